This design comes from an exercise in tuning for small area on the open sky130 flow, not from production work.
In this exercise RTL edits were held to simulation tests only and were not proved equivalent to the original.
The runs stand in the order in which they began. Some may have run side by side, so a run need not build on the results above it, and the first need not be the original design.
Not every run is shown, and edits may drop behaviour that the tests do not exercise.
Power and IR drop assume default switching activity.

<file path="flow/design.v">
module sdram_pro_sync_fifo #(
		parameter DEPTH = 16,
		parameter AW    = 4
)(
		input				clk		,
		input				aclr	,	 
		input		[15:0]	data	,
		input				wrreq	,
		input				rdreq	,
		output	reg	[15:0]	q		,
		output				empty	,
		output				full	,
		output		[9:0]	usedw
);
	reg [15:0]  mem [0:DEPTH-1];
	reg [AW-1:0] wr_ptr;
	reg [AW-1:0] rd_ptr;
	reg [AW:0]   count;
	wire do_wr = wrreq && !full;
	wire do_rd = rdreq && !empty;
	assign empty = (count == 0);
	assign full  = (count == DEPTH);
	assign usedw = count;
	always @(posedge clk) begin
		if(do_wr)
			mem[wr_ptr] <= data;
	end
	always @(posedge clk or posedge aclr) begin
		if(aclr) begin
			wr_ptr <= 'd0;
			rd_ptr <= 'd0;
			count  <= 'd0;
			q      <= 16'd0;
		end
		else begin
			if(do_wr)
				wr_ptr <= wr_ptr + 1'b1;
			if(do_rd) begin
				rd_ptr <= rd_ptr + 1'b1;
				q      <= mem[rd_ptr];
			end
			if(do_wr && !do_rd)
				count <= count + 1'b1;
			else if(do_rd && !do_wr)
				count <= count - 1'b1;
		end
	end
endmodule
module sdram_pro_arbit(
		input					sys_clk					,
		input					sys_rst_n				,
		input   wire    [3:0]   init_cmd    			,   
		input   wire            init_end    			,   
		input   wire    [1:0]   init_bank				,    
		input   wire    [11:0]  init_addr   			,   
		input   wire            atref_req				,   
		input   wire            atref_end				,   
		input   wire    [3:0]   atref_cmd				,   
		input   wire    [1:0]   atref_bank				,    
		input   wire    [11:0]  atref_addr				,   
		input   wire            wr_req     				,   
		input   wire    [1:0]   wr_bank					,    
		input   wire            wr_end     				,   
		input   wire    [3:0]   wr_cmd     				,   
		input   wire    [11:0]  wr_addr    				,   
		input   wire            rd_req      			,   
		input   wire            rd_end      			,   
		input   wire    [3:0]   rd_cmd      			,   
		input   wire    [11:0]  rd_addr     			,   
		input   wire    [1:0]   rd_bank					,    
		output  reg             atref_en    			,   
		output  reg             wr_en       			,   
		output  reg             rd_en       			,   
		output  wire            sdram_cke   			,    
		output	reg		[2:0]	cur_state				,
		output	reg		[2:0]	next_state
);
	parameter INIT 			= 'd0;
	parameter ARBIT 		= 'd1;
	parameter AUTO_REFRESH 	= 'd2;
	parameter WRITE 		= 'd3;
	parameter READ 			= 'd4;
	assign sdram_cke = 1'b1;
	always @(posedge sys_clk or negedge sys_rst_n) begin
		if(!sys_rst_n) begin
			cur_state <= INIT;
		end
		else begin
			cur_state <= next_state;
		end
	end
	always @(*) begin
		case(cur_state)
			INIT :begin
				if(init_end) begin
					next_state = ARBIT;
				end
				else begin
					next_state = INIT;
				end
			end
			ARBIT : begin  
				if((atref_req && wr_end) || (atref_req && rd_end) || (atref_req && !wr_req && !rd_req)) begin  
					next_state = AUTO_REFRESH;
				end
				else if(wr_req && !atref_req) begin
					next_state = WRITE;
				end
				else if(rd_req && !atref_req) begin
					next_state = READ;
				end
				else begin
					next_state = ARBIT;
				end
			end
			AUTO_REFRESH : begin
				if(atref_end) begin
					next_state = ARBIT;
				end
				else begin
					next_state = AUTO_REFRESH;
				end
			end
			WRITE : begin
				if(wr_end) begin
					next_state = ARBIT;
				end
				else begin
					next_state = WRITE;
				end
			end
			READ : begin
				if(rd_end) begin
					next_state = ARBIT;
				end
				else begin
					next_state = READ;
				end
			end
			default : begin
				next_state = ARBIT;
			end
		endcase
	end
	always @(posedge sys_clk or negedge sys_rst_n) begin
		if(!sys_rst_n) begin
			atref_en   <= 1'b0;
			wr_en      <= 1'b0;
			rd_en      <= 1'b0;
		end
		else begin
			case(cur_state)
				INIT : begin
					atref_en <= 1'b0;
					wr_en    <= 1'b0;
					rd_en    <= 1'b0;
				end
				ARBIT : begin
					atref_en <= 1'b0;
					wr_en    <= 1'b0;
					rd_en    <= 1'b0;
				end
				AUTO_REFRESH : begin
					atref_en <= 1'b1;
					wr_en    <= 1'b0;
					rd_en    <= 1'b0;
				end
				WRITE : begin
					atref_en <= 1'b0;
					wr_en    <= 1'b1;
					rd_en    <= 1'b0;
				end
				READ : begin
					atref_en <= 1'b0;
					wr_en    <= 1'b0;
					rd_en    <= 1'b1;
				end
				default : begin
					atref_en <= 1'b0;
					wr_en    <= 1'b0;
					rd_en    <= 1'b0;
				end
			endcase
		end
	end
endmodule
module sdram_pro_autorefresh(
		input					sys_clk					,
		input					sys_rst_n				,
		input					init_end				,   
		output	reg	[ 3:0]		atref_cmd				,
		output	reg	[ 1:0]		atref_bank				,
		output	reg [11:0]		atref_addr				,
		output	reg				atref_end				,
		input					atref_en				,
		output	reg				atref_req
);
	parameter ATREF_IDLE		= 3'd0;
	parameter ATREF_PRECHARGE	= 3'd1;
	parameter ATREF_ATREF 		= 3'd2;
	parameter ATREF_END 		= 3'd3;
	parameter CNT_15US			= 750;
	parameter CNT_TRP			= 2;  
	parameter CNT_TRC			= 4;  
	reg [2:0] cur_state, next_state;
	reg [9:0] cnt_15us;
	wire flag_cnt_15us;
	reg [1:0] cnt_trp;
	wire flag_trp;
	reg [1:0] cnt_trc;
	wire flag_trc;
	assign flag_cnt_15us = (cnt_15us == CNT_15US - 1'b1) ? 1'b1 : 1'b0;
	assign flag_trp = (cnt_trp == CNT_TRP - 1'b1) ? 1'b1 : 1'b0;
	assign flag_trc = (cnt_trc == CNT_TRC - 1'b1) ? 1'b1 : 1'b0;
	always @(posedge sys_clk or negedge sys_rst_n) begin
		if(!sys_rst_n) begin
			cnt_15us <= 'd0;
		end
		else if(init_end) begin
			if(cnt_15us == CNT_15US - 1'b1) begin
				cnt_15us <= 'd0;
			end
			else begin
				cnt_15us <= cnt_15us + 1'b1;
			end
		end
	end
	always @(posedge sys_clk or negedge sys_rst_n) begin
		if(!sys_rst_n) begin
			cnt_trp <= 'd0;
		end
		else if(cur_state == ATREF_PRECHARGE) begin
			cnt_trp <= cnt_trp + 1'b1;
		end
		else begin
			cnt_trp <= 'd0;
		end
	end
	always @(posedge sys_clk or negedge sys_rst_n) begin
		if(!sys_rst_n) begin
			cnt_trc <= 'd0;
		end
		else if(cur_state == ATREF_END) begin
			cnt_trc <= cnt_trc + 1'b1;
		end
		else begin
			cnt_trc <= 'd0;
		end
	end
	always @(posedge sys_clk or negedge sys_rst_n) begin
		if(!sys_rst_n) begin
			atref_req <= 1'b0;
		end
		else if(flag_cnt_15us) begin  
			atref_req <= 1'b1;
		end
		else if(atref_end) begin  
			atref_req <= 1'b0;
		end
		else begin
			atref_req <= atref_req;
		end
	end
	always @(posedge sys_clk or negedge sys_rst_n) begin
		if(!sys_rst_n) begin
			cur_state <= ATREF_IDLE;
		end
		else begin
			cur_state <= next_state;
		end
	end
	always @(*) begin
		case(cur_state)
			ATREF_IDLE : begin
				if(atref_en) begin   
					next_state = ATREF_PRECHARGE;
				end
				else begin
					next_state = ATREF_IDLE;
				end
			end
			ATREF_PRECHARGE : begin
				if(flag_trp) begin
					next_state = ATREF_ATREF;
				end
				else begin
					next_state = ATREF_PRECHARGE;
				end
			end
			ATREF_ATREF : begin
				next_state = ATREF_END;
			end
			ATREF_END : begin
				if(flag_trc) begin
					next_state = ATREF_IDLE;
				end
				else begin
					next_state = ATREF_END;
				end
			end
			default : begin
				next_state = ATREF_IDLE;
			end
		endcase
	end
	always @(posedge sys_clk or negedge sys_rst_n) begin
		if(!sys_rst_n) begin
			atref_cmd	<= 4'b0111;
			atref_bank	<= 2'b11;
			atref_addr	<= 12'hfff;
			atref_end	<= 1'b0;
		end
		else begin
			case(cur_state)
				ATREF_IDLE : begin
					atref_cmd	<= 4'b0111;
					atref_bank	<= 2'b11;
					atref_addr	<= 12'hfff;
					atref_end	<= 1'b0;
				end
				ATREF_PRECHARGE : begin
					atref_cmd	<= 4'b0010;
					atref_bank	<= 2'b11;
					atref_addr	<= 12'hfff;
					atref_end	<= 1'b0;
				end
				ATREF_ATREF : begin
					atref_cmd	<= 4'b0001;
					atref_bank	<= 2'b11;
					atref_addr	<= 12'hfff;
					atref_end	<= 1'b0;
				end
				ATREF_END : begin
					atref_cmd	<= 4'b0111;
					atref_bank	<= 2'b11;
					atref_addr	<= 12'hfff;
					atref_end	<= 1'b1;
				end
				default : begin
					atref_cmd	<= 4'b0111;
					atref_bank	<= 2'b11;
					atref_addr	<= 12'hfff;
					atref_end	<= 1'b0;
				end
			endcase
		end
	end
endmodule
module sdram_pro_init(
		input					sys_clk					,
		input					sys_rst_n				,
		output	reg	[ 3:0]		init_cmd				,
		output	reg	[11:0]		init_addr				,
		output	reg	[ 1:0]		init_bank				,
		output	reg				init_end
);
	parameter	INIT_IDLE			= 3'd0;
	parameter	INIT_PRECHARGE		= 3'd1;
	parameter	INIT_AT_REFRESH_1	= 3'd2; 
	parameter	INIT_Trc_1			= 3'd3; 
	parameter	INIT_AT_REFRESH_2	= 3'd4; 
	parameter	INIT_Trc_2			= 3'd5;  
	parameter	INIT_MODE_RESGISTER	= 3'd6;
	parameter	INIT_END			= 3'd7;
	parameter	CNT_200US			= 10000;
	parameter	CNT_TRP				= 2;  
	parameter	CNT_TRC				= 4;  
	parameter	CNT_TMRD			= 3;  
	reg [ 2:0] cur_state, next_state;
	reg	[13:0] cnt_wait_200us;
	wire flag_200us;
	reg [1:0] cnt_trp;
	wire flag_trp;
	reg [1:0] cnt_trc;
	wire flag_trc;
	reg [1:0] cnt_mrd;
	wire flag_mrd;
	assign flag_200us = (cnt_wait_200us == CNT_200US - 1'b1) ? 1'b1 : 1'b0;
	assign flag_trp = (cnt_trp == CNT_TRP - 1'b1) ? 1'b1 : 1'b0;
	assign flag_trc = (cnt_trc == CNT_TRC - 1'b1) ? 1'b1 : 1'b0;
	assign flag_mrd = (cnt_mrd == CNT_TMRD - 1'b1) ? 1'b1 : 1'b0;
	always @(posedge sys_clk or negedge sys_rst_n) begin
		if(!sys_rst_n) begin
			cnt_wait_200us <= 'd0;
		end
		else if(cur_state == INIT_IDLE) begin
			if(cnt_wait_200us == CNT_200US - 1'b1) begin
				cnt_wait_200us <= CNT_200US;
			end
			else begin
				cnt_wait_200us <= cnt_wait_200us + 1'b1;
			end
		end
		else begin
			cnt_wait_200us <= 'd0;
		end
	end
	always @(posedge sys_clk or negedge sys_rst_n) begin
		if(!sys_rst_n) begin
			cnt_trp <= 'd0;
		end
		else if(cur_state == INIT_PRECHARGE) begin
			cnt_trp <= cnt_trp + 1'b1;
		end
		else begin
			cnt_trp <= 'd0;
		end
	end
	always @(posedge sys_clk or negedge sys_rst_n) begin
		if(!sys_rst_n) begin
			cnt_trc <= 'd0;
		end
		else if(cur_state == INIT_Trc_1 || cur_state == INIT_Trc_2) begin
			cnt_trc <= cnt_trc + 1'b1;
		end
		else begin
			cnt_trc <= 'd0;
		end
	end
	always @(posedge sys_clk or negedge sys_rst_n) begin
		if(!sys_rst_n) begin
			cnt_mrd <= 'd0;
		end
		else if(cur_state == INIT_MODE_RESGISTER) begin
			cnt_mrd <= cnt_mrd + 1'b1;
		end
		else begin
			cnt_mrd <= 'd0;
		end
	end
	always @(posedge sys_clk or negedge sys_rst_n) begin
		if(!sys_rst_n) begin
			cur_state <= INIT_IDLE;
		end
		else begin
			cur_state <= next_state;
		end
	end
	always @(*) begin
		case(cur_state)
			INIT_IDLE : begin
				if(flag_200us) begin
					next_state = INIT_PRECHARGE;
				end
				else begin
					next_state = INIT_IDLE;
				end
			end
			INIT_PRECHARGE : begin
				if(flag_trp) begin  
					next_state = INIT_AT_REFRESH_1;
				end
				else begin
					next_state = INIT_PRECHARGE;
				end
			end
			INIT_AT_REFRESH_1 : begin
				next_state = INIT_Trc_1;
			end
			INIT_Trc_1 : begin
				if(flag_trc) begin  
					next_state = INIT_AT_REFRESH_2;
				end
				else begin
					next_state = INIT_Trc_1;
				end
			end
			INIT_AT_REFRESH_2 : begin
				next_state = INIT_Trc_2;
			end
			INIT_Trc_2 : begin
				if(flag_trc) begin  
					next_state = INIT_MODE_RESGISTER;
				end
				else begin
					next_state = INIT_Trc_2;
				end
			end
			INIT_MODE_RESGISTER : begin
					next_state = INIT_END;
			end
			INIT_END : begin
				next_state = INIT_END;
			end
			default : begin
				next_state = INIT_IDLE;
			end
		endcase
	end
	always @(posedge sys_clk or negedge sys_rst_n) begin
		if(!sys_rst_n) begin
			init_cmd  <= 4'b0111;
			init_addr <= 12'hfff;
			init_bank <= 2'b11;
			init_end  <= 1'b0;
		end
		else begin
			case(cur_state)
				INIT_IDLE : begin
					init_cmd  <= 4'b0111;
					init_addr <= 12'hfff;
					init_bank <= 2'b11;
					init_end  <= 1'b0;
				end
				INIT_PRECHARGE : begin
					init_cmd  <= 4'b0010;
					init_addr <= 12'hfff;  
					init_bank <= 2'b11;
				end
				INIT_AT_REFRESH_1 : begin
					init_cmd  <= 4'b0001;
					init_addr <= 12'hfff;
					init_bank <= 2'b11;
				end
				INIT_Trc_1 : begin
					init_cmd  <= 4'b0111;
					init_addr <= 12'hfff;
					init_bank <= 2'b11;
				end
				INIT_AT_REFRESH_2 : begin
					init_cmd  <= 4'b0001;
					init_addr <= 12'hfff;
					init_bank <= 2'b11;
				end
				INIT_Trc_2 : begin
					init_cmd  <= 4'b0111;
					init_addr <= 12'hfff;
					init_bank <= 2'b11;
				end
				INIT_MODE_RESGISTER : begin
					init_cmd  <= 4'b0000;
					init_addr <= 12'b00_0_00_011_0_111;  
					init_bank <= 2'b00;
				end
				INIT_END : begin
					init_cmd  <= 4'b0111;
					init_addr <= 12'hfff;
					init_bank <= 2'b11;
					init_end  <= 1'b1;
				end
				default : begin
					init_cmd  <= 4'b0111;
					init_addr <= 12'hfff;
					init_bank <= 2'b11;
					init_end  <= 1'b0;
				end
			endcase
		end
	end
endmodule
module sdram_pro_write(
		input					sys_clk						,
		input					sys_rst_n					,
		input		[9:0]		wr_burst_len				, 
		input		[15:0]		wr_data						,  
		input		[22:0]		wr_addr						,  
		input					init_end					, 
		output	reg	[3:0]		wr_sdram_cmd				,
		output	reg	[11:0]		wr_sdram_addr				,
		output	reg	[1:0]		wr_sdram_bank				,
		output	reg				wr_end						,
		output					wr_ack						,  
		output		[15:0]		wr_sdram_data				,  
		output	reg				wr_sdram_en					,  
		input					wr_en						  
);
	parameter WR_IDLE 			= 'd0;
	parameter WR_ACTIVE 		= 'd1;
	parameter WR_TRCD 			= 'd2;
	parameter WR_WRITE_BEGIN 	= 'd3; 
	parameter WR_WRITE_DATA 	= 'd4; 
	parameter WR_TERMINATE 		= 'd5; 
	parameter WR_PRECHARGE 		= 'd6; 
	parameter WR_TRP 			= 'd7; 
	parameter WR_END 			= 'd8; 
	parameter	CNT_TRP			= 2;  
	parameter	CNT_TRC			= 4;  
	reg [3:0] cur_state, next_state;
	reg [1:0] cnt_trp;
	wire flag_trp;
	reg [1:0] cnt_trc;
	wire flag_trc;
	reg [9:0] cnt_burst;
	wire flag_burst_end;
	wire flag_ack;
	assign wr_ack = (cnt_burst <= wr_burst_len - 'd2) &&
						(cur_state == WR_WRITE_DATA || cur_state == WR_WRITE_BEGIN)
						? 1'b1 : 1'b0;
	assign wr_sdram_data = flag_ack ? wr_data : 'd999;
	always @(posedge sys_clk or negedge sys_rst_n) begin
		if(!sys_rst_n) begin
			wr_sdram_en <= 1'b0;
		end
		else begin
			wr_sdram_en <= wr_ack;
		end
	end
	assign flag_trc = (cnt_trc == CNT_TRC - 1'b1) ? 1'b1 : 1'b0;
	assign flag_trp = (cnt_trp == CNT_TRP - 1'b1) ? 1'b1 : 1'b0;
	assign flag_burst_end = (cnt_burst == wr_burst_len - 'd1) ? 1'b1 : 1'b0;
	assign flag_ack = (cnt_burst <= wr_burst_len - 'd1) &&
						(cur_state == WR_WRITE_DATA || cur_state == WR_WRITE_BEGIN)
						? 1'b1 : 1'b0;
	always @(posedge sys_clk or negedge sys_rst_n) begin
		if(!sys_rst_n) begin
			cnt_trc <= 'd0;
		end
		else if(cur_state == WR_TRCD) begin
			cnt_trc <= cnt_trc + 1'b1;
		end
		else begin
			cnt_trc <= 'd0;
		end
	end
	always @(posedge sys_clk or negedge sys_rst_n) begin
		if(!sys_rst_n) begin
			cnt_trp <= 'd0;
		end
		else if(cur_state == WR_TRP) begin
			cnt_trp <= cnt_trp + 1'b1;
		end
		else begin
			cnt_trp <= 'd0;
		end
	end
	always @(posedge sys_clk or negedge sys_rst_n) begin
		if(!sys_rst_n) begin
			cnt_burst <= 'd0;
		end
		else if(cur_state == WR_WRITE_DATA) begin
			cnt_burst <= cnt_burst + 1'b1;
		end
		else begin
			cnt_burst <= 'd0;
		end
	end
	always @(posedge sys_clk or negedge sys_rst_n) begin
		if(!sys_rst_n) begin
			cur_state <= WR_IDLE;
		end
		else begin
			cur_state <= next_state;
		end
	end
	always @(*) begin
		case(cur_state)
			WR_IDLE : begin
				if(init_end && wr_en) begin	
					next_state = WR_ACTIVE;
				end
				else begin
					next_state = WR_IDLE;
				end
			end
			WR_ACTIVE : begin
				next_state = WR_TRCD;
			end
			WR_TRCD : begin  
				if(flag_trc) begin
					next_state = WR_WRITE_BEGIN;
				end
				else begin
					next_state = WR_TRCD;
				end
			end
			WR_WRITE_BEGIN : begin 
				next_state = WR_WRITE_DATA;
			end
			WR_WRITE_DATA : begin 
				if(flag_burst_end) begin
					next_state = WR_TERMINATE;
				end
				else begin
					next_state = WR_WRITE_DATA;
				end
			end
			WR_TERMINATE : begin
				next_state = WR_PRECHARGE;
			end
			WR_PRECHARGE : begin 
				next_state = WR_TRP;
			end
			WR_TRP : begin
				if(flag_trp) begin
					next_state = WR_END;
				end
				else begin
					next_state = WR_TRP;
				end
			end
			WR_END : begin
				if(wr_en) begin
					next_state = WR_IDLE;
				end
				else begin
					next_state = WR_END;
				end
			end
			default : begin
				next_state = WR_IDLE;
			end
		endcase
	end
	always @(posedge sys_clk or negedge sys_rst_n) begin
		if(!sys_rst_n) begin
			wr_sdram_cmd	<= 4'b0111;
			wr_sdram_addr	<= 12'hfff;
			wr_sdram_bank	<= 2'b11;
			wr_end			<= 1'b0;
		end
		else begin
			case(cur_state)
				WR_IDLE : begin
					wr_sdram_cmd	<= 4'b0010;
					wr_sdram_addr	<= 12'hfff;
					wr_sdram_bank	<= 2'b11;
					wr_end			<= 1'b0;
				end
				WR_ACTIVE : begin
					wr_sdram_cmd	<= 4'b0011;
					wr_sdram_addr	<= wr_addr[20:9];
					wr_sdram_bank	<= wr_addr[22:21];
					wr_end			<= 1'b0;
				end
				WR_TRCD : begin
					wr_sdram_cmd	<= 4'b0111;
					wr_sdram_addr	<= 12'hfff;
					wr_sdram_bank	<= 2'b11;
					wr_end			<= 1'b0;
				end
				WR_WRITE_BEGIN : begin
					wr_sdram_cmd	<= 4'b0100;
					wr_sdram_addr	<= {3'd0, wr_addr[8:0]};
					wr_sdram_bank	<= wr_addr[22:21];
					wr_end			<= 1'b0;
				end
				WR_WRITE_DATA : begin
					if(cnt_burst == wr_burst_len - 'd1) begin
						wr_sdram_cmd	<= 4'b0110;
						wr_sdram_addr	<= 12'hfff;
						wr_sdram_bank	<= 2'b11;
						wr_end			<= 1'b0;
					end
					else begin
						wr_sdram_cmd	<= 4'b0111;
						wr_sdram_addr	<= 12'hfff;
						wr_sdram_bank	<= 2'b11;
						wr_end			<= 1'b0;
					end
				end
				WR_TERMINATE : begin
					wr_sdram_cmd	<= 4'b0110;
					wr_sdram_addr	<= 12'hfff;
					wr_sdram_bank	<= 2'b11;
					wr_end			<= 1'b0;
				end
				WR_PRECHARGE : begin
					wr_sdram_cmd	<= 4'b0010;
					wr_sdram_addr	<= 12'hfff;
					wr_sdram_bank	<= wr_addr[22:21];
					wr_end			<= 1'b0;
				end
				WR_TRP : begin
					wr_sdram_cmd	<= 4'b0111;
					wr_sdram_addr	<= 12'hfff;
					wr_sdram_bank	<= 2'b11;
					wr_end			<= 1'b1;   
				end
				WR_END : begin
					wr_sdram_cmd	<= 4'b0111;
					wr_sdram_addr	<= 12'hfff;
					wr_sdram_bank	<= 2'b11;
					wr_end			<= 1'b1;
				end
				default : begin
					wr_sdram_cmd	<= 4'b0111;
					wr_sdram_addr	<= 12'hfff;
					wr_sdram_bank	<= 2'b11;
					wr_end			<= 1'b0;
				end
			endcase
		end
	end
endmodule
module sdram_pro_read(
		input					sys_clk					,
		input					sys_rst_n				,
		input					init_end				,  
		input		[22:0]		rd_addr					,  
		input		[9:0]		rd_burst_len			,
		input		[15:0]		rd_sdram_data			,  
		output	reg				rd_data_valid			, 
		output					rd_ack					, 
		output	reg				rd_end					,
		output	reg	[15:0]		rd_data_out				,
		output	reg	[3:0]		rd_sdram_cmd			,
		output	reg	[11:0]		rd_sdram_addr			,
		output	reg	[1:0]		rd_sdram_bank			,
		input					rd_en
);
	parameter RD_IDLE 			= 'd0;
	parameter RD_ACTIVE 		= 'd1;
	parameter RD_TRCD 			= 'd2;
	parameter RD_READ_CMD 		= 'd3;
	parameter RD_CAS_LATENCY 	= 'd4;
	parameter RD_READ_DATA 		= 'd5;
	parameter RD_TERMINATE 		= 'd6;
	parameter RD_PRECHARGE 		= 'd7;
	parameter RD_TRP 			= 'd8;
	parameter RD_END 			= 'd9;
	parameter RD_PLUS			= 'd10;  
	reg [3:0] cur_state, next_state;
	parameter	CNT_TRP			= 2;  
	parameter	CNT_TRC			= 4;  
	parameter	CNT_CAS_LATENCY	= 3;  
	reg [1:0] cnt_trp;
	wire flag_trp;
	reg [1:0] cnt_trc;
	wire flag_trc;
	reg [1:0] cnt_cas_latency;
	wire flag_cas_latency;
	reg [9:0] cnt_burst;
	wire flag_burst_end;
	reg [9:0] cnt_plus;
	wire flag_plus_end;
	assign flag_trc = (cnt_trc == CNT_TRC - 1'b1) ? 1'b1 : 1'b0;
	assign flag_trp = (cnt_trp == CNT_TRP - 1'b1) ? 1'b1 : 1'b0;
	assign flag_cas_latency = (cnt_cas_latency == CNT_CAS_LATENCY - 1'b1) ? 1'b1 : 1'b0;
	assign flag_burst_end = (cnt_burst == rd_burst_len - 'd4) ? 1'b1 : 1'b0;
	assign flag_plus_end = (cnt_plus == rd_burst_len - 1'b1) ? 1'b1 : 1'b0;
	assign rd_ack = rd_data_valid;
	always @(posedge sys_clk or negedge sys_rst_n) begin
		if(!sys_rst_n) begin
			cnt_trc <= 'd0;
		end
		else if(cur_state == RD_TRCD) begin
			cnt_trc <= cnt_trc + 1'b1;
		end
		else begin
			cnt_trc <= 'd0;
		end
	end
	always @(posedge sys_clk or negedge sys_rst_n) begin
		if(!sys_rst_n) begin
			cnt_trp <= 'd0;
		end
		else if(cur_state == RD_TRP) begin
			cnt_trp <= cnt_trp + 1'b1;
		end
		else begin
			cnt_trp <= 'd0;
		end
	end
	always @(posedge sys_clk or negedge sys_rst_n) begin
		if(!sys_rst_n) begin
			cnt_cas_latency <= 'd0;
		end
		else if(cur_state == RD_CAS_LATENCY) begin
			cnt_cas_latency <= cnt_cas_latency + 1'b1;
		end
		else begin
			cnt_cas_latency <= 'd0;
		end
	end
	always @(posedge sys_clk or negedge sys_rst_n) begin
		if(!sys_rst_n) begin
			cnt_burst <= 'd0;
		end
		else if(cur_state == RD_READ_DATA) begin
			cnt_burst <= cnt_burst + 1'b1;
		end
		else begin
			cnt_burst <= 'd0;
		end
	end
	always @(posedge sys_clk or negedge sys_rst_n) begin
		if(!sys_rst_n) begin
			cnt_plus <= 'd0;
		end
		else if(cur_state == RD_READ_DATA || cur_state == RD_PLUS) begin
			cnt_plus <= cnt_plus + 1'b1;
		end
		else begin
			cnt_plus <= 'd0;
		end
	end
	always @(posedge sys_clk or negedge sys_rst_n) begin
		if(!sys_rst_n) begin
			cur_state <= RD_IDLE;
		end
		else begin
			cur_state <= next_state;
		end
	end
	always @(*) begin
		case(cur_state)
			RD_IDLE : begin
				if(rd_en) begin
					next_state = RD_ACTIVE;
				end
				else begin
					next_state = RD_IDLE;
				end
			end
			RD_ACTIVE : begin
				next_state = RD_TRCD;
			end
			RD_TRCD : begin
				if(flag_trc) begin
					next_state = RD_READ_CMD;
				end
				else begin
					next_state = RD_TRCD;
				end
			end
			RD_READ_CMD : begin  
				next_state = RD_CAS_LATENCY;
			end
			RD_CAS_LATENCY : begin  
				if(flag_cas_latency) begin
					next_state = RD_READ_DATA;
				end
				else begin
					next_state = RD_CAS_LATENCY;
				end
			end
			RD_READ_DATA : begin
				if(flag_burst_end) begin
					next_state = RD_PLUS;
				end
				else begin
					next_state = RD_READ_DATA;
				end
			end
			RD_PLUS : begin
				if(flag_plus_end) begin
					next_state = RD_TERMINATE;
				end
				else begin
					next_state = RD_PLUS;
				end
			end
			RD_TERMINATE : begin
				next_state = RD_PRECHARGE;
			end
			RD_PRECHARGE : begin
				next_state = RD_TRP;
			end
			RD_TRP : begin
				if(flag_trp) begin
					next_state = RD_END;
				end
				else begin
					next_state = RD_TRP;
				end
			end
			RD_END : begin  
				if(rd_en) begin
					next_state = RD_IDLE;
				end
				else begin
					next_state = RD_END;
				end
			end
			default : begin
				next_state = RD_IDLE;
			end
		endcase
	end
	always @(posedge sys_clk or negedge sys_rst_n) begin
		if(!sys_rst_n) begin
			rd_sdram_cmd  <= 4'b0111;
			rd_sdram_addr <= 12'hfff;
			rd_sdram_bank <= 2'b11;
			rd_end        <= 1'b0;
			rd_data_out   <= 16'd0;
			rd_data_valid <= 1'b0;
		end
		else begin
			case(cur_state)
				RD_IDLE : begin
					rd_sdram_cmd  <= 4'b0111;
					rd_sdram_addr <= 12'hfff;
					rd_sdram_bank <= 2'b11;
					rd_end        <= 1'b0;
				end
				RD_ACTIVE : begin
					rd_sdram_cmd  <= 4'b0011;
					rd_sdram_addr <= rd_addr[20:9];
					rd_sdram_bank <= rd_addr[22:21];
					rd_end        <= 1'b0;
				end
				RD_TRCD : begin
					rd_sdram_cmd  <= 4'b0111;
					rd_sdram_addr <= 12'hfff;
					rd_sdram_bank <= 2'b11;
					rd_end        <= 1'b0;
				end
				RD_READ_CMD : begin
					rd_sdram_cmd  <= 4'b0101;
					rd_sdram_addr <= {3'd0, rd_addr[8:0]};
					rd_sdram_bank <= rd_addr[22:21];
					rd_end        <= 1'b0;
				end
				RD_CAS_LATENCY : begin
					rd_sdram_cmd  <= 4'b0111;
					rd_sdram_addr <= 12'hfff;
					rd_sdram_bank <= 2'b11;
					rd_end        <= 1'b0;
				end
				RD_READ_DATA : begin
					if(cnt_burst == rd_burst_len - 'd4) begin
						rd_sdram_cmd	<= 4'b0110;
						rd_sdram_addr	<= 12'hfff;
						rd_sdram_bank	<= 2'b11;
						rd_end			<= 1'b0;
						rd_data_out     <= rd_sdram_data;
						rd_data_valid   <= 1'b1; 
					end
					else begin
						rd_sdram_cmd	<= 4'b0111;
						rd_sdram_addr   <= 12'hfff;
						rd_sdram_bank   <= 2'b11;
						rd_end          <= 1'b0;
						rd_data_out     <= rd_sdram_data;
						rd_data_valid   <= 1'b1; 
					end
				end
				RD_PLUS : begin
					rd_sdram_cmd  <= 4'b0111;
					rd_sdram_addr <= 12'hfff;
					rd_sdram_bank <= 2'b11;
					rd_end        <= 1'b0;
					rd_data_out   <= rd_sdram_data;
					rd_data_valid <= 1'b1; 
				end
				RD_TERMINATE : begin
					rd_sdram_cmd  <= 4'b0110;
					rd_sdram_addr <= 12'hfff;
					rd_sdram_bank <= 2'b11;
					rd_end        <= 1'b0;
					rd_data_out   <= 16'd0;
					rd_data_valid <= 1'b0; 
				end
				RD_PRECHARGE : begin
					rd_sdram_cmd  <= 4'b0010;
					rd_sdram_addr <= 12'hfff;
					rd_sdram_bank <= rd_addr[22:21];
					rd_end        <= 1'b0;
				end
				RD_TRP : begin
					rd_sdram_cmd  <= 4'b0111;
					rd_sdram_addr <= 12'hfff;
					rd_sdram_bank <= 2'b11;
					rd_end        <= 1'b1;
				end
				RD_END : begin
					rd_sdram_cmd  <= 4'b0111;
					rd_sdram_addr <= 12'hfff;
					rd_sdram_bank <= 2'b11;
					rd_end        <= 1'b1;
				end
				default : begin
					rd_sdram_cmd  <= 4'b0111;
					rd_sdram_addr <= 12'hfff;
					rd_sdram_bank <= 2'b11;
					rd_end        <= 1'b0;
				end
			endcase
		end
	end
endmodule
module sdram_pro_sdram_ctrl(
		input					sys_clk					,
		input					sys_rst_n				,
		output					init_end				,
		input		[15:0]		sdram_data_in			,
		input		[9:0]		WR_BURST_LEN			,
		input					sdram_wr_req			,
		input		[22:0]		sdram_wr_addr			,  
		output  	            sdram_wr_ack    		,  
		input					sdram_rd_req			,
		input		[9:0]		RD_BURST_LEN			,
		input		[22:0]		sdram_rd_addr			,  
		output		[15:0]		sdram_data_out			,
		output  	            sdram_rd_ack    		,  
		output					sdram_cke				,
		output	reg	[3:0]		sdram_cmd				,
		output	reg	[1:0]		sdram_bank				,
		output	reg	[11:0]		sdram_addr				,
		input		[15:0]		sdram_dq_in				,
		output		[15:0]		sdram_dq_out			,
		output					sdram_dq_oe
);
	wire [3:0]  init_cmd;
	wire [11:0] init_addr;
	wire [1:0]  init_bank;
	wire [3:0]  atref_cmd;
	wire [11:0] atref_addr;
	wire [1:0]  atref_bank;
	wire atref_req;
	wire atref_en;
	wire atref_end;
	wire [3:0]  wr_sdram_cmd;
	wire [11:0] wr_sdram_addr;
	wire [1:0]  wr_sdram_bank;
	wire [15:0]  wr_sdram_data;
	wire wr_end;
	wire wr_en;
	wire wr_data_valid;
	wire [3:0]  rd_sdram_cmd;
	wire [11:0] rd_sdram_addr;
	wire [1:0]  rd_sdram_bank;
	wire rd_end;
	wire rd_en;
	wire rd_data_valid;
	wire [2:0] cur_state;
	wire [2:0] next_state;
	assign sdram_dq_out = wr_sdram_data;
	assign sdram_dq_oe  = wr_data_valid;
	always @(*) begin
		if(cur_state == 'd3) begin
			sdram_addr = wr_sdram_addr;
			sdram_bank = wr_sdram_bank;
			sdram_cmd  = wr_sdram_cmd;
		end
		else if(cur_state == 'd4) begin
			sdram_addr = rd_sdram_addr;
			sdram_bank = rd_sdram_bank;
			sdram_cmd  = rd_sdram_cmd;
		end
		else if(cur_state == 'd0) begin
			sdram_addr = init_addr;
			sdram_bank = init_bank;
			sdram_cmd  = init_cmd;
		end
		else if(cur_state == 'd2) begin
			sdram_addr = atref_addr;
			sdram_bank = atref_bank;
			sdram_cmd  = atref_cmd;
		end
		else begin
			sdram_addr = 12'hfff;
			sdram_bank = 2'b11;
			sdram_cmd  = 4'b0111;
		end
	end
	sdram_pro_arbit U_sdram_pro_arbit(
		.sys_clk		(sys_clk		),
		.sys_rst_n		(sys_rst_n		),
		.init_cmd       (init_cmd		),
		.init_end       (init_end		),
		.init_bank      (init_bank		),
		.init_addr 		(init_addr 		),
		.atref_req      (atref_req    	),
		.atref_end      (atref_end    	),
	    .atref_cmd      (atref_cmd    	),
	    .atref_bank     (atref_bank   	),
	    .atref_addr     (atref_addr   	),
	    .wr_req         (sdram_wr_req   ),
	    .wr_bank		(wr_sdram_bank	),
	    .wr_end         (wr_end			),
	    .wr_cmd         (wr_sdram_cmd   ),
	    .wr_addr        (wr_sdram_addr  ),
	    .rd_req         (sdram_rd_req   ),
	    .rd_end         (rd_end       	),
	    .rd_cmd         (rd_sdram_cmd   ),
	    .rd_addr        (rd_sdram_addr  ),
	    .rd_bank		(rd_sdram_bank	),
	    .atref_en       (atref_en     	),
	    .wr_en          (wr_en        	),
	    .rd_en          (rd_en        	),
		.sdram_cke      (sdram_cke    	),
		.cur_state		(cur_state		),
		.next_state		(next_state		)
	);
	sdram_pro_init  U_sdram_pro_init(
		.sys_clk   		(sys_clk    	),
		.sys_rst_n 		(sys_rst_n  	),
		.init_cmd   	(init_cmd   	),
		.init_bank		(init_bank		),
		.init_addr  	(init_addr  	),
		.init_end   	(init_end   	)
	);
	sdram_pro_autorefresh U_sdram_pro_autorefresh(
		.sys_clk		(sys_clk		),
		.sys_rst_n		(sys_rst_n		),
		.init_end		(init_end		),
		.atref_en		(atref_en   	),
		.atref_req		(atref_req		),
		.atref_addr		(atref_addr		),
		.atref_cmd		(atref_cmd		),
		.atref_bank		(atref_bank 	),
		.atref_end		(atref_end  	)
	);
	sdram_pro_write U_sdram_pro_write(
		.sys_clk        (sys_clk		),
		.sys_rst_n      (sys_rst_n      ),
		.init_end       (init_end       ),
		.wr_en          (wr_en          ),
		.wr_addr        (sdram_wr_addr  ),
		.wr_data        (sdram_data_in  ),
		.wr_burst_len   (WR_BURST_LEN   ),
		.wr_ack         (sdram_wr_ack   ),
		.wr_end         (wr_end         ),
		.wr_sdram_cmd	(wr_sdram_cmd	),
		.wr_sdram_bank	(wr_sdram_bank	),
		.wr_sdram_addr	(wr_sdram_addr	),
		.wr_sdram_en    (wr_data_valid  ),
		.wr_sdram_data  (wr_sdram_data  )
	);
	sdram_pro_read  U_sdram_pro_read(
		.sys_clk       	(sys_clk        ),
		.sys_rst_n     	(sys_rst_n      ),
		.init_end       (init_end       ),
		.rd_en          (rd_en          ),
		.rd_addr        (sdram_rd_addr	),
		.rd_sdram_data  (sdram_dq_in    ),
		.rd_burst_len   (WR_BURST_LEN   ),
		.rd_ack         (sdram_rd_ack   ),
		.rd_end         (rd_end         ),
		.rd_sdram_cmd	(rd_sdram_cmd	),
		.rd_sdram_bank	(rd_sdram_bank	),
		.rd_sdram_addr	(rd_sdram_addr	),
		.rd_data_valid	(rd_data_valid	),
		.rd_data_out	(sdram_data_out	)
	);
endmodule
module sdram_pro_fifo_ctrl(
		input					sys_clk					,
		input					sys_rst_n				,
		input	[15:0]			wr_fifo_wr_data			,  
		input					wr_fifo_wr_req			,  
		input	[22:0]			sdram_wr_b_addr			,  
		input	[22:0]			sdram_wr_e_addr			,  
		input	[9:0]			wr_burst_len			, 
		output	[9:0]			wr_fifo_num				,  
		output	[15:0]			rd_fifo_rd_data			,  
		input					rd_fifo_rd_req			,  
		input	[22:0]			sdram_rd_b_addr			,  
		input	[22:0]			sdram_rd_e_addr			,  
		input	[9:0]			rd_burst_len			, 
		output	[9:0]			rd_fifo_num				,  
		input   	            read_valid      		,    
		input   	            init_end        		,    
		output	[15:0]			sdram_in_data			,  
		output	reg				sdram_wr_req			,  
		input					sdram_wr_ack			,  
		output	    [22:0]			sdram_wr_addr			,  
		input	[15:0]			sdram_out_data			,  
		output	reg				sdram_rd_req			,  
		input					sdram_rd_ack			,  
		output	    [22:0]			sdram_rd_addr			   
);
	reg [15:0] reg_rd_fifo_rd_data;
	reg [15:0] reg_sdram_in_data;
	reg [15:0] reg_sdram_out_data;
	reg [22:0] reg_sdram_wr_addr;
	wire	sdram_wr_ack_fall ;   
	wire	sdram_rd_ack_fall ;   
	reg		sdram_wr_ack_d1	;      
	reg		sdram_wr_ack_d2	;      
	reg		sdram_rd_ack_d1	;      
	reg		sdram_rd_ack_d2	;      
	always@(posedge sys_clk or negedge sys_rst_n)begin
		if(!sys_rst_n)begin
			sdram_wr_ack_d1 <=  1'b0;
			sdram_wr_ack_d2 <=  1'b0;
		end
		else begin
			sdram_wr_ack_d1 <=  sdram_wr_ack;
			sdram_wr_ack_d2 <=  sdram_wr_ack_d1;
		end
	end
	always@(posedge sys_clk or negedge sys_rst_n)begin
		if(!sys_rst_n)begin
			sdram_rd_ack_d1 <=  1'b0;
			sdram_rd_ack_d2 <=  1'b0;
		end
		else begin
			sdram_rd_ack_d1 <=  sdram_rd_ack;
			sdram_rd_ack_d2 <=  sdram_rd_ack_d1;
		end
	end
	assign  sdram_wr_ack_fall = (sdram_wr_ack_d2 & ~sdram_wr_ack_d1);
	assign  sdram_rd_ack_fall = (sdram_rd_ack_d2 & ~sdram_rd_ack_d1);
	reg  [22:0] wr_addr_q;
	reg         wr_addr_vld;
	reg  [22:0] rd_addr_q;
	reg         rd_addr_vld;
	assign sdram_wr_addr = wr_addr_vld ? wr_addr_q : sdram_wr_b_addr;
	assign sdram_rd_addr = rd_addr_vld ? rd_addr_q : sdram_rd_b_addr;
	always@(posedge sys_clk or negedge sys_rst_n)begin
		if(!sys_rst_n) begin
			wr_addr_q   <= 23'd0;
			wr_addr_vld <= 1'b0;
		end
		else if(sdram_wr_ack_fall) begin
			wr_addr_vld <= 1'b1;
			if(sdram_wr_addr < (sdram_wr_e_addr - wr_burst_len))
				wr_addr_q <= sdram_wr_addr + wr_burst_len;
			else
				wr_addr_q <= sdram_wr_b_addr;
		end
	end
	always@(posedge sys_clk or negedge sys_rst_n)begin
		if(!sys_rst_n) begin
			rd_addr_q   <= 23'd0;
			rd_addr_vld <= 1'b0;
		end
		else if(sdram_rd_ack_fall) begin
			rd_addr_vld <= 1'b1;
			if(sdram_rd_addr < (sdram_rd_e_addr - rd_burst_len))
				rd_addr_q <= sdram_rd_addr + rd_burst_len;
			else
				rd_addr_q <= sdram_rd_b_addr;
		end
	end
	always@(posedge sys_clk or negedge sys_rst_n)begin
		if(!sys_rst_n)
			begin
				sdram_wr_req <= 1'b0;
				sdram_rd_req <= 1'b0;
			end
		else if(init_end)   							
			begin   									 
				if(wr_fifo_num >= 'd1) begin
					sdram_wr_req <=  1'b1;   			
					sdram_rd_req <=  1'b0;
				end
				else if((rd_fifo_num < rd_burst_len) && (read_valid))begin  
					sdram_wr_req <=  1'b0;
					sdram_rd_req <=  1'b1;   			
				end
				else begin
					sdram_wr_req <=  1'b0;
					sdram_rd_req <= 1'b0;
				end
			end
		else begin
			sdram_wr_req <= 1'b0;
			sdram_rd_req <= 1'b0;
		end
	end
	sdram_pro_sync_fifo #(.DEPTH(16), .AW(4)) write_fifo_inst (
	.clk 				( sys_clk 				),
	.aclr 				( !sys_rst_n 			),
	.data 				( wr_fifo_wr_data 		),
	.wrreq 				( wr_fifo_wr_req 		),
	.rdreq 				( sdram_wr_ack 			),
	.q 					( sdram_in_data 		),
	.empty 				(  						),
	.full 				(  						),
	.usedw 				( wr_fifo_num 			)
	);
	sdram_pro_sync_fifo #(.DEPTH(16), .AW(4)) read_fifo_inst (
	.clk 				( sys_clk 				),
	.aclr 				( !sys_rst_n 			),
	.data 				( sdram_out_data 		),
	.wrreq 				( sdram_rd_ack 			),
	.rdreq 				( rd_fifo_rd_req 		),
	.q 					( rd_fifo_rd_data 		),
	.empty 				(  						),
	.full 				(  						),
	.usedw 				( rd_fifo_num			)
	);
endmodule
`timescale  1ns/1ns
module  sdram_pro_top
(
    input   wire            sys_clk		,    
    input   wire            sys_rst_n		,    
    input   wire            wr_fifo_wr_req  ,    
    input   wire    [15:0]  wr_fifo_wr_data ,    
    input   wire    [22:0]  sdram_wr_b_addr ,    
    input   wire    [22:0]  sdram_wr_e_addr ,    
    input   wire    [9:0]   wr_burst_len    ,    
    output  wire    [9:0]   wr_fifo_num     ,    
    input   wire            rd_fifo_rd_req  ,    
    input   wire    [22:0]  sdram_rd_b_addr ,    
    input   wire    [22:0]  sdram_rd_e_addr ,    
    input   wire    [9:0]   rd_burst_len    ,    
    output  wire    [15:0]  rd_fifo_rd_data ,    
    output  wire    [9:0]   rd_fifo_num     ,    
    input   wire            read_valid      ,    
    output  wire            init_end        ,    
    output  wire            sdram_cke       ,    
    output  wire            sdram_cs_n      ,    
    output  wire            sdram_ras_n     ,    
    output  wire            sdram_cas_n     ,    
    output  wire            sdram_we_n      ,    
    output  wire    [1:0]   sdram_bank		,    
    output  wire    [11:0]  sdram_addr      ,    
    output  wire    [1:0]   sdram_dqm       ,    
    input   wire    [15:0]  sdram_dq_in     ,    
    output  wire    [15:0]  sdram_dq_out    ,    
    output  wire            sdram_dq_oe          
);
wire            sdram_wr_req    ;    
wire            sdram_wr_ack    ;    
wire    [22:0]  sdram_wr_addr   ;    
wire    [15:0]  sdram_data_in   ;    
wire            sdram_rd_req    ;    
wire            sdram_rd_ack    ;    
wire    [22:0]  sdram_rd_addr   ;    
wire    [15:0]  sdram_data_out  ;    
wire 	[3:0]	sdram_cmd		;
assign  sdram_dqm = 2'b00;
assign  {sdram_cs_n, sdram_ras_n, sdram_cas_n, sdram_we_n} = sdram_cmd;
sdram_pro_fifo_ctrl   fifo_ctrl_inst(
    .sys_clk		(sys_clk		),   
    .sys_rst_n	(sys_rst_n	),  
    .wr_fifo_wr_req (wr_fifo_wr_req ),   
    .wr_fifo_wr_data(wr_fifo_wr_data),   
    .sdram_wr_b_addr(sdram_wr_b_addr),   
    .sdram_wr_e_addr(sdram_wr_e_addr),   
    .wr_burst_len   (wr_burst_len   ),   
	.wr_fifo_num	(wr_fifo_num	),	 
    .rd_fifo_rd_req (rd_fifo_rd_req ),   
    .rd_fifo_rd_data(rd_fifo_rd_data),   
    .rd_fifo_num    (rd_fifo_num    ),   
    .sdram_rd_b_addr(sdram_rd_b_addr),   
    .sdram_rd_e_addr(sdram_rd_e_addr),   
    .rd_burst_len   (rd_burst_len   ),   
    .read_valid     (read_valid     ),   
    .init_end       (init_end       ),   
    .sdram_wr_ack   (sdram_wr_ack   ),   
    .sdram_wr_req   (sdram_wr_req   ),   
    .sdram_wr_addr  (sdram_wr_addr  ),   
    .sdram_in_data  (sdram_data_in  ),   
    .sdram_rd_ack   (sdram_rd_ack   ),   
    .sdram_out_data (sdram_data_out ),   
    .sdram_rd_req   (sdram_rd_req   ),   
    .sdram_rd_addr  (sdram_rd_addr  )   
);
sdram_pro_sdram_ctrl  sdram_ctrl_inst(
    .sys_clk		(sys_clk        ),   
    .sys_rst_n	(sys_rst_n	),   
    .sdram_wr_req   (sdram_wr_req   ),    
    .sdram_wr_addr  (sdram_wr_addr  ),    
    .WR_BURST_LEN   (wr_burst_len   ),    
    .sdram_data_in  (sdram_data_in  ),    
    .sdram_wr_ack   (sdram_wr_ack   ),    
    .sdram_rd_req   (sdram_rd_req   ),   
    .sdram_rd_addr  (sdram_rd_addr  ),   
    .RD_BURST_LEN   (rd_burst_len   ),   
    .sdram_data_out (sdram_data_out ),   
    .init_end       (init_end       ),   
    .sdram_rd_ack   (sdram_rd_ack   ),   
    .sdram_cke      (sdram_cke      ),   
	.sdram_cmd		(sdram_cmd		),
    .sdram_bank		(sdram_bank		),   
    .sdram_addr     (sdram_addr     ),   
    .sdram_dq_in    (sdram_dq_in    ),
    .sdram_dq_out   (sdram_dq_out   ),
    .sdram_dq_oe    (sdram_dq_oe    )
);
endmodule
</file>
<file path="flow/run.sh">
#!/bin/bash
# synth_recipe.tcl (not shown) runs the flow's synth.tcl, then flattens the netlist and writes it again
# the make line also repeats each setting of config.mk as NAME=value (left out here)
make -C /OpenROAD-flow-scripts/flow DESIGN_CONFIG=/design/flow/config.mk WORK_HOME=/design/flow/orfs CLKGATE_MAP_FILE= SYNTH_SCRIPT=/design/flow/synth_recipe.tcl finish
</file>
<file path="flow/config.mk">
export PLATFORM = sky130hd
export DESIGN_NAME = sdram_pro_top
export DESIGN_NICKNAME = sdram_pro_top
export VERILOG_FILES = /design/flow/design.v
export SDC_FILE = /design/flow/constraint.sdc
export NUM_CORES = 4
export LEC_CHECK = 0
export CAP_MARGIN = 20
export CORE_MARGIN = 2
export CORE_UTILIZATION = 40
export SLEW_MARGIN = 20
</file>
<file path="flow/constraint.sdc">
create_clock -name core_clock -period 10.0 [get_ports {sys_clk}]
set_input_delay 2.0000 -clock core_clock [delete_from_list [all_inputs] [get_ports {sys_clk}]]
set_output_delay 2.0000 -clock core_clock [all_outputs]
set_load 0.01 [all_outputs]
</file>
==> results of run 1 <==
[placed cells by master (no fill, tap or decap), drive strengths merged, types with 17 or more instances in the layout]
| cell | n |
|---|---|
| a211oi | 41 |
| a21o | 18 |
| a21oi | 109 |
| and2 | 24 |
| and3 | 22 |
| buf | 55 |
| clkbuf | 115 |
| clkdlybuf4s50 | 208 |
| clkinv | 26 |
| dfrtp | 225 |
| dfstp | 41 |
| edfxtp | 512 |
| ha | 151 |
| inv | 101 |
| mux2 | 63 |
| mux2i | 41 |
| mux4 | 160 |
| nand2 | 221 |
| nand2b | 22 |
| nand3 | 59 |
| nand4 | 34 |
| nor2 | 185 |
| nor2b | 28 |
| nor3 | 57 |
| nor4 | 19 |
| o211ai | 24 |
| o21a | 28 |
| o21ai | 125 |
| o22a | 21 |
| or3 | 17 |
| xnor2 | 96 |
| xor2 | 55 |
[cell families (layout without fill, tap and decap cells)]
| group | count (synthesis) | after routing | synth area share |
|---|---|---|---|
| AOI/OAI and AO/OA | 465 | 465 | 0.0818 |
| other | 2 | 17 | 0.000198 |
| DFF | 778 | 778 | 0.583 |
| xor gates and xnor gates | 151 | 151 | 0.0351 |
| and+or+nand+nor | 748 | 748 | 0.0957 |
| adders and majority gates | 156 | 156 | 0.0525 |
| muxes | 264 | 264 | 0.125 |
| buffers and inverters | 246 | 519 | 0.0270 |
[worst max path at each step]
| stage | to | start | depth (start not counted) |
|---|---|---|---|
| global route | sdram_dq_out[11] | wr_burst_len[1] | 12 |
| global placement | sdram_dq_out[15] | wr_burst_len[1] | 13 |
| CTS | sdram_dq_out[4] | wr_burst_len[1] | 13 |
| detailed placement | sdram_dq_out[4] | wr_burst_len[1] | 13 |
| floorplan | sdram_dq_out[10] | wr_burst_len[1] | 10 |
| finish | sdram_dq_out[13] | wr_burst_len[1] | 13 |
[cell type report]
type                            count  area (sq um)
Antenna cell                        3          7.51
Clock buffer                      115          2380
Clock inverter                     43           512
Fill cell                        8227         49300
Inverter                           98           368
Multi-Input combinational cell   1798         14900
Sequential cell                   778         22100
Tap cell                         1254          1570
Timing Repair Buffer              263          2510
[metal layers]
metal	GRT usage	vias to the layer above	routed length, um
met2	0.326	624	46400
met3	0.0371	170	5210
met1	0.267	12300	42300
li1	-	11000	-
met4	0.0640	10	2870
met5	0	-	69
[power groups by stage]
stage	Combinational, mW	Sequential, mW	Clock (mW)
finish	2.61	4.00	3.19
global route	2.85	4.04	3.39
CTS	2.63	4.01	3.27
detailed placement	2.61	4.07	0
global placement	2.55	4.06	0
floorplan	1.91	3.89	0
[metrics by stage]
stage / setup slack [ns] / cells / total power, mW / utilization
global placement: 1.57 / 4190 / 6.61 / 0.442
detailed placement: 1.52 / 4190 / 6.68 / 0.442
global route: 1.02 / 4351 / 10.3 / 0.473
floorplan: 3.29 / 2822 / 5.80 / -
CTS: 1.40 / 4348 / 9.91 / 0.473
finish: 1.31 / 4352 / 9.80 / 0.473
[state kept, by name, indices dropped and copies added (netlist names), 4 cells and up]
register                                          count
sdram_ctrl_inst.U_sdram_pro_write.cnt_burst          10
fifo_ctrl_inst.read_fifo_inst.q                      16
fifo_ctrl_inst.write_fifo_inst.count                  5
sdram_ctrl_inst.U_sdram_pro_write.cur_state           4
sdram_ctrl_inst.U_sdram_pro_autorefresh.cnt_15us     10
fifo_ctrl_inst.write_fifo_inst.q                     16
fifo_ctrl_inst.rd_addr_q                             23
sdram_ctrl_inst.U_sdram_pro_read.cnt_burst           10
fifo_ctrl_inst.wr_addr_q                             23
sdram_ctrl_inst.U_sdram_pro_read.rd_data_out         16
fifo_ctrl_inst.write_fifo_inst.wr_ptr                 4
sdram_ctrl_inst.U_sdram_pro_read.cur_state            4
sdram_ctrl_inst.U_sdram_pro_read.cnt_plus            10
fifo_ctrl_inst.read_fifo_inst.mem                   256
sdram_ctrl_inst.U_sdram_pro_write.wr_sdram_addr      12
fifo_ctrl_inst.write_fifo_inst.rd_ptr                 4
sdram_ctrl_inst.U_sdram_pro_read.rd_sdram_addr       12
fifo_ctrl_inst.read_fifo_inst.rd_ptr                  4
fifo_ctrl_inst.read_fifo_inst.count                   5
sdram_ctrl_inst.U_sdram_pro_init.cnt_wait_200us      14
fifo_ctrl_inst.read_fifo_inst.wr_ptr                  4
fifo_ctrl_inst.write_fifo_inst.mem                  256
==> impl_metrics.sql, run 1 <==
INSERT INTO impl_metrics (metric_group, metric, value, unit) VALUES
('global_route', 'pin_count_of_the_biggest_net_entering_global_routing', '91', ''),
('power_and_ir_drop', 'seq_power_share', '0.408', ''),
('timing', 'worstMarginPinSlew', '1.14', 'ns'),
('clocking', 'cts_made_buffers', '84', ''),
('finish', 'drive_above_1_share', '0.164', ''),
('timing', 'final.period_utilization', '0.869', ''),
('floorplan', 'core.rowCount', '112', ''),
('timing', 'finalSetupTns', '0', 'ns'),
('yosys', 'yosys_warnings', '8', ''),
('global_route', 'grt_antenna_before_repair', '7', ''),
('floorplan', 'floorplan.core_area', '93600', 'sq um'),
('power_and_ir_drop', 'switching_power', '3.03', 'mW'),
('route', 'routed_wirelength', '96.9', 'mm'),
('floorplan', 'floorplan.die_area', '97200', 'sq um'),
('floorplan', 'dieHeight', '312', 'um'),
('route', 'dr_total_vias', '24100', ''),
('power_and_ir_drop', 'ir_worst_vdd', '0.166', 'mV'),
('route', 'drtPass1Iterations', '5', ''),
('yosys', 'yosys_most_used_dff', 'sky130_fd_sc_hd__edfxtp_1', ''),
('yosys', 'postSynthRegisterBits', '778', ''),
('critical_path', 'worstPathRequired', '8.00', 'ns'),
('yosys', 'post-synth-top-area-fraction', '0.406', ''),
('global_route', 'grt_overflow', '0', ''),
('yosys', 'ys_top_cells_by_area', 'sky130_fd_sc_hd__edfxtp_1 41%, sky130_fd_sc_hd__dfrtp_1 15%, sky130_fd_sc_hd__mux4_2 9.5%', ''),
('yosys', 'yosys.area.top_type', 'sky130_fd_sc_hd__edfxtp_1', ''),
('clocking', 'cts.clk_slew.worst_paths', '0.06', 'ns'),
('timing', 'finalSetupViolations', '0', ''),
('critical_path', 'cp_slowest_stage_delay', '0.65', 'ns'),
('placement', 'portBuffers', '209', ''),
('clocking', 'clock_insertion_delay_worst_skew', '0.66', 'ns'),
('timing', 'relSlewSlack', '0.243', ''),
('global_route', 'first_global_vias', '24900', ''),
('critical_path', 'setup.worst_path.start_class', 'input port', ''),
('timing', 'finalHoldWorstSlack', '0.432', 'ns'),
('clocking', 'cts_hold_buf', '0', ''),
('critical_path', 'worst-endpoint-arrival', '6.69', 'ns'),
('timing', 'rsz0062_at_grt', 'no', ''),
('critical_path', 'endpoint_kind', 'primary output', ''),
('clocking', 'postCtsSetupRepairBufs', '0', ''),
('critical_path', 'worst-path-max-fanout', '8', ''),
('placement', 'detailedPlacementHpwl', '64.2', 'mm'),
('route', 'first_iter_violations', '1950', ''),
('power_and_ir_drop', 'power_switching_share', '0.309', ''),
('clocking', 'root_buffer', 'sky130_fd_sc_hd__clkbuf_16', ''),
('yosys', 'yosysSeqAreaShare', '0.583', ''),
('timing', 'hold_viol_final', '0', ''),
('min_path', 'hold_path_end', 'sdram_ctrl_inst.U_sdram_pro_write.cnt_trc[0]$_DFF_PN0_', ''),
('status', 'run_status', 'complete, no violations', ''),
('critical_path', 'critPathKind', 'input port to primary output', ''),
('critical_path', 'crit-reg2reg-launch', 'sdram_ctrl_inst.U_sdram_pro_write.cur_state[1]$_DFF_PN0_', ''),
('power_and_ir_drop', 'clkPwrFrac', '0.326', ''),
('clocking', 'cts.sink_count', '778', ''),
('finish', 'layout.cell_area.non_filler', '44300', 'sq um'),
('clocking', 'h_tree_depth', '3', ''),
('yosys', 'synth.most_common_cell', 'sky130_fd_sc_hd__edfxtp_1', ''),
('route', 'detail_route.drc_violations', '0', ''),
('power_and_ir_drop', 'leakage', '16.9', 'nW'),
('power_and_ir_drop', 'power_per_cell_area', '221', 'nW/um^2'),
('yosys', 'async_reset_ff_frac', '0.342', ''),
('clocking', 'tritoncts', 'built', ''),
('min_path', 'worstHoldPathCells', '1', ''),
('critical_path', 'worst_path_max_delay_cell', 'sky130_fd_sc_hd__nor3b_1', ''),
('critical_path', 'timing.critical_path.max_delay_family', 'buffers and inverters', ''),
('min_path', 'holdCritPathClass', 'flop to flop', ''),
('critical_path', 'timing.reg2reg.setup_slack', '5.55', 'ns'),
('floorplan', 'dieWidth', '312', 'um'),
('power_and_ir_drop', 'pwr-share-comb', '0.267', ''),
('yosys', 'syn-cell-area', '37900', 'sq um'),
('critical_path', 'ff2ff_path_depth', '11', ''),
('critical_path', 'critical_path.reg2reg.endpoint', 'fifo_ctrl_inst.write_fifo_inst.count[4]$_DFFE_PN0P_', ''),
('floorplan', 'boundaryPins', '224', '');
==> run 2: changes to the inputs <==
==> flow/design.v (replaced) <==
`timescale  1ns/1ns
module  sdram_pro_top
(
    input   wire            sys_clk         ,
    input   wire            sys_rst_n       ,
    input   wire            wr_fifo_wr_req  ,
    input   wire    [15:0]  wr_fifo_wr_data ,
    input   wire    [22:0]  sdram_wr_b_addr ,
    input   wire    [22:0]  sdram_wr_e_addr ,
    input   wire    [9:0]   wr_burst_len    ,
    output  wire    [9:0]   wr_fifo_num     ,
    input   wire            rd_fifo_rd_req  ,
    input   wire    [22:0]  sdram_rd_b_addr ,
    input   wire    [22:0]  sdram_rd_e_addr ,
    input   wire    [9:0]   rd_burst_len    ,
    output  wire    [15:0]  rd_fifo_rd_data ,
    output  wire    [9:0]   rd_fifo_num     ,
    input   wire            read_valid      ,
    output  wire            init_end        ,
    output  wire            sdram_cke       ,
    output  wire            sdram_cs_n      ,
    output  wire            sdram_ras_n     ,
    output  wire            sdram_cas_n     ,
    output  wire            sdram_we_n      ,
    output  wire    [1:0]   sdram_bank      ,
    output  wire    [11:0]  sdram_addr      ,
    output  wire    [1:0]   sdram_dqm       ,
    input   wire    [15:0]  sdram_dq_in     ,
    output  wire    [15:0]  sdram_dq_out    ,
    output  wire            sdram_dq_oe
);
    localparam A_INIT = 3'd0, A_ARB = 3'd1, A_REF = 3'd2, A_WR = 3'd3, A_RD = 3'd4;
    localparam W_IDLE = 4'd0, W_ACT = 4'd1, W_TRCD = 4'd2, W_BEGIN = 4'd3,
               W_DATA = 4'd4, W_TERM = 4'd5, W_PRE = 4'd6, W_TRP0 = 4'd7,
               W_TRP1 = 4'd8, W_END = 4'd9;
    localparam R_IDLE = 4'd0, R_ACT = 4'd1, R_TRCD = 4'd2, R_RCMD = 4'd3,
               R_CAS0 = 4'd4, R_CAS1 = 4'd5, R_CAS2 = 4'd6, R_DATA = 4'd7,
               R_PLUS = 4'd8, R_TERM = 4'd9, R_PRE = 4'd10, R_TRP0 = 4'd11,
               R_TRP1 = 4'd12, R_END = 4'd13;
    function [23:0] add_23_10;
        input [22:0] a;
        input [9:0]  b;
        integer i;
        reg c;
        begin
            c = 1'b0;
            for(i = 0; i < 23; i = i + 1) begin
                if(i < 10) begin
                    add_23_10[i] = a[i] ^ b[i] ^ c;
                    c = (a[i] & b[i]) | (c & (a[i] ^ b[i]));
                end
                else begin
                    add_23_10[i] = a[i] ^ c;
                    c = a[i] & c;
                end
            end
            add_23_10[23] = c;
        end
    endfunction
    function [13:0] inc_14;
        input [13:0] a;
        integer i;
        reg c;
        begin
            c = 1'b1;
            for(i = 0; i < 14; i = i + 1) begin
                inc_14[i] = a[i] ^ c;
                c = a[i] & c;
            end
        end
    endfunction
    function [4:0] dec_5;
        input [4:0] a;
        integer i;
        reg c;
        begin
            c = 1'b1;
            for(i = 0; i < 5; i = i + 1) begin
                dec_5[i] = a[i] ^ c;
                c = ~a[i] & c;
            end
        end
    endfunction
    function lt_23;
        input [22:0] a;
        input [22:0] b;
        integer i;
        reg l;
        begin
            l = 1'b0;
            for(i = 0; i < 23; i = i + 1)
                l = (~a[i] & b[i]) | (~(a[i] ^ b[i]) & l);
            lt_23 = l;
        end
    endfunction
    function lt_10;
        input [9:0] a;
        input [9:0] b;
        integer i;
        reg l;
        begin
            l = 1'b0;
            for(i = 0; i < 10; i = i + 1)
                l = (~a[i] & b[i]) | (~(a[i] ^ b[i]) & l);
            lt_10 = l;
        end
    endfunction
    function [22:0] next_addr;
        input [22:0] addr;
        input [22:0] b;
        input [22:0] e;
        input [9:0]  len;
        reg [23:0] s;
        reg bw;
        reg c;
        begin
            s  = add_23_10(addr, len);
            bw = (e[22:10] == 13'd0) & lt_10(e[9:0], len);
            c  = (s[23] == bw) ? lt_23(s[22:0], e) : bw;
            next_addr = c ? s[22:0] : b;
        end
    endfunction
    reg  [13:0] cnt;
    reg         init_done;
    wire        c_hi   = cnt[13] & cnt[10] & cnt[9] & cnt[8] & cnt[4];     
    wire        c_last = c_hi & cnt[3] & cnt[2] & ~cnt[1] & cnt[0];         
    wire        c_749  = cnt[9] & cnt[7] & cnt[6] & cnt[5] & cnt[3] & cnt[2] & cnt[0];
    wire        ref_tick = init_done & c_749;
    always @(posedge sys_clk or negedge sys_rst_n) begin
        if(!sys_rst_n) begin
            cnt       <= 14'd0;
            init_done <= 1'b0;
        end
        else begin
            if(init_done ? c_749 : c_last)
                cnt <= 14'd0;
            else
                cnt <= inc_14(cnt);
            if(c_last)
                init_done <= 1'b1;
        end
    end
    assign init_end = init_done;
    reg  [2:0]  rs_ref;
    reg         atref_end;
    reg         atref_req;
    reg         atref_en, wr_en, rd_en;
    always @(posedge sys_clk or negedge sys_rst_n) begin
        if(!sys_rst_n) begin
            rs_ref    <= 3'd0;
            atref_end <= 1'b0;
            atref_req <= 1'b0;
        end
        else begin
            if(rs_ref == 3'd0)
                rs_ref <= {2'b00, atref_en};
            else
                rs_ref <= inc_14({11'd0, rs_ref});
            atref_end <= rs_ref[2];
            if(ref_tick)
                atref_req <= 1'b1;
            else if(atref_end)
                atref_req <= 1'b0;
        end
    end
    reg  [4:0]  wf_cnt;
    reg  [4:0]  rf_cnt;
    wire        wf_empty = (wf_cnt == 5'd0);
    wire        wf_full  = wf_cnt[4];
    wire        rf_empty = (rf_cnt == 5'd0);
    wire        rf_full  = rf_cnt[4];
    reg         wr_req, rd_req;
    always @(posedge sys_clk or negedge sys_rst_n) begin
        if(!sys_rst_n) begin
            wr_req <= 1'b0;
            rd_req <= 1'b0;
        end
        else begin
            wr_req <= init_done & ~wf_empty;
            rd_req <= init_done & wf_empty & lt_10({5'd0, rf_cnt}, rd_burst_len) & read_valid;
        end
    end
    reg  [3:0]  ws;
    reg  [9:0]  wk;
    reg         wr_end;
    reg         wr_oe;
    reg         wr_oe_d;
    wire [13:0] wk1x    = inc_14({4'd0, wk});
    wire [10:0] wk1     = wk1x[10:0];
    wire        w_lt    = ~wk1[10] & lt_10(wk1[9:0], wr_burst_len);
    wire        w_eq    = wk1 == {1'b0, wr_burst_len};
    wire        wlen_le1 = (wr_burst_len[9:1] == 9'd0);
    wire        wlen_0  = wlen_le1 & ~wr_burst_len[0];
    wire        w_begin = (ws == W_BEGIN);
    wire        w_data  = (ws == W_DATA);
    wire        wr_ack  = w_begin | (w_data & (w_lt | wlen_le1));
    wire        w_flag_ack = w_begin | (w_data & (w_lt | w_eq | wlen_0));
    wire        wr_ack_fall = wr_oe_d & ~wr_oe;
    always @(posedge sys_clk or negedge sys_rst_n) begin
        if(!sys_rst_n) begin
            ws      <= W_IDLE;
            wr_end  <= 1'b0;
            wr_oe   <= 1'b0;
            wr_oe_d <= 1'b0;
        end
        else begin
            case(ws)
                W_IDLE : if(wr_en) ws <= W_ACT;
                W_ACT  : ws <= W_TRCD;
                W_TRCD : if(wk[1:0] == 2'd3) ws <= W_BEGIN;
                W_BEGIN: ws <= W_DATA;
                W_DATA : if(w_eq) ws <= W_TERM;
                W_TERM : ws <= W_PRE;
                W_PRE  : ws <= W_TRP0;
                W_TRP0 : ws <= W_TRP1;
                W_TRP1 : ws <= W_END;
                W_END  : if(wr_en) ws <= W_IDLE;
                default: ws <= W_IDLE;
            endcase
            wr_end  <= (ws == W_TRP0) | (ws == W_TRP1) | (ws == W_END);
            wr_oe   <= wr_ack;
            wr_oe_d <= wr_oe;
        end
    end
    always @(posedge sys_clk) begin
        if((ws == W_TRCD) | w_data)
            wk <= wk1[9:0];
        else
            wk <= 10'd0;
    end
    reg  [3:0]  rs;
    reg  [9:0]  rp;
    reg         rd_end;
    reg         rd_valid;
    wire [13:0] rp1x   = inc_14({4'd0, rp});
    wire [9:0]  rp1    = rp1x[9:0];
    wire [13:0] rp4x   = inc_14({6'd0, rp[9:2]});
    wire        r_bend = ({rp4x[8:0], rp[1:0]} == {1'b0, wr_burst_len});
    wire        r_pend = (rp1 == wr_burst_len);
    wire        r_dp   = (rs == R_DATA) | (rs == R_PLUS);
    wire        rd_ack_fall = (rs == R_TRP0);
    always @(posedge sys_clk or negedge sys_rst_n) begin
        if(!sys_rst_n) begin
            rs       <= R_IDLE;
            rd_end   <= 1'b0;
            rd_valid <= 1'b0;
        end
        else begin
            case(rs)
                R_IDLE : if(rd_en) rs <= R_ACT;
                R_ACT  : rs <= R_TRCD;
                R_TRCD : if(rp[1:0] == 2'd3) rs <= R_RCMD;
                R_RCMD : rs <= R_CAS0;
                R_CAS0 : rs <= R_CAS1;
                R_CAS1 : rs <= R_CAS2;
                R_CAS2 : rs <= R_DATA;
                R_DATA : if(r_bend) rs <= R_PLUS;
                R_PLUS : if(r_pend) rs <= R_TERM;
                R_TERM : rs <= R_PRE;
                R_PRE  : rs <= R_TRP0;
                R_TRP0 : rs <= R_TRP1;
                R_TRP1 : rs <= R_END;
                R_END  : if(rd_en) rs <= R_IDLE;
                default: rs <= R_IDLE;
            endcase
            rd_end   <= (rs == R_TRP0) | (rs == R_TRP1) | (rs == R_END);
            rd_valid <= r_dp;
        end
    end
    always @(posedge sys_clk) begin
        if((rs == R_TRCD) | r_dp)
            rp <= rp1;
        else
            rp <= 10'd0;
    end
    reg  [22:0] wa_q;
    reg         wa_v;
    reg  [22:0] ra_q;
    reg         ra_v;
    wire [22:0] wa = wa_v ? wa_q : sdram_wr_b_addr;
    wire [22:0] ra = ra_v ? ra_q : sdram_rd_b_addr;
    always @(posedge sys_clk or negedge sys_rst_n) begin
        if(!sys_rst_n) begin
            wa_v <= 1'b0;
            ra_v <= 1'b0;
        end
        else begin
            if(wr_ack_fall) wa_v <= 1'b1;
            if(rd_ack_fall) ra_v <= 1'b1;
        end
    end
    always @(posedge sys_clk) begin
        if(wr_ack_fall)
            wa_q <= next_addr(wa, sdram_wr_b_addr, sdram_wr_e_addr, wr_burst_len);
        if(rd_ack_fall)
            ra_q <= next_addr(ra, sdram_rd_b_addr, sdram_rd_e_addr, rd_burst_len);
    end
    reg  [2:0]  arb;
    reg  [2:0]  arb_nxt;
    always @(*) begin
        case(arb)
            A_INIT : arb_nxt = init_done ? A_ARB : A_INIT;
            A_ARB  : begin
                if(atref_req) begin
                    if(wr_end | rd_end | ~(wr_req | rd_req))
                        arb_nxt = A_REF;
                    else
                        arb_nxt = A_ARB;
                end
                else if(wr_req)
                    arb_nxt = A_WR;
                else if(rd_req)
                    arb_nxt = A_RD;
                else
                    arb_nxt = A_ARB;
            end
            A_REF  : arb_nxt = atref_end ? A_ARB : A_REF;
            A_WR   : arb_nxt = wr_end ? A_ARB : A_WR;
            A_RD   : arb_nxt = rd_end ? A_ARB : A_RD;
            default: arb_nxt = A_ARB;
        endcase
    end
    always @(posedge sys_clk or negedge sys_rst_n) begin
        if(!sys_rst_n) begin
            arb      <= A_INIT;
            atref_en <= 1'b0;
            wr_en    <= 1'b0;
            rd_en    <= 1'b0;
        end
        else begin
            arb      <= arb_nxt;
            atref_en <= (arb == A_REF);
            wr_en    <= (arb == A_WR);
            rd_en    <= (arb == A_RD);
        end
    end
    reg  [3:0]  o_cmd;
    reg  [1:0]  o_bank;
    reg  [11:0] o_addr;
    reg  [3:0]  n_cmd;
    reg  [1:0]  n_bank;
    reg  [11:0] n_addr;
    always @(*) begin
        n_cmd  = 4'b0111;
        n_bank = 2'b11;
        n_addr = 12'hfff;
        case(arb_nxt)
            A_INIT : begin
                if(c_hi) begin
                    case(cnt[3:0])
                        4'd0, 4'd1 : n_cmd = 4'b0010;
                        4'd2, 4'd7 : n_cmd = 4'b0001;
                        4'd12      : begin
                            n_cmd  = 4'b0000;
                            n_bank = 2'b00;
                            n_addr = 12'b00_0_00_011_0_111;
                        end
                        default    : ;
                    endcase
                end
            end
            A_REF : begin
                if(rs_ref == 3'd1 || rs_ref == 3'd2)
                    n_cmd = 4'b0010;
                else if(rs_ref == 3'd3)
                    n_cmd = 4'b0001;
            end
            A_WR : begin
                case(ws)
                    W_IDLE : n_cmd = 4'b0010;
                    W_ACT  : begin
                        n_cmd  = 4'b0011;
                        n_addr = wa[20:9];
                        n_bank = wa[22:21];
                    end
                    W_BEGIN: begin
                        n_cmd  = 4'b0100;
                        n_addr = {3'd0, wa[8:0]};
                        n_bank = wa[22:21];
                    end
                    W_DATA : if(w_eq) n_cmd = 4'b0110;
                    W_TERM : n_cmd = 4'b0110;
                    W_PRE  : begin
                        n_cmd  = 4'b0010;
                        n_bank = wa[22:21];
                    end
                    default: ;
                endcase
            end
            A_RD : begin
                case(rs)
                    R_ACT  : begin
                        n_cmd  = 4'b0011;
                        n_addr = ra[20:9];
                        n_bank = ra[22:21];
                    end
                    R_RCMD : begin
                        n_cmd  = 4'b0101;
                        n_addr = {3'd0, ra[8:0]};
                        n_bank = ra[22:21];
                    end
                    R_DATA : if(r_bend) n_cmd = 4'b0110;
                    R_TERM : n_cmd = 4'b0110;
                    R_PRE  : begin
                        n_cmd  = 4'b0010;
                        n_bank = ra[22:21];
                    end
                    default: ;
                endcase
            end
            default: ;
        endcase
    end
    always @(posedge sys_clk or negedge sys_rst_n) begin
        if(!sys_rst_n) begin
            o_cmd  <= 4'b0111;
            o_bank <= 2'b11;
            o_addr <= 12'hfff;
        end
        else begin
            o_cmd  <= n_cmd;
            o_bank <= n_bank;
            o_addr <= n_addr;
        end
    end
    assign {sdram_cs_n, sdram_ras_n, sdram_cas_n, sdram_we_n} = o_cmd;
    assign sdram_bank = o_bank;
    assign sdram_addr = o_addr;
    assign sdram_cke  = 1'b1;
    assign sdram_dqm  = 2'b00;
    reg  [15:0] wf_mem [0:15];
    reg  [3:0]  wf_wp;
    reg  [3:0]  wf_last;
    wire        wf_push = wr_fifo_wr_req & ~wf_full;
    wire        wf_pop  = wr_ack & ~wf_empty;
    always @(posedge sys_clk or negedge sys_rst_n) begin
        if(!sys_rst_n) begin
            wf_cnt  <= 5'd0;
            wf_wp   <= 4'd0;
            wf_last <= 4'hf;
        end
        else begin
            if(wf_push)
                wf_wp <= inc_14({10'd0, wf_wp});
            if(wf_pop)
                wf_last <= inc_14({10'd0, wf_last});
            if(wf_push & ~wf_pop)
                wf_cnt <= inc_14({9'd0, wf_cnt});
            else if(wf_pop & ~wf_push)
                wf_cnt <= dec_5(wf_cnt);
        end
    end
    always @(posedge sys_clk) begin
        if(wf_push)
            wf_mem[wf_wp] <= wr_fifo_wr_data;
    end
    assign wr_fifo_num  = {5'd0, wf_cnt};
    assign sdram_dq_oe  = wr_oe;
    assign sdram_dq_out = w_flag_ack ? wf_mem[wf_last] : 16'd999;
    reg  [15:0] rf_mem [0:15];
    reg  [3:0]  rf_wp;
    reg  [3:0]  rf_rp;
    reg  [15:0] rf_q;
    wire        rf_push = rd_valid & ~rf_full;
    wire        rf_pop  = rd_fifo_rd_req & ~rf_empty;
    wire [13:0] rf_cnt_inc = inc_14({9'd0, rf_cnt});
    wire [13:0] rf_wp_inc  = inc_14({10'd0, rf_wp});
    wire [4:0]  rf_cnt_nxt = (rf_push & ~rf_pop) ? rf_cnt_inc[4:0] :
                             (rf_pop & ~rf_push) ? dec_5(rf_cnt) : rf_cnt;
    wire [3:0]  rf_wp_nxt  = rf_push ? rf_wp_inc[3:0] : rf_wp;
    always @(posedge sys_clk or negedge sys_rst_n) begin
        if(!sys_rst_n) begin
            rf_cnt <= 5'd0;
            rf_wp  <= 4'd0;
            rf_rp  <= 4'd0;
            rf_q   <= 16'd0;
        end
        else begin
            rf_cnt <= rf_cnt_nxt;
            rf_wp  <= rf_wp_nxt;
            if(rf_pop) begin
                rf_rp <= inc_14({10'd0, rf_rp});
                rf_q  <= rf_mem[rf_rp];
            end
        end
    end
    always @(posedge sys_clk) begin
        if(r_dp & ~rf_cnt_nxt[4])
            rf_mem[rf_wp_nxt] <= sdram_dq_in;
    end
    assign rd_fifo_num     = {5'd0, rf_cnt};
    assign rd_fifo_rd_data = rf_q;
endmodule
==> impl_metrics.sql, run 2 <==
INSERT INTO impl_metrics (metric_group, metric, value, unit) VALUES
('status', 'run_status', 'complete, no violations', ''),
('timing', 'finalSetupViolations', '0', ''),
('route', 'detail_route.drc_violations', '0', ''),
('finish', 'reg_top3', 'rf_mem x256, wf_mem x256', ''),
('route', 'first_iter_violations', '1269', ''),
('clocking', 'clock_insertion_delay_worst_skew', '0.64', 'ns'),
('critical_path', 'timing.reg2reg.setup_slack', '1.87', 'ns'),
('placement', 'portBuffers', '209', ''),
('timing', 'period_minus_slack', '9.55', 'ns'),
('finish', 'mostFrequentLayoutCell', 'sky130_fd_sc_hd__edfxtp_1', ''),
('power_and_ir_drop', 'power_per_cell_area', '249', 'nW/um^2'),
('power_and_ir_drop', 'leakage', '13.5', 'nW'),
('timing', 'worstMarginPinSlew', '1.10', 'ns'),
('critical_path', 'cp_slowest_stage_delay', '0.52', 'ns'),
('finish', 'filler_cell_count', '6515', ''),
('min_path', 'holdCritPathClass', 'flop to flop', ''),
('clocking', 'h_tree_depth', '3', ''),
('floorplan', 'dieHeight', '283', 'um'),
('floorplan', 'boundaryPins', '224', ''),
('clocking', 'cts_hold_buf', '0', ''),
('finish', 'area.sequential', '19700', 'sq um'),
('finish', 'layout_common_cells', '558 x sky130_fd_sc_hd__edfxtp_1, 208 x sky130_fd_sc_hd__clkdlybuf4s50_1, 168 x sky130_fd_sc_hd__ha_1', ''),
('critical_path', 'ff2ff_path_depth', '32', ''),
('yosys', 'ys_types', '67', ''),
('critical_path', 'critical_path.reg2reg.endpoint', 'wa_q[11]$_DFFE_PP_', ''),
('route', 'antenna_nets_post_route', '0', ''),
('yosys', 'post-synth-top-area-fraction', '0.538', ''),
('min_path', 'min-delay-start', 'rs_ref[2]$_DFF_PN0_', ''),
('critical_path', 'worst-path-max-fanout', '8', ''),
('flow_run', 'drv.max_cap_violation_count', '0', ''),
('placement', 'finalWeightedCongestion', '0.845', ''),
('finish', 'layout.cell_area.non_filler', '37000', 'sq um'),
('yosys', 'synth_common_cells', '558 x sky130_fd_sc_hd__edfxtp_1, 168 x sky130_fd_sc_hd__ha_1, 160 x sky130_fd_sc_hd__mux4_2', ''),
('finish', 'final_nets', '2472', ''),
('yosys', 'yosys_most_used_dff', 'sky130_fd_sc_hd__edfxtp_1', ''),
('yosys', 'synthCells', '1878', ''),
('clocking', 'ctsLongestPathBuffers', '3', ''),
('timing', 'relSlewSlack', '0.264', ''),
('critical_path', 'critPathMostFrequentCell', 'sky130_fd_sc_hd__ha_1', ''),
('floorplan', 'dieWidth', '283', 'um'),
('global_route', 'grt_antenna_before_repair', '4', ''),
('clocking', 'root_buffer', 'sky130_fd_sc_hd__clkbuf_16', ''),
('global_route', 'grt_pass1_wl', '112', 'mm'),
('global_route', 'grt_use_total', '0.185', ''),
('yosys', 'ys_top_cells_by_area', 'sky130_fd_sc_hd__edfxtp_1 54%, sky130_fd_sc_hd__mux4_2 12%, sky130_fd_sc_hd__ha_1 6.8%', ''),
('timing', 'clock_skew', '0.0296', 'ns'),
('route', 'route.detailed.vias_per_inst', '5.30', ''),
('yosys', 'syn-cell-area', '31100', 'sq um'),
('critical_path', 'critPathKind', 'input port to flop', ''),
('yosys', 'yosys.area.top_type', 'sky130_fd_sc_hd__edfxtp_1', ''),
('timing', 'final.period_utilization', '0.955', ''),
('route', 'routed_wirelength', '73.7', 'mm'),
('placement', 'dpl.cell_count', '3101', ''),
('route', 'dr_total_vias', '17200', ''),
('critical_path', 'crit-reg2reg-launch', 'wa_v$_DFFE_PN0P_', ''),
('floorplan', 'starting_density_of_the_core', '0.403', ''),
('critical_path', 'endpoint_kind', 'flop', ''),
('finish', 'area_growth_syn_to_layout', '18.8', '%'),
('finish', 'drive_above_1_share', '0.192', ''),
('yosys', 'async_reset_ff_frac', '0.150', ''),
('timing', 'rsz0062_at_grt', 'no', ''),
('critical_path', 'worstPathRequired', '10.36', 'ns'),
('clocking', 'cts.sink_count', '680', ''),
('yosys', 'yosys_warnings', '1', ''),
('finish', 'multi_input_comb_area', '10500', 'sq um'),
('critical_path', 'worst_path_max_delay_cell', 'sky130_fd_sc_hd__clkdlybuf4s50_1', ''),
('global_route', 'grt_overflow', '0', ''),
('placement', 'detailedPlacementHpwl', '47.7', 'mm'),
('critical_path', 'worst-endpoint-arrival', '9.91', 'ns'),
('route', 'drtPass1Iterations', '5', ''),
('clocking', 'cts_made_buffers', '74', ''),
('timing', 'hold_viol_final', '0', ''),
('power_and_ir_drop', 'ir_worst_vdd', '0.160', 'mV'),
('clocking', 'ctsResizeCount', '0', ''),
('timing', 'max_freq', '105', 'MHz'),
('placement', 'placed_instance_area', '34500', 'sq um'),
('global_route', 'pin_count_of_the_biggest_net_entering_global_routing', '75', ''),
('clocking', 'postCtsSetupRepairBufs', '0', ''),
('yosys', 'postSynthRegisterBits', '680', ''),
('floorplan', 'floorplan.core_area', '77200', 'sq um'),
('global_route', 'first_global_vias', '18400', ''),
('floorplan', 'floorplan.die_area', '80100', 'sq um'),
('clocking', 'tritoncts', 'built', ''),
('critical_path', 'setup.worst_path.start_class', 'input port', ''),
('route', 'routed_wire_length_per_instance', '22.8', 'um'),
('yosys', 'avgSynthCellArea', '16.6', 'sq um'),
('yosys', 'yosysSeqAreaShare', '0.634', ''),
('yosys', 'synth.most_common_cell', 'sky130_fd_sc_hd__edfxtp_1', ''),
('min_path', 'hold_path_end', 'atref_end$_DFF_PN0_', ''),
('yosys', 'synth_edf_count', '558', ''),
('floorplan', 'core.rowCount', '102', ''),
('min_path', 'worstHoldPathCells', '0', ''),
('clocking', 'cts.clk_slew.worst_paths', '0.06', 'ns'),
('finish', 'instances_no_fill', '3235', ''),
('timing', 'final_max_slew_viol_count', '0', '');
run 2: cell types whose count changed after synthesis, sizes merged, moves of 40 or more:
| cell | previous run | this run |
|---|---|---|
| edfxtp | 512 | 558 |
| a21oi | 109 | 42 |
| o21ai | 125 | 48 |
| dfrtp | 225 | 81 |
| nand2 | 221 | 52 |
| nor2 | 185 | 61 |
| clkbuf | 92 | 47 |
| nand3 | 59 | 19 |
| xnor2 | 96 | 18 |
run 2: worst max-delay path, delay by kind of cell:
family	cells	cell delay (ns)
fa+ha+maj	22	5.57
mux	2	0.56
compound gates	5	0.91
buf+inv	5	0.89
run 2: per-layer routing:
layer	share of wire	routed length (um)	global-route usage
met5	0.00027	20	0
met4	0.018	1350	0.0480
met3	0.055	4080	0.0401
met1	0.44	32300	0.247
met2	0.49	36000	0.307
run 2: final cells by class:
cell class / instances / share of cell area
flip-flops and latches: 680 / 0.534
diodes: 1 / 0.0000676
clock buffers: 98 / 0.0544
well taps: 1040 / 0.0352
clock inverters: 35 / 0.0117
inverters: 125 / 0.0127
repair buffers: 264 / 0.0678
multi-input cells: 992 / 0.284
run 2: where the power goes:
part	leakage (nW)	internal (mW)	switching, mW
logic	5.93	1.45	1.35
clock network	1.18	1.57	1.15
registers	6.42	3.36	0.317
run 2: kinds of logic after synthesis:
kind of cell,after synthesis,synth area share
compound gates,181,0.0379
xor+xnor,40,0.0113
fa+ha+maj,186,0.0791
buf+inv,218,0.0314
flops,680,0.634
mux,280,0.158
other cells,2,0.000241
simple gates,291,0.0488
run 2: how the worst max path moves through the flow:
stage | start | endpoint | depth (start not counted)
floorplan | sdram_wr_b_addr[0] | wa_q[20]$_DFFE_PP_ | 34
global placement | sdram_wr_b_addr[0] | wa_q[16]$_DFFE_PP_ | 34
detailed placement | sdram_wr_b_addr[0] | wa_q[14]$_DFFE_PP_ | 34
CTS | sdram_rd_b_addr[0] | ra_q[16]$_DFFE_PP_ | 34
global route | sdram_wr_b_addr[0] | wa_q[11]$_DFFE_PP_ | 34
finish | sdram_rd_b_addr[0] | ra_q[16]$_DFFE_PP_ | 34
run 2: stage by stage:
| stage | setup slack (ns) | hold WS [ns] | power [mW] | util | TNS, ns |
|---|---|---|---|---|---|
| 6_report | 0.445 | 0.373 | 9.20 | 0.479 | 0 |
| 5_1_grt | 0.0347 | 0.390 | 9.69 | 0.479 | 0 |
| 4_1_cts | 0.173 | 0.379 | 9.32 | 0.479 | 0 |
| 3_5_place_dp | -0.449 | 0.364 | 6.56 | 0.447 | -18.39 |
| 3_3_place_gp | -0.424 | 0.362 | 6.51 | 0.447 | -15.52 |
| 2_1_floorplan | 0.533 | 0.354 | 5.63 | - | 0 |
==> run 3: changes to the inputs <==
--- a/flow/config.mk
+++ b/flow/config.mk
@@ -8,4 +8,5 @@
 export CAP_MARGIN = 20
 export CORE_MARGIN = 2
 export CORE_UTILIZATION = 40
+export CTS_BUF_LIST = sky130_fd_sc_hd__clkbuf_4
 export SLEW_MARGIN = 20
==> impl_metrics.sql, run 3 <==
INSERT INTO impl_metrics (metric_group, metric, value, unit) VALUES
('global_route', 'grt_antenna_before_repair', '6', ''),
('yosys', 'post_synthesis_compound_gate_area_fraction', '0.0379', ''),
('clocking', 'cts_hold_buf', '0', ''),
('clocking', 'cts_made_buffers', '175', ''),
('clocking', 'cts.clk_slew.worst_paths', '0.06', 'ns'),
('timing', 'worstMarginPinSlew', '1.09', 'ns'),
('clocking', 'clock_insertion_delay_worst_skew', '1.02', 'ns'),
('timing', 'finalSetupTns', '0', 'ns'),
('global_route', 'grt_use_total', '0.188', ''),
('yosys', 'syn-cell-area', '31100', 'sq um'),
('yosys', 'share_of_the_synthesized_netlist_area_taken_by_xor_and_xnor_gates', '0.0113', ''),
('yosys', 'ys_types', '67', ''),
('route', 'routed_wire_length_per_instance', '21.8', 'um'),
('finish', 'area_growth_syn_to_layout', '18.3', '%'),
('yosys', 'post-synth-top-area-fraction', '0.538', ''),
('route', 'dr_total_vias', '17800', ''),
('route', 'route.detailed.vias_per_inst', '5.20', ''),
('floorplan', 'floorplan.core_area', '77200', 'sq um'),
('critical_path', 'endpoint_kind', 'flop', ''),
('yosys', 'yosysSeqAreaShare', '0.634', ''),
('placement', 'setup_slack_placement', '-0.449', 'ns'),
('timing', 'rsz0062_at_grt', 'no', ''),
('timing', 'finalHoldWorstSlack', '0.374', 'ns'),
('floorplan', 'boundaryPins', '224', ''),
('route', 'drtPass1Iterations', '5', ''),
('global_route', 'first_global_vias', '19200', ''),
('placement', 'dpl.cell_count', '3101', ''),
('yosys', 'yosys_most_used_dff', 'sky130_fd_sc_hd__edfxtp_1', ''),
('status', 'run_status', 'complete, no violations', ''),
('yosys', 'post_synth_mux_area_share', '0.158', ''),
('finish', 'final_nets', '2573', ''),
('yosys', 'synth.most_common_cell', 'sky130_fd_sc_hd__edfxtp_1', ''),
('yosys', 'avgSynthCellArea', '16.6', 'sq um'),
('timing', 'finalSetupViolations', '0', ''),
('yosys', 'yosys.area_share.simple', '0.0488', ''),
('critical_path', 'setup.worst_path.start_class', 'input port', ''),
('clocking', 'tritoncts', 'built', ''),
('placement', 'finalWeightedCongestion', '0.845', ''),
('clocking', 'cts.sink_count', '680', ''),
('route', 'met3_wirelength', '4.30', 'mm'),
('power_and_ir_drop', 'power_per_cell_area', '241', 'nW/um^2'),
('floorplan', 'dieWidth', '283', 'um'),
('finish', 'mostFrequentLayoutCell', 'sky130_fd_sc_hd__edfxtp_1', ''),
('yosys', 'synth_edf_count', '558', ''),
('timing', 'relSlewSlack', '0.271', ''),
('finish', 'drive_above_1_share', '0.246', ''),
('route', 'wl_on_met1', '32.3', 'mm'),
('finish', 'reg_top3', 'rf_mem x256, wf_mem x256', ''),
('route', 'routed_wirelength', '74.6', 'mm'),
('route', 'first_iter_violations', '1273', ''),
('critical_path', 'worst_path_max_delay_cell', 'sky130_fd_sc_hd__clkdlybuf4s50_1', ''),
('min_path', 'holdCritPathClass', 'flop to flop', ''),
('timing', 'final.period_utilization', '0.944', ''),
('route', 'detail_route.drc_violations', '0', ''),
('timing', 'post-route-worst-setup-slack', '0.560', 'ns'),
('clocking', 'h_tree_depth', '4', ''),
('clocking', 'ctsLongestPathBuffers', '3', ''),
('finish', 'fin_util', '0.477', ''),
('timing', 'hold_viol_final', '0', ''),
('global_route', 'grt_overflow', '0', ''),
('clocking', 'ctsResizeCount', '0', ''),
('yosys', 'async_reset_ff_frac', '0.150', ''),
('yosys', 'synth_common_cells', '558 x sky130_fd_sc_hd__edfxtp_1, 168 x sky130_fd_sc_hd__ha_1, 160 x sky130_fd_sc_hd__mux4_2', ''),
('yosys', 'ys_top_cells_by_area', 'sky130_fd_sc_hd__edfxtp_1 54%, sky130_fd_sc_hd__mux4_2 12%, sky130_fd_sc_hd__ha_1 6.8%', ''),
('route', 'wl_met2', '36.5', 'mm'),
('floorplan', 'floorplan.die_area', '80100', 'sq um'),
('yosys', 'yosys.area.top_type', 'sky130_fd_sc_hd__edfxtp_1', ''),
('placement', 'detailedPlacementHpwl', '47.7', 'mm'),
('finish', 'instances_no_fill', '3423', ''),
('route', 'antenna_nets_post_route', '0', ''),
('timing', 'final_max_slew_viol_count', '0', ''),
('route', 'top_signal_layer_used', 'met5', ''),
('global_route', 'pin_count_of_the_biggest_net_entering_global_routing', '75', ''),
('global_route', 'grt_pass1_wl', '114', 'mm'),
('yosys', 'postSynthRegisterBits', '680', ''),
('floorplan', 'core.rowCount', '102', ''),
('floorplan', 'starting_density_of_the_core', '0.403', ''),
('yosys', 'combinational_family_with_the_most_area_after_synthesis', 'multiplexers', ''),
('timing', 'period_minus_slack', '9.44', 'ns'),
('power_and_ir_drop', 'leakage', '13.7', 'nW'),
('flow_run', 'drv.max_cap_violation_count', '0', ''),
('yosys', 'yosys_warnings', '1', ''),
('critical_path', 'critPathKind', 'input port to flop', ''),
('placement', 'portBuffers', '209', ''),
('timing', 'clock_skew', '0.0601', 'ns'),
('floorplan', 'dieHeight', '283', 'um'),
('clocking', 'root_buffer', 'sky130_fd_sc_hd__clkbuf_4', ''),
('timing', 'max_freq', '106', 'MHz'),
('yosys', 'synthCells', '1878', ''),
('critical_path', 'cp_slowest_stage_delay', '0.53', 'ns'),
('yosys', 'yosys.area_share.adder', '0.0791', ''),
('critical_path', 'worst-path-max-fanout', '7', ''),
('critical_path', 'worstPathRequired', '10.74', 'ns'),
('power_and_ir_drop', 'ir_worst_vdd', '0.129', 'mV'),
('critical_path', 'critPathMostFrequentCell', 'sky130_fd_sc_hd__ha_1', ''),
('critical_path', 'timing.reg2reg.setup_slack', '1.63', 'ns'),
('finish', 'layout_common_cells', '558 x sky130_fd_sc_hd__edfxtp_1, 262 x sky130_fd_sc_hd__clkbuf_4, 208 x sky130_fd_sc_hd__clkdlybuf4s50_1', ''),
('critical_path', 'worst-endpoint-arrival', '10.18', 'ns'),
('clocking', 'postCtsSetupRepairBufs', '0', '');
## run 3: cell counts after synthesis
Identical to the previous run, type by type.
## run 3: metrics by stage
stage | area [sq um] | power, mW
floorplan | 31200 | 5.63
global placement | 34500 | 6.51
detailed placement | 34500 | 6.56
CTS | 36800 | 9.04
global route | 36800 | 9.43
finish | 36800 | 8.88
## run 3: cell type report
type	instances	area, sq um
Sequential cell	680	19700
Clock buffer	262	1970
Timing Repair Buffer	264	2500
Clock inverter	54	354
Inverter	125	469
Antenna cell	6	15.0
Multi-Input combinational cell	992	10500
Fill cell	6650	40400
Tap cell	1040	1300
## run 3: kinds of logic (layout without fill, tap and decap cells)
family                     count (synthesis)  in the layout
xor gates and xnor gates                  40             40
DFF                                      680            680
muxes                                    280            280
buffers and inverters                    218            705
other                                      2             20
adders and majority gates                186            186
AOI/OAI and AO/OA                        181            181
and+or+nand+nor                          291            291
## run 3: where the power goes
| group | internal (mW) | total, mW | switching, mW |
|---|---|---|---|
| registers | 3.36 | 3.68 | 0.317 |
| logic | 1.44 | 2.78 | 1.34 |
| clock network | 1.25 | 2.42 | 1.17 |
## run 3: final timing paths
check                                          from                   to  depth (start not counted)
worst max-delay path             sdram_wr_b_addr[0]   wa_q[14]$_DFFE_PP_                         34
worst min-delay path            rs_ref[2]$_DFF_PN0_  atref_end$_DFF_PN0_                          0
worst max register to register     ra_v$_DFFE_PN0P_   ra_q[16]$_DFFE_PP_                         32
worst min register to register  rs_ref[2]$_DFF_PN0_  atref_end$_DFF_PN0_                          0
max in group asynchronous                 sys_rst_n     cnt[9]$_DFF_PN0_                          2
min in group asynchronous                 sys_rst_n  rf_q[5]$_DFFE_PN0P_                          1
## run 3: critical path, delay by kind of cell
| kind | cells | cell delay (ns) |
|---|---|---|
| buf+inv | 5 | 0.90 |
| mux | 2 | 0.55 |
| compound gates | 5 | 1.00 |
| fa+ha+maj | 22 | 5.71 |
## run 3: metal layers
metal	global-route usage	vias to the layer above
li1	-	8148
met1	0.245	9045
met2	0.308	476
met3	0.0506	116
met4	0.0593	4
met5	0	-
==> run 4: changes to the inputs <==
--- a/flow/design.v
+++ b/flow/design.v
@@ -81,6 +81,20 @@
             end
         end
     endfunction
+    function [3:0] add_4;
+        input [3:0] a;
+        input [3:0] b;
+        input       ci;
+        integer i;
+        reg c;
+        begin
+            c = ci;
+            for(i = 0; i < 4; i = i + 1) begin
+                add_4[i] = a[i] ^ b[i] ^ c;
+                c = (a[i] & b[i]) | (c & (a[i] ^ b[i]));
+            end
+        end
+    endfunction
     function lt_23;
         input [22:0] a;
         input [22:0] b;
@@ -89,7 +103,7 @@
         begin
             l = 1'b0;
             for(i = 0; i < 23; i = i + 1)
-                l = (~a[i] & b[i]) | (~(a[i] ^ b[i]) & l);
+                l = (~a[i] & b[i]) | (~a[i] & l) | (b[i] & l);
             lt_23 = l;
         end
     endfunction
@@ -101,7 +115,7 @@
         begin
             l = 1'b0;
             for(i = 0; i < 10; i = i + 1)
-                l = (~a[i] & b[i]) | (~(a[i] ^ b[i]) & l);
+                l = (~a[i] & b[i]) | (~a[i] & l) | (b[i] & l);
             lt_10 = l;
         end
     endfunction
@@ -430,20 +444,17 @@
     assign sdram_dqm  = 2'b00;
     reg  [15:0] wf_mem [0:15];
     reg  [3:0]  wf_wp;
-    reg  [3:0]  wf_last;
+    wire [3:0]  wf_last = add_4(wf_wp, ~wf_cnt[3:0], 1'b0);
     wire        wf_push = wr_fifo_wr_req & ~wf_full;
     wire        wf_pop  = wr_ack & ~wf_empty;
     always @(posedge sys_clk or negedge sys_rst_n) begin
         if(!sys_rst_n) begin
             wf_cnt  <= 5'd0;
             wf_wp   <= 4'd0;
-            wf_last <= 4'hf;
         end
         else begin
             if(wf_push)
                 wf_wp <= inc_14({10'd0, wf_wp});
-            if(wf_pop)
-                wf_last <= inc_14({10'd0, wf_last});
             if(wf_push & ~wf_pop)
                 wf_cnt <= inc_14({9'd0, wf_cnt});
             else if(wf_pop & ~wf_push)
@@ -459,7 +470,7 @@
     assign sdram_dq_out = w_flag_ack ? wf_mem[wf_last] : 16'd999;
     reg  [15:0] rf_mem [0:15];
     reg  [3:0]  rf_wp;
-    reg  [3:0]  rf_rp;
+    wire [3:0]  rf_rp = add_4(rf_wp, ~rf_cnt[3:0], 1'b1);
     reg  [15:0] rf_q;
     wire        rf_push = rd_valid & ~rf_full;
     wire        rf_pop  = rd_fifo_rd_req & ~rf_empty;
@@ -472,14 +483,12 @@
         if(!sys_rst_n) begin
             rf_cnt <= 5'd0;
             rf_wp  <= 4'd0;
-            rf_rp  <= 4'd0;
             rf_q   <= 16'd0;
         end
         else begin
             rf_cnt <= rf_cnt_nxt;
             rf_wp  <= rf_wp_nxt;
             if(rf_pop) begin
-                rf_rp <= inc_14({10'd0, rf_rp});
                 rf_q  <= rf_mem[rf_rp];
             end
         end
--- a/flow/config.mk
+++ b/flow/config.mk
@@ -8,5 +8,7 @@
 export CAP_MARGIN = 20
 export CORE_MARGIN = 2
 export CORE_UTILIZATION = 40
-export CTS_BUF_LIST = sky130_fd_sc_hd__clkbuf_4
+export CTS_BUF_LIST = sky130_fd_sc_hd__clkbuf_16
+export CTS_CLUSTER_DIAMETER = 100
+export CTS_CLUSTER_SIZE = 24
 export SLEW_MARGIN = 20
==> impl_metrics.sql, run 4 <==
INSERT INTO impl_metrics (metric_group, metric, value, unit) VALUES
('status', 'run_status', 'complete, no violations', ''),
('finish', 'area_growth_syn_to_layout', '15.8', '%'),
('route', 'drtPass1Iterations', '5', ''),
('power_and_ir_drop', 'power_per_cell_area', '285', 'nW/um^2'),
('yosys', 'post-synth-top-area-fraction', '0.545', ''),
('yosys', 'syn-cell-area', '30700', 'sq um'),
('floorplan', 'starting_density_of_the_core', '0.404', ''),
('yosys', 'ys_types', '85', ''),
('yosys', 'synth_common_cells', '558 x sky130_fd_sc_hd__edfxtp_1, 160 x sky130_fd_sc_hd__mux4_2, 107 x sky130_fd_sc_hd__inv_1', ''),
('global_route', 'grt_overflow', '0', ''),
('timing', 'post-route-worst-setup-slack', '0.270', 'ns'),
('floorplan', 'core.rowCount', '101', ''),
('route', 'antenna_nets_post_route', '0', ''),
('global_route', 'grt_use_total', '0.189', ''),
('global_route', 'pin_count_of_the_biggest_net_entering_global_routing', '70', ''),
('timing', 'hold_viol_final', '0', ''),
('timing', 'relSlewSlack', '0.239', ''),
('timing', 'clock_skew', '0.0227', 'ns'),
('yosys', 'ys_top_cells_by_area', 'sky130_fd_sc_hd__edfxtp_1 55%, sky130_fd_sc_hd__mux4_2 12%, sky130_fd_sc_hd__dfrtp_1 6.3%', ''),
('timing', 'worstMarginPinSlew', '1.14', 'ns'),
('yosys', 'async_reset_ff_frac', '0.140', ''),
('timing', 'max_freq', '103', 'MHz'),
('critical_path', 'critPathMostFrequentCell', 'sky130_fd_sc_hd__ha_1', ''),
('critical_path', 'critPathKind', 'input port to flop', ''),
('critical_path', 'crit-reg2reg-launch', 'wa_v$_DFFE_PN0P_', ''),
('min_path', 'holdCritPathClass', 'flop to flop', ''),
('finish', 'reg_top3', 'rf_mem x256, wf_mem x256', ''),
('finish', 'final_nets', '2404', ''),
('route', 'routed_wire_length_per_instance', '23.5', 'um'),
('global_route', 'grt_antenna_before_repair', '5', ''),
('clocking', 'tritoncts', 'built', ''),
('flow_run', 'drv.max_cap_violation_count', '0', ''),
('min_path', 'hold_path_end', 'atref_end$_DFF_PN0_', ''),
('critical_path', 'endpoint_kind', 'flop', ''),
('placement', 'detailedPlacementHpwl', '48.6', 'mm'),
('placement', 'placed_instance_area', '34400', 'sq um'),
('yosys', 'synth_edf_count', '558', ''),
('timing', 'period_minus_slack', '9.73', 'ns'),
('power_and_ir_drop', 'leakage', '12.5', 'nW'),
('critical_path', 'worst-path-max-fanout', '9', ''),
('yosys', 'synthCells', '1885', ''),
('floorplan', 'floorplan.core_area', '75900', 'sq um'),
('global_route', 'grt_pass1_wl', '112', 'mm'),
('yosys', 'synth.most_common_cell', 'sky130_fd_sc_hd__edfxtp_1', ''),
('clocking', 'cts.sink_count', '672', ''),
('timing', 'finalSetupViolations', '0', ''),
('clocking', 'cts_made_buffers', '35', ''),
('floorplan', 'boundaryPins', '224', ''),
('critical_path', 'critical_path.reg2reg.endpoint', 'wa_q[4]$_DFFE_PP_', ''),
('floorplan', 'dieHeight', '281', 'um'),
('finish', 'layout_common_cells', '558 x sky130_fd_sc_hd__edfxtp_1, 207 x sky130_fd_sc_hd__clkdlybuf4s50_1, 160 x sky130_fd_sc_hd__mux4_2', ''),
('yosys', 'avgSynthCellArea', '16.3', 'sq um'),
('yosys', 'yosys_most_used_dff', 'sky130_fd_sc_hd__edfxtp_1', ''),
('critical_path', 'worstPathRequired', '10.35', 'ns'),
('clocking', 'h_tree_depth', '2', ''),
('timing', 'final_max_slew_viol_count', '0', ''),
('min_path', 'worstHoldPathCells', '0', ''),
('route', 'dr_total_vias', '17400', ''),
('floorplan', 'floorplan.die_area', '79000', 'sq um'),
('power_and_ir_drop', 'ir_worst_vdd', '0.274', 'mV'),
('timing', 'final.period_utilization', '0.973', ''),
('clocking', 'root_buffer', 'sky130_fd_sc_hd__clkbuf_16', ''),
('clocking', 'clock_insertion_delay_worst_skew', '0.59', 'ns'),
('critical_path', 'worst-endpoint-arrival', '10.08', 'ns'),
('finish', 'layout.cell_area.non_filler', '35600', 'sq um'),
('critical_path', 'worst_path_max_delay_cell', 'sky130_fd_sc_hd__clkdlybuf4s50_1', ''),
('yosys', 'yosys_warnings', '1', ''),
('global_route', 'first_global_vias', '18000', ''),
('yosys', 'yosysSeqAreaShare', '0.636', ''),
('clocking', 'ctsLongestPathBuffers', '3', ''),
('floorplan', 'dieWidth', '281', 'um'),
('finish', 'mostFrequentLayoutCell', 'sky130_fd_sc_hd__edfxtp_1', ''),
('critical_path', 'cp_slowest_stage_delay', '0.42', 'ns'),
('route', 'routed_wirelength', '74.8', 'mm'),
('power_and_ir_drop', 'total_chip_power', '10.1', 'mW'),
('critical_path', 'timing.reg2reg.setup_slack', '1.47', 'ns'),
('yosys', 'postSynthRegisterBits', '672', ''),
('clocking', 'cts.clk_slew.worst_paths', '0.11', 'ns'),
('clocking', 'cts_hold_buf', '0', ''),
('critical_path', 'setup.worst_path.start_class', 'input port', ''),
('route', 'route.detailed.vias_per_inst', '5.46', ''),
('min_path', 'min-delay-start', 'rs_ref[2]$_DFF_PN0_', ''),
('route', 'detail_route.drc_violations', '0', ''),
('placement', 'portBuffers', '209', ''),
('placement', 'setup_slack_placement', '-0.894', 'ns'),
('critical_path', 'ff2ff_path_depth', '34', ''),
('placement', 'finalWeightedCongestion', '0.905', ''),
('route', 'first_iter_violations', '1324', ''),
('finish', 'drive_above_1_share', '0.201', ''),
('yosys', 'yosys.area.top_type', 'sky130_fd_sc_hd__edfxtp_1', '');
## run 4: worst max-delay path by stage
stage                        from           endpoint
6_report       sdram_wr_b_addr[1]  wa_q[4]$_DFFE_PP_
5_1_grt        sdram_wr_b_addr[1]  wa_q[4]$_DFFE_PP_
4_1_cts        sdram_wr_b_addr[0]  wa_q[4]$_DFFE_PP_
3_5_place_dp   sdram_wr_b_addr[0]  wa_q[4]$_DFFE_PP_
3_3_place_gp   sdram_wr_b_addr[0]  wa_q[2]$_DFFE_PP_
2_1_floorplan  sdram_wr_b_addr[0]  wa_q[0]$_DFFE_PP_
## run 4: cells by family after synthesis
group | synth area share
AND/OR/NAND/NOR | 0.0637
flip-flops | 0.636
multiplexers | 0.154
XOR/XNOR | 0.0114
buffers and inverters | 0.0278
other | 0.000244
adder cells (fa/ha/maj) | 0.0581
AO/OA/AOI/OAI | 0.0490
## run 4: timing repair
item / in CTS / in global routing
endpoints found under the setup margin: 22 / 44
buffers inserted: 0 / 1
gates resized for setup: 6 / 18
pin swaps: 4 / 11
cloned: 0 / 1
## run 4: power by group
group / internal, mW / leakage [nW] / switching [mW] / total (mW)
combinational: 2.65 / 5.60 / 2.38 / 5.03
clock: 0.671 / 0.545 / 0.914 / 1.59
sequential: 3.32 / 6.34 / 0.185 / 3.50
## run 4: cell type report
type	count	area (sq um)
antenna	2	5.00
clock buffer	36	901
clock inverter	20	130
fill	6521	40400
inverter	108	405
multi-input combinational	1024	10500
sequential	672	19500
tap	1030	1290
timing repair buffer	292	2770
## run 4: worst max-delay path, delay by kind of cell
family	cells	cell delay, ns
AO/OA/AOI/OAI	4	0.70
multiplexers	2	0.61
buffers and inverters	5	0.74
adder cells (fa/ha/maj)	23	6.03
## run 4: through the flow
stage | TNS, ns | utilization | std cells | hold WS [ns]
floorplan | 0 | - | 1897 | 0.354
global placement | -25.32 | 0.453 | 3123 | 0.360
detailed placement | -28.33 | 0.453 | 3124 | 0.367
CTS | 0 | 0.467 | 3180 | 0.387
global route | -0.0308 | 0.468 | 3184 | 0.405
finish | 0 | 0.468 | 3184 | 0.381
## run 4: metal layers
layer / global-route usage / wire length, um / share of wire / vias up
li1: - / - / - / 7808
met1: 0.258 / 32600 / 0.44 / 9045
met2: 0.315 / 36500 / 0.49 / 433
met3: 0.0282 / 3900 / 0.052 / 96
met4: 0.0521 / 1830 / 0.024 / 6
met5: 0 / 42 / 0.00056 / -
==> run 5: changes to the inputs <==
--- a/flow/config.mk
+++ b/flow/config.mk
@@ -7,7 +7,7 @@
 export LEC_CHECK = 0
 export CAP_MARGIN = 20
 export CORE_MARGIN = 2
-export CORE_UTILIZATION = 40
+export CORE_UTILIZATION = 65
 export CTS_BUF_LIST = sky130_fd_sc_hd__clkbuf_16
 export CTS_CLUSTER_DIAMETER = 100
 export CTS_CLUSTER_SIZE = 24
==> impl_metrics.sql, run 5 <==
INSERT INTO impl_metrics (metric_group, metric, value, unit) VALUES
('status', 'run_status', 'complete, no violations', ''),
('global_route', 'met2_usage', '0.480', ''),
('critical_path', 'worst-endpoint-arrival', '10.02', 'ns'),
('timing', 'period_minus_slack', '9.69', 'ns'),
('power_and_ir_drop', 'pint', '6.62', 'mW'),
('yosys', 'synth_edf_count', '558', ''),
('clocking', 'ctsLongestPathBuffers', '3', ''),
('route', 'antenna_nets_post_route', '0', ''),
('route', 'routed_wire_length_per_instance', '26.0', 'um'),
('min_path', 'holdCritPathClass', 'flop to flop', ''),
('floorplan', 'core.rowCount', '79', ''),
('floorplan', 'boundaryPins', '224', ''),
('global_route', 'gr-usage-met1', '0.408', ''),
('placement', 'placed_instance_area', '33700', 'sq um'),
('finish', 'drive_above_1_share', '0.202', ''),
('yosys', 'syn-cell-area', '30700', 'sq um'),
('timing', 'hold_viol_final', '0', ''),
('power_and_ir_drop', 'power_per_cell_area', '289', 'nW/um^2'),
('clocking', 'h_tree_depth', '2', ''),
('yosys', 'yosysSeqAreaShare', '0.636', ''),
('route', 'detail_route.drc_violations', '0', ''),
('yosys', 'ys_top_cells_by_area', 'sky130_fd_sc_hd__edfxtp_1 55%, sky130_fd_sc_hd__mux4_2 12%, sky130_fd_sc_hd__dfrtp_1 6.3%', ''),
('route', 'routed_wirelength', '71.3', 'mm'),
('power_and_ir_drop', 'clkPwrFrac', '0.148', ''),
('placement', 'finalWeightedCongestion', '0.935', ''),
('timing', 'relSlewSlack', '0.237', ''),
('critical_path', 'critPathMostFrequentCell', 'sky130_fd_sc_hd__ha_1', ''),
('timing', 'max_freq', '103', 'MHz'),
('critical_path', 'critPathKind', 'input port to flop', ''),
('power_and_ir_drop', 'leakage', '12.4', 'nW'),
('yosys', 'synthCells', '1885', ''),
('yosys', 'synth_common_cells', '558 x sky130_fd_sc_hd__edfxtp_1, 160 x sky130_fd_sc_hd__mux4_2, 107 x sky130_fd_sc_hd__inv_1', ''),
('clocking', 'cts_hold_buf', '0', ''),
('finish', 'final_nets', '2385', ''),
('timing', 'final_max_slew_viol_count', '0', ''),
('global_route', 'first_global_vias', '18000', ''),
('placement', 'detailedPlacementHpwl', '44.9', 'mm'),
('critical_path', 'worst_path_max_delay_cell', 'sky130_fd_sc_hd__clkdlybuf4s50_1', ''),
('yosys', 'yosys_most_used_dff', 'sky130_fd_sc_hd__edfxtp_1', ''),
('power_and_ir_drop', 'power_switching_share', '0.343', ''),
('yosys', 'postSynthRegisterBits', '672', ''),
('yosys', 'yosys.area.top_type', 'sky130_fd_sc_hd__edfxtp_1', ''),
('clocking', 'cts_made_buffers', '34', ''),
('placement', 'setup_slack_placement', '-0.857', 'ns'),
('power_and_ir_drop', 'ir_worst_vdd', '0.349', 'mV'),
('power_and_ir_drop', 'switching_power', '3.45', 'mW'),
('critical_path', 'setup.worst_path.start_class', 'input port', ''),
('timing', 'final.period_utilization', '0.969', ''),
('placement', 'portBuffers', '209', ''),
('clocking', 'cts.sink_count', '672', ''),
('route', 'dr_total_vias', '17800', ''),
('clocking', 'tritoncts', 'built', ''),
('finish', 'mostFrequentLayoutCell', 'sky130_fd_sc_hd__edfxtp_1', ''),
('power_and_ir_drop', 'pwr-share-comb', '0.504', ''),
('floorplan', 'dieWidth', '221', 'um'),
('yosys', 'ys_types', '85', ''),
('finish', 'layout_common_cells', '558 x sky130_fd_sc_hd__edfxtp_1, 207 x sky130_fd_sc_hd__clkdlybuf4s50_1, 160 x sky130_fd_sc_hd__mux4_2', ''),
('global_route', 'grt_antenna_before_repair', '3', ''),
('power_and_ir_drop', 'total_chip_power', '10.1', 'mW'),
('global_route', 'grt_use_total', '0.293', ''),
('finish', 'reg_top3', 'rf_mem x256, wf_mem x256', ''),
('finish', 'filler_cell_count', '2774', ''),
('finish', 'area_growth_syn_to_layout', '13.5', '%'),
('timing', 'finalSetupViolations', '0', ''),
('timing', 'post-route-worst-setup-slack', '0.306', 'ns'),
('power_and_ir_drop', 'seq_power_share', '0.348', ''),
('critical_path', 'worstPathRequired', '10.33', 'ns'),
('floorplan', 'starting_density_of_the_core', '0.660', ''),
('timing', 'worstMarginPinSlew', '1.14', 'ns'),
('global_route', 'global_route.usage.met3', '0.0458', ''),
('route', 'drtPass1Iterations', '5', ''),
('timing', 'clock_skew', '0.0178', 'ns'),
('clocking', 'cts.clk_slew.worst_paths', '0.09', 'ns'),
('clocking', 'clock_insertion_delay_worst_skew', '0.58', 'ns'),
('yosys', 'async_reset_ff_frac', '0.140', ''),
('global_route', 'grt_overflow', '0', ''),
('floorplan', 'floorplan.die_area', '49000', 'sq um'),
('floorplan', 'dieHeight', '221', 'um'),
('floorplan', 'floorplan.core_area', '46600', 'sq um'),
('finish', 'layout.cell_area.non_filler', '34900', 'sq um'),
('global_route', 'grt_pass1_wl', '108', 'mm'),
('yosys', 'synth.most_common_cell', 'sky130_fd_sc_hd__edfxtp_1', ''),
('yosys', 'yosys_warnings', '1', ''),
('critical_path', 'worst-path-max-fanout', '6', ''),
('global_route', 'pin_count_of_the_biggest_net_entering_global_routing', '65', ''),
('flow_run', 'drv.max_cap_violation_count', '0', ''),
('route', 'route.detailed.vias_per_inst', '6.51', ''),
('critical_path', 'endpoint_kind', 'flop', ''),
('route', 'first_iter_violations', '1813', ''),
('critical_path', 'cp_slowest_stage_delay', '0.41', 'ns'),
('yosys', 'avgSynthCellArea', '16.3', 'sq um'),
('clocking', 'root_buffer', 'sky130_fd_sc_hd__clkbuf_16', ''),
('yosys', 'post-synth-top-area-fraction', '0.545', ''),
('timing', 'finalHoldWorstSlack', '0.389', 'ns'),
('global_route', 'top_usage_layer', 'met2', '');
-- run 5: cell counts after synthesis --
Identical to the previous run, type by type.
-- run 5: kinds of logic (layout without fill, tap and decap cells) --
family / count (synthesis) / count (layout) / share of synthesized area
flops: 672 / 672 / 0.636
buf+inv: 201 / 435 / 0.0278
simple gates: 369 / 369 / 0.0637
fa+ha+maj: 131 / 131 / 0.0581
compound gates: 214 / 214 / 0.0490
other cells: 2 / 17 / 0.000244
xor+xnor: 40 / 40 / 0.0114
mux: 256 / 256 / 0.154
-- run 5: per-stage QoR --
stage | utilization | TNS [ns] | instances
after floorplan | - | 0 | 1897
after global placement | 0.724 | -20.48 | 2679
after detailed placement | 0.724 | -26.92 | 2679
after CTS | 0.745 | 0 | 2732
after global routing | 0.749 | -0.0852 | 2740
final | 0.749 | 0 | 2741
-- run 5: area by class of cell --
class,instances,area (sq um),area share
antenna,3,7.51,0.000215
clock buffer,34,851,0.0244
clock inverter,19,115,0.00330
inverter,108,405,0.0116
multi-input combinational,1024,10600,0.303
sequential,672,19500,0.560
tap,607,759,0.0218
timing repair buffer,274,2640,0.0756
-- run 5: worst max-delay path, delay by kind of cell --
family,cells,cell delay [ns]
AND/OR/NAND/NOR,2,0.25
adder cells (fa/ha/maj),22,5.66
multiplexers,2,0.57
buffers and inverters,5,0.95
AO/OA/AOI/OAI,3,0.59
-- run 5: per-layer routing --
layer,up-vias,routed length (um)
met5,-,13
met4,2,2330
met3,138,5300
met2,851,35400
met1,9083,28200
li1,7761,-
-- run 5: repair_timing --
action,4_1_cts,5_1_grt
resized for setup,5,27
setup buffers,0,4
pin swaps,5,17
setup endpoints to repair,22,46
gates cloned,0,1
-- run 5: power groups by stage --
stage               clock, mW  sequential, mW  combinational (mW)
global placement            0            3.55                4.92
CTS                      1.52            3.51                5.06
floorplan                   0            3.49                3.63
finish                   1.49            3.51                5.07
detailed placement          0            3.57                5.01
global route             1.60            3.53                5.42
-- run 5: worst paths after layout --
path,start,end,slack [ns],depth (start not counted)
max in group asynchronous,sys_rst_n,rf_q[8]$_DFFE_PN0P_,7.37,2
min in group asynchronous,sys_rst_n,wa_v$_DFFE_PN0P_,1.41,1
worst max-delay path,sdram_rd_b_addr[0],ra_q[4]$_DFFE_PP_,0.31,34
worst min-delay path,rs_ref[2]$_DFF_PN0_,atref_end$_DFF_PN0_,0.39,0
worst max register to register,wa_v$_DFFE_PN0P_,wa_q[9]$_DFFE_PP_,1.43,34
worst min register to register,rs_ref[2]$_DFF_PN0_,atref_end$_DFF_PN0_,0.39,0
==> run 6: changes to the inputs <==
==> flow/flow/run.sh (new file) <==
#!/bin/bash
# Layout flow: the standard flow (standard.sh, unchanged synthesis), with
# two make variables added:
#  - the port buffers are sky130_fd_sc_hd__buf_1 (the smallest buffer)
#    instead of the cell buffer_ports picks by default;
set -euo pipefail
CTS="-sink_clustering_enable -repair_clock_nets -dont_use_dummy_load"
CTS="$CTS -buf_list sky130_fd_sc_hd__clkbuf_16"
CTS="$CTS -sink_clustering_size ${CTS_SIZE:-24} -sink_clustering_max_diameter ${CTS_DIAM:-100}"
bash standard.sh \
  "BUFFER_PORTS_ARGS=-inputs -outputs -buffer_cell sky130_fd_sc_hd__buf_1" \
  "CTS_ARGS=$CTS" \
  finish > make.log 2>&1
==> flow/standard.sh (new file) <==
#!/bin/bash
# synth_recipe.tcl (not shown) runs the flow's synth.tcl, then flattens the netlist and writes it again
# the make line also repeats each setting of config.mk as NAME=value (left out here)
make -C /OpenROAD-flow-scripts/flow DESIGN_CONFIG=/design/flow/config.mk WORK_HOME=/design/flow/orfs CLKGATE_MAP_FILE= SYNTH_SCRIPT=/design/flow/synth_recipe.tcl "${@:-finish}"
--- a/flow/config.mk
+++ b/flow/config.mk
@@ -7,8 +7,5 @@
 export LEC_CHECK = 0
 export CAP_MARGIN = 20
 export CORE_MARGIN = 2
-export CORE_UTILIZATION = 65
-export CTS_BUF_LIST = sky130_fd_sc_hd__clkbuf_16
-export CTS_CLUSTER_DIAMETER = 100
-export CTS_CLUSTER_SIZE = 24
+export CORE_UTILIZATION = 40
 export SLEW_MARGIN = 20
removed: flow/run.sh
==> impl_metrics.sql, run 6 <==
INSERT INTO impl_metrics (metric_group, metric, value, unit) VALUES
('floorplan', 'dieHeight', '281', 'um'),
('finish', 'instances_no_fill', '3139', ''),
('placement', 'finalWeightedCongestion', '0.894', ''),
('critical_path', 'worstPathRequired', '10.29', 'ns'),
('timing', 'relSlewSlack', '0.234', ''),
('critical_path', 'crit_path_start', 'sdram_wr_b_addr[0]', ''),
('critical_path', 'worstSetupEndpoint', 'wa_q[1]$_DFFE_PP_', ''),
('power_and_ir_drop', 'leakage', '11.7', 'nW'),
('clocking', 'root_buffer', 'sky130_fd_sc_hd__clkbuf_16', ''),
('clocking', 'cts_made_buffers', '35', ''),
('route', 'routed_wire_length_per_instance', '23.6', 'um'),
('clocking', 'cts.clk_slew.worst_paths', '0.09', 'ns'),
('route', 'route.detailed.vias_per_inst', '5.55', ''),
('clocking', 'clock_insertion_delay_worst_skew', '0.59', 'ns'),
('yosys', 'synth_common_cells', '558 x sky130_fd_sc_hd__edfxtp_1, 160 x sky130_fd_sc_hd__mux4_2, 107 x sky130_fd_sc_hd__inv_1', ''),
('yosys', 'post-synth-top-area-fraction', '0.545', ''),
('floorplan', 'starting_density_of_the_core', '0.404', ''),
('timing', 'finalSetupViolations', '0', ''),
('timing', 'final_max_slew_viol_count', '0', ''),
('timing', 'period_minus_slack', '9.74', 'ns'),
('critical_path', 'timing.reg2reg.setup_slack', '1.30', 'ns'),
('global_route', 'grt_pass1_wl', '111', 'mm'),
('finish', 'area.sequential', '19500', 'sq um'),
('floorplan', 'floorplan.die_area', '79000', 'sq um'),
('power_and_ir_drop', 'ir_worst_vdd', '0.404', 'mV'),
('yosys', 'async_reset_ff_frac', '0.140', ''),
('min_path', 'holdCritPathClass', 'flop to flop', ''),
('critical_path', 'critPathMostFrequentCell', 'sky130_fd_sc_hd__ha_1', ''),
('yosys', 'yosys.area.top_type', 'sky130_fd_sc_hd__edfxtp_1', ''),
('yosys', 'yosys_most_used_dff', 'sky130_fd_sc_hd__edfxtp_1', ''),
('placement', 'dpl.cell_count', '3103', ''),
('timing', 'worstMarginPinSlew', '1.15', 'ns'),
('yosys', 'avgSynthCellArea', '16.3', 'sq um'),
('finish', 'drive_above_1_share', '0.191', ''),
('route', 'antenna_nets_post_route', '0', ''),
('critical_path', 'critical_path.reg2reg.endpoint', 'ra_q[0]$_DFFE_PP_', ''),
('route', 'dr_total_vias', '17400', ''),
('floorplan', 'boundaryPins', '224', ''),
('timing', 'max_freq', '103', 'MHz'),
('finish', 'multi_input_comb_area', '10500', 'sq um'),
('critical_path', 'crit-reg2reg-launch', 'ra_v$_DFFE_PN0P_', ''),
('finish', 'antenna-diode-count', '0', ''),
('critical_path', 'worst-path-max-fanout', '10', ''),
('timing', 'final.period_utilization', '0.974', ''),
('yosys', 'synthCells', '1885', ''),
('global_route', 'pin_count_of_the_biggest_net_entering_global_routing', '70', ''),
('finish', 'area_growth_syn_to_layout', '10.4', '%'),
('min_path', 'min-delay-start', 'rs_ref[2]$_DFF_PN0_', ''),
('critical_path', 'ff2ff_path_depth', '33', ''),
('floorplan', 'dieWidth', '281', 'um'),
('yosys', 'postSynthRegisterBits', '672', ''),
('floorplan', 'core.rowCount', '101', ''),
('critical_path', 'worst-endpoint-arrival', '10.03', 'ns'),
('critical_path', 'endpoint_kind', 'flop', ''),
('yosys', 'synth.most_common_cell', 'sky130_fd_sc_hd__edfxtp_1', ''),
('clocking', 'ctsLongestPathBuffers', '3', ''),
('yosys', 'syn-cell-area', '30700', 'sq um'),
('flow_run', 'drv.max_cap_violation_count', '0', ''),
('timing', 'rsz0062_at_grt', 'no', ''),
('yosys', 'synth_edf_count', '558', ''),
('placement', 'portBuffers', '209', ''),
('yosys', 'ys_top_cells_by_area', 'sky130_fd_sc_hd__edfxtp_1 55%, sky130_fd_sc_hd__mux4_2 12%, sky130_fd_sc_hd__dfrtp_1 6.3%', ''),
('timing', 'clock_skew', '0.0573', 'ns'),
('critical_path', 'critPathKind', 'input port to flop', ''),
('route', 'detail_route.drc_violations', '0', ''),
('route', 'first_iter_violations', '1573', ''),
('global_route', 'first_global_vias', '17800', ''),
('global_route', 'grt_antenna_before_repair', '2', ''),
('finish', 'mostFrequentLayoutCell', 'sky130_fd_sc_hd__edfxtp_1', ''),
('critical_path', 'critical_path_buf_inv_count', '5', ''),
('status', 'run_status', 'complete, no violations', ''),
('timing', 'hold_viol_final', '0', ''),
('route', 'routed_wirelength', '74.1', 'mm'),
('critical_path', 'setup.worst_path.start_class', 'input port', ''),
('global_route', 'grt_overflow', '0', ''),
('critical_path', 'timing.critical_path.max_delay_family', 'adder cells', ''),
('finish', 'fin_util', '0.446', ''),
('finish', 'reg_top3', 'rf_mem x256, wf_mem x256', ''),
('clocking', 'cts_hold_buf', '0', ''),
('yosys', 'ys_types', '85', ''),
('placement', 'detailedPlacementHpwl', '48.5', 'mm'),
('critical_path', 'cp_slowest_stage_delay', '0.39', 'ns'),
('power_and_ir_drop', 'power_per_cell_area', '289', 'nW/um^2'),
('floorplan', 'floorplan.core_area', '75900', 'sq um'),
('global_route', 'grt_use_total', '0.187', ''),
('critical_path', 'count_of_cell_instances_traversed_by_the_critical_path', '35', ''),
('yosys', 'yosys_warnings', '1', ''),
('route', 'drtPass1Iterations', '5', ''),
('clocking', 'cts.sink_count', '672', ''),
('critical_path', 'worst_path_max_delay_cell', 'sky130_fd_sc_hd__fa_1', ''),
('finish', 'filler_cell_count', '6701', ''),
('finish', 'final_nets', '2382', ''),
('clocking', 'tritoncts', 'built', ''),
('finish', 'layout_common_cells', '558 x sky130_fd_sc_hd__edfxtp_1, 208 x sky130_fd_sc_hd__buf_1, 160 x sky130_fd_sc_hd__mux4_2', ''),
('yosys', 'yosysSeqAreaShare', '0.636', ''),
('clocking', 'h_tree_depth', '2', '');
## run 6: cell type report
class	count	area share
repair buffers	270	0.0387
clock buffers	35	0.0258
inverters	108	0.0120
flip-flops and latches	672	0.576
multi-input cells	1024	0.309
well taps	1030	0.0380
## run 6: worst min path at each step
stage | endpoint | slack [ns] | cells past startpoint
finish | atref_end$_DFF_PN0_ | 0.38 | 0
global route | atref_end$_DFF_PN0_ | 0.41 | 0
CTS | atref_end$_DFF_PN0_ | 0.38 | 0
detailed placement | atref_end$_DFF_PN0_ | 0.36 | 0
global placement | atref_end$_DFF_PN0_ | 0.36 | 0
floorplan | atref_end$_DFF_PN0_ | 0.35 | 0
## run 6: what timing repair did
action                                  CTS  global route
endpoints found under the setup margin    0            22
endpoints found under the hold margin     0             0
setup buffers                             0             1
gates resized for setup                   0             6
## run 6: stage by stage
step | hold WS (ns) | total power, mW | TNS (ns) | area (sq um) | setup WS (ns)
3_3_place_gp | 0.362 | 8.36 | -10.41 | 32900 | -0.549
3_5_place_dp | 0.360 | 8.43 | -11.92 | 33000 | -0.560
6_report | 0.381 | 9.79 | 0 | 33900 | 0.257
2_1_floorplan | 0.354 | 7.12 | 0 | 30800 | 0.0121
4_1_cts | 0.383 | 9.91 | 0 | 33900 | 0.00334
5_1_grt | 0.406 | 10.4 | 0 | 33900 | 0.0188
## run 6: where the power goes
group	total (mW)	switching, mW	internal (mW)
logic	4.81	2.38	2.43
clock network	1.48	0.850	0.629
registers	3.51	0.186	3.32
total	9.79	3.42	6.38
## run 6: logic make-up after synthesis
| kind of cell | after synthesis | synth area share |
|---|---|---|
| buffers and inverters | 201 | 0.0278 |
| adder cells (fa/ha/maj) | 131 | 0.0581 |
| flip-flops | 672 | 0.636 |
| multiplexers | 256 | 0.154 |
| other | 2 | 0.000244 |
| XOR/XNOR | 40 | 0.0114 |
| AND/OR/NAND/NOR | 369 | 0.0637 |
| AO/OA/AOI/OAI | 214 | 0.0490 |
## run 6: routing by layer
layer	track usage	wire length, um
met1	0.261	32200
met2	0.308	35900
met3	0.0275	4310
met4	0.0491	1670
met5	0	13
==> run 7: changes to the inputs <==
--- a/flow/config.mk
+++ b/flow/config.mk
@@ -7,5 +7,5 @@
 export LEC_CHECK = 0
 export CAP_MARGIN = 20
 export CORE_MARGIN = 2
-export CORE_UTILIZATION = 40
+export CORE_UTILIZATION = 65
 export SLEW_MARGIN = 20
==> impl_metrics.sql, run 7 <==
INSERT INTO impl_metrics (metric_group, metric, value, unit) VALUES
('power_and_ir_drop', 'leakage', '11.6', 'nW'),
('clocking', 'cts_made_buffers', '34', ''),
('floorplan', 'starting_density_of_the_core', '0.660', ''),
('placement', 'dpl.cell_count', '2673', ''),
('yosys', 'synthCells', '1885', ''),
('critical_path', 'cp_slowest_stage_delay', '0.42', 'ns'),
('clocking', 'root_buffer', 'sky130_fd_sc_hd__clkbuf_16', ''),
('finish', 'reg_top3', 'rf_mem x256, wf_mem x256', ''),
('route', 'dr_total_vias', '17400', ''),
('critical_path', 'worst-endpoint-arrival', '9.97', 'ns'),
('power_and_ir_drop', 'pwr-share-comb', '0.494', ''),
('global_route', 'first_global_vias', '17800', ''),
('power_and_ir_drop', 'switching_power', '3.38', 'mW'),
('timing', 'final_max_slew_viol_count', '0', ''),
('power_and_ir_drop', 'total_chip_power', '9.74', 'mW'),
('timing', 'rsz0062_at_grt', 'no', ''),
('timing', 'period_minus_slack', '9.66', 'ns'),
('floorplan', 'dieWidth', '221', 'um'),
('timing', 'finalSetupTns', '0', 'ns'),
('floorplan', 'boundaryPins', '224', ''),
('clocking', 'cts.clk_slew.worst_paths', '0.10', 'ns'),
('finish', 'fin_util', '0.715', ''),
('timing', 'final.period_utilization', '0.966', ''),
('finish', 'multi_input_comb_area', '10500', 'sq um'),
('timing', 'post-route-worst-setup-slack', '0.339', 'ns'),
('yosys', 'ys_types', '85', ''),
('yosys', 'postSynthRegisterBits', '672', ''),
('power_and_ir_drop', 'pint', '6.36', 'mW'),
('route', 'first_iter_violations', '1711', ''),
('yosys', 'avgSynthCellArea', '16.3', 'sq um'),
('global_route', 'pin_count_of_the_biggest_net_entering_global_routing', '65', ''),
('finish', 'final_nets', '2374', ''),
('route', 'routed_wire_length_per_instance', '25.3', 'um'),
('yosys', 'syn-cell-area', '30700', 'sq um'),
('global_route', 'grt_antenna_before_repair', '3', ''),
('critical_path', 'worst-path-max-fanout', '8', ''),
('finish', 'layout.cell_area.non_filler', '33300', 'sq um'),
('yosys', 'yosys_warnings', '1', ''),
('finish', 'drive_above_1_share', '0.189', ''),
('timing', 'clock_skew', '0.0474', 'ns'),
('global_route', 'grt_use_total', '0.281', ''),
('clocking', 'postCtsSetupRepairBufs', '0', ''),
('clocking', 'h_tree_depth', '2', ''),
('floorplan', 'floorplan.core_area', '46600', 'sq um'),
('power_and_ir_drop', 'clkPwrFrac', '0.147', ''),
('critical_path', 'worstPathRequired', '10.31', 'ns'),
('placement', 'placed_instance_area', '32400', 'sq um'),
('timing', 'worstMarginPinSlew', '1.14', 'ns'),
('timing', 'relSlewSlack', '0.238', ''),
('clocking', 'cts.sink_count', '672', ''),
('yosys', 'yosys_most_used_dff', 'sky130_fd_sc_hd__edfxtp_1', ''),
('clocking', 'clock_insertion_delay_worst_skew', '0.57', 'ns'),
('min_path', 'holdCritPathClass', 'flop to flop', ''),
('yosys', 'async_reset_ff_frac', '0.140', ''),
('yosys', 'ys_top_cells_by_area', 'sky130_fd_sc_hd__edfxtp_1 55%, sky130_fd_sc_hd__mux4_2 12%, sky130_fd_sc_hd__dfrtp_1 6.3%', ''),
('clocking', 'ctsLongestPathBuffers', '3', ''),
('route', 'route.detailed.vias_per_inst', '6.42', ''),
('finish', 'mostFrequentLayoutCell', 'sky130_fd_sc_hd__edfxtp_1', ''),
('yosys', 'post-synth-top-area-fraction', '0.545', ''),
('power_and_ir_drop', 'power_per_cell_area', '293', 'nW/um^2'),
('yosys', 'yosys.area.top_type', 'sky130_fd_sc_hd__edfxtp_1', ''),
('placement', 'finalWeightedCongestion', '0.900', ''),
('finish', 'layout_common_cells', '558 x sky130_fd_sc_hd__edfxtp_1, 208 x sky130_fd_sc_hd__buf_1, 160 x sky130_fd_sc_hd__mux4_2', ''),
('power_and_ir_drop', 'ir_worst_vdd', '0.270', 'mV'),
('critical_path', 'critPathMostFrequentCell', 'sky130_fd_sc_hd__ha_1', ''),
('finish', 'filler_cell_count', '3042', ''),
('placement', 'detailedPlacementHpwl', '44.5', 'mm'),
('critical_path', 'worst_path_max_delay_cell', 'sky130_fd_sc_hd__fa_1', ''),
('critical_path', 'setup.worst_path.start_class', 'input port', ''),
('timing', 'finalSetupViolations', '0', ''),
('placement', 'portBuffers', '209', ''),
('floorplan', 'floorplan.die_area', '49000', 'sq um'),
('route', 'detail_route.drc_violations', '0', ''),
('route', 'antenna_nets_post_route', '0', ''),
('yosys', 'synth.most_common_cell', 'sky130_fd_sc_hd__edfxtp_1', ''),
('placement', 'setup_slack_placement', '-0.455', 'ns'),
('timing', 'finalHoldWorstSlack', '0.371', 'ns'),
('clocking', 'tritoncts', 'built', ''),
('critical_path', 'endpoint_kind', 'flop', ''),
('global_route', 'grt_overflow', '0', ''),
('timing', 'hold_viol_final', '0', ''),
('finish', 'instances_no_fill', '2710', ''),
('yosys', 'synth_common_cells', '558 x sky130_fd_sc_hd__edfxtp_1, 160 x sky130_fd_sc_hd__mux4_2, 107 x sky130_fd_sc_hd__inv_1', ''),
('power_and_ir_drop', 'power_switching_share', '0.347', ''),
('critical_path', 'critPathKind', 'input port to flop', ''),
('finish', 'area_growth_syn_to_layout', '8.38', '%'),
('flow_run', 'drv.max_cap_violation_count', '0', ''),
('route', 'drtPass1Iterations', '5', ''),
('global_route', 'grt_pass1_wl', '104', 'mm'),
('timing', 'max_freq', '104', 'MHz'),
('floorplan', 'dieHeight', '221', 'um'),
('yosys', 'synth_edf_count', '558', ''),
('finish', 'area.sequential', '19500', 'sq um'),
('route', 'routed_wirelength', '68.6', 'mm'),
('yosys', 'yosysSeqAreaShare', '0.636', ''),
('floorplan', 'core.rowCount', '79', ''),
('status', 'run_status', 'complete, no violations', ''),
('power_and_ir_drop', 'seq_power_share', '0.360', '');
## run 7: cell counts after synthesis
Identical to the previous run, type by type.
## run 7: what timing repair did
item / CTS / global route
setup endpoints to repair: 0 / 22
hold buffers: 0 / 0
endpoints found under the hold margin: 0 / 0
gates resized for setup: 0 / 4
## run 7: cells by family after synthesis
| family | Yosys count | share of synthesized area |
|---|---|---|
| AOI/OAI and AO/OA | 214 | 0.0490 |
| xor gates and xnor gates | 40 | 0.0114 |
| adders and majority gates | 131 | 0.0581 |
| buffers and inverters | 201 | 0.0278 |
| DFF | 672 | 0.636 |
| muxes | 256 | 0.154 |
| other | 2 | 0.000244 |
| and+or+nand+nor | 369 | 0.0637 |
## run 7: worst paths after layout
| path | slack (ns) | from | to | cells past startpoint |
|---|---|---|---|---|
| worst max-delay path | 0.34 | sdram_wr_b_addr[0] | wa_q[0]$_DFFE_PP_ | 35 |
| max in group asynchronous | 7.29 | sys_rst_n | cnt[10]$_DFF_PN0_ | 2 |
| min in group asynchronous | 1.46 | sys_rst_n | wa_v$_DFFE_PN0P_ | 1 |
| worst max register to register | 1.26 | wa_v$_DFFE_PN0P_ | wa_q[0]$_DFFE_PP_ | 34 |
| worst min register to register | 0.37 | rs_ref[2]$_DFF_PN0_ | atref_end$_DFF_PN0_ | 0 |
| worst min-delay path | 0.37 | rs_ref[2]$_DFF_PN0_ | atref_end$_DFF_PN0_ | 0 |
## run 7: cell type report
cell class	instances	share of cell area
Antenna cell	2	0.000150
Clock buffer	34	0.0256
Inverter	108	0.0122
Multi-Input combinational cell	1024	0.315
Sequential cell	672	0.587
Tap cell	607	0.0228
Timing Repair Buffer	263	0.0374
## run 7: metal layers
metal | up-vias | track usage | part of all wire | wire (um)
met2 | 712 | 0.466 | 0.50 | 34200
met4 | 2 | 0.0916 | 0.029 | 1970
met1 | 8831 | 0.395 | 0.40 | 27300
li1 | 7717 | - | - | -
met5 | - | 0 | 0.00020 | 14
met3 | 123 | 0.0345 | 0.074 | 5090
## run 7: power by group through the flow
stage | registers (mW) | clock network [mW] | logic, mW
after floorplan | 3.49 | 0 | 3.63
after global placement | 3.55 | 0 | 4.77
after detailed placement | 3.56 | 0 | 4.83
after CTS | 3.50 | 1.46 | 4.86
after global routing | 3.53 | 1.54 | 5.15
final | 3.50 | 1.43 | 4.81
## run 7: critical path: cells and delay by family
family | cells | cell delay, ns
adders and majority gates | 24 | 6.35
AOI/OAI and AO/OA | 4 | 0.60
muxes | 2 | 0.58
buffers and inverters | 5 | 0.43
==> run 8: changes to the inputs <==
--- a/flow/config.mk
+++ b/flow/config.mk
@@ -7,5 +7,5 @@
 export LEC_CHECK = 0
 export CAP_MARGIN = 20
 export CORE_MARGIN = 2
-export CORE_UTILIZATION = 65
+export CORE_UTILIZATION = 80
 export SLEW_MARGIN = 20
==> impl_metrics.sql, run 8 <==
INSERT INTO impl_metrics (metric_group, metric, value, unit) VALUES
('status', 'run_status', 'complete, no violations', ''),
('global_route', 'grt_antenna_before_repair', '5', ''),
('clocking', 'cts_made_buffers', '31', ''),
('floorplan', 'boundaryPins', '224', ''),
('critical_path', 'worst-endpoint-arrival', '10.14', 'ns'),
('critical_path', 'critical_path.reg2reg.endpoint', 'wa_q[0]$_DFFE_PP_', ''),
('timing', 'final.period_utilization', '0.973', ''),
('route', 'antenna_nets_post_route', '0', ''),
('power_and_ir_drop', 'power_per_cell_area', '315', 'nW/um^2'),
('timing', 'worstMarginPinSlew', '1.24', 'ns'),
('clocking', 'tritoncts', 'built', ''),
('placement', 'detailedPlacementHpwl', '55.6', 'mm'),
('yosys', 'yosys_warnings', '1', ''),
('floorplan', 'floorplan.die_area', '40000', 'sq um'),
('clocking', 'ctsLongestPathBuffers', '3', ''),
('critical_path', 'crit-reg2reg-launch', 'wa_v$_DFFE_PN0P_', ''),
('timing', 'relSlewSlack', '0.173', ''),
('floorplan', 'floorplan.core_area', '37800', 'sq um'),
('min_path', 'min-delay-start', 'rs_ref[2]$_DFF_PN0_', ''),
('route', 'detail_route.drc_violations', '0', ''),
('timing', 'finalSetupViolations', '0', ''),
('min_path', 'holdCritPathClass', 'flop to flop', ''),
('floorplan', 'core.rowCount', '71', ''),
('finish', 'mostFrequentLayoutCell', 'sky130_fd_sc_hd__edfxtp_1', ''),
('min_path', 'hold_path_end', 'atref_end$_DFF_PN0_', ''),
('floorplan', 'dieWidth', '200', 'um'),
('critical_path', 'cp_slowest_stage_delay', '0.44', 'ns'),
('route', 'first_iter_violations', '4011', ''),
('floorplan', 'dieHeight', '200', 'um'),
('finish', 'final_nets', '2365', ''),
('yosys', 'synth.most_common_cell', 'sky130_fd_sc_hd__edfxtp_1', ''),
('global_route', 'first_global_vias', '21200', ''),
('yosys', 'syn-cell-area', '30700', 'sq um'),
('yosys', 'post-synth-top-area-fraction', '0.545', ''),
('yosys', 'postSynthRegisterBits', '672', ''),
('global_route', 'grt_use_total', '0.494', ''),
('yosys', 'yosys_most_used_dff', 'sky130_fd_sc_hd__edfxtp_1', ''),
('clocking', 'h_tree_depth', '1', ''),
('finish', 'area.sequential', '19500', 'sq um'),
('placement', 'dpl.cell_count', '2568', ''),
('timing', 'period_minus_slack', '9.73', 'ns'),
('finish', 'reg_top3', 'rf_mem x256, wf_mem x256', ''),
('placement', 'finalWeightedCongestion', '0.920', ''),
('placement', 'portBuffers', '209', ''),
('finish', 'layout_common_cells', '558 x sky130_fd_sc_hd__edfxtp_1, 208 x sky130_fd_sc_hd__buf_1, 160 x sky130_fd_sc_hd__mux4_2', ''),
('yosys', 'yosys.area.top_type', 'sky130_fd_sc_hd__edfxtp_1', ''),
('critical_path', 'ff2ff_path_depth', '34', ''),
('critical_path', 'setup.worst_path.start_class', 'input port', ''),
('power_and_ir_drop', 'ir_worst_vdd', '0.322', 'mV'),
('global_route', 'pin_count_of_the_biggest_net_entering_global_routing', '66', ''),
('timing', 'finalHoldWorstSlack', '0.424', 'ns'),
('finish', 'drive_above_1_share', '0.182', ''),
('yosys', 'avgSynthCellArea', '16.3', 'sq um'),
('flow_run', 'drv.max_cap_violation_count', '0', ''),
('timing', 'rsz0062_at_grt', 'no', ''),
('global_route', 'grt_overflow', '0', ''),
('placement', 'placed_instance_area', '32200', 'sq um'),
('yosys', 'async_reset_ff_frac', '0.140', ''),
('critical_path', 'worst-path-max-fanout', '10', ''),
('timing', 'max_freq', '103', 'MHz'),
('floorplan', 'starting_density_of_the_core', '0.814', ''),
('yosys', 'yosysSeqAreaShare', '0.636', ''),
('critical_path', 'worst_path_max_delay_cell', 'sky130_fd_sc_hd__fa_1', ''),
('route', 'dr_total_vias', '21400', ''),
('finish', 'area_growth_syn_to_layout', '7.62', '%'),
('route', 'routed_wirelength', '96.8', 'mm'),
('clocking', 'clock_insertion_delay_worst_skew', '0.64', 'ns'),
('timing', 'final_max_slew_viol_count', '0', ''),
('min_path', 'worstHoldPathCells', '0', ''),
('yosys', 'synthCells', '1885', ''),
('power_and_ir_drop', 'leakage', '11.6', 'nW'),
('route', 'wl_met2', '43.2', 'mm'),
('finish', 'layout.cell_area.non_filler', '33100', 'sq um'),
('yosys', 'synth_common_cells', '558 x sky130_fd_sc_hd__edfxtp_1, 160 x sky130_fd_sc_hd__mux4_2, 107 x sky130_fd_sc_hd__inv_1', ''),
('global_route', 'grt_pass1_wl', '138', 'mm'),
('route', 'top_signal_layer_used', 'met5', ''),
('timing', 'hold_viol_final', '0', ''),
('clocking', 'root_buffer', 'sky130_fd_sc_hd__clkbuf_16', ''),
('finish', 'filler_cell_count', '1329', ''),
('route', 'drtPass1Iterations', '9', ''),
('finish', 'multi_input_comb_area', '10500', 'sq um'),
('critical_path', 'critPathKind', 'input port to flop', ''),
('critical_path', 'endpoint_kind', 'flop', ''),
('route', 'wl_on_met1', '28.7', 'mm'),
('critical_path', 'critPathMostFrequentCell', 'sky130_fd_sc_hd__ha_1', ''),
('critical_path', 'timing.reg2reg.setup_slack', '1.01', 'ns'),
('route', 'routed_wire_length_per_instance', '37.1', 'um'),
('finish', 'instances_no_fill', '2609', ''),
('critical_path', 'worstPathRequired', '10.41', 'ns'),
('route', 'met3_wirelength', '15.5', 'mm'),
('route', 'route.detailed.vias_per_inst', '8.18', ''),
('clocking', 'cts.sink_count', '672', ''),
('clocking', 'cts.clk_slew.worst_paths', '0.11', 'ns'),
('timing', 'clock_skew', '0.0222', 'ns'),
('yosys', 'synth_edf_count', '558', ''),
('yosys', 'ys_top_cells_by_area', 'sky130_fd_sc_hd__edfxtp_1 55%, sky130_fd_sc_hd__mux4_2 12%, sky130_fd_sc_hd__dfrtp_1 6.3%', ''),
('yosys', 'ys_types', '85', '');
run 8: cell counts after synthesis:
No cell type changed its count.
run 8: power by group:
part | total [mW] | leakage, nW | internal (mW) | switching [mW]
Sequential | 3.58 | 6.34 | 3.32 | 0.258
Combinational | 5.41 | 4.83 | 2.47 | 2.94
Clock | 1.42 | 0.382 | 0.553 | 0.863
Total | 10.4 | 11.6 | 6.35 | 4.06
run 8: routing by layer:
layer  up-vias  track usage
met5         -            0
met4         4        0.339
met3       876        0.163
met2      2756        0.741
met1     10000        0.623
li1       7696            -
run 8: area by class of cell:
type / count / share of cell area
Antenna cell: 6 / 0.000454
Inverter: 108 / 0.0123
Sequential cell: 672 / 0.591
Clock buffer: 31 / 0.0235
Tap cell: 511 / 0.0193
Multi-Input combinational cell: 1024 / 0.317
Timing Repair Buffer: 257 / 0.0362
run 8: critical path: cells and delay by family:
family                     cells  cell delay [ns]
adders and majority gates     22             5.90
AOI/OAI and AO/OA              4             0.82
muxes                          2             0.66
buffers and inverters          4             0.45
and+or+nand+nor                2             0.28
run 8: kinds of logic (layout without fill, tap and decap cells):
kind of cell | after synthesis | in the layout | share of synthesized area
AOI/OAI and AO/OA | 214 | 214 | 0.0490
adders and majority gates | 131 | 131 | 0.0581
muxes | 256 | 256 | 0.154
buffers and inverters | 201 | 396 | 0.0278
xor gates and xnor gates | 40 | 40 | 0.0114
other | 2 | 20 | 0.000244
and+or+nand+nor | 369 | 369 | 0.0637
DFF | 672 | 672 | 0.636
run 8: through the flow:
stage                     setup WS [ns]  TNS, ns  total power, mW   util
after global routing            0.00418        0             10.6  0.875
after CTS                         0.124        0             10.1  0.872
after global placement           -0.353    -6.44             8.16  0.852
final                             0.268        0             10.4  0.876
after detailed placement         -0.431   -10.60             8.57  0.852
after floorplan                  0.0121        0             7.12      -
run 8: worst max path at each step:
stage / depth (start not counted) / startpoint / endpoint / slack, ns
after floorplan: 33 / sdram_wr_b_addr[0] / wa_q[0]$_DFFE_PP_ / 0.01
after global placement: 34 / sdram_wr_b_addr[0] / wa_q[5]$_DFFE_PP_ / -0.35
after detailed placement: 34 / sdram_wr_b_addr[0] / wa_q[1]$_DFFE_PP_ / -0.43
after CTS: 34 / sdram_wr_b_addr[0] / wa_q[3]$_DFFE_PP_ / 0.12
after global routing: 34 / sdram_rd_b_addr[0] / ra_q[15]$_DFFE_PP_ / 0.004
final: 34 / sdram_rd_b_addr[0] / ra_q[1]$_DFFE_PP_ / 0.27
run 8: what timing repair did:
action | in CTS | in global routing
resized for setup | 0 | 9
hold buffers | 0 | 0
buffers inserted | 0 | 2
setup endpoints to repair | 0 | 36
endpoints found under the hold margin | 0 | 0
==> run 9: changes to the inputs <==
--- a/flow/design.v
+++ b/flow/design.v
@@ -467,11 +467,27 @@
     end
     assign wr_fifo_num  = {5'd0, wf_cnt};
     assign sdram_dq_oe  = wr_oe;
-    assign sdram_dq_out = w_flag_ack ? wf_mem[wf_last] : 16'd999;
+    wire [15:0] wf_sel = 16'd1 << wf_last;
+    reg  [15:0] wf_rd;
+    integer wi;
+    always @(*) begin
+        wf_rd = 16'd0;
+        for(wi = 0; wi < 16; wi = wi + 1)
+            wf_rd = wf_rd | (wf_mem[wi] & {16{wf_sel[wi]}});
+    end
+    assign sdram_dq_out = w_flag_ack ? wf_rd : 16'd999;
     reg  [15:0] rf_mem [0:15];
     reg  [3:0]  rf_wp;
     wire [3:0]  rf_rp = add_4(rf_wp, ~rf_cnt[3:0], 1'b1);
     reg  [15:0] rf_q;
+    wire [15:0] rf_sel = 16'd1 << rf_rp;
+    reg  [15:0] rf_rd;
+    integer ri;
+    always @(*) begin
+        rf_rd = 16'd0;
+        for(ri = 0; ri < 16; ri = ri + 1)
+            rf_rd = rf_rd | (rf_mem[ri] & {16{rf_sel[ri]}});
+    end
     wire        rf_push = rd_valid & ~rf_full;
     wire        rf_pop  = rd_fifo_rd_req & ~rf_empty;
     wire [13:0] rf_cnt_inc = inc_14({9'd0, rf_cnt});
@@ -489,7 +505,7 @@
             rf_cnt <= rf_cnt_nxt;
             rf_wp  <= rf_wp_nxt;
             if(rf_pop) begin
-                rf_q  <= rf_mem[rf_rp];
+                rf_q  <= rf_rd;
             end
         end
     end
--- a/flow/config.mk
+++ b/flow/config.mk
@@ -7,5 +7,5 @@
 export LEC_CHECK = 0
 export CAP_MARGIN = 20
 export CORE_MARGIN = 2
-export CORE_UTILIZATION = 80
+export CORE_UTILIZATION = 65
 export SLEW_MARGIN = 20
==> impl_metrics.sql, run 9 <==
INSERT INTO impl_metrics (metric_group, metric, value, unit) VALUES
('status', 'run_status', 'complete, no violations', ''),
('yosys', 'ys_top_cells_by_area', 'sky130_fd_sc_hd__edfxtp_1 57%, sky130_fd_sc_hd__dfrtp_1 6.5%, sky130_fd_sc_hd__ha_1 4.2%', ''),
('placement', 'detailedPlacementHpwl', '48.8', 'mm'),
('floorplan', 'dieHeight', '217', 'um'),
('floorplan', 'starting_density_of_the_core', '0.662', ''),
('clocking', 'cts.clk_slew.worst_paths', '0.09', 'ns'),
('timing', 'relSlewSlack', '0.236', ''),
('yosys', 'syn-cell-area', '29500', 'sq um'),
('yosys', 'yosys.area.top_type', 'sky130_fd_sc_hd__edfxtp_1', ''),
('critical_path', 'critPathMostFrequentCell', 'sky130_fd_sc_hd__ha_1', ''),
('clocking', 'root_buffer', 'sky130_fd_sc_hd__clkbuf_16', ''),
('timing', 'final_max_slew_viol_count', '0', ''),
('clocking', 'ctsLongestPathBuffers', '3', ''),
('route', 'dr_total_vias', '19300', ''),
('finish', 'area_growth_syn_to_layout', '9.46', '%'),
('finish', 'layout_common_cells', '558 x sky130_fd_sc_hd__edfxtp_1, 208 x sky130_fd_sc_hd__buf_1, 165 x sky130_fd_sc_hd__a22oi_1', ''),
('timing', 'hold_viol_final', '0', ''),
('timing', 'finalHoldWorstSlack', '0.387', 'ns'),
('global_route', 'first_global_vias', '18800', ''),
('yosys', 'synth_common_cells', '558 x sky130_fd_sc_hd__edfxtp_1, 165 x sky130_fd_sc_hd__a22oi_1, 113 x sky130_fd_sc_hd__nor2_1', ''),
('critical_path', 'critPathKind', 'input port to flop', ''),
('route', 'drtPass1Iterations', '5', ''),
('clocking', 'cts_hold_buf', '0', ''),
('critical_path', 'worst-path-max-fanout', '10', ''),
('critical_path', 'setup.worst_path.start_class', 'input port', ''),
('floorplan', 'core.rowCount', '77', ''),
('clocking', 'h_tree_depth', '1', ''),
('global_route', 'grt_use_total', '0.324', ''),
('finish', 'fin_util', '0.724', ''),
('timing', 'period_minus_slack', '9.64', 'ns'),
('flow_run', 'drv.max_cap_violation_count', '0', ''),
('yosys', 'postSynthRegisterBits', '672', ''),
('critical_path', 'cp_slowest_stage_delay', '0.43', 'ns'),
('critical_path', 'worst-endpoint-arrival', '10.01', 'ns'),
('critical_path', 'critical_path_buf_inv_count', '4', ''),
('critical_path', 'worst_path_max_delay_cell', 'sky130_fd_sc_hd__fa_1', ''),
('yosys', 'ys_types', '74', ''),
('yosys', 'async_reset_ff_frac', '0.140', ''),
('yosys', 'synthCells', '2077', ''),
('route', 'route.detailed.vias_per_inst', '6.64', ''),
('timing', 'worstMarginPinSlew', '1.15', 'ns'),
('yosys', 'post-synth-top-area-fraction', '0.569', ''),
('timing', 'finalSetupTns', '0', 'ns'),
('floorplan', 'floorplan.core_area', '44500', 'sq um'),
('yosys', 'synth_edf_count', '558', ''),
('yosys', 'yosysSeqAreaShare', '0.663', ''),
('placement', 'portBuffers', '209', ''),
('power_and_ir_drop', 'leakage', '11.3', 'nW'),
('finish', 'drive_above_1_share', '0.117', ''),
('yosys', 'avgSynthCellArea', '14.2', 'sq um'),
('global_route', 'grt_antenna_before_repair', '5', ''),
('global_route', 'grt_overflow', '0', ''),
('route', 'routed_wirelength', '76.7', 'mm'),
('yosys', 'yosys_warnings', '1', ''),
('power_and_ir_drop', 'ir_worst_vdd', '0.242', 'mV'),
('floorplan', 'boundaryPins', '224', ''),
('floorplan', 'floorplan.die_area', '47000', 'sq um'),
('clocking', 'cts.sink_count', '672', ''),
('power_and_ir_drop', 'power_per_cell_area', '279', 'nW/um^2'),
('timing', 'clock_skew', '0.0355', 'ns'),
('min_path', 'holdCritPathClass', 'flop to flop', ''),
('yosys', 'yosys_most_used_dff', 'sky130_fd_sc_hd__edfxtp_1', ''),
('finish', 'reg_top3', 'rf_mem x256, wf_mem x256', ''),
('clocking', 'cts_made_buffers', '31', ''),
('finish', 'final_nets', '2588', ''),
('route', 'first_iter_violations', '2483', ''),
('timing', 'final.period_utilization', '0.964', ''),
('clocking', 'clock_insertion_delay_worst_skew', '0.64', 'ns'),
('timing', 'finalSetupViolations', '0', ''),
('floorplan', 'dieWidth', '217', 'um'),
('yosys', 'synth.most_common_cell', 'sky130_fd_sc_hd__edfxtp_1', ''),
('route', 'detail_route.drc_violations', '0', ''),
('clocking', 'tritoncts', 'built', ''),
('finish', 'mostFrequentLayoutCell', 'sky130_fd_sc_hd__edfxtp_1', ''),
('global_route', 'pin_count_of_the_biggest_net_entering_global_routing', '54', ''),
('route', 'routed_wire_length_per_instance', '26.4', 'um'),
('critical_path', 'endpoint_kind', 'flop', ''),
('critical_path', 'timing.critical_path.max_delay_family', 'adder cells', ''),
('global_route', 'grt_pass1_wl', '114', 'mm'),
('placement', 'finalWeightedCongestion', '0.908', ''),
('route', 'antenna_nets_post_route', '0', ''),
('critical_path', 'worstPathRequired', '10.37', 'ns'),
('timing', 'max_freq', '104', 'MHz');
## run 9: cell count changes after synthesis, sizes merged, moves of 11 or more
cell and delta:
clkbuf +20, a22oi +158, o21ai +14, or3 +11, a22o +51, nor2 +49, a221oi +48, or4 -11
buf -19, mux4 -160, nand4 +31
## run 9: per-stage QoR
step	total power, mW	setup WS [ns]	std cells	instance area, sq um
CTS	8.87	0.0611	2896	32000
floorplan	6.08	0.111	2089	29500
global route	9.43	-0.0212	2908	32200
finish	8.99	0.364	2909	32200
detailed placement	7.54	-0.791	2865	31200
global placement	7.45	-0.684	2864	31200
## run 9: power breakdown
part / switching, mW / internal, mW
clock: 0.812 / 0.551
combinational: 2.61 / 1.53
sequential: 0.165 / 3.32
total: 3.59 / 5.40
## run 9: cells by family after synthesis
family          Yosys count  synth area share
flops                   672             0.663
compound gates          474             0.119
simple gates            457            0.0797
buf+inv                 203            0.0287
fa+ha+maj               137            0.0627
mux                      92            0.0347
xor+xnor                 40            0.0119
other cells               2          0.000255
## run 9: final cells by class
| class | instances | area, sq um |
|---|---|---|
| Inverter | 109 | 409 |
| Sequential cell | 672 | 19500 |
| Tap cell | 592 | 741 |
| Antenna cell | 2 | 5.00 |
| Timing Repair Buffer | 286 | 1390 |
| Fill cell | 2974 | 12300 |
| Clock buffer | 31 | 776 |
| Multi-Input combinational cell | 1217 | 9380 |
## run 9: worst paths after layout
| kind | startpoint | to | slack [ns] | cells after the start |
|---|---|---|---|---|
| max in group asynchronous | sys_rst_n | wf_wp[0]$_DFFE_PN0P_ | 7.40 | 2 |
| min | rs_ref[2]$_DFF_PN0_ | atref_end$_DFF_PN0_ | 0.39 | 0 |
| max | sdram_wr_b_addr[0] | wa_q[19]$_DFFE_PP_ | 0.36 | 35 |
| min in group asynchronous | sys_rst_n | init_done$_DFFE_PN0P_ | 1.43 | 1 |
| min reg2reg | rs_ref[2]$_DFF_PN0_ | atref_end$_DFF_PN0_ | 0.39 | 0 |
| max reg2reg | wa_v$_DFFE_PN0P_ | wa_q[19]$_DFFE_PP_ | 1.24 | 34 |
## run 9: what timing repair did
action	4_1_cts	5_1_grt
hold endpoints to repair	0	0
pin swaps	0	9
setup endpoints to repair	22	45
cloned	0	3
setup buffers	0	7
gates resized for setup	1	17
## run 9: worst register-to-register path: cells and delay by family, from the launching register on
kind,cells,cell delay (ns)
buffers and inverters,4,0.63
muxes,2,0.70
AOI/OAI and AO/OA,3,0.75
adders and majority gates,21,5.47
DFF,1,0.37
and+or+nand+nor,4,0.58
## run 9: metal layers
metal | routed length (um) | track usage
met1 | 30400 | 0.467
met2 | 36100 | 0.521
met3 | 7860 | 0.0491
met4 | 2340 | 0.0950
met5 | 42 | 0
==> run 10: changes to the inputs <==
--- a/flow/flow/run.sh
+++ b/flow/flow/run.sh
@@ -6,7 +6,7 @@
 set -euo pipefail
 CTS="-sink_clustering_enable -repair_clock_nets -dont_use_dummy_load"
 CTS="$CTS -buf_list sky130_fd_sc_hd__clkbuf_16"
-CTS="$CTS -sink_clustering_size ${CTS_SIZE:-24} -sink_clustering_max_diameter ${CTS_DIAM:-100}"
+CTS="$CTS -sink_clustering_size 32 -sink_clustering_max_diameter 60"
 bash standard.sh \
   "BUFFER_PORTS_ARGS=-inputs -outputs -buffer_cell sky130_fd_sc_hd__buf_1" \
   "CTS_ARGS=$CTS" \
==> impl_metrics.sql, run 10 <==
INSERT INTO impl_metrics (metric_group, metric, value, unit) VALUES
('flow_run', 'drv.max_cap_violation_count', '0', ''),
('route', 'antenna_nets_post_route', '0', ''),
('clocking', 'root_buffer', 'sky130_fd_sc_hd__clkbuf_16', ''),
('yosys', 'ys_top_cells_by_area', 'sky130_fd_sc_hd__edfxtp_1 57%, sky130_fd_sc_hd__dfrtp_1 6.5%, sky130_fd_sc_hd__ha_1 4.2%', ''),
('power_and_ir_drop', 'ir_worst_vdd', '0.228', 'mV'),
('yosys', 'yosys_warnings', '1', ''),
('critical_path', 'worstPathRequired', '10.30', 'ns'),
('route', 'routed_wirelength', '76.8', 'mm'),
('status', 'run_status', 'complete, no violations', ''),
('yosys', 'synth_edf_count', '558', ''),
('clocking', 'ctsLongestPathBuffers', '3', ''),
('clocking', 'h_tree_depth', '2', ''),
('critical_path', 'cp_slowest_stage_delay', '0.39', 'ns'),
('yosys', 'async_reset_ff_frac', '0.140', ''),
('timing', 'final_max_slew_viol_count', '0', ''),
('timing', 'max_freq', '104', 'MHz'),
('route', 'routed_wire_length_per_instance', '26.3', 'um'),
('power_and_ir_drop', 'leakage', '11.3', 'nW'),
('finish', 'layout.cell_area.non_filler', '32500', 'sq um'),
('yosys', 'post-synth-top-area-fraction', '0.569', ''),
('clocking', 'tritoncts', 'built', ''),
('global_route', 'first_global_vias', '18900', ''),
('timing', 'clock_skew', '0.0882', 'ns'),
('route', 'drtPass1Iterations', '6', ''),
('timing', 'hold_viol_final', '0', ''),
('timing', 'finalHoldWorstSlack', '0.384', 'ns'),
('timing', 'final.period_utilization', '0.961', ''),
('yosys', 'avgSynthCellArea', '14.2', 'sq um'),
('placement', 'detailedPlacementHpwl', '48.8', 'mm'),
('clocking', 'cts.clk_slew.worst_paths', '0.08', 'ns'),
('critical_path', 'worst-endpoint-arrival', '9.91', 'ns'),
('finish', 'layout_common_cells', '558 x sky130_fd_sc_hd__edfxtp_1, 208 x sky130_fd_sc_hd__buf_1, 165 x sky130_fd_sc_hd__a22oi_1', ''),
('route', 'dr_total_vias', '19400', ''),
('route', 'first_iter_violations', '2450', ''),
('placement', 'finalWeightedCongestion', '0.908', ''),
('yosys', 'yosysSeqAreaShare', '0.663', ''),
('power_and_ir_drop', 'total_chip_power', '9.18', 'mW'),
('critical_path', 'timing.critical_path.max_delay_family', 'adder cells', ''),
('timing', 'relSlewSlack', '0.256', ''),
('timing', 'finalSetupViolations', '0', ''),
('yosys', 'synthCells', '2077', ''),
('finish', 'area_growth_syn_to_layout', '10.3', '%'),
('floorplan', 'floorplan.die_area', '47000', 'sq um'),
('finish', 'instances_no_fill', '2917', ''),
('floorplan', 'dieHeight', '217', 'um'),
('critical_path', 'worst_path_max_delay_cell', 'sky130_fd_sc_hd__fa_1', ''),
('finish', 'final_nets', '2596', ''),
('placement', 'dpl.cell_count', '2865', ''),
('yosys', 'synth_common_cells', '558 x sky130_fd_sc_hd__edfxtp_1, 165 x sky130_fd_sc_hd__a22oi_1, 113 x sky130_fd_sc_hd__nor2_1', ''),
('yosys', 'syn-cell-area', '29500', 'sq um'),
('critical_path', 'endpoint_kind', 'flop', ''),
('floorplan', 'floorplan.core_area', '44500', 'sq um'),
('yosys', 'postSynthRegisterBits', '672', ''),
('timing', 'worstMarginPinSlew', '1.12', 'ns'),
('global_route', 'grt_overflow', '0', ''),
('floorplan', 'starting_density_of_the_core', '0.662', ''),
('power_and_ir_drop', 'power_per_cell_area', '282', 'nW/um^2'),
('finish', 'drive_above_1_share', '0.124', ''),
('clocking', 'cts_made_buffers', '40', ''),
('yosys', 'ys_types', '74', ''),
('critical_path', 'critPathKind', 'input port to flop', ''),
('finish', 'reg_top3', 'rf_mem x256, wf_mem x256', ''),
('finish', 'mostFrequentLayoutCell', 'sky130_fd_sc_hd__edfxtp_1', ''),
('floorplan', 'dieWidth', '217', 'um'),
('yosys', 'synth.most_common_cell', 'sky130_fd_sc_hd__edfxtp_1', ''),
('global_route', 'pin_count_of_the_biggest_net_entering_global_routing', '54', ''),
('critical_path', 'setup.worst_path.start_class', 'input port', ''),
('yosys', 'yosys_most_used_dff', 'sky130_fd_sc_hd__edfxtp_1', ''),
('route', 'detail_route.drc_violations', '0', ''),
('timing', 'period_minus_slack', '9.61', 'ns'),
('yosys', 'yosys.area.top_type', 'sky130_fd_sc_hd__edfxtp_1', ''),
('route', 'route.detailed.vias_per_inst', '6.64', ''),
('clocking', 'cts.sink_count', '672', ''),
('floorplan', 'boundaryPins', '224', ''),
('placement', 'placed_instance_area', '31200', 'sq um'),
('global_route', 'grt_use_total', '0.326', ''),
('finish', 'fin_util', '0.730', ''),
('critical_path', 'critPathMostFrequentCell', 'sky130_fd_sc_hd__ha_1', ''),
('global_route', 'grt_pass1_wl', '114', 'mm'),
('critical_path', 'critical_path_buf_inv_count', '3', ''),
('critical_path', 'worst-path-max-fanout', '5', ''),
('timing', 'rsz0062_at_grt', 'no', ''),
('floorplan', 'core.rowCount', '77', ''),
('clocking', 'clock_insertion_delay_worst_skew', '0.62', 'ns'),
('placement', 'portBuffers', '209', ''),
('global_route', 'grt_antenna_before_repair', '5', ''),
('min_path', 'holdCritPathClass', 'flop to flop', '');
==> run 10: cell counts after synthesis <==
No cell type changed its count.
==> run 10: layout make-up <==
class	count	area, sq um
Inverter	109	409
Tap cell	592	741
Timing Repair Buffer	283	1370
Multi-Input combinational cell	1219	9430
Clock buffer	40	1000
Sequential cell	672	19500
Fill cell	2965	12000
Antenna cell	2	5.00
==> run 10: final timing paths <==
path / start / end / depth (start not counted) / slack [ns]
worst max-delay path: sdram_wr_b_addr[0] / wa_q[0]$_DFFE_PP_ / 34 / 0.39
worst min-delay path: rs_ref[2]$_DFF_PN0_ / atref_end$_DFF_PN0_ / 0 / 0.38
worst max register to register: wa_v$_DFFE_PN0P_ / wa_q[0]$_DFFE_PP_ / 33 / 1.38
worst min register to register: rs_ref[2]$_DFF_PN0_ / atref_end$_DFF_PN0_ / 0 / 0.38
max in group asynchronous: sys_rst_n / wf_wp[2]$_DFFE_PN0P_ / 2 / 7.31
min in group asynchronous: sys_rst_n / rf_q[10]$_DFFE_PN0P_ / 1 / 1.47
==> run 10: stage by stage <==
stage	setup WS [ns]	TNS, ns
finish	0.392	0
global route	0.0188	0
CTS	0.0160	0
detailed placement	-0.791	-26.73
global placement	-0.684	-22.28
floorplan	0.111	0
==> run 10: what timing repair did <==
item	CTS	global route
gates resized for setup	1	26
hold buffers	0	0
pin swaps	0	11
setup buffers	0	4
cloned	0	5
setup endpoints to repair	22	46
==> run 10: metal layers <==
metal  vias to the layer above  wire length, um  global-route usage
li1                       8527                -                   -
met1                      9536            30200               0.462
met2                      1122            35800               0.519
met3                       175             8040              0.0531
met4                         6             2720               0.115
met5                         -               41                   0
==> run 10: report_power, final <==
group	switching, mW	internal [mW]	total, mW
clock network	0.836	0.712	1.55
registers	0.165	3.32	3.48
logic	2.62	1.53	4.15
==> run 10: cell families after synthesis <==
| family | count (synthesis) | synth area share |
|---|---|---|
| multiplexers | 92 | 0.0347 |
| other | 2 | 0.000255 |
| XOR/XNOR | 40 | 0.0119 |
| adder cells (fa/ha/maj) | 137 | 0.0627 |
| AO/OA/AOI/OAI | 474 | 0.119 |
| AND/OR/NAND/NOR | 457 | 0.0797 |
| flip-flops | 672 | 0.663 |
| buffers and inverters | 203 | 0.0287 |
==> run 11: changes to the inputs <==
--- a/flow/flow/run.sh
+++ b/flow/flow/run.sh
@@ -6,7 +6,7 @@
 set -euo pipefail
 CTS="-sink_clustering_enable -repair_clock_nets -dont_use_dummy_load"
 CTS="$CTS -buf_list sky130_fd_sc_hd__clkbuf_16"
-CTS="$CTS -sink_clustering_size 32 -sink_clustering_max_diameter 60"
+CTS="$CTS -sink_clustering_size ${CTS_SIZE:-24} -sink_clustering_max_diameter ${CTS_DIAM:-100}"
 bash standard.sh \
   "BUFFER_PORTS_ARGS=-inputs -outputs -buffer_cell sky130_fd_sc_hd__buf_1" \
   "CTS_ARGS=$CTS" \
--- a/flow/config.mk
+++ b/flow/config.mk
@@ -8,4 +8,5 @@
 export CAP_MARGIN = 20
 export CORE_MARGIN = 2
 export CORE_UTILIZATION = 65
+export GPL_TIMING_DRIVEN = 0
 export SLEW_MARGIN = 20
==> impl_metrics.sql, run 11 <==
INSERT INTO impl_metrics (metric_group, metric, value, unit) VALUES
('status', 'run_status', 'complete, no violations', ''),
('yosys', 'synth_common_cells', '558 x sky130_fd_sc_hd__edfxtp_1, 165 x sky130_fd_sc_hd__a22oi_1, 113 x sky130_fd_sc_hd__nor2_1', ''),
('critical_path', 'setup.worst_path.start_class', 'input port', ''),
('min_path', 'holdCritPathClass', 'flop to flop', ''),
('finish', 'final_nets', '2610', ''),
('finish', 'area.sequential', '19500', 'sq um'),
('timing', 'clock_skew', '0.0237', 'ns'),
('route', 'antenna_nets_post_route', '0', ''),
('critical_path', 'worst-path-max-fanout', '10', ''),
('floorplan', 'floorplan.die_area', '47000', 'sq um'),
('timing', 'hold_viol_final', '0', ''),
('critical_path', 'worst-endpoint-arrival', '10.14', 'ns'),
('global_route', 'first_global_vias', '19100', ''),
('critical_path', 'endpoint_kind', 'flop', ''),
('finish', 'instances_no_fill', '2932', ''),
('placement', 'setup_slack_placement', '-0.669', 'ns'),
('yosys', 'synth.most_common_cell', 'sky130_fd_sc_hd__edfxtp_1', ''),
('route', 'drtPass1Iterations', '5', ''),
('timing', 'relSlewSlack', '0.227', ''),
('placement', 'detailedPlacementHpwl', '50.7', 'mm'),
('yosys', 'postSynthRegisterBits', '672', ''),
('finish', 'fin_util', '0.723', ''),
('global_route', 'pin_count_of_the_biggest_net_entering_global_routing', '34', ''),
('finish', 'mostFrequentLayoutCell', 'sky130_fd_sc_hd__edfxtp_1', ''),
('yosys', 'yosysSeqAreaShare', '0.663', ''),
('timing', 'finalSetupViolations', '0', ''),
('yosys', 'yosys_warnings', '1', ''),
('clocking', 'cts.clk_slew.worst_paths', '0.09', 'ns'),
('finish', 'multi_input_comb_area', '9360', 'sq um'),
('critical_path', 'worst_path_max_delay_cell', 'sky130_fd_sc_hd__fa_1', ''),
('timing', 'period_minus_slack', '9.77', 'ns'),
('route', 'routed_wirelength', '77.3', 'mm'),
('yosys', 'async_reset_ff_frac', '0.140', ''),
('finish', 'filler_cell_count', '3039', ''),
('yosys', 'yosys_most_used_dff', 'sky130_fd_sc_hd__edfxtp_1', ''),
('clocking', 'cts_made_buffers', '31', ''),
('yosys', 'avgSynthCellArea', '14.2', 'sq um'),
('yosys', 'syn-cell-area', '29500', 'sq um'),
('placement', 'dpl.cell_count', '2897', ''),
('floorplan', 'dieHeight', '217', 'um'),
('floorplan', 'core.rowCount', '77', ''),
('clocking', 'tritoncts', 'built', ''),
('finish', 'layout_common_cells', '558 x sky130_fd_sc_hd__edfxtp_1, 210 x sky130_fd_sc_hd__buf_1, 165 x sky130_fd_sc_hd__a22oi_1', ''),
('floorplan', 'starting_density_of_the_core', '0.662', ''),
('finish', 'drive_above_1_share', '0.0958', ''),
('yosys', 'ys_top_cells_by_area', 'sky130_fd_sc_hd__edfxtp_1 57%, sky130_fd_sc_hd__dfrtp_1 6.5%, sky130_fd_sc_hd__ha_1 4.2%', ''),
('floorplan', 'dieWidth', '217', 'um'),
('placement', 'portBuffers', '209', ''),
('route', 'route.detailed.vias_per_inst', '6.63', ''),
('critical_path', 'critPathMostFrequentCell', 'sky130_fd_sc_hd__ha_1', ''),
('global_route', 'grt_antenna_before_repair', '5', ''),
('flow_run', 'drv.max_cap_violation_count', '0', ''),
('clocking', 'clock_insertion_delay_worst_skew', '0.62', 'ns'),
('power_and_ir_drop', 'ir_worst_vdd', '0.261', 'mV'),
('global_route', 'grt_use_total', '0.325', ''),
('timing', 'final.period_utilization', '0.977', ''),
('yosys', 'ys_types', '74', ''),
('finish', 'reg_top3', 'rf_mem x256, wf_mem x256', ''),
('critical_path', 'worstPathRequired', '10.37', 'ns'),
('clocking', 'root_buffer', 'sky130_fd_sc_hd__clkbuf_16', ''),
('placement', 'finalWeightedCongestion', '0.940', ''),
('power_and_ir_drop', 'power_per_cell_area', '279', 'nW/um^2'),
('finish', 'area_growth_syn_to_layout', '9.26', '%'),
('global_route', 'grt_pass1_wl', '114', 'mm'),
('critical_path', 'cp_slowest_stage_delay', '0.41', 'ns'),
('global_route', 'grt_overflow', '0', ''),
('critical_path', 'critPathKind', 'input port to flop', ''),
('route', 'first_iter_violations', '2451', ''),
('timing', 'worstMarginPinSlew', '1.15', 'ns'),
('route', 'detail_route.drc_violations', '0', ''),
('yosys', 'post-synth-top-area-fraction', '0.569', ''),
('power_and_ir_drop', 'leakage', '11.1', 'nW'),
('clocking', 'h_tree_depth', '1', ''),
('route', 'dr_total_vias', '19400', ''),
('yosys', 'yosys.area.top_type', 'sky130_fd_sc_hd__edfxtp_1', ''),
('timing', 'final_max_slew_viol_count', '0', ''),
('floorplan', 'boundaryPins', '224', ''),
('yosys', 'synthCells', '2077', ''),
('timing', 'post-route-worst-setup-slack', '0.232', 'ns'),
('yosys', 'synth_edf_count', '558', ''),
('timing', 'max_freq', '102', 'MHz'),
('clocking', 'cts.sink_count', '672', ''),
('route', 'routed_wire_length_per_instance', '26.4', 'um'),
('floorplan', 'floorplan.core_area', '44500', 'sq um'),
('clocking', 'ctsLongestPathBuffers', '3', '');
run 11: layout make-up:
type,instances,area share
buffer,94,0.0138
tap,592,0.0230
timing repair buffer,217,0.0284
clock buffer,31,0.0241
multi-input combinational,1214,0.291
antenna,3,0.000233
inverter,109,0.0127
sequential,672,0.607
run 11: power breakdown:
group | total [mW] | internal [mW] | switching (mW)
Sequential | 3.44 | 3.32 | 0.122
Combinational | 4.18 | 1.46 | 2.73
Clock | 1.36 | 0.552 | 0.806
run 11: worst paths after layout:
check                                 endpoint  cells past startpoint           startpoint  slack [ns]
setup / recovery            wa_q[15]$_DFFE_PP_                     35   sdram_wr_b_addr[0]        0.23
hold / removal             atref_end$_DFF_PN0_                      0  rs_ref[2]$_DFF_PN0_        0.39
min in group asynchronous  o_addr[4]$_DFF_PN1_                      1            sys_rst_n        1.49
max in group asynchronous    ws[1]$_DFFE_PN0P_                      4            sys_rst_n        7.81
hold reg to reg            atref_end$_DFF_PN0_                      0  rs_ref[2]$_DFF_PN0_        0.39
setup reg to reg            ra_q[15]$_DFFE_PP_                     35     ra_v$_DFFE_PN0P_        0.60
run 11: worst max-delay path: cells and delay by family:
family          cells  cell delay, ns
compound gates      3            0.80
fa+ha+maj          22            5.71
buf+inv             4            0.41
mux                 2            0.59
simple gates        4            0.65
run 11: cells by family after synthesis:
kind of cell / synth area share
AOI/OAI and AO/OA: 0.119
DFF: 0.663
muxes: 0.0347
and+or+nand+nor: 0.0797
xor gates and xnor gates: 0.0119
buffers and inverters: 0.0287
other: 0.000255
adders and majority gates: 0.0627
run 11: repair_timing:
| action | CTS | global route |
|---|---|---|
| buffers inserted | 0 | 1 |
| setup endpoints to repair | 17 | 41 |
| resized for setup | 3 | 17 |
| hold buffers | 0 | 0 |
| pin swaps | 3 | 6 |
| hold endpoints to repair | 0 | 0 |
run 11: per-layer routing:
| metal | share of wire | track usage |
|---|---|---|
| met5 | 0.00030 | 0 |
| met4 | 0.035 | 0.110 |
| met3 | 0.10 | 0.0538 |
| met2 | 0.47 | 0.532 |
| met1 | 0.39 | 0.450 |
run 11: metrics by stage:
stage	cell area (sq um)	power [mW]	TNS (ns)	hold WS [ns]
floorplan	29500	6.08	0	0.354
global placement	31000	7.38	-17.74	0.360
detailed placement	31300	7.56	-19.98	0.365
CTS	32100	8.89	0	0.387
global route	32200	9.39	-0.0206	0.394
finish	32200	8.98	0	0.385

==> afterwards: timing with drivers on the ports <==
The results above use ideal ports. As a check the final layouts listed here were re-extracted and re-timed, cells and wires unchanged.
Step 1 (the two cells are an assumption about what drives the block):
set clk [get_ports {sys_clk}]
set_driving_cell -lib_cell sky130_fd_sc_hd__clkbuf_16 $clk
set_driving_cell -lib_cell sky130_fd_sc_hd__buf_2 [delete_from_list [all_inputs] $clk]
Step 2 adds t to the input delays and takes it off the output delays; t is the mean of the earliest and latest rising clock arrival at the registers after step 1. Input paths then give back, and output paths get back, about the clock's delay inside the block.
a / b / c = ideal ports / drivers / drivers and shift; a / b = the first two.
run	t, ns	slack for setup (ns)	worst setup path after step 2	slew at the worst register clock pin (ns)
run 1	0.709	1.307 / 1.276 / 1.276	input to output	0.07 / 0.07
run 2	0.692	0.445 / 0.483 / -0.209	input to register	0.06 / 0.06
run 3	1.035	0.560 / 0.562 / -0.474	input to register	0.08 / 0.08
run 4	0.648	0.270 / 0.304 / -0.344	input to register	0.11 / 0.11
run 5	0.629	0.306 / 0.342 / -0.288	input to register	0.10 / 0.10
run 6	0.613	0.257 / 0.272 / -0.342	input to register	0.10 / 0.10
run 7	0.613	0.339 / 0.378 / -0.234	input to register	0.10 / 0.10
run 8	0.684	0.268 / 0.302 / -0.382	input to register	0.11 / 0.11
run 9	0.688	0.364 / 0.397 / -0.291	input to register	0.11 / 0.11
run 10	0.639	0.392 / 0.426 / -0.213	input to register	0.12 / 0.12
run 11	0.665	0.232 / 0.261 / -0.404	input to register	0.11 / 0.11
With both steps, setup timing fails in 10 of these runs, where it was met with ideal ports. The setup slack of run 3, which loses most, moves by +0.002 ns with the drivers and by -1.034 ns with both steps.
